This design comes from an exercise in tuning for small area and a short achievable clock period on the open sky130 flow, not from production work.
Where RTL was checked, it was by simulation tests only, not by an equivalence proof against the original.
Order is by start time. A run may have started before the one above it ended, and the first run may already hold edits.
Not every run is shown, and edits may drop behaviour that the tests do not exercise.
Function not checked in runs 3 and 6 to 12: the RTL went through the layout flow alone.
Power is estimated from default activity; no workload was simulated.

==> design/flow/design.v <==
`timescale 1ns / 1ps
module color_identify(
    input clk,
	input rst_n,
	input per_frame_vsync,
	input per_frame_href,
	input per_frame_clken,
	input [15:0] img_data,
	output post_frame_vsync,
	output post_frame_href,
	output post_frame_clken,
	output  post_img_Y,
	output reg	[7:0]	img_Y_r1,
	output [15:0] y
	);
	wire	[7:0]	per_img_red	;
    wire	[7:0]	per_img_green;
    wire	[7:0]	per_img_blue;
	assign  per_img_red		=	{img_data[15:11], img_data[13:11]};
    assign  per_img_green	=	{img_data[10:5], img_data[6:5]};	
    assign 	per_img_blue	=	{img_data[4:0], img_data[2:0]};	
reg	[15:0]	img_red_r0,		img_red_r1,		img_red_r2;	
reg	[15:0]	img_green_r0,	img_green_r1,	img_green_r2; 
reg	[15:0]	img_blue_r0,	img_blue_r1,	img_blue_r2; 
always@(posedge clk or negedge rst_n)
begin
	if(!rst_n)
		begin
		img_red_r0		<=	0; 		
		img_red_r1		<=	0; 		
		img_red_r2		<=	0; 	
		img_green_r0	<=	0; 		
		img_green_r1	<=	0; 		
		img_green_r2	<=	0; 	
		img_blue_r0		<=	0; 		
		img_blue_r1		<=	0; 		
		img_blue_r2		<=	0; 			
		end
	else
		begin
		img_red_r0		<=	per_img_red 	* 	8'd77; 		
		img_red_r1		<=	per_img_red 	* 	8'd43; 	
		img_red_r2		<=	per_img_red 	* 	8'd128; 	
		img_green_r0	<=	per_img_green 	* 	8'd150; 
		img_green_r1	<=	per_img_green 	* 	8'd85; 		
		img_green_r2	<=	per_img_green 	* 	8'd107; 
		img_blue_r0		<=	per_img_blue 	* 	8'd29; 				
		img_blue_r1		<=	per_img_blue 	* 	8'd128; 			
		img_blue_r2		<=	per_img_blue 	* 	8'd21; 		
		end
end
reg	[15:0]	img_Y_r0;	
reg	[15:0]	img_Cb_r0; 
reg	[15:0]	img_Cr_r0; 
always@(posedge clk or negedge rst_n)
begin
	if(!rst_n)
		begin
		img_Y_r0	<=	0; 		
		img_Cb_r0	<=	0; 		
		img_Cr_r0	<=	0; 	
		end
	else
		begin
		img_Y_r0	<=	img_red_r0 	+ 	img_green_r0 	+ 	img_blue_r0; 		
		img_Cb_r0	<=	img_blue_r1 - 	img_red_r1 		- 	img_green_r1	+	16'd32768; 		
		img_Cr_r0	<=	img_red_r2 	- 	img_green_r2 	- 	img_blue_r2		+	16'd32768; 		
		end
end
reg	[7:0]	img_Cb_r1; 
reg	[7:0]	img_Cr_r1; 
reg [15:0]  y1;
always@(posedge clk or negedge rst_n)
begin
	if(!rst_n)
		begin
		img_Y_r1	<=	0; 		
		img_Cb_r1	<=	0; 		
		img_Cr_r1	<=	0; 	
		y1      <=  0;
		end
	else
		begin
		img_Y_r1	<=	img_Y_r0[15:8];
		img_Cb_r1	<=	img_Cb_r0[15:8];
		img_Cr_r1	<=	img_Cr_r0[15:8]; 
		y1      <=  {img_Y_r0[15:11],img_Y_r0[15:10],img_Y_r0[15:11]};
		end
end
reg     color_zone;
always@(posedge clk or negedge rst_n) begin
	    if(!rst_n) color_zone <= 0;
		else if(img_Cb_r1 >= 'd150 && img_Cb_r1 <= 'd180 && img_Cr_r1 >= 'd80 && img_Cr_r1 <= 'd111) color_zone <= 1'b1;
		else color_zone <= 1'b0;
	end
reg 	[3:0] 	per_frame_clken_r;
reg 	[3:0] 	per_frame_href_r;
reg 	[3:0] 	per_frame_vsync_r;
always @(posedge clk or negedge rst_n)
begin
	if(!rst_n)begin
		per_frame_clken_r <= 4'b0;
		per_frame_href_r <=  4'b0;
		per_frame_vsync_r <= 4'b0;
	end	
	else begin
		per_frame_clken_r <= {per_frame_clken_r [2:0], per_frame_clken};
		per_frame_href_r  <= {per_frame_href_r  [2:0],per_frame_href};
		per_frame_vsync_r <= {per_frame_vsync_r [2:0],per_frame_vsync};
	end
end
assign post_frame_clken = per_frame_clken_r [3];
assign post_frame_href  = per_frame_href_r  [3];
assign post_frame_vsync = per_frame_vsync_r [2];
wire	[7:0]	post_img_Cb; 
wire	[7:0]	post_img_Cr; 
assign	post_img_Y 	= 	post_frame_href ? color_zone : 1'd0;
assign	post_img_Cb =	post_frame_href ? img_Cb_r1: 8'd0;
assign	post_img_Cr = 	post_frame_href ? img_Cr_r1: 8'd0;
assign  y       =   post_frame_href ? y1   : 16'd0;
endmodule
`timescale 1ns / 1ps
module position(
	input					sclk			, 
	input					s_rst_n			,
	input					vsync_i			,
	input					hsync_i			,
	input					data_en_i		,
	input					bound_data_i	,
	output	wire	[10:0]	x_coor			,
	output	wire  	[9:0]	y_coor			,
	output	wire			coor_valid_flag	
);
reg 						data_en_i_pos	;
reg 						data_en_i_r1	;
reg 						vsync_i_pos		;
reg 						vsync_i_neg		;
reg 						vsync_i_r1		;
reg 			[15:0]		valid_num_cnt	;
reg 						valid_flag		;
reg				[31:0]		x_coor_all		;
reg				[31:0]		y_coor_all		;
reg 			[9:0]		row_cnt			;
reg 			[10:0]		col_cnt			;
reg 			[9:0]		row_cnt_0			;
reg 			[9:0]		row_cnt_1			;
reg 			[9:0]		row_cnt_2			;
reg 			[9:0]		row_cnt_3			;
reg 			[10:0]		col_cnt_0			;
reg 			[10:0]		col_cnt_1			;
reg 			[10:0]		col_cnt_2			;
reg 			[10:0]		col_cnt_3			;
parameter     RANGE     =     4000;
always @ (posedge sclk) begin	
	data_en_i_r1 <= data_en_i;
end
always @ (posedge sclk or negedge s_rst_n) begin
	if(s_rst_n == 1'b0)
		data_en_i_pos <= 1'b0;
	else if (~data_en_i_r1 && data_en_i)
	    data_en_i_pos <= 1'b1;    
	else	
        data_en_i_pos <= 1'b0;
end
always @ (posedge sclk) begin	
	vsync_i_r1 <= vsync_i;
end
always @ (posedge sclk or negedge s_rst_n) begin
	if(s_rst_n == 1'b0)
		vsync_i_pos <= 1'b0;
	else if (~vsync_i_r1 && vsync_i)
	    vsync_i_pos <= 1'b1;    
	else	
        vsync_i_pos <= 1'b0;
end
always @ (posedge sclk or negedge s_rst_n) begin
	if(s_rst_n == 1'b0)
		vsync_i_neg <= 1'b0;
	else if (vsync_i_r1 && ~vsync_i)
	    vsync_i_neg <= 1'b1;    
	else	
        vsync_i_neg <= 1'b0;
end
reg vsync_i_neg_r;
always @ (posedge sclk ) 
    vsync_i_neg_r <= vsync_i_neg;
always @ (posedge sclk or negedge s_rst_n) begin
	if(s_rst_n == 1'b0)
		row_cnt <= 10'd0;
	else if (vsync_i_neg == 1'b1)        	
		row_cnt <= 10'd0; 	
	else if (data_en_i_pos == 1'b1 )
		row_cnt <= row_cnt + 1'b1;   
end
 always @ (posedge sclk or negedge s_rst_n) begin
 	if(s_rst_n == 1'b0)
 		col_cnt <= 11'd0;
 	else if (data_en_i == 1'b1 )
 		col_cnt <= col_cnt + 1'b1;
 	else	
         col_cnt <= 11'd0;
 end
always @ (posedge sclk or negedge s_rst_n) begin
	if(s_rst_n == 1'b0)
		valid_num_cnt <= 16'd0;
	else if (vsync_i_neg == 1'b1)
		valid_num_cnt <= 16'd0;   
	else if (data_en_i == 1'b1 && bound_data_i == 1'b1 )
		valid_num_cnt <= valid_num_cnt + 1'b1;   
end
always @ (posedge sclk or negedge s_rst_n) begin
	if(s_rst_n == 1'b0)
		valid_flag <= 1'b0;
	else if (vsync_i_neg == 1'b1)
		valid_flag <= 1'b0;	        
	else if (valid_num_cnt >= RANGE)
		valid_flag <= 1'b1;      
end
always @ (posedge sclk or negedge s_rst_n) begin
	if(s_rst_n == 1'b0)
		x_coor_all <= 32'd0;
	else if (data_en_i == 1'b1 && bound_data_i == 1'b1)
	    x_coor_all <=  x_coor_all +  col_cnt;  
	else if (vsync_i_neg == 1'b1)
	    x_coor_all <= 32'd0;    	   
end
always @ (posedge sclk or negedge s_rst_n) begin
	if(s_rst_n == 1'b0)
		y_coor_all <= 32'd0;
	else if (data_en_i == 1'b1 && bound_data_i == 1'b1 )
	    y_coor_all <=  y_coor_all +  row_cnt;  
	else if (vsync_i_neg == 1'b1)
	    y_coor_all <= 32'd0;    	   
end
reg [10:0] x_coor_nocir; 
reg [9:0] y_coor_nocir; 
always @ (posedge sclk or negedge s_rst_n) begin
	if(s_rst_n == 1'b0)
	   x_coor_nocir <= 11'd0;
	else if((vsync_i == 1'b1 && valid_flag))
	    x_coor_nocir <=  x_coor_all/valid_num_cnt;
	else 
	   x_coor_nocir <= x_coor_nocir;
	 end
assign x_coor = x_coor_nocir ;
reg coor_valid_hold;
always @ (posedge sclk or negedge s_rst_n) begin
	if(s_rst_n == 1'b0)
	   coor_valid_hold <= 1'b0;
	else
	   coor_valid_hold <= coor_valid_flag;
end
assign coor_valid_flag = (vsync_i) ? valid_flag : coor_valid_hold;
always @ (posedge sclk or negedge s_rst_n) begin
	if(s_rst_n == 1'b0)
	   y_coor_nocir <= 10'd0;
	else if((vsync_i == 1'b1 && valid_flag))
	    y_coor_nocir <=  y_coor_all/valid_num_cnt;
	else 
	   y_coor_nocir <= y_coor_nocir;
	 end
 assign y_coor = y_coor_nocir ;
endmodule
`timescale 1ns / 1ps
module color_tracker(
	input			clk,
	input			rst_n,
	input			vsync,
	input			de,
	input	[15:0]	rgb,
	output			mask_valid,
	output			mask,
	output	[10:0]	x_coor,
	output	[9:0]	y_coor,
	output			coor_valid
);
wire		post_vsync;
wire		post_href;
wire		post_clken;
wire		post_mask;
wire [7:0]	img_Y;
wire [15:0]	y_unused;
color_identify color_identify (
	.clk				(clk),
	.rst_n				(rst_n),
	.per_frame_vsync	(vsync),
	.per_frame_href		(de),
	.per_frame_clken	(de),
	.img_data			(rgb),
	.post_frame_vsync	(post_vsync),
	.post_frame_href	(post_href),
	.post_frame_clken	(post_clken),
	.post_img_Y			(post_mask),
	.img_Y_r1			(img_Y),
	.y					(y_unused)
);
position position (
	.sclk				(clk),
	.s_rst_n			(rst_n),
	.vsync_i			(post_vsync),
	.hsync_i			(1'b0),
	.data_en_i			(post_href),
	.bound_data_i		(post_mask),
	.x_coor				(x_coor),
	.y_coor				(y_coor),
	.coor_valid_flag	(coor_valid)
);
assign mask_valid = post_href;
assign mask       = post_mask;
endmodule
==> design/flow/run.sh <==
#!/bin/bash
# synth_recipe.tcl (not shown) runs the flow's synth.tcl, then flattens the netlist and writes it again
# the make line also repeats each setting of config.mk as NAME=value (left out here)
make -C /OpenROAD-flow-scripts/flow DESIGN_CONFIG=/design/flow/config.mk WORK_HOME=/design/flow/orfs CLKGATE_MAP_FILE= SYNTH_SCRIPT=/design/flow/synth_recipe.tcl finish
==> design/flow/config.mk <==
export PLATFORM = sky130hd
export DESIGN_NAME = color_tracker
export DESIGN_NICKNAME = color_tracker
export VERILOG_FILES = /design/flow/design.v
export SDC_FILE = /design/flow/constraint.sdc
export NUM_CORES = 4
export LEC_CHECK = 0
export CAP_MARGIN = 20
export CORE_MARGIN = 2
export CORE_UTILIZATION = 40
export SLEW_MARGIN = 20
==> design/flow/constraint.sdc <==
create_clock -name core_clock -period 95.0 [get_ports {clk}]
set_input_delay 19.0000 -clock core_clock [delete_from_list [all_inputs] [get_ports {clk}]]
set_output_delay 19.0000 -clock core_clock [all_outputs]
set_load 0.01 [all_outputs]
==> metrics.md, run 1 <==
| Metric | Value |
|---|---|
| DRT Pass-1 Iters | 6 |
| Max-cap violations | 0 |
| Status | no timing/DRC/antenna violations |
| I/O pin count | 44 |
| Core ar. | 142,000 um^2 |
| FF+latch area | 5520 um^2 |
| Routed len/inst | 19.0 um |
| Family with the most delay on the worst path | compound AO/OA/AOI/OAI gates |
| Die Span X | 382 um |
| CTS buffer count | 29 |
| Top FF cell, synth | dfrtp_1 |
| Row cnt | 138 |
| Tmin final | 88.80 ns |
| Initial antenna violation count | 2 |
| Max-slew violations | 0 |
| Final nets | 8,848 |
| Root Buffer | clkbuf_16 |
| Count of input and output buffers | 43 |
| Syn. warnings | 2 |
| DR iter-0 viols | 4,196 |
| Non-Filler Instances | 9,738 |
| Worst Slack Setup Final | 6.20 ns |
| Via/cell ratio | 6.01 |
| Dpl ws | -1.41 ns |
| Seq cells post-synth | 221 |
| Sequential share of the synthesized area | 0.0968 |
| Fmax | 11.3 MHz |
| Worst skew pair latency | 0.65 ns |
| Syn_area_per_cell | 7.53 um^2 |
| RePlAce Congestion | 0.945 |
| Post-Syn Instances | 7,579 |
| Gr usage total | 0.241 |
| CTS max path bufs | 3 |
| Post-route design area | 64,100 um^2 |
| CP required | 95.51 ns |
| CTS H-tree lvls | 1 |
| CP startpoint kind | flip-flop |
| CP dominant cell by count | o21a_1 |
| Final hold violations | 0 |
| Synthesized area | 57,100 um^2 |
| CP Data Arrival Time | 89.31 ns |
| CTS sink cnt | 221 |
| Fillcell total | 14,439 |
| Setup Skew | 0.0202 ns |
| First-pass GRT wire length | 291,000 um |
| Yosys top cell by area | ha_1 |
| DRC | 0 |
| Die Ht | 382 um |
| Hpwl dp | 142,000 um |
| Grt total ovfl | 0 |
| Largest stage delay on the critical path | 0.64 ns |
| Vias in the first global route | 54,817 |
| Multi-input logic area | 50,500 um^2 |
| R2r setup slk | 6.20 ns |
| Post-synth EDFFs | 0 |
| Final period util | 0.935 |
| Slew headroom | 0.251 |
| Area growth, synth to finish | 12.3% |
| Final setup vio count | 0 |
| Synth async-reset ratio | 0.991 |
| Commonest cells after routing, fill and taps aside | 964 x ha_1, 697 x nand2_1, 620 x nor2_1, 437 x a21oi_1, 426 x nor3_1 |
| Setup tns final | 0 ns |
| Vias | 58,479 |
| Syn Nets | 8,603 |
| ANT nets after route | 0 |
| CTS Hold Bufs | 0 |
| Setup CP Type | flip-flop to flip-flop |
| Main area contributors after synthesis | ha_1 21%, dfrtp_1 9.6%, o21a_1 5.1% |
| Share of cells above drive strength 1 | 0.130 |
| Initial core utilization | 0.403 |
| Synth top area share | 0.212 |
| Slowest cell on crit path | or4_4 |
| Dpl cells | 9,609 |
| Commonest non-fill, non-tap cell in the layout | ha_1 |
| Largest net degree at the start of global routing | 131 |
| Crit end category | flip-flop |
| Clock-pin slew on the worst setup and hold paths | 0.07 ns |
| Netlist cell types | 132 |
| Critical path buffer and inverter count | 19 |
| CTS tree | done |
| Hold Crit Class | flip-flop to flip-flop |
| Full die area | 146,000 um^2 |
| Worst Tran Pin Value | 1.12 ns |
| Final wirelength | 185,000 um |
| Max FO, Critical Path | 31 |
| Post-Place Cell Area | 61,500 um^2 |
[area by class of cell]
cell class	instances	area share
Clock inverter	17	0.00291
Clock buffer	37	0.0126
Antenna cell	1	0.0000391
Multi-Input combinational cell	6825	0.788
Sequential cell	221	0.0862
Timing Repair Buffer	456	0.0559
Tap cell	1890	0.0369
Inverter	291	0.0172
[cell families (layout without fill, tap and decap cells)]
family | Yosys count | in the layout | synth area share
XOR/XNOR | 449 | 449 | 0.0689
flip-flops | 221 | 221 | 0.0968
other | 0 | 1 | 0
buffers and inverters | 537 | 801 | 0.0370
adder cells (fa/ha/maj) | 1007 | 1007 | 0.226
AO/OA/AOI/OAI | 2385 | 2387 | 0.288
multiplexers | 255 | 255 | 0.0488
AND/OR/NAND/NOR | 2725 | 2727 | 0.234
[sequential cells by signal, summed over array words and instances (netlist names), 10 cells and up]
| register | flops |
|---|---|
| position.row_cnt | 10 |
| position.valid_num_cnt | 16 |
| position.col_cnt | 11 |
| position.y_coor_all | 32 |
| color_identify.img_blue_r2 | 11 |
| color_identify.img_red_r1 | 13 |
| position.x_coor_all | 32 |
| position.x_coor_nocir | 11 |
| position.y_coor_nocir | 10 |
| color_identify.img_green_r2 | 14 |
| color_identify.img_green_r1 | 13 |
[timing repair]
action	in CTS	in global routing
cloned	0	4
endpoints found under the setup margin	1	4
setup buffers	4	66
gates resized for setup	10	233
pin swaps	2	27
[metrics by stage]
stage                     hold slack (ns)   util
after floorplan                     0.331      -
after global placement              0.331  0.434
after detailed placement            0.336  0.434
after CTS                           0.336  0.442
after global routing                0.342  0.453
final                               0.338  0.453
[worst register-to-register path: cells and delay by family, from the launching register on]
kind	cells	cell delay, ns
muxes	8	2.58
DFF	1	0.49
adders and majority gates	31	9.47
and+or+nand+nor	93	18.15
AOI/OAI and AO/OA	266	54.73
buffers and inverters	19	3.23
[worst paths after layout]
| kind | startpoint | end | cells past startpoint |
|---|---|---|---|
| min in group asynchronous | rst_n | color_identify.img_blue_r1[10]$_DFF_PN0_ | 1 |
| max in group asynchronous | rst_n | position.y_coor_nocir[8]$_DFFE_PN0P_ | 2 |
| setup reg to reg | position.valid_num_cnt[13]$_DFFE_PN0P_ | position.x_coor_nocir[0]$_DFFE_PN0P_ | 417 |
| hold / removal | color_identify.per_frame_href_r[2]$_DFF_PN0_ | color_identify.per_frame_href_r[3]$_DFF_PN0_ | 0 |
| hold reg to reg | color_identify.per_frame_href_r[2]$_DFF_PN0_ | color_identify.per_frame_href_r[3]$_DFF_PN0_ | 0 |
| setup / recovery | position.valid_num_cnt[13]$_DFFE_PN0P_ | position.x_coor_nocir[0]$_DFFE_PN0P_ | 417 |
[cells in the mapped netlist, types with 171 or more instances]
cell	instances
ha_1	966
nand2_1	703
nor2_1	629
a21oi_1	470
nor3_1	436
o21a_1	384
o21ai_0	364
inv_1	289
xnor2_1	278
o31ai_1	236
dfrtp_1	219
nand3_1	192
clkbuf_1	188
a21o_1	176
xor2_1	171
[per-layer routing]
layer,up-vias,GRT usage,part of all wire
li1,29019,-,-
met1,27678,0.339,0.48
met2,1537,0.394,0.44
met3,245,0.0221,0.054
met4,0,0.0628,0.025
met5,-,0,0
Power of run 1 is left out: the tool's default activity adds up to more than one toggle a clock period on the data nets, which glitch-free logic cannot reach.
==> inputs of run 2 (changes only) <==
==> design/flow/design.v (replaced) <==
module color_identify(
	input	[15:0]	img_data,
	output			hit
);
wire [7:0] R = {img_data[15:11], img_data[13:11]};
wire [7:0] G = {img_data[10:5],  img_data[6:5]};
wire [7:0] B = {img_data[4:0],   img_data[2:0]};
wire [10:0] u = {3'd0,B} + {2'd0,B,1'b0} + {3'd0,~R} + {2'd0,~G,1'b0};
wire [11:0] v = {3'd0,R,1'b0} + {2'd0,R,2'b0} + {4'd0,~G} + {2'd0,~G,2'b0} + {4'd0,~B};
assign hit = (u >= 11'd897) && (u <= 11'd1082) && (v >= 12'd954) && (v <= 12'd1337);
endmodule
module position(
	input				clk,
	input				rst_n,
	input				vs,		 
	input				mv,		 
	input				hit,	 
	output	reg	[10:0]	x_coor,
	output	reg	[9:0]	y_coor,
	output	reg			coor_valid
);
reg  [10:0] col;	 
reg  [9:0]  line;	 
reg         mv_d;
reg  [15:0] n;		 
reg  [52:0] z;		 
wire        line_end = mv_d & ~mv;
wire        col_inc  = mv | ~col[6];	 
wire        col_ge2  = |col[10:1];
wire [10:0] addx = hit ? col : 11'd0;
wire [10:0] addy = hit ? {1'b0, line} + col_ge2 : 11'd0;
wire [26:0] sx = z[52:26] + addx;
wire [25:0] sy = z[25:0] + addy;
wire        valid = (n >= 16'd4000);
wire        xstep = (col <= 11'd10);
wire        ystep = (col >= 11'd27) && (col <= 11'd36);
wire [16:0] p     = z[52:36];
wire [16:0] diff  = p - {1'b0, n};
wire        q     = (xstep | ystep) & ~diff[16];
wire [15:0] top   = q ? diff[15:0] : p[15:0];
always @(posedge clk or negedge rst_n) begin
	if (!rst_n) begin
		col <= 11'd0;
		line <= 10'd0;
		mv_d <= 1'b0;
		n <= 16'd0;
		z <= 53'd0;
		x_coor <= 11'd0;
		y_coor <= 10'd0;
		coor_valid <= 1'b0;
	end else begin
		mv_d <= mv;
		if (mv | vs)
			col <= col + col_inc;
		else
			col <= 11'd0;
		if (vs)
			line <= 10'd0;
		else
			line <= line + line_end;
		if (vs & col[6])
			n <= 16'd0;
		else
			n <= n + {15'd0, hit};
		if (vs)
			z <= {top, z[35:0], 1'b0};
		else
			z <= {sx, sy};
		if (vs & ~col[6])
			coor_valid <= valid;
		if (vs & valid & (xstep | ystep))
			{x_coor, y_coor} <= {x_coor[9:0], y_coor, q};
	end
end
endmodule
module color_tracker(
	input			clk,
	input			rst_n,
	input			vsync,
	input			de,
	input	[15:0]	rgb,
	output			mask_valid,
	output			mask,
	output	[10:0]	x_coor,
	output	[9:0]	y_coor,
	output			coor_valid
);
wire hit_c;
reg  mv, hit, vs;
color_identify color_identify (
	.img_data	(rgb),
	.hit		(hit_c)
);
always @(posedge clk or negedge rst_n) begin
	if (!rst_n) begin
		mv  <= 1'b0;
		hit <= 1'b0;
		vs  <= 1'b0;
	end else begin
		mv  <= de;
		hit <= de & hit_c;
		vs  <= vsync;
	end
end
position position (
	.clk		(clk),
	.rst_n		(rst_n),
	.vs			(vs),
	.mv			(mv),
	.hit		(hit),
	.x_coor		(x_coor),
	.y_coor		(y_coor),
	.coor_valid	(coor_valid)
);
assign mask_valid = mv;
assign mask       = hit;
endmodule
==> run 2 against run 1 <==
Compared with the run above:
- final cell count is 86% lower
- worst setup slack better by 65 ns
- count of clock-buffer cells in the layout is 19 lower
- first-iteration DRC count is 93% lower
- sequential share of layout area is 19 points higher
- utilization is 1.3 points higher
- via count is 88% lower
- still clean
- wire length is 90% lower
- global-route usage is 8.2 points lower
- register-to-register slack better by 84 ns
- non-clock buffer count is 405 lower
- hold slack better by 0.15 ns
==> metrics.md, run 2 <==
| Metric | Value |
|---|---|
| Status | no timing/DRC/antenna violations |
| Fmax | 42.6 MHz (+280%) |
| Worst Tran Pin Value | 0.864 ns (-0.259 ns) |
| Crit-path cells | clkdlybuf4s50_1 > ha_1 > fa_1 > inv_1 > fa_1 > fa_1 > fa_1 > inv_1 > ha_1 > a21o_1 > a21oi_1 > o21a_1 > nor2_1 > o311a_1 > nor4_1 > o221ai_1 > a31oi_1 |
| Initial core utilization | 0.408 (+0.00492) |
| ANT nets after route | 0 (unchanged) |
| Via/cell ratio | 5.27 (-12%) |
| Utilization after layout | 0.466 (+0.0133) |
| CTS Hold Bufs | 0 (unchanged) |
| P_leak | 0.00477 uW |
| Post-Place Cell Area | 10,000 um^2 (-84%) |
| Row cnt | 55 (-60%) |
| I/O pin count | 44 (unchanged) |
| Main area contributors after synthesis | dfrtp_1 31%, ha_1 13%, fa_1 5.6% |
| CTS buffer count | 17 (-41%) |
| Tmin final | 23.48 ns (-65.32 ns) |
| Reg with most FFs | position.z |
| Hpwl dp | 13,300 um (-91%) |
| Syn_area_per_cell | 9.25 um^2 (+23%) |
| Synthesized area | 9260 um^2 (-84%) |
| Family with the most delay on the worst path | adder cells |
| Max-cap violations | 0 (unchanged) |
| DR iter-0 viols | 286 (-93%) |
| DRC | 0 (unchanged) |
| Slew headroom | 0.424 (+0.173) |
| Root Buffer | clkbuf_16 |
| RePlAce Congestion | 0.813 (-14%) |
| CP required | 95.34 ns (-0.17 ns) |
| Grt total ovfl | 0 (unchanged) |
| CP startpoint kind | input port |
| Vias in the first global route | 6,935 (-87%) |
| Full die area | 24,400 um^2 (-83%) |
| Die Span X | 156 um (-59%) |
| Slowest cell on crit path | fa_1 |
| Hold WS | 0.488 ns (+0.150 ns) |
| Commonest cells after routing, fill and taps aside | 115 x dfrtp_1, 94 x ha_1, 70 x nor2_1, 68 x inv_1, 66 x nand2_1 |
| Sequential share of the synthesized area | 0.313 (+0.217) |
| Largest stage delay on the critical path | 0.62 ns (-0.02 ns) |
| Setup Skew | 0.0156 ns (-0.00462 ns) |
| Syn Nets | 1,141 (-87%) |
| Largest net degree at the start of global routing | 82 (-37%) |
| Final setup vio count | 0 (unchanged) |
| Top cells by count, synth | 116 x dfrtp_1, 94 x ha_1, 70 x nor2_1 |
| DRT Pass-1 Iters | 4 (-2) |
| Setup tns final | 0 ns (unchanged) |
| Gr usage total | 0.159 (-0.0819) |
| Initial antenna violation count | 0 (-2) |
| Synth top area share | 0.313 (+0.102) |
| Most common cell in the netlist | dfrtp_1 |
| CTS max path bufs | 2 (-1) |
| Post-CTS Resized | 0 (-10) |
| Hold Crit Class | flip-flop to flip-flop |
| Synth async-reset ratio | 1.00 (+0.00905) |
| PwrDens | 20.5 nW/um^2 |
| Post-route design area | 10,600 um^2 (-83%) |
| Yosys top cell by area | dfrtp_1 |
| Seq cells post-synth | 116 (-48%) |
| Max FFs per register | 53 |
| Ant. Diodes | 0 (-1) |
| Setup CP Type | input port to flip-flop |
| Vias | 7,076 (-88%) |
| Max-slew violations | 0 (unchanged) |
| Count of input and output buffers | 43 (unchanged) |
| Final hold violations | 0 (unchanged) |
| Critical path buffer and inverter count | 3 (-16) |
| Clock-pin slew on the worst setup and hold paths | 0.06 ns (about the same) |
| Top FF cell, synth | dfrtp_1 |
| Core ar. | 22,700 um^2 (-84%) |
| Netlist cell types | 67 (-49%) |
| Biggest registers after layout | position.z x53, position.n x16 |
| CTS tree | done |
| CTS H-tree lvls | 4 (+3) |
| Max FO, Critical Path | 4 (-87%) |
| Crit end category | flip-flop |
| CP dominant cell by count | fa_1 |
| Syn. warnings | 2 (unchanged) |
| Area growth, synth to finish | 14.2% |
| Final nets | 1,185 (-87%) |
| Share of cells above drive strength 1 | 0.0757 (-0.0539) |
| Worst skew pair latency | 0.43 ns (-0.22 ns) |
| Post-Syn Instances | 1,001 (-87%) |
| Commonest non-fill, non-tap cell in the layout | dfrtp_1 |
| RSZ-0062 raised after global routing | false |
| First-pass GRT wire length | 31,800 um (-89%) |
| Die Ht | 156 um (-59%) |
| Routed len/inst | 13.6 um (-28%) |
| Peak supply drop | 0.0112 mV |
| Overall Power | 217 uW |
| Final period util | 0.247 (-0.688) |
| Fillcell total | 2,196 (-85%) |
| CP Data Arrival Time | 23.82 ns (-65.49 ns) |
| Post-CTS Setup Repair Bufs | 0 (-4) |
| CTS sink cnt | 116 (-48%) |
| Post-synth EDFFs | 0 (unchanged) |
| Final wirelength | 18,300 um (-90%) |
-- run 2: changes by cell type in the layout (fill, tap and decap cells not counted), sizes merged, moves of 159 or more --
cell,previous run,this run
a21o,176,17
a21oi,475,52
buf,414,9
ha,966,94
inv,291,69
nand2,703,66
nor2,636,71
nor3,440,17
o21a,384,14
o21ai,390,56
o31ai,237,2
xnor2,278,51
-- run 2: layout make-up --
cell class	count	area [um^2]	area share
well taps	285	357	0.0337
clock buffers	18	429	0.0406
clock inverters	13	111	0.0105
repair buffers	51	488	0.0461
inverters	68	255	0.0241
flip-flops and latches	116	2900	0.275
multi-input cells	791	6030	0.570
-- run 2: routing by layer --
| metal | track usage | part of all wire | vias to the layer above | routed length [um] |
|---|---|---|---|---|
| met5 | 0 | 0 | - | 0 |
| met4 | 0.0559 | 0.010 | 0 | 185 |
| met3 | 0.0264 | 0.021 | 15 | 387 |
| met2 | 0.276 | 0.49 | 69 | 8890 |
| met1 | 0.202 | 0.48 | 3358 | 8840 |
| li1 | - | - | 3634 | - |
-- run 2: stage by stage --
step,setup WS (ns),instances
after floorplan,71.99,1001
after global placement,71.22,1311
after detailed placement,71.17,1311
after CTS,71.54,1342
after global routing,71.31,1342
final,71.52,1342
-- run 2: power by group --
group          total (uW)  internal, uW  switching [uW]
clock network        59.0          35.6            23.5
logic                94.7          45.0            49.7
registers            63.3          55.0            8.25
-- run 2: logic make-up (layout without fill, tap and decap cells) --
| group | after synthesis | in the layout | synth area share |
|---|---|---|---|
| buffers and inverters | 94 | 150 | 0.0390 |
| adders and majority gates | 120 | 120 | 0.183 |
| AOI/OAI and AO/OA | 213 | 213 | 0.147 |
| xor gates and xnor gates | 90 | 90 | 0.0851 |
| DFF | 116 | 116 | 0.313 |
| and+or+nand+nor | 318 | 318 | 0.174 |
| muxes | 50 | 50 | 0.0578 |
-- run 2: path summary, 6_finish.rpt --
path | startpoint | to | slack [ns] | cells after the start
max in group asynchronous | rst_n | position.z[34]$_DFF_PN0_ | 75.10 | 2
worst min register to register | mv$_DFF_PN0_ | position.mv_d$_DFF_PN0_ | 0.49 | 0
worst max-delay path | rgb[12] | hit$_DFF_PN0_ | 71.52 | 17
worst max register to register | position.col[9]$_DFF_PN0_ | position.z[25]$_DFF_PN0_ | 90.70 | 15
worst min-delay path | mv$_DFF_PN0_ | position.mv_d$_DFF_PN0_ | 0.49 | 0
min in group asynchronous | rst_n | position.z[5]$_DFF_PN0_ | 18.60 | 1
==> inputs of run 3 (changes only) <==
==> design/flow/design.v (replaced) <==
module color_identify(
	input	[15:0]	img_data,
	output			hit
);
function [12:0] radd;
	input [12:0] a, b; input ci;
	integer k; reg c;
	begin
		c = ci;
		for (k = 0; k < 13; k = k + 1) begin
			radd[k] = a[k] ^ b[k] ^ c;
			c = (a[k] & b[k]) | (c & (a[k] ^ b[k]));
		end
	end
endfunction
function rge;
	input [12:0] a, k;
	integer j; reg g;
	begin
		g = 1'b1;
		for (j = 0; j < 13; j = j + 1)
			g = k[j] ? (a[j] & g) : (a[j] | g);
		rge = g;
	end
endfunction
wire [7:0] R = {img_data[15:11], img_data[13:11]};
wire [7:0] G = {img_data[10:5],  img_data[6:5]};
wire [7:0] B = {img_data[4:0],   img_data[2:0]};
wire [12:0] d1 = radd({5'd0,B}, {5'd0,~G}, 1'b1);
wire [12:0] d2 = radd({5'd0,R}, {5'd0,~G}, 1'b1);
wire [12:0] du = {4'd0, d1[8:0]};
wire [12:0] dv = {4'd0, d2[8:0]};
wire [12:0] u1 = radd({3'd0,du[8:0],1'b0}, du, 1'b1);				 
wire [12:0] u  = radd(u1, {4'd0,~dv[8:0]}, 1'b0);				 
wire [12:0] v1 = radd({2'd0,dv[8:0],2'b0}, {3'd0,dv[8:0],1'b0}, 1'b0);
wire [12:0] v  = radd(v1, {4'd0,~du[8:0]}, 1'b0);				 
assign hit = rge(u, 13'd1156) & ~rge(u, 13'd1342) & rge(v, 13'd1215) & ~rge(v, 13'd1599);
endmodule
module position(
	input				clk,
	input				rst_n,
	input				vs,		 
	input				mv,		 
	input				hit,	 
	output	reg	[10:0]	x_coor,
	output	reg	[9:0]	y_coor,
	output	reg			coor_valid
);
reg  [10:0] col;	 
reg  [9:0]  line;	 
reg         mv_d;
reg  [15:0] n;		 
reg  [52:0] z;		 
genvar i;
wire        col_inc = mv | ~col[6];
wire [11:0] col_c;
wire [10:0] col_s;
assign col_c[0] = col_inc;
generate for (i = 0; i < 11; i = i + 1) begin : g_col
	assign col_s[i]   = col[i] ^ col_c[i];
	assign col_c[i+1] = col[i] & col_c[i];
end endgenerate
wire        line_end = mv_d & ~mv;
wire [10:0] line_c;
wire [9:0]  line_s;
assign line_c[0] = line_end;
generate for (i = 0; i < 10; i = i + 1) begin : g_line
	assign line_s[i]   = line[i] ^ line_c[i];
	assign line_c[i+1] = line[i] & line_c[i];
end endgenerate
wire [16:0] n_c;
wire [15:0] n_s;
assign n_c[0] = hit;
generate for (i = 0; i < 16; i = i + 1) begin : g_n
	assign n_s[i]   = n[i] ^ n_c[i];
	assign n_c[i+1] = n[i] & n_c[i];
end endgenerate
wire [26:0] ax = {16'd0, col & {11{hit}}};
wire [25:0] ay = {16'd0, line & {10{hit}}};
wire [27:0] sx_c;
wire [26:0] sx;
wire [26:0] sy_c;
wire [25:0] sy;
assign sx_c[0] = 1'b0;
assign sy_c[0] = hit & (|col[10:1]);
generate for (i = 0; i < 27; i = i + 1) begin : g_sx
	assign sx[i]     = z[26+i] ^ ax[i] ^ sx_c[i];
	assign sx_c[i+1] = (z[26+i] & ax[i]) | (sx_c[i] & (z[26+i] ^ ax[i]));
end endgenerate
generate for (i = 0; i < 26; i = i + 1) begin : g_sy
	assign sy[i]     = z[i] ^ ay[i] ^ sy_c[i];
	assign sy_c[i+1] = (z[i] & ay[i]) | (sy_c[i] & (z[i] ^ ay[i]));
end endgenerate
wire [16:0] p = z[52:36];
wire [16:0] nn = {1'b0, n};
wire [17:0] bw;
wire [16:0] diff;
assign bw[0] = 1'b0;
generate for (i = 0; i < 17; i = i + 1) begin : g_div
	assign diff[i] = p[i] ^ nn[i] ^ bw[i];
	assign bw[i+1] = (~p[i] & nn[i]) | (bw[i] & ~(p[i] ^ nn[i]));
end endgenerate
wire        xstep = ~col[6] & ~col[5] & ~col[4] & (~col[3] | (~col[2] & ~(col[1] & col[0])));	 
wire        ystep = ~col[6] & ((~col[5] & col[4] & col[3] & (col[2] | (col[1] & col[0])))	 
				| (col[5] & ~col[4] & ~col[3] & (~col[2] | (~col[1] & ~col[0]))));			 
wire        step  = xstep | ystep;
wire        q     = step & ~bw[17];
wire [15:0] top   = q ? diff[15:0] : p[15:0];
wire        valid = (|n[15:12]) | (&n[11:7] & (n[6] | n[5]));	 
always @(posedge clk) begin
	col <= (mv | vs) ? col_s : 11'd0;
end
always @(posedge clk or negedge rst_n) begin
	if (!rst_n) begin
		line <= 10'd0;
		mv_d <= 1'b0;
		n <= 16'd0;
		z <= 53'd0;
		x_coor <= 11'd0;
		y_coor <= 10'd0;
		coor_valid <= 1'b0;
	end else begin
		mv_d <= mv;
		line <= vs ? 10'd0 : line_s;
		n <= (vs & col[6]) ? 16'd0 : n_s;
		z <= vs ? {top, z[35:0], 1'b0} : {sx, sy};
		if (vs & ~col[6])
			coor_valid <= valid;
		if (vs & valid & step)
			{x_coor, y_coor} <= {x_coor[9:0], y_coor, q};
	end
end
endmodule
module color_tracker(
	input			clk,
	input			rst_n,
	input			vsync,
	input			de,
	input	[15:0]	rgb,
	output			mask_valid,
	output			mask,
	output	[10:0]	x_coor,
	output	[9:0]	y_coor,
	output			coor_valid
);
reg  [15:0] rgb_r;
reg  de_r, mv, hit, vs;
wire hit_c;
color_identify color_identify (
	.img_data	(rgb_r),
	.hit		(hit_c)
);
always @(posedge clk) begin
	rgb_r <= rgb;
end
always @(posedge clk or negedge rst_n) begin
	if (!rst_n) begin
		de_r <= 1'b0;
		mv   <= 1'b0;
		hit  <= 1'b0;
		vs   <= 1'b0;
	end else begin
		de_r <= de;
		mv   <= de_r;
		hit  <= de_r & hit_c;
		vs   <= vsync;
	end
end
position position (
	.clk		(clk),
	.rst_n		(rst_n),
	.vs			(vs),
	.mv			(mv),
	.hit		(hit),
	.x_coor		(x_coor),
	.y_coor		(y_coor),
	.coor_valid	(coor_valid)
);
assign mask_valid = mv;
assign mask       = hit;
endmodule
--- a/design/flow/config.mk
+++ b/design/flow/config.mk
@@ -8,4 +8,5 @@
 export CAP_MARGIN = 20
 export CORE_MARGIN = 2
 export CORE_UTILIZATION = 40
+export CTS_BUF_LIST = sky130_fd_sc_hd__clkbuf_4 sky130_fd_sc_hd__clkbuf_8
 export SLEW_MARGIN = 20
==> run 3 against run 2 <==
Compared with the run above:
- still clean
- critical path depth shrank 16
- clock skew fell by 0.0021 ns
- register-to-register slack worse by 4.2 ns
- design area fell by 16%
- wire length is 33% lower
- global-route usage fell by 2.3 points
- sequential power up 8.5%
- hold slack worse by 0.095 ns
- largest power group is now sequential cells
==> metrics.md, run 3 <==
| Metric | Value |
|---|---|
| CP startpoint kind | flip-flop |
| Max-slew violations | 0 (unchanged) |
| Comb pwr share | 0.328 (-0.108) |
| DRT Pass-1 Iters | 4 (unchanged) |
| Reg with most FFs | position.z |
| DRC | 0 (unchanged) |
| Synth top area share | 0.342 (+0.0282) |
| Max-cap violations | 0 (unchanged) |
| Slowest cell on crit path | dfrtp_1 |
| Clock power share | 0.272 (about the same) |
| Yosys top cell by area | dfrtp_1 |
| Root Buffer | clkbuf_8 |
| Gr usage total | 0.137 (-0.0226) |
| Core ar. | 18,900 um^2 (-17%) |
| Via/cell ratio | 4.69 (-11%) |
| Most common cell in the netlist | dfrtp_1 |
| Main area contributors after synthesis | dfrtp_1 34%, fa_1 21%, ha_1 12% |
| Routed len/inst | 13.3 um (-2.2%) |
| Share of cells above drive strength 1 | 0.154 (+0.0784) |
| PwrDens | 19.3 nW/um^2 (-5.9%) |
| Sw power | 56.7 uW (-30%) |
| Synthesized area | 7760 um^2 (-16%) |
| Hpwl dp | 9530 um (-28%) |
| Overall Power | 171 uW (-21%) |
| Die Span X | 143 um (-8.2%) |
| Synth async-reset ratio | 0.797 (-0.203) |
| Largest stage delay on the critical path | 0.74 ns (+0.12 ns) |
| Setup CP Type | flip-flop to output port |
| Biggest registers after layout | position.z x53, position.n x16, rgb_r x16 |
| Post-CTS Setup Repair Bufs | 0 (unchanged) |
| Initial antenna violation count | 0 (unchanged) |
| Top cells by count, synth | 106 x dfrtp_1, 90 x inv_1, 80 x fa_1 |
| Final wirelength | 12,300 um (-33%) |
| Post-synth EDFFs | 0 (unchanged) |
| Post-CTS Resized | 0 (unchanged) |
| ANT nets after route | 0 (unchanged) |
| Grt total ovfl | 0 (unchanged) |
| Max FO, Critical Path | 24 (+20) |
| Syn_area_per_cell | 13.0 um^2 (+40%) |
| Max FFs per register | 53 (unchanged) |
| Commonest non-fill, non-tap cell in the layout | dfrtp_1 |
| Worst skew pair latency | 0.45 ns (+0.02 ns) |
| RSZ-0062 raised after global routing | false |
| Fillcell total | 1,733 (-21%) |
| CP Data Arrival Time | 1.84 ns (-21.98 ns) |
| Final hold violations | 0 (unchanged) |
| Critical path buffer and inverter count | 1 (-2) |
| CTS sink cnt | 133 (+15%) |
| Hold WS | 0.393 ns (-0.0951 ns) |
| Sequential Power Share | 0.401 (+0.109) |
| Vias | 4,323 (-39%) |
| Initial core utilization | 0.411 (+0.00311) |
| Internal Pwr Total | 115 uW (-15%) |
| P_leak | 0.00454 uW (-4.7%) |
| Commonest cells after routing, fill and taps aside | 105 x dfrtp_1, 90 x inv_1, 80 x fa_1, 77 x ha_1, 57 x mux2_2 |
| Family with the most delay on the worst path | flip-flops |
| Netlist cell types | 42 (-37%) |
| Count of input and output buffers | 43 (unchanged) |
| Seq cells post-synth | 133 (+15%) |
| Final nets | 826 (-30%) |
| CTS tree | done |
| First-pass GRT wire length | 21,800 um (-31%) |
| Final period util | 0.219 (-0.0278) |
| CTS max path bufs | 2 (unchanged) |
| Area growth, synth to finish | 14.3% |
| I/O pin count | 44 (unchanged) |
| Tmin final | 20.84 ns (-2.64 ns) |
| Switching share of total power | 0.331 (-0.0444) |
| CTS buffer count | 17 (unchanged) |
| Crit end category | output port |
| Peak supply drop | 0.0137 mV (+22%) |
| Post-Syn Instances | 599 (-40%) |
| Clock-pin slew on the worst setup and hold paths | 0.07 ns (about the same) |
| Crit-path cells | clkdlybuf4s50_1 |
| CTS H-tree lvls | 4 (unchanged) |
| Fmax | 48.0 MHz (+13%) |
| CP required | 76.00 ns (-19.34 ns) |
| Ant. Diodes | 0 (unchanged) |
| DR iter-0 viols | 161 (-44%) |
| Worst Tran Pin Value | 0.751 ns (-0.113 ns) |
| Top FF cell, synth | dfrtp_1 |
| Sequential share of the synthesized area | 0.411 (+0.0978) |
| Syn Nets | 776 (-32%) |
| Setup tns final | 0 ns (unchanged) |
| Final setup vio count | 0 (unchanged) |
| CTS Hold Bufs | 0 (unchanged) |
| Full die area | 20,500 um^2 (-16%) |
| RePlAce Congestion | 0.798 (-1.9%) |
| Die Ht | 143 um (-8.2%) |
| Hold Crit Class | flip-flop to flip-flop |
| Row cnt | 50 (-9.1%) |
| Setup Skew | 0.0135 ns (-0.00208 ns) |
| Largest net degree at the start of global routing | 81 (-1.2%) |
| Slew headroom | 0.500 (+0.0756) |
| Syn. warnings | 3 (+1) |
| Status | no timing/DRC/antenna violations |
| Vias in the first global route | 4,771 (-31%) |
## run 3: cell families (layout without fill, tap and decap cells)
group / after synthesis / after routing / synth area share
adder cells (fa/ha/maj): 157 / 157 / 0.330
flip-flops: 133 / 133 / 0.411
buffers and inverters: 105 / 168 / 0.0520
AND/OR/NAND/NOR: 102 / 102 / 0.0759
multiplexers: 64 / 64 / 0.0923
AO/OA/AOI/OAI: 33 / 33 / 0.0325
XOR/XNOR: 5 / 5 / 0.00564
## run 3: power groups by stage
stage / Clock (uW) / Combinational [uW] / Sequential (uW)
global route: 51.0 / 66.6 / 69.8
detailed placement: 0 / 57.5 / 69.8
global placement: 0 / 53.5 / 69.5
floorplan: 0 / 43.9 / 68.1
CTS: 48.4 / 57.6 / 68.8
finish: 46.5 / 56.1 / 68.7
## run 3: area by class of cell
class	count	area, um^2	area share
Inverter	90	338	0.0380
Timing Repair Buffer	46	454	0.0512
Clock buffer	20	269	0.0303
Multi-Input combinational cell	361	4170	0.469
Clock inverter	12	130	0.0147
Tap cell	260	325	0.0366
Sequential cell	133	3190	0.360
## run 3: per-layer routing
layer | vias up | part of all wire | GRT usage
met4 | 0 | 0.013 | 0.0433
met3 | 13 | 0.035 | 0.0400
li1 | 2041 | - | -
met1 | 2207 | 0.40 | 0.154
met2 | 62 | 0.55 | 0.250
met5 | - | 0 | 0
## run 3: final timing paths
check | start | to | slack (ns) | cells past startpoint
max in group asynchronous | rst_n | vs$_DFF_PN0_ | 75.46 | 2
min in group asynchronous | rst_n | position.z[37]$_DFF_PN0_ | 18.45 | 1
hold reg to reg | de_r$_DFF_PN0_ | mv$_DFF_PN0_ | 0.39 | 0
hold / removal | de_r$_DFF_PN0_ | mv$_DFF_PN0_ | 0.39 | 0
setup reg to reg | hit$_DFF_PN0_ | position.z[52]$_DFF_PN0_ | 86.46 | 33
setup / recovery | hit$_DFF_PN0_ | mask | 74.16 | 1
## run 3: through the flow
step	utilization	setup slack, ns	cell area (um^2)	cells
floorplan	-	75.58	7760	599
global placement	0.449	74.63	8480	890
detailed placement	0.449	74.57	8480	890
CTS	0.470	74.09	8870	922
global route	0.470	74.02	8880	922
finish	0.470	74.16	8880	922
==> inputs of run 4 (changes only) <==
--- a/design/flow/design.v
+++ b/design/flow/design.v
@@ -2,7 +2,7 @@
 	input	[15:0]	img_data,
 	output			hit
 );
-function [12:0] radd;
+function [12:0] radd;	 
 	input [12:0] a, b; input ci;
 	integer k; reg c;
 	begin
@@ -13,7 +13,7 @@
 		end
 	end
 endfunction
-function rge;
+function rge;	 
 	input [12:0] a, k;
 	integer j; reg g;
 	begin
@@ -26,15 +26,15 @@
 wire [7:0] R = {img_data[15:11], img_data[13:11]};
 wire [7:0] G = {img_data[10:5],  img_data[6:5]};
 wire [7:0] B = {img_data[4:0],   img_data[2:0]};
-wire [12:0] d1 = radd({5'd0,B}, {5'd0,~G}, 1'b1);
-wire [12:0] d2 = radd({5'd0,R}, {5'd0,~G}, 1'b1);
-wire [12:0] du = {4'd0, d1[8:0]};
-wire [12:0] dv = {4'd0, d2[8:0]};
-wire [12:0] u1 = radd({3'd0,du[8:0],1'b0}, du, 1'b1);				 
-wire [12:0] u  = radd(u1, {4'd0,~dv[8:0]}, 1'b0);				 
-wire [12:0] v1 = radd({2'd0,dv[8:0],2'b0}, {3'd0,dv[8:0],1'b0}, 1'b0);
-wire [12:0] v  = radd(v1, {4'd0,~du[8:0]}, 1'b0);				 
-assign hit = rge(u, 13'd1156) & ~rge(u, 13'd1342) & rge(v, 13'd1215) & ~rge(v, 13'd1599);
+wire [12:0] d1 = radd({5'd0,B}, {5'd0,~G}, 1'b1);	 
+wire [12:0] d2 = radd({5'd0,R}, {5'd0,~G}, 1'b1);	 
+wire        inr = d1[8] & ~d1[7] & ~d2[8] & d2[7];	 
+wire [6:0]  a = d1[6:0], b = d2[6:0];				 
+wire [12:0] u1 = radd({5'd0,a,1'b0}, {6'd0,a}, 1'b0);
+wire [12:0] u  = radd(u1, {6'd0,~b}, 1'b0);			 
+wire [12:0] v1 = radd({4'd0,b,2'b0}, {5'd0,b,1'b0}, 1'b0);
+wire [12:0] v  = radd(v1, {6'd0,~a}, 1'b0);			 
+assign hit = inr & rge(u, 13'd131) & ~rge(u, 13'd317) & rge(v, 13'd319) & ~rge(v, 13'd703);
 endmodule
 module position(
 	input				clk,
@@ -144,7 +144,7 @@
 	output			coor_valid
 );
 reg  [15:0] rgb_r;
-reg  de_r, mv, hit, vs;
+reg  de_r, mv, hit, hit_o, vs;	 
 wire hit_c;
 color_identify color_identify (
 	.img_data	(rgb_r),
@@ -158,11 +158,13 @@
 		de_r <= 1'b0;
 		mv   <= 1'b0;
 		hit  <= 1'b0;
+		hit_o <= 1'b0;
 		vs   <= 1'b0;
 	end else begin
 		de_r <= de;
 		mv   <= de_r;
 		hit  <= de_r & hit_c;
+		hit_o <= hit_c;	 
 		vs   <= vsync;
 	end
 end
@@ -177,5 +179,5 @@
 	.coor_valid	(coor_valid)
 );
 assign mask_valid = mv;
-assign mask       = hit;
+assign mask       = hit_o;
 endmodule
==> run 4 against run 3 <==
Compared with the run above:
- still clean on timing, DRC and antenna
- fmax grew 2.1%
- utilization grew 0.28 points
- non-clock buffer count is the same
- sequential power is essentially flat
- via count grew 1.2%
- first-iteration DRC count grew 13%
- synthesized cell count grew 1.5%
- synthesized area is essentially flat
- highest routed layer unchanged
==> metrics.md, run 4 <==
| Metric | Value |
|---|---|
| Max FFs per register | 53 (unchanged) |
| Tmin final | 20.40 ns (-0.437 ns) |
| Family with the most delay on the worst path | buffers and inverters |
| R2r setup slk | 86.27 ns (-0.19 ns) |
| Final period util | 0.215 (-0.00460) |
| Syn_area_per_cell | 12.8 um^2 (-1.4%) |
| Post-Place Cell Area | 8460 um^2 (-0.24%) |
| RePlAce Congestion | 0.803 (+0.65%) |
| CTS H-tree lvls | 4 (unchanged) |
| Hold Crit Class | flip-flop to flip-flop |
| Seq cells post-synth | 134 (+0.75%) |
| Hold WS | 0.451 ns (+0.0584 ns) |
| Status | no timing/DRC/antenna violations |
| Hold path endpoint | position.mv_d$_DFF_PN0_ |
| ANT nets after route | 0 (unchanged) |
| CTS Hold Bufs | 0 (unchanged) |
| Routed len/inst | 13.3 um (-0.27%) |
| Max-cap violations | 0 (unchanged) |
| Count of input and output buffers | 43 (unchanged) |
| Top FF cell, synth | dfrtp_1 |
| Final hold violations | 0 (unchanged) |
| Largest stage delay on the critical path | 0.57 ns (-0.17 ns) |
| Die Ht | 143 um (about the same) |
| Vias in the first global route | 4,865 (+2.0%) |
| Max FO, Critical Path | 5 (-79%) |
| Post-route design area | 8930 um^2 (+0.59%) |
| Row cnt | 50 (unchanged) |
| Critical path buffer and inverter count | 1 (unchanged) |
| Ant. Diodes | 0 (unchanged) |
| Final nets | 827 (+0.12%) |
| DR iter-0 viols | 182 (+13%) |
| Worst hold start | mv$_DFF_PN0_ |
| Setup Skew | 0.0128 ns (-0.000730 ns) |
| Area growth, synth to finish | 14.9% |
| Sequential share of the synthesized area | 0.414 (+0.00296) |
| Gr usage total | 0.139 (+0.00170) |
| Core ar. | 18,900 um^2 (unchanged) |
| Slew headroom | 0.464 (-0.0360) |
| Syn Nets | 779 (+0.39%) |
| Worst Tran Pin Value | 0.805 ns (+0.0540 ns) |
| R2r startpoint | hit$_DFF_PN0_ |
| Post-CTS Setup Repair Bufs | 0 (unchanged) |
| Largest net degree at the start of global routing | 69 (-15%) |
| Clock-pin slew on the worst setup and hold paths | 0.08 ns (about the same) |
| Vias | 4,375 (+1.2%) |
| DRC | 0 (unchanged) |
| Top cells by count, synth | 107 x dfrtp_1, 86 x inv_1, 79 x ha_1 |
| I/O pin count | 44 (unchanged) |
| PwrDens | 19.2 nW/um^2 (-0.32%) |
| Post-synth EDFFs | 0 (unchanged) |
| Synth top area share | 0.345 (+0.00300) |
| Commonest cells after routing, fill and taps aside | 106 x dfrtp_1, 86 x inv_1, 79 x ha_1, 72 x fa_1, 53 x mux2_2 |
| Full die area | 20,600 um^2 (about the same) |
| Reg2reg path depth | 33 (unchanged) |
| Crit end category | output port |
| Via/cell ratio | 4.71 (+0.44%) |
| Hold depth | 0 (unchanged) |
| Biggest registers after layout | position.z x53, position.n x16, rgb_r x16 |
| RR Endpoint | position.z[51]$_DFF_PN0_ |
| Peak supply drop | 0.00931 mV (-32%) |
| Initial antenna violation count | 0 (unchanged) |
| Initial core utilization | 0.411 (about the same) |
| Grt total ovfl | 0 (unchanged) |
| RSZ-0062 raised after global routing | false |
| Setup tns final | 0 ns (unchanged) |
| Hpwl dp | 9120 um (-4.4%) |
| Share of cells above drive strength 1 | 0.158 (+0.00437) |
| CP startpoint kind | flip-flop |
| CTS sink cnt | 134 (+0.75%) |
| Reg with most FFs | position.z |
| Root Buffer | clkbuf_8 |
| First-pass GRT wire length | 22,600 um (+3.5%) |
| CP Data Arrival Time | 1.40 ns (-0.44 ns) |
| Max-slew violations | 0 (unchanged) |
| Setup CP Type | flip-flop to output port |
| CTS tree | done |
| Slowest cell on crit path | clkdlybuf4s50_1 |
| Fmax | 49.0 MHz (+2.1%) |
| Worst skew pair latency | 0.44 ns (about the same) |
| DRT Pass-1 Iters | 4 (unchanged) |
| CTS max path bufs | 2 (unchanged) |
| Netlist cell types | 49 (+17%) |
| Synthesized area | 7770 um^2 (about the same) |
| Crit-path cells | clkdlybuf4s50_1 |
| Yosys top cell by area | dfrtp_1 |
| Final setup vio count | 0 (unchanged) |
| Synth async-reset ratio | 0.799 (+0.00151) |
| Commonest non-fill, non-tap cell in the layout | dfrtp_1 |
| Post-Syn Instances | 608 (+1.5%) |
| Die Span X | 143 um (about the same) |
| CP required | 76.00 ns (about the same) |
| Final wirelength | 12,400 um (+0.49%) |
| Main area contributors after synthesis | dfrtp_1 34%, fa_1 19%, ha_1 13% |
| CTS buffer count | 17 (unchanged) |
| Most common cell in the netlist | dfrtp_1 |
| P_leak | 0.00461 uW (+1.6%) |
| Post-CTS Resized | 0 (unchanged) |
| Syn. warnings | 3 (unchanged) |
-- run 4: changes by cell type in the layout (fill, tap and decap cells not counted), sizes merged, moves of 5 or more --
| cell | change |
|---|---|
| a221o | +14 |
| and2b | +7 |
| clkinvlp | -5 |
| fa | -8 |
| mux2 | -5 |
| mux2i | -5 |
| nand2 | -8 |
| nor2 | +18 |
| nor2b | +7 |
| o21ai | -5 |
| o221ai | -8 |
-- run 4: report_power, final --
| part | internal (uW) | switching, uW |
|---|---|---|
| Clock | 32.2 | 24.4 |
| Sequential | 62.8 | 5.63 |
| Combinational | 22.1 | 24.7 |
| Total | 117 | 54.7 |
-- run 4: routing by layer --
layer  vias up  GRT usage  share of wire
li1       2091          -              -
met1      2216      0.172           0.46
met2        62      0.242           0.50
met3         6     0.0380          0.032
met4         0     0.0325         0.0088
met5         -          0              0
-- run 4: layout make-up --
type / count / area, um^2
inverters: 86 / 323
well taps: 260 / 325
clock inverters: 15 / 241
multi-input cells: 371 / 4140
repair buffers: 46 / 450
flip-flops and latches: 134 / 3220
fillers: 1700 / 9960
clock buffers: 17 / 234
-- run 4: logic make-up (layout without fill, tap and decap cells) --
logic type,count (synthesis),after routing,share of synthesized area
fa+ha+maj,151,151,0.313
flops,134,134,0.414
simple gates,120,120,0.0878
buf+inv,103,164,0.0543
mux,54,54,0.0781
compound gates,41,41,0.0473
xor+xnor,5,5,0.00564
-- run 4: per-stage QoR --
stage                     total power, uW  worst slack, ns  utilization  instances
final                                 172            74.60        0.473        929
after global placement                115            74.63        0.448        897
after floorplan                       105            75.59            -        608
after CTS                             175            74.55        0.473        929
after detailed placement              118            74.57        0.448        897
after global routing                  186            74.51        0.473        929
-- run 4: how the worst max path moves through the flow --
stage / start / endpoint / cells past startpoint
finish: mv$_DFF_PN0_ / mask_valid / 1
floorplan: mv$_DFF_PN0_ / mask_valid / 0
detailed placement: rst_n / vs$_DFF_PN0_ / 2
global placement: rst_n / vs$_DFF_PN0_ / 2
CTS: mv$_DFF_PN0_ / mask_valid / 1
global route: mv$_DFF_PN0_ / mask_valid / 1
==> inputs of run 5 (changes only) <==
==> design/flow/flow/run.sh (new file) <==
#!/bin/bash
# Standard layout, with the port buffers made from the smallest buffer cell.
set -euo pipefail
bash standard.sh "BUFFER_PORTS_ARGS=-buffer_cell sky130_fd_sc_hd__buf_1" finish > flow.log 2>&1
==> design/flow/standard.sh (new file) <==
#!/bin/bash
# synth_recipe.tcl (not shown) runs the flow's synth.tcl, then flattens the netlist and writes it again
# the make line also repeats each setting of config.mk as NAME=value (left out here)
make -C /OpenROAD-flow-scripts/flow DESIGN_CONFIG=/design/flow/config.mk WORK_HOME=/design/flow/orfs CLKGATE_MAP_FILE= SYNTH_SCRIPT=/design/flow/synth_recipe.tcl "${@:-finish}"
removed: design/flow/run.sh
==> run 5 against run 4 <==
Compared with the run above:
- fmax increased by 1.8%
- design area decreased by 3.9%
- sequential power about the same
- die area unchanged
- sequential share of layout area grew 1.5 points
- combinational power grew 3%
- largest cell class unchanged
==> metrics.md, run 5 <==
| Metric | Value |
|---|---|
| CP Data Arrival Time | 1.03 ns (-0.37 ns) |
| Synth async-reset ratio | 0.799 (unchanged) |
| Slowest cell on crit path | dfrtp_1 |
| Slew headroom | 0.394 (-0.0699) |
| Non-Filler Instances | 929 (unchanged) |
| Main area contributors after synthesis | dfrtp_1 34%, fa_1 19%, ha_1 13% |
| CP required | 76.00 ns (about the same) |
| Status | no timing/DRC/antenna violations |
| Hpwl dp | 9090 um (-0.30%) |
| Hold depth | 0 (unchanged) |
| Most common cell in the netlist | dfrtp_1 |
| CP startpoint kind | flip-flop |
| Commonest non-fill, non-tap cell in the layout | dfrtp_1 |
| Syn_area_per_cell | 12.8 um^2 (unchanged) |
| Post-synth EDFFs | 0 (unchanged) |
| Post-route design area | 8580 um^2 (-3.9%) |
| Setup CP Type | flip-flop to output port |
| CTS Hold Bufs | 0 (unchanged) |
| Family with the most delay on the worst path | flip-flops |
| Gr usage total | 0.136 (-0.00260) |
| CTS tree | done |
| Largest stage delay on the critical path | 0.40 ns (-0.17 ns) |
| Initial antenna violation count | 0 (unchanged) |
| Post-Syn Instances | 608 (unchanged) |
| PwrDens | 19.0 nW/um^2 (-1.5%) |
| RR Endpoint | position.z[51]$_DFF_PN0_ |
| Clock-pin slew on the worst setup and hold paths | 0.07 ns (about the same) |
| Die Ht | 143 um (unchanged) |
| CTS buffer count | 17 (unchanged) |
| Initial core utilization | 0.411 (unchanged) |
| Seq cells post-synth | 134 (unchanged) |
| Ant. Diodes | 0 (unchanged) |
| Critical path buffer and inverter count | 1 (unchanged) |
| Core ar. | 18,900 um^2 (unchanged) |
| DR iter-0 viols | 234 (+29%) |
| Count of input and output buffers | 43 (unchanged) |
| Max-cap violations | 0 (unchanged) |
| Commonest cells after routing, fill and taps aside | 106 x dfrtp_1, 86 x inv_1, 79 x ha_1, 72 x fa_1, 53 x mux2_2 |
| Root Buffer | clkbuf_8 |
| Post-CTS Resized | 0 (unchanged) |
| Dpl cells | 897 (unchanged) |
| Yosys top cell by area | dfrtp_1 |
| Vias | 4,310 (-1.5%) |
| Peak supply drop | 0.00924 mV (-0.70%) |
| DRT Pass-1 Iters | 4 (unchanged) |
| Synth top area share | 0.345 (unchanged) |
| Reg with most FFs | position.z |
| Final nets | 827 (unchanged) |
| Worst skew pair latency | 0.44 ns (about the same) |
| Syn Nets | 779 (unchanged) |
| Via/cell ratio | 4.64 (-1.5%) |
| Final wirelength | 12,600 um (+2.1%) |
| Fmax | 49.9 MHz (+1.8%) |
| Top cells by count, synth | 107 x dfrtp_1, 86 x inv_1, 79 x ha_1 |
| R2r startpoint | hit$_DFF_PN0_ |
| Worst hold start | de_r$_DFF_PN0_ |
| ANT nets after route | 0 (unchanged) |
| Max FFs per register | 53 (unchanged) |
| Tmin final | 20.03 ns (-0.366 ns) |
| DRC | 0 (unchanged) |
| Row cnt | 50 (unchanged) |
| Max FO, Critical Path | 5 (unchanged) |
| Routed len/inst | 13.6 um (+2.1%) |
| Final hold violations | 0 (unchanged) |
| Vias in the first global route | 4,722 (-2.9%) |
| Fillcell total | 1,740 (+2.4%) |
| P_leak | 0.00446 uW (-3.3%) |
| Biggest registers after layout | position.z x53, position.n x16, rgb_r x16 |
| Max-slew violations | 0 (unchanged) |
| Crit-path cells | buf_1 |
| Sequential share of the synthesized area | 0.414 (unchanged) |
| Share of cells above drive strength 1 | 0.158 (unchanged) |
| Grt total ovfl | 0 (unchanged) |
| Synthesized area | 7770 um^2 (unchanged) |
| Reg2reg path depth | 33 (unchanged) |
| Hold Crit Class | flip-flop to flip-flop |
| Setup tns final | 0 ns (unchanged) |
| Post-CTS Setup Repair Bufs | 0 (unchanged) |
| Syn. warnings | 3 (unchanged) |
| Crit end category | output port |
| Setup Skew | 0.0145 ns (+0.00172 ns) |
| Worst Tran Pin Value | 0.910 ns (+0.105 ns) |
| Post-Place Cell Area | 8190 um^2 (-3.1%) |
| Largest net degree at the start of global routing | 73 (+5.8%) |
| R2r setup slk | 86.28 ns (about the same) |
| Hold path endpoint | mv$_DFF_PN0_ |
| Final setup vio count | 0 (unchanged) |
| Final period util | 0.211 (-0.00385) |
| I/O pin count | 44 (unchanged) |
| First-pass GRT wire length | 21,800 um (-3.6%) |
| Area growth, synth to finish | 10.4% |
| CTS max path bufs | 2 (unchanged) |
| RSZ-0062 raised after global routing | false |
| Netlist cell types | 49 (unchanged) |
| Full die area | 20,600 um^2 (unchanged) |
| Dpl ws | 74.57 ns (+0.00330 ns) |
| CTS sink cnt | 134 (unchanged) |
| Die Span X | 143 um (unchanged) |
| Top FF cell, synth | dfrtp_1 |
| CTS H-tree lvls | 4 (unchanged) |
| RePlAce Congestion | 0.816 (+1.6%) |
| Worst Slack Setup Final | 74.97 ns (+0.366 ns) |
## run 5: cell counts after synthesis
Identical to the previous run, type by type.
## run 5: layout make-up
| type | instances | area (um^2) | area share |
|---|---|---|---|
| clock inverter | 7 | 75.1 | 0.00875 |
| timing repair buffer | 46 | 188 | 0.0219 |
| sequential | 134 | 3220 | 0.375 |
| multi-input combinational | 371 | 4140 | 0.482 |
| inverter | 86 | 323 | 0.0376 |
| tap | 260 | 325 | 0.0379 |
| clock buffer | 25 | 313 | 0.0365 |
## run 5: worst max-delay path by stage
| stage | from | endpoint | depth (start not counted) |
|---|---|---|---|
| after global placement | rst_n | position.z[10]$_DFF_PN0_ | 2 |
| after detailed placement | rst_n | position.z[11]$_DFF_PN0_ | 2 |
| after CTS | mv$_DFF_PN0_ | mask_valid | 1 |
| final | mv$_DFF_PN0_ | mask_valid | 1 |
| after floorplan | mv$_DFF_PN0_ | mask_valid | 0 |
| after global routing | mv$_DFF_PN0_ | mask_valid | 1 |
## run 5: report_power, final
| part | leakage (uW) | internal, uW | switching, uW |
|---|---|---|---|
| sequential | 0.00168 | 62.9 | 5.49 |
| combinational | 0.00259 | 22.1 | 26.0 |
| clock | 0.000194 | 24.3 | 21.9 |
| total | 0.00446 | 109 | 53.4 |
## run 5: metrics by stage
stage          power, uW   util  hold slack [ns]
2_1_floorplan        105      -            0.354
3_3_place_gp         114  0.434            0.432
3_5_place_dp         118  0.434            0.445
4_1_cts              165  0.454            0.461
5_1_grt              176  0.454            0.473
6_report             163  0.454            0.443
## run 5: per-layer routing
layer	track usage	up-vias	part of all wire
met5	0	-	0
met4	0.0490	0	0.016
met3	0.0387	15	0.034
met2	0.230	64	0.49
met1	0.167	2139	0.46
li1	-	2092	-
## run 5: cells by family after synthesis
family,after synthesis,share of synthesized area
and+or+nand+nor,120,0.0878
muxes,54,0.0781
adders and majority gates,151,0.313
DFF,134,0.414
xor gates and xnor gates,5,0.00564
AOI/OAI and AO/OA,41,0.0473
buffers and inverters,103,0.0543
==> inputs of run 6 (changes only) <==
--- a/design/flow/design.v
+++ b/design/flow/design.v
@@ -7,10 +7,8 @@
 	integer k; reg c;
 	begin
 		c = ci;
-		for (k = 0; k < 13; k = k + 1) begin
-			radd[k] = a[k] ^ b[k] ^ c;
-			c = (a[k] & b[k]) | (c & (a[k] ^ b[k]));
-		end
+		for (k = 0; k < 13; k = k + 1)
+			{c, radd[k]} = a[k] + b[k] + c;
 	end
 endfunction
 function rge;	 
@@ -26,15 +24,16 @@
 wire [7:0] R = {img_data[15:11], img_data[13:11]};
 wire [7:0] G = {img_data[10:5],  img_data[6:5]};
 wire [7:0] B = {img_data[4:0],   img_data[2:0]};
-wire [12:0] d1 = radd({5'd0,B}, {5'd0,~G}, 1'b1);	 
-wire [12:0] d2 = radd({5'd0,R}, {5'd0,~G}, 1'b1);	 
-wire        inr = d1[8] & ~d1[7] & ~d2[8] & d2[7];	 
-wire [6:0]  a = d1[6:0], b = d2[6:0];				 
-wire [12:0] u1 = radd({5'd0,a,1'b0}, {6'd0,a}, 1'b0);
-wire [12:0] u  = radd(u1, {6'd0,~b}, 1'b0);			 
-wire [12:0] v1 = radd({4'd0,b,2'b0}, {5'd0,b,1'b0}, 1'b0);
-wire [12:0] v  = radd(v1, {6'd0,~a}, 1'b0);			 
-assign hit = inr & rge(u, 13'd131) & ~rge(u, 13'd317) & rge(v, 13'd319) & ~rge(v, 13'd703);
+wire [7:0] Gn = ~G, Rn = ~R;
+wire [12:0] dx = radd({5'd0,B}, {5'd0,Gn}, 1'b1);	 
+wire [12:0] dy = radd({5'd0,G}, {5'd0,Rn}, 1'b1);	 
+wire        inr = dx[8] & ~dx[7] & dy[8] & ~dy[7];	 
+wire [6:0]  x = dx[6:0], y = dy[6:0];
+wire [12:0] u1 = radd({5'd0,x,1'b0}, {6'd0,x}, 1'b0);
+wire [12:0] u  = radd(u1, {6'd0,y}, 1'b0);			 
+wire [12:0] w1 = radd({4'd0,y,2'b0}, {5'd0,y,1'b0}, 1'b0);
+wire [12:0] w  = radd(w1, {6'd0,x}, 1'b0);			 
+assign hit = inr & rge(u, 13'd132) & ~rge(u, 13'd318) & rge(w, 13'd193) & ~rge(w, 13'd577);
 endmodule
 module position(
 	input				clk,
@@ -57,23 +56,20 @@
 wire [10:0] col_s;
 assign col_c[0] = col_inc;
 generate for (i = 0; i < 11; i = i + 1) begin : g_col
-	assign col_s[i]   = col[i] ^ col_c[i];
-	assign col_c[i+1] = col[i] & col_c[i];
+	assign {col_c[i+1], col_s[i]} = col[i] + col_c[i];
 end endgenerate
 wire        line_end = mv_d & ~mv;
 wire [10:0] line_c;
 wire [9:0]  line_s;
 assign line_c[0] = line_end;
 generate for (i = 0; i < 10; i = i + 1) begin : g_line
-	assign line_s[i]   = line[i] ^ line_c[i];
-	assign line_c[i+1] = line[i] & line_c[i];
+	assign {line_c[i+1], line_s[i]} = line[i] + line_c[i];
 end endgenerate
 wire [16:0] n_c;
 wire [15:0] n_s;
 assign n_c[0] = hit;
 generate for (i = 0; i < 16; i = i + 1) begin : g_n
-	assign n_s[i]   = n[i] ^ n_c[i];
-	assign n_c[i+1] = n[i] & n_c[i];
+	assign {n_c[i+1], n_s[i]} = n[i] + n_c[i];
 end endgenerate
 wire [26:0] ax = {16'd0, col & {11{hit}}};
 wire [25:0] ay = {16'd0, line & {10{hit}}};
@@ -84,27 +80,24 @@
 assign sx_c[0] = 1'b0;
 assign sy_c[0] = hit & (|col[10:1]);
 generate for (i = 0; i < 27; i = i + 1) begin : g_sx
-	assign sx[i]     = z[26+i] ^ ax[i] ^ sx_c[i];
-	assign sx_c[i+1] = (z[26+i] & ax[i]) | (sx_c[i] & (z[26+i] ^ ax[i]));
+	assign {sx_c[i+1], sx[i]} = z[26+i] + ax[i] + sx_c[i];
 end endgenerate
 generate for (i = 0; i < 26; i = i + 1) begin : g_sy
-	assign sy[i]     = z[i] ^ ay[i] ^ sy_c[i];
-	assign sy_c[i+1] = (z[i] & ay[i]) | (sy_c[i] & (z[i] ^ ay[i]));
+	assign {sy_c[i+1], sy[i]} = z[i] + ay[i] + sy_c[i];
 end endgenerate
 wire [16:0] p = z[52:36];
-wire [16:0] nn = {1'b0, n};
-wire [17:0] bw;
+wire [16:0] nb = ~{1'b0, n};
+wire [17:0] dc;		 
 wire [16:0] diff;
-assign bw[0] = 1'b0;
+assign dc[0] = 1'b1;
 generate for (i = 0; i < 17; i = i + 1) begin : g_div
-	assign diff[i] = p[i] ^ nn[i] ^ bw[i];
-	assign bw[i+1] = (~p[i] & nn[i]) | (bw[i] & ~(p[i] ^ nn[i]));
+	assign {dc[i+1], diff[i]} = p[i] + nb[i] + dc[i];
 end endgenerate
 wire        xstep = ~col[6] & ~col[5] & ~col[4] & (~col[3] | (~col[2] & ~(col[1] & col[0])));	 
 wire        ystep = ~col[6] & ((~col[5] & col[4] & col[3] & (col[2] | (col[1] & col[0])))	 
 				| (col[5] & ~col[4] & ~col[3] & (~col[2] | (~col[1] & ~col[0]))));			 
 wire        step  = xstep | ystep;
-wire        q     = step & ~bw[17];
+wire        q     = step & dc[17];
 wire [15:0] top   = q ? diff[15:0] : p[15:0];
 wire        valid = (|n[15:12]) | (&n[11:7] & (n[6] | n[5]));	 
 always @(posedge clk) begin
==> run 6 against run 5 <==
Compared with the run above:
- wire length fell by 7.3%
- global-route usage decreased by 0.50 points
- fmax barely moved
==> metrics.md, run 6 <==
| Metric | Value |
|---|---|
| Sw power | 54.8 uW (+2.5%) |
| Final period util | 0.211 (about the same) |
| CTS max path bufs | 2 (unchanged) |
| Grt total ovfl | 0 (unchanged) |
| Yosys top cell by area | dfrtp_1 |
| Seq cells post-synth | 134 (unchanged) |
| Final hold violations | 0 (unchanged) |
| PwrDens | 19.6 nW/um^2 (+3.5%) |
| CTS tree | done |
| Synth async-reset ratio | 0.799 (unchanged) |
| Family with the most delay on the worst path | flip-flops |
| Row cnt | 50 (unchanged) |
| CP required | 76.00 ns (about the same) |
| Max-slew violations | 0 (unchanged) |
| Post-CTS Setup Repair Bufs | 0 (unchanged) |
| DR iter-0 viols | 119 (-49%) |
| Internal Pwr Total | 110 uW (+0.71%) |
| Via/cell ratio | 4.83 (+4.2%) |
| Hold WS | 0.451 ns (+0.00794 ns) |
| Peak supply drop | 0.0118 mV (+28%) |
| I/O pin count | 44 (unchanged) |
| DRC | 0 (unchanged) |
| Commonest non-fill, non-tap cell in the layout | dfrtp_1 |
| Slew headroom | 0.291 (-0.102) |
| Comb pwr share | 0.292 (-0.004) |
| Netlist cell types | 38 (-22%) |
| Top cells by count, synth | 107 x dfrtp_1, 82 x ha_1, 70 x fa_1 |
| CP Data Arrival Time | 1.03 ns (about the same) |
| Crit end category | output port |
| Non-Filler Instances | 865 (-6.9%) |
| Worst skew pair latency | 0.44 ns (about the same) |
| RePlAce Congestion | 0.803 (-1.5%) |
| ANT nets after route | 0 (unchanged) |
| Critical path buffer and inverter count | 1 (unchanged) |
| Hpwl dp | 8530 um (-6.1%) |
| Share of cells above drive strength 1 | 0.176 (+0.0175) |
| Die Span X | 142 um (-1.0%) |
| CTS Hold Bufs | 0 (unchanged) |
| Fmax | 49.9 MHz (about the same) |
| Top FF cell, synth | dfrtp_1 |
| Clock power share | 0.291 (+0.007) |
| Setup Skew | 0.0111 ns (-0.00338 ns) |
| Max FO, Critical Path | 5 (unchanged) |
| Hold Crit Class | flip-flop to flip-flop |
| Final setup vio count | 0 (unchanged) |
| Max-cap violations | 0 (unchanged) |
| Sequential share of the synthesized area | 0.423 (+0.00879) |
| WL met1 | 5440 um (-6.3%) |
| Syn. warnings | 3 (unchanged) |
| Worst Tran Pin Value | 1.06 ns (+0.153 ns) |
| Main area contributors after synthesis | dfrtp_1 35%, fa_1 18%, ha_1 13% |
| Max FFs per register | 53 (unchanged) |
| Sequential Power Share | 0.417 (-0.003) |
| Fillcell total | 1,674 (-3.8%) |
| Final nets | 790 (-4.5%) |
| Setup tns final | 0 ns (unchanged) |
| Highest routed layer | met4 |
| Gr usage total | 0.131 (-0.00499) |
| Post-Place Cell Area | 7990 um^2 (-2.5%) |
| Overall Power | 165 uW (+1.3%) |
| Largest stage delay on the critical path | 0.40 ns (about the same) |
| Final wirelength | 11,700 um (-7.3%) |
| P_leak | 0.00437 uW (-2.1%) |
| Setup CP Type | flip-flop to output port |
| CTS H-tree lvls | 4 (unchanged) |
| Switching share of total power | 0.332 (+0.00385) |
| RSZ-0062 raised after global routing | false |
| Initial core utilization | 0.407 (-0.00450) |
| Dpl cells | 832 (-7.2%) |
| Root Buffer | clkbuf_8 |
| Die Ht | 142 um (-1.0%) |
| Post-Syn Instances | 569 (-6.4%) |
| DRT Pass-1 Iters | 4 (unchanged) |
| Count of input and output buffers | 43 (unchanged) |
| Post-synth EDFFs | 0 (unchanged) |
| CP startpoint kind | flip-flop |
| Initial antenna violation count | 0 (unchanged) |
| Crit-path cells | buf_1 |
| Synth top area share | 0.352 (+0.00731) |
| Met3 WL | 418 um (-3.9%) |
| Largest net degree at the start of global routing | 69 (-5.5%) |
| Vias in the first global route | 4,541 (-3.8%) |
| First-pass GRT wire length | 20,800 um (-4.2%) |
| Clock-pin slew on the worst setup and hold paths | 0.08 ns (about the same) |
| CTS buffer count | 17 (unchanged) |
| Tmin final | 20.03 ns (-0.000300 ns) |
| Reg with most FFs | position.z |
| Synthesized area | 7610 um^2 (-2.1%) |
| Syn_area_per_cell | 13.4 um^2 (+4.6%) |
| Ant. Diodes | 0 (unchanged) |
| Full die area | 20,100 um^2 (-2.0%) |
| Slowest cell on crit path | dfrtp_1 |
| Met2 wire length | 5720 um (-7.4%) |
| Most common cell in the netlist | dfrtp_1 |
| Routed len/inst | 13.5 um (-0.46%) |
| Post-CTS Resized | 0 (unchanged) |
| Commonest cells after routing, fill and taps aside | 106 x dfrtp_1, 82 x ha_1, 70 x fa_1, 68 x inv_1, 56 x mux2_2 |
| Core ar. | 18,700 um^2 (-0.99%) |
| Syn Nets | 741 (-4.9%) |
| Vias | 4,181 (-3.0%) |
| CTS sink cnt | 134 (unchanged) |
| Area growth, synth to finish | 10.4% (about the same) |
| Post-route design area | 8400 um^2 (-2.1%) |
| Status | no timing/DRC/antenna violations |
| Biggest registers after layout | position.z x53, position.n x16, rgb_r x16 |
[run 6: cell types whose count changed after synthesis, moves of 7 or more]
cell / delta
nor2_1: -8
and2b_1: -7
a221o_1: -7
a221oi_2: +9
nand2_1: -7
inv_1: -18
[run 6: final timing paths]
kind / from / endpoint / slack [ns] / cells after the start
hold reg to reg: de_r$_DFF_PN0_ / mv$_DFF_PN0_ / 0.45 / 0
setup reg to reg: hit$_DFF_PN0_ / position.z[52]$_DFF_PN0_ / 86.49 / 33
min in group asynchronous: rst_n / position.x_coor[9]$_DFFE_PN0P_ / 18.61 / 1
setup / recovery: mv$_DFF_PN0_ / mask_valid / 74.97 / 1
hold / removal: de_r$_DFF_PN0_ / mv$_DFF_PN0_ / 0.45 / 0
max in group asynchronous: rst_n / vs$_DFF_PN0_ / 75.12 / 2
[run 6: layer usage]
layer / vias to the layer above / track usage
li1: 1983 / -
met1: 2129 / 0.166
met2: 60 / 0.218
met3: 9 / 0.0388
met4: 0 / 0.0405
met5: - / 0
[run 6: cells by family (layout without fill, tap and decap cells)]
kind of cell	count (synthesis)	count (layout)	share of synthesized area
adders and majority gates	152	152	0.319
DFF	134	134	0.423
and+or+nand+nor	103	103	0.0791
buffers and inverters	84	146	0.0459
muxes	57	57	0.0842
AOI/OAI and AO/OA	34	34	0.0431
xor gates and xnor gates	5	5	0.00576
[run 6: layout make-up]
type	count	area (um^2)	area share
tap	234	293	0.0349
inverter	68	255	0.0304
multi-input combinational	351	4040	0.481
clock inverter	15	166	0.0198
timing repair buffer	46	191	0.0228
sequential	134	3220	0.383
clock buffer	17	234	0.0279
[run 6: stage by stage]
step                utilization  worst slack, ns
floorplan                     -            75.59
global placement          0.427            74.61
detailed placement        0.427            74.56
CTS                       0.448            74.92
global route              0.449            74.85
finish                    0.449            74.97
[run 6: power by group through the flow]
stage                     combinational, uW  sequential, uW  clock, uW
final                                  48.1            68.7       48.0
after detailed placement               48.9            69.9          0
after global routing                   56.6            69.7       52.1
after CTS                              49.2            68.7       49.6
after floorplan                        38.5            68.4          0
after global placement                 45.7            69.5          0
==> inputs of run 7 (changes only) <==
--- a/design/flow/config.mk
+++ b/design/flow/config.mk
@@ -8,5 +8,6 @@
 export CAP_MARGIN = 20
 export CORE_MARGIN = 2
 export CORE_UTILIZATION = 40
-export CTS_BUF_LIST = sky130_fd_sc_hd__clkbuf_4 sky130_fd_sc_hd__clkbuf_8
+export CTS_BUF_LIST = sky130_fd_sc_hd__clkbuf_8
+export CTS_CLUSTER_SIZE = 20
 export SLEW_MARGIN = 20
==> run 7 against run 6 <==
Compared with the run above:
- critical endpoint unchanged
- via count unchanged
- design area unchanged
- power unchanged
- largest power group unchanged
- fmax unchanged
- sequential power about the same
- largest cell class unchanged
- count of clock-buffer cells in the layout unchanged
==> metrics.md, run 7 <==
| Metric | Value |
|---|---|
| Status | no timing/DRC/antenna violations |
| Vias | 4,181 (unchanged) |
| Max-slew violations | 0 (unchanged) |
| Count of input and output buffers | 43 (unchanged) |
| Core ar. | 18,700 um^2 (unchanged) |
| Final period util | 0.211 (unchanged) |
| Via/cell ratio | 4.83 (unchanged) |
| Post-Syn Instances | 569 (unchanged) |
| Row cnt | 50 (unchanged) |
| Routed len/inst | 13.5 um (unchanged) |
| Dpl ws | 74.56 ns (unchanged) |
| Sequential share of the synthesized area | 0.423 (unchanged) |
| Post-synth EDFFs | 0 (unchanged) |
| Initial core utilization | 0.407 (unchanged) |
| Initial antenna violation count | 0 (unchanged) |
| Syn Nets | 741 (unchanged) |
| Ant. Diodes | 0 (unchanged) |
| Worst Tran Pin Value | 1.06 ns (unchanged) |
| Top cells by count, synth | 107 x dfrtp_1, 82 x ha_1, 70 x fa_1 |
| Slowest cell on crit path | dfrtp_1 |
| Crit-path cells | buf_1 |
| Yosys top cell by area | dfrtp_1 |
| Biggest registers after layout | position.z x53, position.n x16, rgb_r x16 |
| Setup tns final | 0 ns (unchanged) |
| Max FFs per register | 53 (unchanged) |
| CTS sink cnt | 134 (unchanged) |
| Hold WS | 0.451 ns (unchanged) |
| Root Buffer | clkbuf_8 |
| Area growth, synth to finish | 10.4% (unchanged) |
| Setup Skew | 0.0111 ns (unchanged) |
| RePlAce Congestion | 0.803 (unchanged) |
| CTS Hold Bufs | 0 (unchanged) |
| Top FF cell, synth | dfrtp_1 |
| CTS buffer count | 17 (unchanged) |
| Utilization after layout | 0.449 (unchanged) |
| Seq cells post-synth | 134 (unchanged) |
| Fmax | 49.9 MHz (unchanged) |
| DR iter-0 viols | 119 (unchanged) |
| Vias in the first global route | 4,541 (unchanged) |
| Critical path buffer and inverter count | 1 (unchanged) |
| Peak supply drop | 0.0118 mV (unchanged) |
| Max FO, Critical Path | 5 (unchanged) |
| Tmin final | 20.03 ns (unchanged) |
| RSZ-0062 raised after global routing | false |
| CP required | 76.00 ns (about the same) |
| Final wirelength | 11,700 um (unchanged) |
| Reg with most FFs | position.z |
| Full die area | 20,100 um^2 (unchanged) |
| DRT Pass-1 Iters | 4 (unchanged) |
| Final hold violations | 0 (unchanged) |
| ANT nets after route | 0 (unchanged) |
| Commonest non-fill, non-tap cell in the layout | dfrtp_1 |
| CP Data Arrival Time | 1.03 ns (about the same) |
| Worst Slack Setup Final | 74.97 ns (unchanged) |
| Max-cap violations | 0 (unchanged) |
| Final nets | 790 (unchanged) |
| Setup CP Type | flip-flop to output port |
| Overall Power | 165 uW (unchanged) |
| Slew headroom | 0.291 (unchanged) |
| PwrDens | 19.6 nW/um^2 (unchanged) |
| Hold Crit Class | flip-flop to flip-flop |
| Crit end category | output port |
| CTS H-tree lvls | 4 (unchanged) |
| Final setup vio count | 0 (unchanged) |
| Post-CTS Setup Repair Bufs | 0 (unchanged) |
| Most common cell in the netlist | dfrtp_1 |
| Largest net degree at the start of global routing | 69 (unchanged) |
| Netlist cell types | 38 (unchanged) |
| Commonest cells after routing, fill and taps aside | 106 x dfrtp_1, 82 x ha_1, 70 x fa_1, 68 x inv_1, 56 x mux2_2 |
| R2r setup slk | 86.49 ns (about the same) |
| I/O pin count | 44 (unchanged) |
| Post-CTS Resized | 0 (unchanged) |
| Gr usage total | 0.131 (unchanged) |
| Syn_area_per_cell | 13.4 um^2 (unchanged) |
| CTS max path bufs | 2 (unchanged) |
| FF+latch area | 3220 um^2 (unchanged) |
| Largest stage delay on the critical path | 0.40 ns (about the same) |
| DRC | 0 (unchanged) |
| Synth top area share | 0.352 (unchanged) |
| Synth async-reset ratio | 0.799 (unchanged) |
| First-pass GRT wire length | 20,800 um (unchanged) |
| P_leak | 0.00437 uW (unchanged) |
| CTS tree | done |
| Syn. warnings | 3 (unchanged) |
| Die Span X | 142 um (unchanged) |
| CP startpoint kind | flip-flop |
| Family with the most delay on the worst path | flip-flops |
| Fillcell total | 1,674 (unchanged) |
| Synthesized area | 7610 um^2 (unchanged) |
| Share of cells above drive strength 1 | 0.176 (unchanged) |
| Grt total ovfl | 0 (unchanged) |
| Main area contributors after synthesis | dfrtp_1 35%, fa_1 18%, ha_1 13% |
| Worst skew pair latency | 0.44 ns (about the same) |
| Die Ht | 142 um (unchanged) |
| Clock-pin slew on the worst setup and hold paths | 0.08 ns (about the same) |
| Hpwl dp | 8530 um (unchanged) |
| Multi-input logic area | 4040 um^2 (unchanged) |
## run 7: cell counts in the layout (fill, tap and decap cells not counted)
Identical to the previous run, type by type.
## run 7: metal layers
metal	global-route usage	vias to the layer above	wire (um)
met1	0.166	2129	5440
met4	0.0405	0	125
met5	0	-	0
met3	0.0388	9	418
met2	0.218	60	5720
li1	-	1983	-
## run 7: cell type report
| type | instances | area share |
|---|---|---|
| clock inverter | 15 | 0.0198 |
| inverter | 68 | 0.0304 |
| tap | 234 | 0.0349 |
| timing repair buffer | 46 | 0.0228 |
| multi-input combinational | 351 | 0.481 |
| sequential | 134 | 0.383 |
| clock buffer | 17 | 0.0279 |
## run 7: stage by stage
stage,instances,cell area [um^2]
floorplan,569,7610
CTS,864,8390
finish,865,8400
global route,865,8400
detailed placement,832,7990
global placement,832,7990
## run 7: kinds of logic (layout without fill, tap and decap cells)
kind of cell    after synthesis  count (layout)  share of synthesized area
flops                       134             134                      0.423
buf+inv                      84             146                     0.0459
compound gates               34              34                     0.0431
mux                          57              57                     0.0842
xor+xnor                      5               5                    0.00576
fa+ha+maj                   152             152                      0.319
simple gates                103             103                     0.0791
## run 7: path summary, 6_finish.rpt
kind                                 from                        endpoint  cells past startpoint
max                          mv$_DFF_PN0_                      mask_valid                      1
max in group asynchronous           rst_n                    vs$_DFF_PN0_                      2
min reg2reg                de_r$_DFF_PN0_                    mv$_DFF_PN0_                      0
min                        de_r$_DFF_PN0_                    mv$_DFF_PN0_                      0
min in group asynchronous           rst_n  position.x_coor[9]$_DFFE_PN0P_                      1
max reg2reg                 hit$_DFF_PN0_        position.z[52]$_DFF_PN0_                     33
## run 7: where the power goes
| group | total (uW) | switching [uW] | leakage (uW) | internal [uW] |
|---|---|---|---|---|
| clock | 48.0 | 24.0 | 0.000200 | 23.9 |
| combinational | 48.1 | 25.4 | 0.00251 | 22.8 |
| sequential | 68.7 | 5.37 | 0.00165 | 63.3 |
| total | 165 | 54.8 | 0.00437 | 110 |
==> inputs of run 8 (changes only) <==
--- a/design/flow/design.v
+++ b/design/flow/design.v
@@ -40,6 +40,7 @@
 	input				rst_n,
 	input				vs,		 
 	input				mv,		 
+	input				mv_next,	 
 	input				hit,	 
 	output	reg	[10:0]	x_coor,
 	output	reg	[9:0]	y_coor,
@@ -47,7 +48,6 @@
 );
 reg  [10:0] col;	 
 reg  [9:0]  line;	 
-reg         mv_d;
 reg  [15:0] n;		 
 reg  [52:0] z;		 
 genvar i;
@@ -58,7 +58,7 @@
 generate for (i = 0; i < 11; i = i + 1) begin : g_col
 	assign {col_c[i+1], col_s[i]} = col[i] + col_c[i];
 end endgenerate
-wire        line_end = mv_d & ~mv;
+wire        line_end = mv & ~mv_next;	 
 wire [10:0] line_c;
 wire [9:0]  line_s;
 assign line_c[0] = line_end;
@@ -106,14 +106,12 @@
 always @(posedge clk or negedge rst_n) begin
 	if (!rst_n) begin
 		line <= 10'd0;
-		mv_d <= 1'b0;
 		n <= 16'd0;
 		z <= 53'd0;
 		x_coor <= 11'd0;
 		y_coor <= 10'd0;
 		coor_valid <= 1'b0;
 	end else begin
-		mv_d <= mv;
 		line <= vs ? 10'd0 : line_s;
 		n <= (vs & col[6]) ? 16'd0 : n_s;
 		z <= vs ? {top, z[35:0], 1'b0} : {sx, sy};
@@ -166,6 +164,7 @@
 	.rst_n		(rst_n),
 	.vs			(vs),
 	.mv			(mv),
+	.mv_next	(de_r),
 	.hit		(hit),
 	.x_coor		(x_coor),
 	.y_coor		(y_coor),
==> design/flow/flow/run.sh (replaced) <==
#!/bin/bash
# Standard layout, with the port buffers made from the smallest buffer cell
# and a clock tree without dummy balancing loads.
set -euo pipefail
bash standard.sh "BUFFER_PORTS_ARGS=-buffer_cell sky130_fd_sc_hd__buf_1" \
	"CTS_ARGS=-sink_clustering_enable -repair_clock_nets -dont_use_dummy_load -buf_list sky130_fd_sc_hd__clkbuf_8" \
	finish > flow.log 2>&1
--- a/design/flow/config.mk
+++ b/design/flow/config.mk
@@ -8,6 +8,4 @@
 export CAP_MARGIN = 20
 export CORE_MARGIN = 2
 export CORE_UTILIZATION = 40
-export CTS_BUF_LIST = sky130_fd_sc_hd__clkbuf_8
-export CTS_CLUSTER_SIZE = 20
 export SLEW_MARGIN = 20
==> run 8 against run 7 <==
Compared with the run above:
- synthesized area decreased by 0.48%
- critical path depth is the same
- synthesized cell count grew 2.6%
- worst setup slack better by 0.018 ns
- clock power shrank about 30%
- still clean
- sequential share of layout area up 0.67 points
- count of clock-buffer cells in the layout stayed put
- clock skew is 0.017 ns higher
- wire length is 0.62% lower
- utilization down 0.96 points
- global-route usage grew 0.16 points
- die area is 0.46% lower
==> metrics.md, run 8 <==
| Metric | Value |
|---|---|
| DRT Pass-1 Iters | 4 (unchanged) |
| Area growth, synth to finish | 8.20% |
| Synthesized area | 7570 um^2 (-0.48%) |
| Tmin final | 20.02 ns (-0.0184 ns) |
| Comb pwr share | 0.331 (+0.039) |
| Post-CTS Setup Repair Bufs | 0 (unchanged) |
| ANT nets after route | 0 (unchanged) |
| CTS Hold Bufs | 0 (unchanged) |
| I/O pin count | 44 (unchanged) |
| Slowest cell on crit path | dfrtp_1 |
| Final nets | 803 (+1.6%) |
| Worst hold start | de_r$_DFF_PN0_ |
| Peak supply drop | 0.0129 mV (+8.7%) |
| Seq cells post-synth | 133 (-0.75%) |
| Worst Tran Pin Value | 0.985 ns (-0.0781 ns) |
| Crit end category | output port |
| Die Ht | 142 um (-0.23%) |
| Max-cap violations | 0 (unchanged) |
| Reg with most FFs | position.z |
| Routed len/inst | 13.5 um (-0.39%) |
| Die Span X | 142 um (-0.23%) |
| Family with the most delay on the worst path | flip-flops |
| Initial core utilization | 0.406 (-0.000581) |
| Row cnt | 50 (unchanged) |
| R2r startpoint | hit$_DFF_PN0_ |
| Max-slew violations | 0 (unchanged) |
| Synth async-reset ratio | 0.797 (-0.00151) |
| Yosys top cell by area | dfrtp_1 |
| CTS sink cnt | 133 (-0.75%) |
| Switching share of total power | 0.323 (-0.00890) |
| Post-route design area | 8190 um^2 (-2.5%) |
| Sequential Power Share | 0.447 (+0.030) |
| Root Buffer | clkbuf_8 |
| R2r setup slk | 86.53 ns (+0.04 ns) |
| Post-CTS Resized | 0 (unchanged) |
| Fmax | 50.0 MHz (about the same) |
| Main area contributors after synthesis | dfrtp_1 35%, fa_1 19%, ha_1 14% |
| RePlAce Congestion | 0.773 (-3.8%) |
| CP startpoint kind | flip-flop |
| Count of input and output buffers | 43 (unchanged) |
| RSZ-0062 raised after global routing | false |
| Syn. warnings | 3 (unchanged) |
| CP Data Arrival Time | 1.02 ns (about the same) |
| Final wirelength | 11,600 um (-0.62%) |
| Hold Crit Class | flip-flop to flip-flop |
| Sequential share of the synthesized area | 0.422 (-0.00128) |
| Initial antenna violation count | 0 (unchanged) |
| Largest net degree at the start of global routing | 74 (+7.2%) |
| DRC | 0 (unchanged) |
| Hold depth | 0 (unchanged) |
| Vias in the first global route | 4,717 (+3.9%) |
| Syn Nets | 756 (+2.0%) |
| Max FO, Critical Path | 4 (-1) |
| Final period util | 0.211 (about the same) |
| CTS max path bufs | 2 (unchanged) |
| First-pass GRT wire length | 21,300 um (+2.0%) |
| Commonest non-fill, non-tap cell in the layout | dfrtp_1 |
| DR iter-0 viols | 154 (+29%) |
| Clock power share | 0.222 (-0.069) |
| Setup tns final | 0 ns (unchanged) |
| Crit path depth | 1 (unchanged) |
| Crit-path cells | buf_1 |
| Post-Place Cell Area | 7960 um^2 (-0.38%) |
| Vias | 4,185 (+0.096%) |
| CTS buffer count | 17 (unchanged) |
| Syn_area_per_cell | 13.0 um^2 (-3.0%) |
| Setup CP Type | flip-flop to output port |
| Netlist cell types | 38 (unchanged) |
| P_leak | 0.00427 uW (-2.2%) |
| Most common cell in the netlist | dfrtp_1 |
| Internal Pwr Total | 102 uW (-7.5%) |
| Max FFs per register | 53 (unchanged) |
| Final setup vio count | 0 (unchanged) |
| Ant. Diodes | 0 (unchanged) |
| RR Endpoint | position.z[52]$_DFF_PN0_ |
| Hpwl dp | 8710 um (+2.0%) |
| Post-Syn Instances | 584 (+2.6%) |
| Gr usage total | 0.133 (+0.00161) |
| CP required | 76.00 ns (about the same) |
| Commonest cells after routing, fill and taps aside | 105 x dfrtp_1, 82 x ha_1, 70 x fa_1, 59 x inv_1, 42 x buf_1 |
| Worst skew pair latency | 0.44 ns (about the same) |
| Via/cell ratio | 4.85 (+0.33%) |
| PwrDens | 18.4 nW/um^2 (-6.4%) |
| Sw power | 48.7 uW (-11%) |
| Top FF cell, synth | dfrtp_1 |
| Setup Skew | 0.0282 ns (+0.0171 ns) |
| Post-synth EDFFs | 0 (unchanged) |
| Status | no timing/DRC/antenna violations |
| Clock-pin slew on the worst setup and hold paths | 0.07 ns (about the same) |
| Grt total ovfl | 0 (unchanged) |
| Hold path endpoint | mv$_DFF_PN0_ |
| Core ar. | 18,600 um^2 (-0.33%) |
| Share of cells above drive strength 1 | 0.0986 (-0.0773) |
| Final hold violations | 0 (unchanged) |
| Full die area | 20,000 um^2 (-0.46%) |
| CTS H-tree lvls | 4 (unchanged) |
| Slew headroom | 0.343 (+0.0513) |
| Critical path buffer and inverter count | 1 (unchanged) |
| Top cells by count, synth | 106 x dfrtp_1, 82 x ha_1, 70 x fa_1 |
| Synth top area share | 0.350 (-0.00162) |
| Largest stage delay on the critical path | 0.40 ns (about the same) |
| Biggest registers after layout | position.z x53, position.n x16, rgb_r x16 |
| CTS tree | done |
| Reg2reg path depth | 32 (-3.0%) |
## run 8: cell types whose count changed after synthesis, moves of 4 or more
cell	delta
nand2_1	+22
mux2_2	-21
mux2_1	+20
a22o_1	+12
a21oi_1	+11
a221oi_2	-9
inv_1	-9
nor2_1	-7
a221o_2	-6
and2_1	+4
## run 8: routing by layer
metal / track usage / vias up / wire, um
met4: 0.0374 / 0 / 117
met5: 0 / - / 0
li1: - / 1997 / -
met3: 0.0371 / 11 / 423
met1: 0.156 / 2112 / 5050
met2: 0.238 / 65 / 6040
## run 8: worst max path at each step
| stage | end | startpoint | slack, ns |
|---|---|---|---|
| finish | mask_valid | mv$_DFF_PN0_ | 74.98 |
| global route | vs$_DFF_PN0_ | rst_n | 74.81 |
| CTS | mask_valid | mv$_DFF_PN0_ | 74.95 |
| detailed placement | vs$_DFF_PN0_ | rst_n | 74.52 |
| global placement | vs$_DFF_PN0_ | rst_n | 74.59 |
| floorplan | mask_valid | mv$_DFF_PN0_ | 75.60 |
## run 8: kinds of logic (layout without fill, tap and decap cells)
logic type / Yosys count / in the layout / synth area share
AOI/OAI and AO/OA: 44 / 44 / 0.0387
xor gates and xnor gates: 5 / 5 / 0.00578
DFF: 133 / 133 / 0.422
adders and majority gates: 152 / 152 / 0.321
muxes: 58 / 58 / 0.0869
and+or+nand+nor: 115 / 115 / 0.0851
buffers and inverters: 77 / 122 / 0.0413
## run 8: metrics by stage
stage | std cells | worst slack [ns] | total power, uW | utilization | hold WS (ns)
2_1_floorplan | 584 | 75.60 | 107 | - | 0.367
3_3_place_gp | 846 | 74.59 | 116 | 0.427 | 0.393
3_5_place_dp | 846 | 74.52 | 119 | 0.427 | 0.398
4_1_cts | 863 | 74.95 | 154 | 0.439 | 0.409
5_1_grt | 863 | 74.81 | 165 | 0.439 | 0.449
6_report | 863 | 74.98 | 150 | 0.439 | 0.405
## run 8: cell type report
cell class                      count  area (um^2)
Timing Repair Buffer               45          180
Fill cell                        1697        10500
Sequential cell                   133         3190
Tap cell                          234          293
Clock buffer                       17          234
Inverter                           60          225
Multi-Input combinational cell    374         4070
## run 8: power by group through the flow
| stage | Clock, uW | Sequential (uW) | Combinational, uW |
|---|---|---|---|
| 5_1_grt | 37.5 | 68.4 | 58.6 |
| 2_1_floorplan | 0 | 67.1 | 39.8 |
| 4_1_cts | 35.2 | 67.4 | 51.2 |
| 3_3_place_gp | 0 | 68.2 | 47.9 |
| 6_report | 33.4 | 67.3 | 49.8 |
| 3_5_place_dp | 0 | 68.4 | 50.8 |
==> inputs of run 9 (changes only) <==
==> design/flow/flow/run.sh (replaced) <==
#!/bin/bash
# Standard layout, with the port buffers made from the smallest buffer cell
# and a clock tree without dummy balancing loads.
set -euo pipefail
bash standard.sh "BUFFER_PORTS_ARGS=-buffer_cell sky130_fd_sc_hd__buf_1" \
	"CTS_ARGS=-sink_clustering_enable -repair_clock_nets -dont_use_dummy_load -buf_list sky130_fd_sc_hd__clkbuf_8 -sink_clustering_size 30 -sink_clustering_max_diameter 200" \
	finish > flow.log 2>&1
==> run 9 against run 8 <==
Compared with the run above:
- power unchanged
- critical endpoint unchanged
- die area unchanged
- combinational power about the same
- synthesized cell count unchanged
- sequential share of layout area unchanged
- design area unchanged
- still clean on timing, DRC and antenna
==> metrics.md, run 9 <==
| Metric | Value |
|---|---|
| Status | no timing/DRC/antenna violations |
| CP Data Arrival Time | 1.02 ns (about the same) |
| CP startpoint kind | flip-flop |
| Clock-pin slew on the worst setup and hold paths | 0.07 ns (about the same) |
| Hpwl dp | 8710 um (unchanged) |
| Slowest cell on crit path | dfrtp_1 |
| Seq cells post-synth | 133 (unchanged) |
| ANT nets after route | 0 (unchanged) |
| Synth top area share | 0.350 (unchanged) |
| Crit end category | output port |
| CTS H-tree lvls | 4 (unchanged) |
| Sequential share of the synthesized area | 0.422 (unchanged) |
| Crit-path cells | buf_1 |
| Vias in the first global route | 4,717 (unchanged) |
| Reg with most FFs | position.z |
| I/O pin count | 44 (unchanged) |
| Final nets | 803 (unchanged) |
| Post-synth EDFFs | 0 (unchanged) |
| Root Buffer | clkbuf_8 |
| Main area contributors after synthesis | dfrtp_1 35%, fa_1 19%, ha_1 14% |
| CTS sink cnt | 133 (unchanged) |
| Hold WS | 0.405 ns (unchanged) |
| Final hold violations | 0 (unchanged) |
| RePlAce Congestion | 0.773 (unchanged) |
| Initial core utilization | 0.406 (unchanged) |
| Routed len/inst | 13.5 um (unchanged) |
| Post-Syn Instances | 584 (unchanged) |
| Sw power | 48.7 uW (unchanged) |
| Top FF cell, synth | dfrtp_1 |
| Clock power share | 0.222 (about the same) |
| Family with the most delay on the worst path | flip-flops |
| Internal Pwr Total | 102 uW (unchanged) |
| Syn. warnings | 3 (unchanged) |
| Hold Crit Class | flip-flop to flip-flop |
| Fmax | 50.0 MHz (unchanged) |
| Full die area | 20,000 um^2 (unchanged) |
| Comb pwr share | 0.331 (about the same) |
| Vias | 4,185 (unchanged) |
| Final wirelength | 11,600 um (unchanged) |
| DRT Pass-1 Iters | 4 (unchanged) |
| Die Ht | 142 um (unchanged) |
| Worst Tran Pin Value | 0.985 ns (unchanged) |
| Max FFs per register | 53 (unchanged) |
| Via/cell ratio | 4.85 (unchanged) |
| Count of input and output buffers | 43 (unchanged) |
| Synth async-reset ratio | 0.797 (unchanged) |
| CTS Hold Bufs | 0 (unchanged) |
| Die Span X | 142 um (unchanged) |
| PwrDens | 18.4 nW/um^2 (unchanged) |
| Row cnt | 50 (unchanged) |
| Sequential Power Share | 0.447 (about the same) |
| Post-CTS Setup Repair Bufs | 0 (unchanged) |
| Ant. Diodes | 0 (unchanged) |
| Area growth, synth to finish | 8.20% (unchanged) |
| Core ar. | 18,600 um^2 (unchanged) |
| Syn Nets | 756 (unchanged) |
| Commonest cells after routing, fill and taps aside | 105 x dfrtp_1, 82 x ha_1, 70 x fa_1, 59 x inv_1, 42 x buf_1 |
| Top cells by count, synth | 106 x dfrtp_1, 82 x ha_1, 70 x fa_1 |
| Final setup vio count | 0 (unchanged) |
| Gr usage total | 0.133 (unchanged) |
| Switching share of total power | 0.323 (unchanged) |
| CTS max path bufs | 2 (unchanged) |
| Setup Skew | 0.0282 ns (unchanged) |
| Slew headroom | 0.343 (unchanged) |
| Peak supply drop | 0.0129 mV (unchanged) |
| Syn_area_per_cell | 13.0 um^2 (unchanged) |
| Initial antenna violation count | 0 (unchanged) |
| Max-slew violations | 0 (unchanged) |
| Yosys top cell by area | dfrtp_1 |
| Netlist cell types | 38 (unchanged) |
| P_leak | 0.00427 uW (unchanged) |
| Max-cap violations | 0 (unchanged) |
| CTS tree | done |
| Share of cells above drive strength 1 | 0.0986 (unchanged) |
| Synthesized area | 7570 um^2 (unchanged) |
| Grt total ovfl | 0 (unchanged) |
| DRC | 0 (unchanged) |
| Commonest non-fill, non-tap cell in the layout | dfrtp_1 |
| Largest net degree at the start of global routing | 74 (unchanged) |
| Max FO, Critical Path | 4 (unchanged) |
| RSZ-0062 raised after global routing | false |
| Setup tns final | 0 ns (unchanged) |
| Fillcell total | 1,697 (unchanged) |
| Final period util | 0.211 (unchanged) |
| First-pass GRT wire length | 21,300 um (unchanged) |
| Tmin final | 20.02 ns (unchanged) |
| Biggest registers after layout | position.z x53, position.n x16, rgb_r x16 |
| Most common cell in the netlist | dfrtp_1 |
| Setup CP Type | flip-flop to output port |
| CTS buffer count | 17 (unchanged) |
| Worst skew pair latency | 0.44 ns (about the same) |
| Largest stage delay on the critical path | 0.40 ns (about the same) |
| CP required | 76.00 ns (about the same) |
| DR iter-0 viols | 154 (unchanged) |
| Critical path buffer and inverter count | 1 (unchanged) |
| Post-CTS Resized | 0 (unchanged) |
## run 9: cell counts in the layout (fill, tap and decap cells not counted)
Identical to the previous run, type by type.
## run 9: worst paths after layout
check	end	cells after the start	slack [ns]	start
worst max-delay path	mask_valid	1	74.98	mv$_DFF_PN0_
worst min-delay path	mv$_DFF_PN0_	0	0.40	de_r$_DFF_PN0_
worst max register to register	position.z[52]$_DFF_PN0_	32	86.53	hit$_DFF_PN0_
worst min register to register	mv$_DFF_PN0_	0	0.40	de_r$_DFF_PN0_
max in group asynchronous	vs$_DFF_PN0_	2	75.06	rst_n
min in group asynchronous	position.y_coor[4]$_DFFE_PN0P_	1	18.56	rst_n
## run 9: stage by stage
stage / instances / worst slack (ns) / total power, uW / cell area [um^2] / util
floorplan: 584 / 75.60 / 107 / 7570 / -
global placement: 846 / 74.59 / 116 / 7960 / 0.427
detailed placement: 846 / 74.52 / 119 / 7960 / 0.427
CTS: 863 / 74.95 / 154 / 8190 / 0.439
global route: 863 / 74.81 / 165 / 8190 / 0.439
finish: 863 / 74.98 / 150 / 8190 / 0.439
## run 9: routing by layer
| metal | track usage | routed length [um] |
|---|---|---|
| met1 | 0.156 | 5050 |
| met2 | 0.238 | 6040 |
| met3 | 0.0371 | 423 |
| met4 | 0.0374 | 117 |
| met5 | 0 | 0 |
## run 9: power by group through the flow
stage                     clock, uW  combinational, uW  sequential [uW]
final                          33.4               49.8             67.3
after CTS                      35.2               51.2             67.4
after detailed placement          0               50.8             68.4
after global routing           37.5               58.6             68.4
after global placement            0               47.9             68.2
after floorplan                   0               39.8             67.1
## run 9: layout make-up
| type | instances | area (um^2) | share of cell area |
|---|---|---|---|
| clock buffer | 17 | 234 | 0.0286 |
| timing repair buffer | 45 | 180 | 0.0220 |
| sequential | 133 | 3190 | 0.390 |
| tap | 234 | 293 | 0.0357 |
| inverter | 60 | 225 | 0.0275 |
| multi-input combinational | 374 | 4070 | 0.496 |
## run 9: kinds of logic (layout without fill, tap and decap cells)
group                    after synthesis  in the layout  share of synthesized area
AO/OA/AOI/OAI                         44             44                     0.0387
XOR/XNOR                               5              5                    0.00578
adder cells (fa/ha/maj)              152            152                      0.321
buffers and inverters                 77            122                     0.0413
flip-flops                           133            133                      0.422
multiplexers                          58             58                     0.0869
AND/OR/NAND/NOR                      115            115                     0.0851
==> inputs of run 10 (changes only) <==
--- a/design/flow/design.v
+++ b/design/flow/design.v
@@ -40,7 +40,7 @@
 	input				rst_n,
 	input				vs,		 
 	input				mv,		 
-	input				mv_next,	 
+	input				mv_prev,	 
 	input				hit,	 
 	output	reg	[10:0]	x_coor,
 	output	reg	[9:0]	y_coor,
@@ -58,7 +58,7 @@
 generate for (i = 0; i < 11; i = i + 1) begin : g_col
 	assign {col_c[i+1], col_s[i]} = col[i] + col_c[i];
 end endgenerate
-wire        line_end = mv & ~mv_next;	 
+wire        line_end = mv_prev & ~mv;	 
 wire [10:0] line_c;
 wire [9:0]  line_s;
 assign line_c[0] = line_end;
@@ -135,7 +135,7 @@
 	output			coor_valid
 );
 reg  [15:0] rgb_r;
-reg  de_r, mv, hit, hit_o, vs;	 
+reg  de_r, mv, hit_o, vs;
 wire hit_c;
 color_identify color_identify (
 	.img_data	(rgb_r),
@@ -148,14 +148,12 @@
 	if (!rst_n) begin
 		de_r <= 1'b0;
 		mv   <= 1'b0;
-		hit  <= 1'b0;
 		hit_o <= 1'b0;
 		vs   <= 1'b0;
 	end else begin
 		de_r <= de;
 		mv   <= de_r;
-		hit  <= de_r & hit_c;
-		hit_o <= hit_c;	 
+		hit_o <= hit_c;		 
 		vs   <= vsync;
 	end
 end
@@ -163,9 +161,9 @@
 	.clk		(clk),
 	.rst_n		(rst_n),
 	.vs			(vs),
-	.mv			(mv),
-	.mv_next	(de_r),
-	.hit		(hit),
+	.mv			(de_r),
+	.mv_prev	(mv),
+	.hit		(de_r & hit_c),
 	.x_coor		(x_coor),
 	.y_coor		(y_coor),
 	.coor_valid	(coor_valid)
==> design/flow/flow/run.sh (replaced) <==
#!/bin/bash
# Standard layout, with the port buffers made from the smallest buffer cell
# and a clock tree without dummy balancing loads.
set -euo pipefail
bash standard.sh "BUFFER_PORTS_ARGS=-buffer_cell sky130_fd_sc_hd__buf_1" \
	"CTS_ARGS=-sink_clustering_enable -repair_clock_nets -dont_use_dummy_load -buf_list {sky130_fd_sc_hd__clkbuf_4 sky130_fd_sc_hd__clkbuf_8}" \
	finish > flow.log 2>&1
==> run 10 against run 9 <==
Compared with the run above:
- largest power group unchanged
- still clean on timing, DRC and antenna
- worst setup slack improved by 0.051 ns
- largest cell class unchanged
- critical path depth stayed put
- power rose by 3.2%
- first-iteration DRC count shrank 19%
==> metrics.md, run 10 <==
| Metric | Value |
|---|---|
| DRC | 0 (unchanged) |
| Largest net degree at the start of global routing | 70 (-5.4%) |
| Setup tns final | 0 ns (unchanged) |
| CTS tree | done |
| Setup CP Type | flip-flop to output port |
| Sequential share of the synthesized area | 0.416 (-0.00592) |
| Fmax | 50.1 MHz (+0.26%) |
| CTS sink cnt | 132 (-0.75%) |
| Final wirelength | 12,200 um (+5.0%) |
| Reg2reg path depth | 45 (+41%) |
| Grt total ovfl | 0 (unchanged) |
| Tmin final | 19.97 ns (-0.0512 ns) |
| Synth async-reset ratio | 0.795 (-0.00154) |
| Sw power | 54.1 uW (+11%) |
| Worst Slack Setup Final | 75.04 ns (+0.0512 ns) |
| Critical path buffer and inverter count | 1 (unchanged) |
| Hold Crit Class | flip-flop to flip-flop |
| Biggest registers after layout | position.z x53, position.n x16, rgb_r x16 |
| Status | no timing/DRC/antenna violations |
| CP startpoint kind | flip-flop |
| Area growth, synth to finish | 8.47% |
| Vias | 4,196 (+0.26%) |
| Post-CTS Setup Repair Bufs | 0 (unchanged) |
| Row cnt | 50 (unchanged) |
| M2 GR Usage | 0.231 (-0.00649) |
| Commonest non-fill, non-tap cell in the layout | dfrtp_1 |
| Synthesized area | 7620 um^2 (+0.63%) |
| Final nets | 799 (-0.50%) |
| Syn_area_per_cell | 13.1 um^2 (+1.1%) |
| Gr usage total | 0.137 (+0.00482) |
| Hold depth | 2 (+2) |
| Top FF cell, synth | dfrtp_1 |
| DR iter-0 viols | 124 (-19%) |
| Gr busiest metal | met2 |
| Vias in the first global route | 4,735 (+0.38%) |
| Core ar. | 18,700 um^2 (+0.34%) |
| Clock power share | 0.218 (-0.004) |
| Routed len/inst | 14.2 um (+5.5%) |
| Full die area | 20,200 um^2 (+0.61%) |
| Yosys top cell by area | dfrtp_1 |
| Max-cap violations | 0 (unchanged) |
| Ant. Diodes | 0 (unchanged) |
| CP Data Arrival Time | 0.96 ns (-0.06 ns) |
| Reg with most FFs | position.z |
| Syn Nets | 753 (-0.40%) |
| Utilization after layout | 0.442 (+0.00241) |
| Non-Filler Instances | 859 (-0.46%) |
| CTS buffer count | 17 (unchanged) |
| Switching share of total power | 0.348 (+0.0248) |
| Slew headroom | 0.382 (+0.0392) |
| Clock-pin slew on the worst setup and hold paths | 0.06 ns (about the same) |
| Dpl ws | 74.60 ns (+0.0813 ns) |
| Count of input and output buffers | 43 (unchanged) |
| Internal Pwr Total | 101 uW (-0.58%) |
| P_leak | 0.00422 uW (-1.3%) |
| Main area contributors after synthesis | dfrtp_1 34%, fa_1 18%, ha_1 13% |
| Worst Tran Pin Value | 0.927 ns (-0.0577 ns) |
| Root Buffer | clkbuf_8 |
| Initial core utilization | 0.407 (+0.00118) |
| Crit path depth | 1 (unchanged) |
| Crit end category | output port |
| Syn. warnings | 3 (unchanged) |
| First-pass GRT wire length | 22,000 um (+3.6%) |
| CTS max path bufs | 2 (unchanged) |
| Slowest cell on crit path | dfrtp_1 |
| RSZ-0062 raised after global routing | false |
| Worst skew pair latency | 0.45 ns (about the same) |
| Most common cell in the netlist | dfrtp_1 |
| ANT nets after route | 0 (unchanged) |
| Largest stage delay on the critical path | 0.37 ns (-0.03 ns) |
| CTS Hold Bufs | 0 (unchanged) |
| Top cells by count, synth | 105 x dfrtp_1, 82 x ha_1, 70 x fa_1 |
| Final period util | 0.210 (-0.000539) |
| GRT met1 Usage | 0.172 (+0.0155) |
| CP required | 76.00 ns (about the same) |
| Dpl cells | 842 (-0.47%) |
| Setup Skew | 0.0386 ns (+0.0104 ns) |
| Comb pwr share | 0.363 (+0.032) |
| Die Span X | 142 um (+0.30%) |
| Hpwl dp | 9150 um (+5.0%) |
| Die Ht | 142 um (+0.30%) |
| Max-slew violations | 0 (unchanged) |
| CTS H-tree lvls | 4 (unchanged) |
| Commonest cells after routing, fill and taps aside | 104 x dfrtp_1, 82 x ha_1, 70 x fa_1, 55 x mux2_2, 54 x inv_1 |
| Sequential Power Share | 0.419 (-0.028) |
| DRT Pass-1 Iters | 4 (unchanged) |
| Initial antenna violation count | 0 (unchanged) |
| Hold WS | 0.486 ns (+0.0810 ns) |
| Via/cell ratio | 4.88 (+0.73%) |
| Family with the most delay on the worst path | flip-flops |
| Post-synth EDFFs | 0 (unchanged) |
| Final hold violations | 0 (unchanged) |
| Post-Syn Instances | 581 (-0.51%) |
| Crit-path cells | buf_1 |
| Final setup vio count | 0 (unchanged) |
| Max FFs per register | 53 (unchanged) |
| Netlist cell types | 41 (+7.9%) |
| Post-CTS Resized | 0 (unchanged) |
| Peak supply drop | 0.00917 mV (-29%) |
| Share of cells above drive strength 1 | 0.154 (+0.0550) |
| I/O pin count | 44 (unchanged) |
| Synth top area share | 0.345 (-0.00547) |
| PwrDens | 18.8 nW/um^2 (+2.3%) |
| Max FO, Critical Path | 3 (-1) |
| M3 GR Usage | 0.0299 (-0.00718) |
| RePlAce Congestion | 0.773 (about the same) |
| Seq cells post-synth | 132 (-0.75%) |
run 10: final timing paths:
path / from / to / slack (ns)
max: position.y_coor[7]$_DFFE_PN0P_ / y_coor[7] / 75.04
min: position.coor_valid$_DFFE_PN0P_ / position.coor_valid$_DFFE_PN0P_ / 0.49
max reg2reg: rgb_r[0]$_DFF_P_ / position.z[52]$_DFF_PN0_ / 81.63
min reg2reg: position.coor_valid$_DFFE_PN0P_ / position.coor_valid$_DFFE_PN0P_ / 0.49
max in group asynchronous: rst_n / position.z[36]$_DFF_PN0_ / 75.19
min in group asynchronous: rst_n / position.z[17]$_DFF_PN0_ / 18.62
run 10: per-layer routing:
layer  part of all wire  up-vias
met4              0.021        0
met5                  0        -
met1               0.43     2118
met2               0.53       30
met3              0.019       21
li1                   -     2027
run 10: logic make-up (layout without fill, tap and decap cells):
kind of cell | Yosys count | count (layout) | synth area share
adder cells (fa/ha/maj) | 152 | 152 | 0.319
flip-flops | 132 | 132 | 0.416
AND/OR/NAND/NOR | 123 | 123 | 0.0883
buffers and inverters | 76 | 120 | 0.0407
multiplexers | 65 | 65 | 0.0944
AO/OA/AOI/OAI | 28 | 28 | 0.0365
XOR/XNOR | 5 | 5 | 0.00575
run 10: area by class of cell:
type,count,area [um^2]
clock buffers,17,234
repair buffers,49,210
multi-input cells,373,4160
flip-flops and latches,132,3170
inverters,54,203
well taps,234,293
fillers,1706,10400
run 10: power by group through the flow:
stage | sequential [uW] | combinational, uW | clock, uW
floorplan | 65.0 | 43.7 | 0
global placement | 65.9 | 53.3 | 0
detailed placement | 66.1 | 57.4 | 0
CTS | 65.0 | 57.8 | 35.3
global route | 65.8 | 65.6 | 37.5
finish | 65.0 | 56.4 | 33.9
run 10: through the flow:
stage	cell area, um^2	power, uW
after floorplan	7620	109
after global placement	8030	119
after detailed placement	8030	123
after CTS	8270	158
after global routing	8270	169
final	8270	155
==> inputs of run 11 (changes only) <==
--- a/design/flow/design.v
+++ b/design/flow/design.v
@@ -2,15 +2,6 @@
 	input	[15:0]	img_data,
 	output			hit
 );
-function [12:0] radd;	 
-	input [12:0] a, b; input ci;
-	integer k; reg c;
-	begin
-		c = ci;
-		for (k = 0; k < 13; k = k + 1)
-			{c, radd[k]} = a[k] + b[k] + c;
-	end
-endfunction
 function rge;	 
 	input [12:0] a, k;
 	integer j; reg g;
@@ -25,15 +16,54 @@
 wire [7:0] G = {img_data[10:5],  img_data[6:5]};
 wire [7:0] B = {img_data[4:0],   img_data[2:0]};
 wire [7:0] Gn = ~G, Rn = ~R;
-wire [12:0] dx = radd({5'd0,B}, {5'd0,Gn}, 1'b1);	 
-wire [12:0] dy = radd({5'd0,G}, {5'd0,Rn}, 1'b1);	 
-wire        inr = dx[8] & ~dx[7] & dy[8] & ~dy[7];	 
+genvar i;
+wire [8:0] cx, cy; wire [8:0] dx, dy;
+assign dx[0] = ~(B[0] ^ Gn[0]);	assign cx[1] = B[0] | Gn[0];
+assign dy[0] = ~(G[0] ^ Rn[0]);	assign cy[1] = G[0] | Rn[0];
+generate for (i = 1; i < 8; i = i + 1) begin : g_xy
+	fa_c fx (.a(B[i]), .b(Gn[i]), .ci(cx[i]), .s(dx[i]), .co(cx[i+1]));
+	fa_c fy (.a(G[i]), .b(Rn[i]), .ci(cy[i]), .s(dy[i]), .co(cy[i+1]));
+end endgenerate
+assign dx[8] = cx[8]; assign dy[8] = cy[8];
+wire        inr = dx[8] & ~dx[7] & dy[8] & ~dy[7];
 wire [6:0]  x = dx[6:0], y = dy[6:0];
-wire [12:0] u1 = radd({5'd0,x,1'b0}, {6'd0,x}, 1'b0);
-wire [12:0] u  = radd(u1, {6'd0,y}, 1'b0);			 
-wire [12:0] w1 = radd({4'd0,y,2'b0}, {5'd0,y,1'b0}, 1'b0);
-wire [12:0] w  = radd(w1, {6'd0,x}, 1'b0);			 
-assign hit = inr & rge(u, 13'd132) & ~rge(u, 13'd318) & rge(w, 13'd193) & ~rge(w, 13'd577);
+wire [8:0] u1; wire [8:0] cu1;
+assign u1[0] = x[0];
+ha_c hu1 (.a(x[1]), .b(x[0]), .s(u1[1]), .co(cu1[2]));
+generate for (i = 2; i < 7; i = i + 1) begin : g_u1
+	fa_c f (.a(x[i]), .b(x[i-1]), .ci(cu1[i]), .s(u1[i]), .co(cu1[i+1]));
+end endgenerate
+ha_c hu7 (.a(x[6]), .b(cu1[7]), .s(u1[7]), .co(u1[8]));
+wire [9:0] u; wire [9:0] cu;
+ha_c hu0 (.a(u1[0]), .b(y[0]), .s(u[0]), .co(cu[1]));
+generate for (i = 1; i < 7; i = i + 1) begin : g_u
+	fa_c f (.a(u1[i]), .b(y[i]), .ci(cu[i]), .s(u[i]), .co(cu[i+1]));
+end endgenerate
+ha_c hu8 (.a(u1[7]), .b(cu[7]), .s(u[7]), .co(cu[8]));
+ha_c hu9 (.a(u1[8]), .b(cu[8]), .s(u[8]), .co(u[9]));
+wire [9:0] w1; wire [9:0] cw1;
+assign w1[0] = 1'b0; assign w1[1] = y[0];
+ha_c hw2 (.a(y[1]), .b(y[0]), .s(w1[2]), .co(cw1[3]));
+generate for (i = 3; i < 8; i = i + 1) begin : g_w1
+	fa_c f (.a(y[i-1]), .b(y[i-2]), .ci(cw1[i]), .s(w1[i]), .co(cw1[i+1]));
+end endgenerate
+ha_c hw8 (.a(y[6]), .b(cw1[8]), .s(w1[8]), .co(w1[9]));
+wire [10:0] w; wire [10:0] cw;
+assign w[0] = x[0];
+ha_c hwa (.a(w1[1]), .b(x[1]), .s(w[1]), .co(cw[2]));
+generate for (i = 2; i < 7; i = i + 1) begin : g_w
+	fa_c f (.a(w1[i]), .b(x[i]), .ci(cw[i]), .s(w[i]), .co(cw[i+1]));
+end endgenerate
+ha_c hw7 (.a(w1[7]), .b(cw[7]), .s(w[7]), .co(cw[8]));
+ha_c hw9 (.a(w1[8]), .b(cw[8]), .s(w[8]), .co(cw[9]));
+ha_c hwb (.a(w1[9]), .b(cw[9]), .s(w[9]), .co(w[10]));
+assign hit = inr & rge({3'd0,u}, 13'd132) & ~rge({3'd0,u}, 13'd318) & rge({2'd0,w}, 13'd193) & ~rge({2'd0,w}, 13'd577);
+endmodule
+module fa_c(input a, input b, input ci, output s, output co);
+assign {co, s} = a + b + ci;
+endmodule
+module ha_c(input a, input b, output s, output co);
+assign {co, s} = a + b;
 endmodule
 module position(
 	input				clk,
==> design/flow/flow/run.sh (replaced) <==
#!/bin/bash
# Standard layout, with the port buffers made from the smallest buffer cell
# and a clock tree without dummy balancing loads.
set -euo pipefail
bash standard.sh "BUFFER_PORTS_ARGS=-buffer_cell sky130_fd_sc_hd__buf_1" \
	"CTS_ARGS=-sink_clustering_enable -repair_clock_nets -dont_use_dummy_load -buf_list sky130_fd_sc_hd__clkbuf_4" \
	finish > flow.log 2>&1
--- a/design/flow/config.mk
+++ b/design/flow/config.mk
@@ -7,5 +7,8 @@
 export LEC_CHECK = 0
 export CAP_MARGIN = 20
 export CORE_MARGIN = 2
-export CORE_UTILIZATION = 40
+export CORE_UTILIZATION = 70
+export PLACE_DENSITY = 0.8
 export SLEW_MARGIN = 20
+export SYNTH_HIERARCHICAL = 1
+export SYNTH_MINIMUM_KEEP_SIZE = 0
==> run 11 against run 10 <==
Compared with the run above:
- worst setup slack worse by 0.14 ns
- via count up 3.3%
- count of clock-buffer cells in the layout unchanged
- sequential power up 2%
- power down 11%
- design area down 2.8%
- final cell count down 13%
- sequential share of layout area up 1.1 points
- critical endpoint is now y_coor[0]
- largest cell class unchanged
==> metrics.md, run 11 <==
| Metric | Value |
|---|---|
| Initial antenna violation count | 1 (+1) |
| Worst Tran Pin Value | 1.10 ns (+0.174 ns) |
| Largest stage delay on the critical path | 0.40 ns (+0.03 ns) |
| Final hold violations | 0 (unchanged) |
| Grt total ovfl | 0 (unchanged) |
| Hold Crit Class | flip-flop to flip-flop |
| CTS max path bufs | 2 (unchanged) |
| Multiplexer area fraction after synthesis | 0.0921 (-0.00235) |
| Setup tns final | 0 ns (unchanged) |
| Full die area | 11,800 um^2 (-41%) |
| Clock-pin slew on the worst setup and hold paths | 0.10 ns (+0.04 ns) |
| Max-slew violations | 0 (unchanged) |
| Post-CTS Setup Repair Bufs | 0 (unchanged) |
| Biggest registers after layout | position.z x53, position.n x16, rgb_r x16 |
| Setup CP Type | flip-flop to output port |
| Synth top area share | 0.343 (-0.00203) |
| R2r startpoint | rgb_r[5]$_DFF_P_ |
| Largest net degree at the start of global routing | 86 (+23%) |
| RR Endpoint | position.z[24]$_DFF_PN0_ |
| Netlist cell types | 42 (+2.4%) |
| Row cnt | 38 (-24%) |
| CP startpoint kind | flip-flop |
| Fmax | 49.7 MHz (-0.68%) |
| Post-CTS Resized | 0 (unchanged) |
| Tmin final | 20.10 ns (+0.137 ns) |
| I/O pin count | 44 (unchanged) |
| Via/cell ratio | 5.83 (+19%) |
| Hpwl dp | 8830 um (-3.5%) |
| Slew headroom | 0.266 (-0.116) |
| Largest family of logic cells by synthesized area | adder cells |
| Die Ht | 109 um (-24%) |
| Yosys top cell by area | dfrtp_1 |
| Hold WS | 0.512 ns (+0.0257 ns) |
| Slowest cell on crit path | dfrtp_1 |
| Status | no timing/DRC/antenna violations |
| Synthesized area | 7660 um^2 (+0.59%) |
| Sequential share of the synthesized area | 0.413 (-0.00244) |
| Final setup vio count | 0 (unchanged) |
| Main area contributors after synthesis | dfrtp_1 34%, fa_1 18%, ha_1 13% |
| CP Data Arrival Time | 1.10 ns (+0.14 ns) |
| Peak supply drop | 0.0163 mV (+78%) |
| Vias in the first global route | 4,677 (-1.2%) |
| Count of input and output buffers | 43 (unchanged) |
| Seq cells post-synth | 132 (unchanged) |
| DR iter-0 viols | 203 (+64%) |
| Commonest cells after routing, fill and taps aside | 104 x dfrtp_1, 79 x ha_1, 70 x fa_1, 43 x inv_1, 42 x buf_1 |
| Synth async-reset ratio | 0.795 (unchanged) |
| Worst skew pair latency | 0.55 ns (+0.10 ns) |
| Die Span X | 109 um (-24%) |
| Dpl cells | 726 (-14%) |
| CTS H-tree lvls | 4 (unchanged) |
| RSZ-0062 raised after global routing | false |
| Final wirelength | 12,100 um (-0.66%) |
| Crit end category | output port |
| Reg with most FFs | position.z |
| Top FF cell, synth | dfrtp_1 |
| DRC | 0 (unchanged) |
| Worst hold start | position.z[22]$_DFF_PN0_ |
| CP required | 76.00 ns (about the same) |
| Area growth, synth to finish | 4.80% |
| Family with the most delay on the worst path | flip-flops |
| CTS sink cnt | 132 (unchanged) |
| Non-Filler Instances | 744 (-13%) |
| P_leak | 0.00418 uW (-0.96%) |
| Fillcell total | 712 (-58%) |
| Syn. warnings | 9 (+6) |
| Gr usage total | 0.241 (+0.103) |
| Reg2reg path depth | 44 (-2.2%) |
| Crit-path cells | buf_1 |
| First-pass GRT wire length | 21,400 um (-2.9%) |
| Max-cap violations | 0 (unchanged) |
| ANT nets after route | 0 (unchanged) |
| Setup Skew | 0.0272 ns (-0.0114 ns) |
| Vias | 4,335 (+3.3%) |
| Critical path buffer and inverter count | 1 (unchanged) |
| Post-Syn Instances | 564 (-2.9%) |
| CTS tree | done |
| DRT Pass-1 Iters | 4 (unchanged) |
| R2r setup slk | 81.89 ns (+0.26 ns) |
| Root Buffer | clkbuf_4 |
| Hold depth | 1 (-1) |
| Share of cells above drive strength 1 | 0.139 (-0.0143) |
| Final period util | 0.212 (+0.00144) |
| Initial core utilization | 0.713 (+0.306) |
| Post-Synth XOR/XNOR Area | 0.00571 (-0.0000338) |
| Top cells by count, synth | 105 x dfrtp_1, 79 x ha_1, 70 x fa_1 |
| Post-synthesis adder-cell area fraction | 0.312 (-0.00677) |
| Commonest non-fill, non-tap cell in the layout | dfrtp_1 |
| Final nets | 774 (-3.1%) |
| Syn_area_per_cell | 13.6 um^2 (+3.6%) |
| Routed len/inst | 16.3 um (+15%) |
| RePlAce Congestion | 0.811 (+4.9%) |
| Syn Nets | 733 (-2.7%) |
| CTS Hold Bufs | 0 (unchanged) |
| Core ar. | 10,700 um^2 (-43%) |
| Post-synthesis simple-gate area fraction | 0.0728 (-0.0155) |
| Post-synth EDFFs | 0 (unchanged) |
| Max FFs per register | 53 (unchanged) |
| Most common cell in the netlist | dfrtp_1 |
| Max FO, Critical Path | 3 (unchanged) |
| Post-synthesis compound-gate area fraction | 0.0674 (+0.0310) |
| CTS buffer count | 17 (unchanged) |
| Hold path endpoint | position.z[23]$_DFF_PN0_ |
| PwrDens | 17.1 nW/um^2 (-8.8%) |
-- run 11: routing by layer --
layer  up-vias  GRT usage  routed length (um)
met1      2211      0.305                5310
li1       2020          -                   -
met3        19     0.0556                 422
met2        85      0.400                6160
met4         0      0.106                 234
met5         -          0                   0
-- run 11: layout make-up --
class,instances,area [um^2],area share
diodes,1,2.50,0.000312
clock buffers,17,128,0.0159
inverters,43,161,0.0201
multi-input cells,366,4220,0.525
flip-flops and latches,132,3170,0.395
well taps,140,175,0.0218
repair buffers,45,180,0.0224
-- run 11: worst max path at each step --
stage / start / cells after the start / endpoint
6_report: position.y_coor[0]$_DFFE_PN0P_ / 1 / y_coor[0]
5_1_grt: position.y_coor[8]$_DFFE_PN0P_ / 1 / y_coor[8]
4_1_cts: position.y_coor[0]$_DFFE_PN0P_ / 1 / y_coor[0]
3_5_place_dp: rst_n / 2 / vs$_DFF_PN0_
3_3_place_gp: rst_n / 2 / vs$_DFF_PN0_
2_1_floorplan: position.x_coor[0]$_DFFE_PN0P_ / 0 / x_coor[0]
-- run 11: cell families (layout without fill, tap and decap cells) --
group | count (synthesis) | count (layout)
AOI/OAI and AO/OA | 65 | 65
xor gates and xnor gates | 5 | 5
adders and majority gates | 149 | 149
buffers and inverters | 66 | 105
DFF | 132 | 132
muxes | 56 | 56
other | 0 | 1
and+or+nand+nor | 91 | 91
-- run 11: modules after synthesis, one instance, submodules excluded --
module,times used,area (um^2),flip-flops and latches
position,1,6200,112
ha_c,11,12.5,0
color_identify,1,201,0
fa_c,35,20.0,0
color_tracker,1,427,20
-- run 11: metrics by stage --
step / cell area (um^2) / total power (uW) / worst slack, ns / utilization
5_1_grt: 8030 / 150 / 74.81 / 0.748
3_5_place_dp: 7900 / 115 / 74.61 / 0.735
3_3_place_gp: 7900 / 111 / 74.64 / 0.735
2_1_floorplan: 7660 / 103 / 75.61 / -
6_report: 8030 / 138 / 74.90 / 0.748
4_1_cts: 8030 / 139 / 74.85 / 0.747
-- run 11: where the power goes --
part           internal, uW  leakage, uW  switching (uW)
combinational          22.2      0.00246            24.8
clock                  8.14    0.0000782            16.3
sequential             61.5      0.00164            4.68
total                  91.9      0.00418            45.8
==> inputs of run 12 (changes only) <==
==> design/flow/flow/run.sh (replaced) <==
#!/bin/bash
# Standard layout, with the port buffers made from the smallest buffer cell
# and a clock tree without dummy balancing loads.
set -euo pipefail
bash standard.sh "BUFFER_PORTS_ARGS=-buffer_cell sky130_fd_sc_hd__buf_1" \
	"CTS_ARGS=-sink_clustering_enable -repair_clock_nets -dont_use_dummy_load -buf_list sky130_fd_sc_hd__clkbuf_8" \
	finish > flow.log 2>&1
--- a/design/flow/config.mk
+++ b/design/flow/config.mk
@@ -7,8 +7,7 @@
 export LEC_CHECK = 0
 export CAP_MARGIN = 20
 export CORE_MARGIN = 2
-export CORE_UTILIZATION = 70
-export PLACE_DENSITY = 0.8
+export CORE_UTILIZATION = 40
 export SLEW_MARGIN = 20
 export SYNTH_HIERARCHICAL = 1
 export SYNTH_MINIMUM_KEEP_SIZE = 0
==> run 12 against run 11 <==
Compared with the run above:
- sequential share of layout area down 1.1 points
- still clean
- wire length grew 7.3%
- fmax rose by 0.58%
- synthesized cell count unchanged
- global-route usage shrank 10 points
- non-clock buffer count rose by 1
- highest routed layer unchanged
- final cell count is 13% higher
- critical path type unchanged
- count of clock-buffer cells in the layout stayed put
- utilization is 31 points lower
- flip-flop and latch count is the same
- design area up 2.9%
==> metrics.md, run 12 <==
| Metric | Value |
|---|---|
| Synth async-reset ratio | 0.795 (unchanged) |
| DRC | 0 (unchanged) |
| Fillcell total | 1,706 (+140%) |
| Final nets | 775 (+0.13%) |
| Area growth, synth to finish | 7.79% |
| Routed len/inst | 15.5 um (-4.8%) |
| CTS buffer count | 17 (unchanged) |
| Most common cell in the netlist | dfrtp_1 |
| Critical path buffer and inverter count | 1 (unchanged) |
| Core ar. | 18,800 um^2 (+75%) |
| Slew headroom | 0.212 (-0.0542) |
| Syn_area_per_cell | 13.6 um^2 (unchanged) |
| Crit-path cells | buf_1 |
| DRT Pass-1 Iters | 4 (unchanged) |
| Slowest cell on crit path | dfrtp_1 |
| CTS Hold Bufs | 0 (unchanged) |
| Setup tns final | 0 ns (unchanged) |
| Row cnt | 50 (+32%) |
| CTS tree | done |
| Syn. warnings | 9 (unchanged) |
| Largest net degree at the start of global routing | 86 (unchanged) |
| Synth top area share | 0.343 (unchanged) |
| Seq cells post-synth | 132 (unchanged) |
| Count of input and output buffers | 43 (unchanged) |
| Gr usage total | 0.141 (-0.100) |
| Post-route design area | 8260 um^2 (+2.9%) |
| First-pass GRT wire length | 22,300 um (+4.3%) |
| Max-cap violations | 0 (unchanged) |
| ANT nets after route | 0 (unchanged) |
| Family with the most delay on the worst path | flip-flops |
| Yosys top cell by area | dfrtp_1 |
| Via/cell ratio | 5.13 (-12%) |
| Biggest registers after layout | position.z x53, position.n x16, rgb_r x16 |
| Main area contributors after synthesis | dfrtp_1 34%, fa_1 18%, ha_1 13% |
| CP startpoint kind | flip-flop |
| Initial core utilization | 0.408 (-0.305) |
| Top cells by count, synth | 105 x dfrtp_1, 79 x ha_1, 70 x fa_1 |
| Max-slew violations | 0 (unchanged) |
| Initial antenna violation count | 0 (-1) |
| Largest stage delay on the critical path | 0.38 ns (-0.02 ns) |
| Post-CTS Resized | 0 (unchanged) |
| Post-Place Cell Area | 8030 um^2 (+1.6%) |
| CTS max path bufs | 2 (unchanged) |
| Top FF cell, synth | dfrtp_1 |
| Sequential share of the synthesized area | 0.413 (unchanged) |
| Tmin final | 19.99 ns (-0.116 ns) |
| Reg with most FFs | position.z |
| Ant. Diodes | 0 (-1) |
| Syn Nets | 733 (unchanged) |
| Root Buffer | clkbuf_8 |
| RePlAce Congestion | 0.746 (-8.0%) |
| Post-Syn Instances | 564 (unchanged) |
| Final hold violations | 0 (unchanged) |
| Final wirelength | 13,000 um (+7.3%) |
| Final period util | 0.210 (-0.00122) |
| Commonest cells after routing, fill and taps aside | 104 x dfrtp_1, 79 x ha_1, 70 x fa_1, 43 x inv_1, 42 x buf_1 |
| FF+latch area | 3170 um^2 (unchanged) |
| Dpl cells | 821 (+13%) |
| Setup Skew | 0.0196 ns (-0.00759 ns) |
| Max FO, Critical Path | 3 (unchanged) |
| Hold Crit Class | flip-flop to flip-flop |
| Post-CTS Setup Repair Bufs | 0 (unchanged) |
| CP required | 76.00 ns (about the same) |
| CTS sink cnt | 132 (unchanged) |
| Worst skew pair latency | 0.43 ns (-0.12 ns) |
| Netlist cell types | 42 (unchanged) |
| Die Ht | 142 um (+31%) |
| Final setup vio count | 0 (unchanged) |
| Clock-pin slew on the worst setup and hold paths | 0.07 ns (-0.03 ns) |
| Share of cells above drive strength 1 | 0.141 (+0.00142) |
| DR iter-0 viols | 149 (-27%) |
| Post-synth EDFFs | 0 (unchanged) |
| Peak supply drop | 0.00955 mV (-42%) |
| P_leak | 0.00422 uW (+1.2%) |
| Multi-input logic area | 4220 um^2 (unchanged) |
| Crit end category | output port |
| Setup CP Type | flip-flop to output port |
| Vias in the first global route | 4,667 (-0.21%) |
| PwrDens | 17.8 nW/um^2 (+4.1%) |
| Synthesized area | 7660 um^2 (unchanged) |
| I/O pin count | 44 (unchanged) |
| Full die area | 20,300 um^2 (+72%) |
| Die Span X | 142 um (+31%) |
| Grt total ovfl | 0 (unchanged) |
| Worst Tran Pin Value | 1.18 ns (+0.0812 ns) |
| Fmax | 50.0 MHz (+0.58%) |
| Non-Filler Instances | 838 (+13%) |
| Commonest non-fill, non-tap cell in the layout | dfrtp_1 |
| Max FFs per register | 53 (unchanged) |
| Utilization after layout | 0.440 (-0.307) |
| Vias | 4,301 (-0.78%) |
| Hpwl dp | 9130 um (+3.4%) |
| CP Data Arrival Time | 0.99 ns (-0.11 ns) |
| RSZ-0062 raised after global routing | false |
| Status | no timing/DRC/antenna violations |
| CTS H-tree lvls | 4 (unchanged) |
-- run 12: cell counts after synthesis --
No cell type changed its count.
-- run 12: tightest hold or removal path, delay by kind of cell (launching register included) --
kind / cells / cell delay (ns)
flip-flops: 1 / 0.34
AO/OA/AOI/OAI: 1 / 0.06
AND/OR/NAND/NOR: 1 / 0.05
-- run 12: routing by layer --
| layer | GRT usage | share of wire | vias up | wire (um) |
|---|---|---|---|---|
| li1 | - | - | 2014 | - |
| met1 | 0.172 | 0.45 | 2193 | 5810 |
| met2 | 0.238 | 0.51 | 77 | 6580 |
| met3 | 0.0336 | 0.032 | 17 | 416 |
| met4 | 0.0599 | 0.016 | 0 | 211 |
| met5 | 0 | 0 | - | 0 |
-- run 12: modules after synthesis (local to each module, per instance) --
module | cells inside | flip-flops and latches
color_identify | 36 | 0
position | 461 | 112
ha_c | 1 | 0
color_tracker | 21 | 20
fa_c | 1 | 0
-- run 12: worst paths after layout --
path / depth (start not counted) / slack, ns / from / to
setup / recovery: 1 / 75.01 / position.y_coor[5]$_DFFE_PN0P_ / y_coor[5]
hold / removal: 2 / 0.50 / position.z[24]$_DFF_PN0_ / position.z[25]$_DFF_PN0_
setup reg to reg: 48 / 81.53 / rgb_r[5]$_DFF_P_ / position.z[52]$_DFF_PN0_
hold reg to reg: 2 / 0.50 / position.z[24]$_DFF_PN0_ / position.z[25]$_DFF_PN0_
max in group asynchronous: 2 / 75.12 / rst_n / position.line[4]$_DFF_PN0_
min in group asynchronous: 1 / 18.53 / rst_n / position.x_coor[0]$_DFFE_PN0P_
-- run 12: metrics by stage --
| step | setup slack [ns] | hold WS [ns] | total power (uW) |
|---|---|---|---|
| floorplan | 75.61 | 0.400 | 103 |
| global placement | 74.67 | 0.471 | 111 |
| detailed placement | 74.60 | 0.495 | 115 |
| CTS | 74.97 | 0.510 | 150 |
| global route | 74.88 | 0.525 | 160 |
| finish | 75.01 | 0.498 | 147 |
-- run 12: cells by family after synthesis --
kind of cell / share of synthesized area
simple gates: 0.0728
compound gates: 0.0674
mux: 0.0921
fa+ha+maj: 0.312
buf+inv: 0.0369
xor+xnor: 0.00571
flops: 0.413
-- run 12: final cells by class --
| cell class | count | area share |
|---|---|---|
| inverters | 43 | 0.0195 |
| flip-flops and latches | 132 | 0.384 |
| well taps | 234 | 0.0354 |
| repair buffers | 46 | 0.0227 |
| clock buffers | 17 | 0.0283 |
| multi-input cells | 366 | 0.510 |
-- run 12: power by group --
part / internal [uW] / switching [uW] / total, uW / leakage [uW]
clock: 15.7 / 18.3 / 34.0 / 0.000122
sequential: 61.6 / 4.30 / 65.9 / 0.00164
combinational: 22.2 / 25.2 / 47.4 / 0.00247
total: 99.6 / 47.8 / 147 / 0.00422
==> inputs of run 13 (changes only) <==
--- a/design/flow/design.v
+++ b/design/flow/design.v
@@ -78,6 +78,7 @@
 );
 reg  [10:0] col;	 
 reg  [9:0]  line;	 
+reg         run;	 
 reg  [15:0] n;		 
 reg  [52:0] z;		 
 genvar i;
@@ -132,18 +133,18 @@
 wire        valid = (|n[15:12]) | (&n[11:7] & (n[6] | n[5]));	 
 always @(posedge clk) begin
 	col <= (mv | vs) ? col_s : 11'd0;
+	line <= (vs | ~run) ? 10'd0 : line_s;
+	n <= ((vs & col[6]) | ~run) ? 16'd0 : n_s;
 end
 always @(posedge clk or negedge rst_n) begin
 	if (!rst_n) begin
-		line <= 10'd0;
-		n <= 16'd0;
+		run <= 1'b0;
 		z <= 53'd0;
 		x_coor <= 11'd0;
 		y_coor <= 10'd0;
 		coor_valid <= 1'b0;
 	end else begin
-		line <= vs ? 10'd0 : line_s;
-		n <= (vs & col[6]) ? 16'd0 : n_s;
+		run <= 1'b1;
 		z <= vs ? {top, z[35:0], 1'b0} : {sx, sy};
 		if (vs & ~col[6])
 			coor_valid <= valid;
==> run 13 against run 12 <==
Compared with the run above:
- largest power group unchanged
- hold slack lost 0.011 ns
- synthesized cell count fell by 1.4%
- critical path type unchanged
- clock power is essentially flat
- sequential share of layout area down 0.090 points
- still clean on timing, DRC and antenna
- critical endpoint is now x_coor[4]
==> metrics.md, run 13 <==
| Metric | Value |
|---|---|
| Final nets | 773 (-0.26%) |
| DR iter-0 viols | 106 (-29%) |
| Peak supply drop | 0.0134 mV (+40%) |
| Area growth, synth to finish | 8.46% |
| Non-Filler Instances | 831 (-0.84%) |
| Most common cell in the netlist | dfrtp_1 |
| Routed len/inst | 13.8 um (-11%) |
| P_leak | 0.00405 uW (-4.2%) |
| Gr usage total | 0.133 (-0.00739) |
| Final hold violations | 0 (unchanged) |
| ANT nets after route | 0 (unchanged) |
| Worst Tran Pin Value | 1.03 ns (-0.155 ns) |
| Setup tns final | 0 ns (unchanged) |
| DRT Pass-1 Iters | 4 (unchanged) |
| Reg with most FFs | position.z |
| Hold Crit Class | flip-flop to flip-flop |
| Final wirelength | 11,500 um (-12%) |
| CTS sink cnt | 133 (+0.76%) |
| Top cells by count, synth | 80 x dfrtp_1, 79 x ha_1, 70 x fa_1 |
| Final period util | 0.210 (about the same) |
| Syn Nets | 725 (-1.1%) |
| Core ar. | 18,000 um^2 (-4.0%) |
| Post-CTS Setup Repair Bufs | 0 (unchanged) |
| RePlAce Congestion | 0.793 (+6.3%) |
| Main area contributors after synthesis | dfrtp_1 27%, fa_1 19%, dfxtp_1 14% |
| Initial core utilization | 0.410 (+0.00115) |
| Family with the most delay on the worst path | flip-flops |
| PwrDens | 17.8 nW/um^2 (-0.40%) |
| Count of input and output buffers | 43 (unchanged) |
| Clock-pin slew on the worst setup and hold paths | 0.06 ns (about the same) |
| Setup CP Type | flip-flop to output port |
| Max-slew violations | 0 (unchanged) |
| Tmin final | 19.99 ns (+0.00360 ns) |
| Die Ht | 140 um (-1.8%) |
| Root Buffer | clkbuf_8 |
| Via/cell ratio | 4.76 (-7.3%) |
| Max FFs per register | 53 (unchanged) |
| Status | no timing/DRC/antenna violations |
| Syn. warnings | 9 (unchanged) |
| Vias | 3,952 (-8.1%) |
| Full die area | 19,600 um^2 (-3.6%) |
| Critical path buffer and inverter count | 1 (unchanged) |
| Row cnt | 49 (-2.0%) |
| Max-cap violations | 0 (unchanged) |
| Hold WS | 0.486 ns (-0.0115 ns) |
| Grt total ovfl | 0 (unchanged) |
| Netlist cell types | 43 (+2.4%) |
| Sequential share of the synthesized area | 0.415 (+0.00159) |
| Slowest cell on crit path | dfrtp_1 |
| Ant. Diodes | 0 (unchanged) |
| Post-CTS Resized | 0 (unchanged) |
| Worst skew pair latency | 0.44 ns (about the same) |
| CTS H-tree lvls | 4 (unchanged) |
| Setup Skew | 0.0161 ns (-0.00355 ns) |
| Commonest cells after routing, fill and taps aside | 79 x ha_1, 79 x dfrtp_1, 70 x fa_1, 53 x dfxtp_1, 48 x and2_1 |
| Dpl cells | 814 (-0.85%) |
| Crit end category | output port |
| Fmax | 50.0 MHz (about the same) |
| Vias in the first global route | 4,441 (-4.8%) |
| CP required | 76.00 ns (about the same) |
| CTS Hold Bufs | 0 (unchanged) |
| Die Span X | 140 um (-1.8%) |
| Crit-path cells | buf_1 |
| CTS buffer count | 17 (unchanged) |
| Post-synth EDFFs | 0 (unchanged) |
| CP Data Arrival Time | 0.99 ns (about the same) |
| Syn_area_per_cell | 13.3 um^2 (-2.3%) |
| Share of cells above drive strength 1 | 0.128 (-0.0128) |
| Final setup vio count | 0 (unchanged) |
| Top FF cell, synth | dfrtp_1 |
| Biggest registers after layout | position.z x53, position.n x16, rgb_r x16 |
| CP startpoint kind | flip-flop |
| Initial antenna violation count | 0 (unchanged) |
| Hpwl dp | 8640 um (-5.4%) |
| I/O pin count | 44 (unchanged) |
| Slew headroom | 0.314 (+0.102) |
| First-pass GRT wire length | 20,800 um (-7.0%) |
| Largest net degree at the start of global routing | 81 (-5.8%) |
| CTS tree | done |
| Yosys top cell by area | dfrtp_1 |
| Largest stage delay on the critical path | 0.40 ns (+0.02 ns) |
| Synthesized area | 7380 um^2 (-3.7%) |
| DRC | 0 (unchanged) |
| Max FO, Critical Path | 3 (unchanged) |
| Post-Syn Instances | 556 (-1.4%) |
| CTS max path bufs | 2 (unchanged) |
| Synth top area share | 0.271 (-0.0716) |
| Synth async-reset ratio | 0.602 (-0.194) |
| Seq cells post-synth | 133 (+0.76%) |
| RSZ-0062 raised after global routing | false |
==> run 13: cell types whose count changed after synthesis, sizes merged, moves of 11 or more <==
cell / change
dfxtp: +26
nand2: +11
and2: +12
dfrtp: -25
o41ai: -16
a31oi: -16
o22a: -13
==> run 13: cells by family after synthesis <==
family	share of synthesized area
buffers and inverters	0.0317
AOI/OAI and AO/OA	0.0341
DFF	0.415
other	0.000508
xor gates and xnor gates	0.00593
adders and majority gates	0.324
and+or+nand+nor	0.0853
muxes	0.104
==> run 13: power breakdown <==
part | leakage, uW | total (uW) | internal [uW] | switching (uW)
sequential | 0.00149 | 65.1 | 61.2 | 3.94
combinational | 0.00243 | 43.4 | 20.6 | 22.8
clock | 0.000122 | 33.7 | 15.7 | 18.0
==> run 13: modules after synthesis, one instance, submodules excluded <==
module,flip-flops and latches,copies in the design,cells,area (um^2)
fa_c,0,35,1,20.0
color_tracker,20,1,21,427
color_identify,0,1,36,201
ha_c,0,11,1,12.5
position,113,1,453,5920
==> run 13: final timing paths <==
kind / slack, ns / endpoint / startpoint / depth (start not counted)
setup / recovery: 75.01 / x_coor[4] / position.x_coor[4]$_DFFE_PN0P_ / 1
hold / removal: 0.49 / mv$_DFF_PN0_ / de_r$_DFF_PN0_ / 0
setup reg to reg: 81.79 / position.z[52]$_DFF_PN0_ / rgb_r[5]$_DFF_P_ / 48
hold reg to reg: 0.49 / mv$_DFF_PN0_ / de_r$_DFF_PN0_ / 0
max in group asynchronous: 75.75 / vs$_DFF_PN0_ / rst_n / 2
min in group asynchronous: 18.71 / position.z[41]$_DFF_PN0_ / rst_n / 2
==> run 13: worst register-to-register path: cells and delay by family (launching register included) <==
family,cells,cell delay [ns]
adder cells (fa/ha/maj),37,11.08
flip-flops,1,0.40
AO/OA/AOI/OAI,4,0.53
XOR/XNOR,1,0.13
buffers and inverters,3,0.17
AND/OR/NAND/NOR,3,0.81
==> run 13: cell type report <==
cell class	count	area, um^2
fill	1637	10000
multi-input combinational	369	4090
sequential	133	3060
tap	229	287
clock buffer	17	234
timing repair buffer	46	191
inverter	37	139
==> run 13: metal layers <==
layer / wire, um / share of wire / GRT usage / vias up
met5: 0 / 0 / 0 / -
met4: 159 / 0.014 / 0.0474 / 0
met3: 364 / 0.032 / 0.0368 / 16
met2: 5640 / 0.49 / 0.221 / 39
met1: 5300 / 0.46 / 0.168 / 1968
li1: - / - / - / 1929
==> run 13: through the flow <==
step	cell area [um^2]	setup slack, ns	total power [uW]	util
3_5_place_dp	7760	74.85	111	0.431
2_1_floorplan	7380	75.61	100	-
3_3_place_gp	7760	74.92	107	0.431
4_1_cts	8000	74.97	145	0.444
5_1_grt	8010	74.93	155	0.444
6_report	8010	75.01	142	0.444
==> inputs of run 14 (changes only) <==
==> design/flow/flow/run.sh (replaced) <==
#!/bin/bash
# Standard layout, with the port buffers made from the smallest buffer cell
# and a clock tree without dummy balancing loads.
set -euo pipefail
bash standard.sh "BUFFER_PORTS_ARGS=-buffer_cell sky130_fd_sc_hd__buf_1" \
	"CTS_ARGS=-sink_clustering_enable -repair_clock_nets -dont_use_dummy_load -buf_list sky130_fd_sc_hd__clkbuf_4" \
	finish > flow.log 2>&1
--- a/design/flow/config.mk
+++ b/design/flow/config.mk
@@ -7,7 +7,8 @@
 export LEC_CHECK = 0
 export CAP_MARGIN = 20
 export CORE_MARGIN = 2
-export CORE_UTILIZATION = 40
+export CORE_UTILIZATION = 70
+export PLACE_DENSITY = 0.8
 export SLEW_MARGIN = 20
 export SYNTH_HIERARCHICAL = 1
 export SYNTH_MINIMUM_KEEP_SIZE = 0
==> run 14 against run 13 <==
Compared with the run above:
- critical path type unchanged
- sequential power is essentially flat
- worst setup slack lost 0.082 ns
- first-iteration DRC count increased by 9.4%
- combinational power barely moved
- hold slack improved by 0.011 ns
- register-to-register slack improved by 0.03 ns
- wire length down 6.5%
- clock power down 26%
- critical path depth is the same
- global-route usage up 8.3 points
- clock skew grew 0.015 ns
- utilization is 32 points higher
- critical endpoint is now x_coor[2]
==> metrics.md, run 14 <==
| Metric | Value |
|---|---|
| Status | no timing/DRC/antenna violations |
| Post-CTS Resized | 0 (unchanged) |
| Slew headroom | 0.240 (-0.0743) |
| Post-Syn Instances | 556 (unchanged) |
| Max FFs per register | 53 (unchanged) |
| Worst Slack Setup Final | 74.93 ns (-0.0820 ns) |
| Hpwl dp | 8060 um (-6.6%) |
| Reg with most FFs | position.z |
| CTS buffer count | 17 (unchanged) |
| Setup tns final | 0 ns (unchanged) |
| Dpl ws | 74.92 ns (+0.0726 ns) |
| Main area contributors after synthesis | dfrtp_1 27%, fa_1 19%, dfxtp_1 14% |
| Peak supply drop | 0.0121 mV (-10%) |
| Max FO, Critical Path | 3 (unchanged) |
| Setup Skew | 0.0314 ns (+0.0153 ns) |
| Share of cells above drive strength 1 | 0.128 (-0.000212) |
| P_leak | 0.00401 uW (-0.82%) |
| Yosys top cell by area | dfrtp_1 |
| Post-CTS Setup Repair Bufs | 0 (unchanged) |
| Crit end category | output port |
| Post-Place Cell Area | 7650 um^2 (-1.5%) |
| RSZ-0062 raised after global routing | false |
| Setup CP Type | flip-flop to output port |
| Worst Tran Pin Value | 1.14 ns (+0.110 ns) |
| Initial core utilization | 0.718 (+0.309) |
| Post-Synth XOR/XNOR Area | 0.00593 (unchanged) |
| CTS H-tree lvls | 4 (unchanged) |
| Row cnt | 37 (-24%) |
| DRT Pass-1 Iters | 4 (unchanged) |
| Core ar. | 10,300 um^2 (-43%) |
| Initial antenna violation count | 1 (+1) |
| PwrDens | 17.1 nW/um^2 (-3.9%) |
| Die Ht | 107 um (-24%) |
| Top FF cell, synth | dfrtp_1 |
| Count of input and output buffers | 43 (unchanged) |
| CTS tree | done |
| Final nets | 774 (+0.13%) |
| CP startpoint kind | flip-flop |
| RePlAce Congestion | 0.769 (-3.0%) |
| Synth top area share | 0.271 (unchanged) |
| Full die area | 11,400 um^2 (-42%) |
| Final period util | 0.211 (+0.000863) |
| Biggest registers after layout | position.z x53, position.n x16, rgb_r x16 |
| R2r startpoint | rgb_r[5]$_DFF_P_ |
| CP required | 76.00 ns (about the same) |
| Clock-pin slew on the worst setup and hold paths | 0.11 ns (+0.05 ns) |
| Grt total ovfl | 0 (unchanged) |
| Largest net degree at the start of global routing | 81 (unchanged) |
| Die Span X | 107 um (-24%) |
| Worst skew pair latency | 0.52 ns (+0.08 ns) |
| Dpl cells | 721 (-11%) |
| Post-synthesis simple-gate area fraction | 0.0853 (unchanged) |
| Critical path buffer and inverter count | 1 (unchanged) |
| Final wirelength | 10,700 um (-6.5%) |
| Post-synthesis compound-gate area fraction | 0.0341 (unchanged) |
| Hold Crit Class | flip-flop to flip-flop |
| DR iter-0 viols | 116 (+9.4%) |
| Via/cell ratio | 5.40 (+14%) |
| Slowest cell on crit path | dfrtp_1 |
| Family with the most delay on the worst path | flip-flops |
| Vias in the first global route | 4,346 (-2.1%) |
| Worst setup path start | position.x_coor[2]$_DFFE_PN0P_ |
| Syn_area_per_cell | 13.3 um^2 (unchanged) |
| Largest family of logic cells by synthesized area | adder cells |
| Root Buffer | clkbuf_4 |
| ANT nets after route | 0 (unchanged) |
| Final hold violations | 0 (unchanged) |
| Post-synth EDFFs | 0 (unchanged) |
| DRC | 0 (unchanged) |
| Post-synthesis adder-cell area fraction | 0.324 (unchanged) |
| Fillcell total | 690 (-58%) |
| Area growth, synth to finish | 5.75% |
| Tmin final | 20.07 ns (+0.0820 ns) |
| Post-route design area | 7810 um^2 (-2.5%) |
| CTS max path bufs | 2 (unchanged) |
| Top cells by count, synth | 80 x dfrtp_1, 79 x ha_1, 70 x fa_1 |
| Worst hold start | position.x_coor[10]$_DFFE_PN0P_ |
| CP Data Arrival Time | 1.07 ns (+0.08 ns) |
| CTS Hold Bufs | 0 (unchanged) |
| Commonest cells after routing, fill and taps aside | 79 x ha_1, 79 x dfrtp_1, 70 x fa_1, 53 x dfxtp_1, 48 x and2_1 |
| Multiplexer area fraction after synthesis | 0.104 (unchanged) |
| Non-Filler Instances | 740 (-11%) |
| Vias | 3,999 (+1.2%) |
| Synth async-reset ratio | 0.602 (unchanged) |
| FF+latch area | 3060 um^2 (unchanged) |
| Netlist cell types | 43 (unchanged) |
| Max-slew violations | 0 (unchanged) |
| Crit-path cells | buf_1 |
| Sequential share of the synthesized area | 0.415 (unchanged) |
| Largest stage delay on the critical path | 0.39 ns (about the same) |
| Multi-input logic area | 4090 um^2 (about the same) |
| I/O pin count | 44 (unchanged) |
| Most common cell in the netlist | dfrtp_1 |
| Gr usage total | 0.216 (+0.0828) |
| Routed len/inst | 14.5 um (+5.0%) |
| First-pass GRT wire length | 18,900 um (-8.7%) |
| Seq cells post-synth | 133 (unchanged) |
| CTS sink cnt | 133 (unchanged) |
| Fmax | 49.8 MHz (-0.41%) |
| Final setup vio count | 0 (unchanged) |
| Max-cap violations | 0 (unchanged) |
| Synthesized area | 7380 um^2 (unchanged) |
| Syn Nets | 725 (unchanged) |
| Syn. warnings | 9 (unchanged) |
-- run 14: cell counts after synthesis --
No cell type changed its count.
-- run 14: worst paths after layout --
| check | slack [ns] | endpoint | depth (start not counted) |
|---|---|---|---|
| worst min-delay path | 0.50 | position.x_coor[10]$_DFFE_PN0P_ | 1 |
| max in group asynchronous | 75.92 | hit_o$_DFF_PN0_ | 3 |
| worst max register to register | 81.82 | position.z[52]$_DFF_PN0_ | 48 |
| worst max-delay path | 74.93 | x_coor[2] | 1 |
| worst min register to register | 0.50 | position.x_coor[10]$_DFFE_PN0P_ | 1 |
| min in group asynchronous | 18.47 | position.z[1]$_DFF_PN0_ | 2 |
-- run 14: final cells by class --
type | count | share of cell area
Antenna cell | 1 | 0.000321
Clock buffer | 17 | 0.0163
Inverter | 37 | 0.0178
Multi-Input combinational cell | 369 | 0.524
Sequential cell | 133 | 0.393
Tap cell | 136 | 0.0218
Timing Repair Buffer | 47 | 0.0276
-- run 14: kinds of logic after synthesis --
kind of cell	Yosys count
adders and majority gates	149
DFF	133
and+or+nand+nor	112
muxes	69
buffers and inverters	54
AOI/OAI and AO/OA	33
xor gates and xnor gates	5
other	1
-- run 14: power breakdown --
part | switching, uW | internal (uW)
clock | 16.7 | 8.17
combinational | 22.6 | 20.8
sequential | 3.86 | 61.1
-- run 14: through the flow --
step / utilization / hold WS, ns / power [uW]
4_1_cts: 0.757 / 0.494 / 135
2_1_floorplan: - / 0.400 / 100
5_1_grt: 0.760 / 0.512 / 144
3_5_place_dp: 0.744 / 0.464 / 110
3_3_place_gp: 0.744 / 0.466 / 107
6_report: 0.760 / 0.497 / 133
-- run 14: routing by layer --
layer,share of wire,GRT usage,vias up
li1,-,-,1936
met5,0,0,-
met2,0.52,0.372,45
met3,0.022,0.0462,21
met1,0.43,0.263,1997
met4,0.025,0.0955,0
-- run 14: modules after synthesis, one instance, submodules excluded --
module | flip-flops and latches | times used
fa_c | 0 | 35
color_tracker | 20 | 1
position | 113 | 1
color_identify | 0 | 1
ha_c | 0 | 11
==> inputs of run 15 (changes only) <==
==> design/flow/flow/run.sh (replaced) <==
#!/bin/bash
# Standard layout, with the port buffers made from the smallest buffer cell
# and a clock tree without dummy balancing loads.
set -euo pipefail
bash standard.sh "BUFFER_PORTS_ARGS=-buffer_cell sky130_fd_sc_hd__buf_1" \
	"CTS_ARGS=-repair_clock_nets -dont_use_dummy_load -buf_list sky130_fd_sc_hd__clkbuf_4" \
	finish > flow.log 2>&1
==> run 15 against run 14 <==
Compared with the run above:
- fmax stayed put
- largest power group unchanged
- register-to-register slack hardly changed
- critical path depth stayed put
- via count stayed put
- still clean on timing, DRC and antenna
- clock power hardly changed
- global-route usage stayed put
- largest cell class unchanged
- final cell count stayed put
- sequential share of layout area stayed put
==> metrics.md, run 15 <==
| Metric | Value |
|---|---|
| DR iter-0 viols | 116 (unchanged) |
| Largest net degree at the start of global routing | 81 (unchanged) |
| Final wirelength | 10,700 um (unchanged) |
| Syn Nets | 725 (unchanged) |
| Fmax | 49.8 MHz (unchanged) |
| Syn_area_per_cell | 13.3 um^2 (unchanged) |
| Multi-input logic area | 4090 um^2 (unchanged) |
| Hold Crit Class | flip-flop to flip-flop |
| Status | no timing/DRC/antenna violations |
| Syn. warnings | 9 (unchanged) |
| Post-route design area | 7810 um^2 (unchanged) |
| Post-Place Cell Area | 7650 um^2 (unchanged) |
| Core ar. | 10,300 um^2 (unchanged) |
| Final period util | 0.211 (unchanged) |
| Top cells by count, synth | 80 x dfrtp_1, 79 x ha_1, 70 x fa_1 |
| Die Ht | 107 um (unchanged) |
| CTS H-tree lvls | 4 (unchanged) |
| Full die area | 11,400 um^2 (unchanged) |
| Initial antenna violation count | 1 (unchanged) |
| Vias in the first global route | 4,346 (unchanged) |
| CP required | 76.00 ns (about the same) |
| Synth top area share | 0.271 (unchanged) |
| Post-CTS Resized | 0 (unchanged) |
| Max FFs per register | 53 (unchanged) |
| Routed len/inst | 14.5 um (unchanged) |
| Family with the most delay on the worst path | flip-flops |
| CTS tree | done |
| First-pass GRT wire length | 18,900 um (unchanged) |
| Largest stage delay on the critical path | 0.39 ns (about the same) |
| Area growth, synth to finish | 5.75% (unchanged) |
| Post-CTS Setup Repair Bufs | 0 (unchanged) |
| Max-slew violations | 0 (unchanged) |
| PwrDens | 17.1 nW/um^2 (unchanged) |
| Slowest cell on crit path | dfrtp_1 |
| Count of input and output buffers | 43 (unchanged) |
| RePlAce Congestion | 0.769 (unchanged) |
| Clock-pin slew on the worst setup and hold paths | 0.11 ns (about the same) |
| Reg with most FFs | position.z |
| Max FO, Critical Path | 3 (unchanged) |
| Synth async-reset ratio | 0.602 (unchanged) |
| Post-synth EDFFs | 0 (unchanged) |
| Synthesized area | 7380 um^2 (unchanged) |
| CTS buffer count | 17 (unchanged) |
| Max-cap violations | 0 (unchanged) |
| Yosys top cell by area | dfrtp_1 |
| CTS Hold Bufs | 0 (unchanged) |
| Main area contributors after synthesis | dfrtp_1 27%, fa_1 19%, dfxtp_1 14% |
| FF+latch area | 3060 um^2 (unchanged) |
| Final hold violations | 0 (unchanged) |
| Setup Skew | 0.0314 ns (unchanged) |
| RSZ-0062 raised after global routing | false |
| Worst Tran Pin Value | 1.14 ns (unchanged) |
| Via/cell ratio | 5.40 (unchanged) |
| Gr usage total | 0.216 (unchanged) |
| Crit end category | output port |
| CTS max path bufs | 2 (unchanged) |
| Sequential share of the synthesized area | 0.415 (unchanged) |
| Peak supply drop | 0.0121 mV (unchanged) |
| DRC | 0 (unchanged) |
| Vias | 3,999 (unchanged) |
| Post-Syn Instances | 556 (unchanged) |
| CTS sink cnt | 133 (unchanged) |
| Worst skew pair latency | 0.52 ns (about the same) |
| ANT nets after route | 0 (unchanged) |
| Setup tns final | 0 ns (unchanged) |
| Most common cell in the netlist | dfrtp_1 |
| Commonest cells after routing, fill and taps aside | 79 x ha_1, 79 x dfrtp_1, 70 x fa_1, 53 x dfxtp_1, 48 x and2_1 |
| Seq cells post-synth | 133 (unchanged) |
| Critical path buffer and inverter count | 1 (unchanged) |
| Biggest registers after layout | position.z x53, position.n x16, rgb_r x16 |
| CP Data Arrival Time | 1.07 ns (about the same) |
| Root Buffer | clkbuf_4 |
| Top FF cell, synth | dfrtp_1 |
| Final nets | 774 (unchanged) |
| Initial core utilization | 0.718 (unchanged) |
| DRT Pass-1 Iters | 4 (unchanged) |
| Crit-path cells | buf_1 |
| CP startpoint kind | flip-flop |
| Hpwl dp | 8060 um (unchanged) |
| Die Span X | 107 um (unchanged) |
| Grt total ovfl | 0 (unchanged) |
| P_leak | 0.00401 uW (unchanged) |
| Slew headroom | 0.240 (unchanged) |
| Row cnt | 37 (unchanged) |
| Tmin final | 20.07 ns (unchanged) |
| Final setup vio count | 0 (unchanged) |
| I/O pin count | 44 (unchanged) |
| Setup CP Type | flip-flop to output port |
| Fillcell total | 690 (unchanged) |
| Share of cells above drive strength 1 | 0.128 (unchanged) |
| Netlist cell types | 43 (unchanged) |
[run 15: cell counts after synthesis]
Identical to the previous run, type by type.
[run 15: final cells by class]
class / instances / area share
clock buffer: 17 / 0.0163
tap: 136 / 0.0218
antenna: 1 / 0.000321
timing repair buffer: 47 / 0.0276
multi-input combinational: 369 / 0.524
inverter: 37 / 0.0178
sequential: 133 / 0.393
[run 15: where the power goes]
group          total, uW  leakage [uW]  switching [uW]  internal, uW
clock               24.8     0.0000782            16.7          8.17
sequential          64.9       0.00149            3.86          61.1
combinational       43.5       0.00244            22.6          20.8
[run 15: per-module statistics from Yosys, one instance, submodules excluded]
| module | cells | flip-flops and latches | copies in the design | area, um^2 |
|---|---|---|---|---|
| color_identify | 36 | 0 | 1 | 201 |
| color_tracker | 21 | 20 | 1 | 427 |
| fa_c | 1 | 0 | 35 | 20.0 |
| ha_c | 1 | 0 | 11 | 12.5 |
| position | 453 | 113 | 1 | 5920 |
[run 15: cell families (layout without fill, tap and decap cells)]
group / count (synthesis) / in the layout / synth area share
compound gates: 33 / 33 / 0.0341
buf+inv: 54 / 101 / 0.0317
flops: 133 / 133 / 0.415
fa+ha+maj: 149 / 149 / 0.324
other cells: 1 / 2 / 0.000508
mux: 69 / 69 / 0.104
xor+xnor: 5 / 5 / 0.00593
simple gates: 112 / 112 / 0.0853
[run 15: through the flow]
| step | power, uW | instances | setup WS (ns) | hold slack (ns) | utilization |
|---|---|---|---|---|---|
| after floorplan | 100 | 556 | 75.61 | 0.400 | - |
| after global placement | 107 | 721 | 74.96 | 0.466 | 0.744 |
| after detailed placement | 110 | 721 | 74.92 | 0.464 | 0.744 |
| after CTS | 135 | 738 | 74.88 | 0.494 | 0.757 |
| after global routing | 144 | 740 | 74.84 | 0.512 | 0.760 |
| final | 133 | 740 | 74.93 | 0.497 | 0.760 |
[run 15: final timing paths]
kind	slack, ns	cells past startpoint	end	from
hold / removal	0.50	1	position.x_coor[10]$_DFFE_PN0P_	position.x_coor[10]$_DFFE_PN0P_
setup / recovery	74.93	1	x_coor[2]	position.x_coor[2]$_DFFE_PN0P_
setup reg to reg	81.82	48	position.z[52]$_DFF_PN0_	rgb_r[5]$_DFF_P_
hold reg to reg	0.50	1	position.x_coor[10]$_DFFE_PN0P_	position.x_coor[10]$_DFFE_PN0P_
max in group asynchronous	75.92	3	hit_o$_DFF_PN0_	rst_n
min in group asynchronous	18.47	2	position.z[1]$_DFF_PN0_	rst_n
[run 15: metal layers]
metal | part of all wire | GRT usage | vias up
li1 | - | - | 1936
met3 | 0.022 | 0.0462 | 21
met2 | 0.52 | 0.372 | 45
met4 | 0.025 | 0.0955 | 0
met1 | 0.43 | 0.263 | 1997
met5 | 0 | 0 | -
[run 15: worst register-to-register path, delay by kind of cell (launching register included)]
| family | cells | cell delay, ns |
|---|---|---|
| DFF | 1 | 0.42 |
| and+or+nand+nor | 3 | 0.79 |
| AOI/OAI and AO/OA | 4 | 0.40 |
| adders and majority gates | 37 | 11.14 |
| buffers and inverters | 3 | 0.17 |
| xor gates and xnor gates | 1 | 0.18 |
==> inputs of run 16 (changes only) <==
==> design/flow/flow/run.sh (replaced) <==
#!/bin/bash
# Standard layout, with the port buffers made from the smallest buffer cell
# and a clock tree without dummy balancing loads.
set -euo pipefail
bash standard.sh "BUFFER_PORTS_ARGS=-buffer_cell sky130_fd_sc_hd__buf_1" \
	"CTS_ARGS=-sink_clustering_enable -repair_clock_nets -dont_use_dummy_load -buf_list sky130_fd_sc_hd__clkbuf_4" \
	finish > flow.log 2>&1
--- a/design/flow/config.mk
+++ b/design/flow/config.mk
@@ -8,6 +8,8 @@
 export CAP_MARGIN = 20
 export CORE_MARGIN = 2
 export CORE_UTILIZATION = 70
+export GPL_ROUTABILITY_DRIVEN = 0
+export GPL_TIMING_DRIVEN = 0
 export PLACE_DENSITY = 0.8
 export SLEW_MARGIN = 20
 export SYNTH_HIERARCHICAL = 1
==> run 16 against run 15 <==
Compared with the run above:
- worst setup slack got worse by 0.039 ns
- largest cell class unchanged
- clock power barely moved
- synthesized cell count did not move
- design area rose by 1.1%
- count of clock-buffer cells in the layout did not move
==> metrics.md, run 16 <==
| Metric | Value |
|---|---|
| Status | no timing/DRC/antenna violations |
| Synth top area share | 0.271 (unchanged) |
| Top cells by count, synth | 80 x dfrtp_1, 79 x ha_1, 70 x fa_1 |
| Gr usage total | 0.256 (+0.0398) |
| Via/cell ratio | 5.59 (+3.4%) |
| Synthesized area | 7380 um^2 (unchanged) |
| Root Buffer | clkbuf_4 |
| Setup Skew | 0.0286 ns (-0.00274 ns) |
| Routed len/inst | 16.5 um (+14%) |
| Final period util | 0.212 (+0.000407) |
| Utilization after layout | 0.768 (+0.00816) |
| Fmax | 49.7 MHz (-0.19%) |
| Slew headroom | 0.509 (+0.269) |
| Post-synth EDFFs | 0 (unchanged) |
| Biggest registers after layout | position.z x53, position.n x16, rgb_r x16 |
| Share of cells above drive strength 1 | 0.131 (+0.00337) |
| CTS Hold Bufs | 0 (unchanged) |
| Max FFs per register | 53 (unchanged) |
| Critical path buffer and inverter count | 1 (unchanged) |
| DRC | 0 (unchanged) |
| Sequential share of the synthesized area | 0.415 (unchanged) |
| Final wirelength | 12,400 um (+16%) |
| DRT Pass-1 Iters | 6 (+2) |
| Syn_area_per_cell | 13.3 um^2 (unchanged) |
| Most common cell in the netlist | dfrtp_1 |
| Netlist cell types | 43 (unchanged) |
| Post-CTS Resized | 0 (unchanged) |
| CP required | 76.00 ns (about the same) |
| CTS sink cnt | 133 (unchanged) |
| CTS max path bufs | 2 (unchanged) |
| Slowest cell on crit path | dfrtp_1 |
| Hold WS | 0.503 ns (+0.00636 ns) |
| Seq cells post-synth | 133 (unchanged) |
| Crit-path cells | buf_1 |
| DR iter-0 viols | 150 (+29%) |
| Main area contributors after synthesis | dfrtp_1 27%, fa_1 19%, dfxtp_1 14% |
| PwrDens | 17.2 nW/um^2 (+0.85%) |
| CTS buffer count | 17 (unchanged) |
| RSZ-0062 raised after global routing | false |
| Yosys top cell by area | dfrtp_1 |
| Crit end category | output port |
| Reg with most FFs | position.z |
| Largest net degree at the start of global routing | 33 (-59%) |
| Final nets | 789 (+1.9%) |
| I/O pin count | 44 (unchanged) |
| Initial antenna violation count | 0 (-1) |
| Syn. warnings | 9 (unchanged) |
| Vias | 4,214 (+5.4%) |
| Hpwl dp | 9820 um (+22%) |
| Final hold violations | 0 (unchanged) |
| Count of input and output buffers | 43 (unchanged) |
| Worst skew pair latency | 0.54 ns (+0.02 ns) |
| Peak supply drop | 0.0149 mV (+24%) |
| Die Span X | 107 um (unchanged) |
| Post-CTS Setup Repair Bufs | 0 (unchanged) |
| Vias in the first global route | 4,710 (+8.4%) |
| CP Data Arrival Time | 1.11 ns (+0.04 ns) |
| Setup CP Type | flip-flop to output port |
| Max-cap violations | 0 (unchanged) |
| Area growth, synth to finish | 6.88% |
| Top FF cell, synth | dfrtp_1 |
| Initial core utilization | 0.718 (unchanged) |
| Synth async-reset ratio | 0.602 (unchanged) |
| Hold Crit Class | flip-flop to flip-flop |
| Grt total ovfl | 0 (unchanged) |
| Max-slew violations | 0 (unchanged) |
| Syn Nets | 725 (unchanged) |
| Post-Syn Instances | 556 (unchanged) |
| Largest stage delay on the critical path | 0.41 ns (+0.02 ns) |
| Row cnt | 37 (unchanged) |
| Commonest non-fill, non-tap cell in the layout | dfrtp_1 |
| First-pass GRT wire length | 22,100 um (+17%) |
| Worst Tran Pin Value | 0.737 ns (-0.401 ns) |
| Die Ht | 107 um (unchanged) |
| Setup tns final | 0 ns (unchanged) |
| Core ar. | 10,300 um^2 (unchanged) |
| P_leak | 0.00406 uW (+1.2%) |
| CP startpoint kind | flip-flop |
| ANT nets after route | 0 (unchanged) |
| Full die area | 11,400 um^2 (unchanged) |
| Final setup vio count | 0 (unchanged) |
| Commonest cells after routing, fill and taps aside | 80 x dfrtp_1, 79 x ha_1, 70 x fa_1, 53 x dfxtp_1, 48 x and2_1 |
| Clock-pin slew on the worst setup and hold paths | 0.10 ns (about the same) |
| CTS H-tree lvls | 4 (unchanged) |
| Max FO, Critical Path | 3 (unchanged) |
| Ant. Diodes | 0 (-1) |
| CTS tree | done |
| Tmin final | 20.11 ns (+0.0387 ns) |
| Family with the most delay on the worst path | flip-flops |
-- run 16: cell types whose count changed in the layout (fill, tap and decap cells not counted), sizes merged --
cell    before  now
clkbuf      18   25
diode        1    0
buf         46   54
-- run 16: kinds of logic (layout without fill, tap and decap cells) --
logic type      Yosys count  count (layout)  synth area share
compound gates           33              33            0.0341
xor+xnor                  5               5           0.00593
fa+ha+maj               149             149             0.324
buf+inv                  54             116            0.0317
flops                   133             133             0.415
mux                      69              69             0.104
other cells               1               1          0.000508
simple gates            112             112            0.0853
-- run 16: per-stage QoR --
stage / instances / cell area, um^2 / total power [uW] / setup slack (ns)
2_1_floorplan: 556 / 7380 / 100 / 75.61
3_3_place_gp: 735 / 7710 / 108 / 71.79
3_5_place_dp: 737 / 7760 / 113 / 75.08
4_1_cts: 754 / 7890 / 137 / 74.85
5_1_grt: 754 / 7890 / 147 / 74.82
6_report: 754 / 7890 / 136 / 74.89
-- run 16: routing by layer --
layer / track usage / routed length, um / vias to the layer above
li1: - / - / 1974
met2: 0.428 / 6340 / 67
met4: 0.115 / 343 / 0
met5: 0 / 0 / -
met1: 0.324 / 5420 / 2141
met3: 0.0535 / 347 / 32
-- run 16: cell type report --
cell class | count | area, um^2
multi-input cells | 369 | 4090
flip-flops and latches | 133 | 3060
fillers | 671 | 2390
repair buffers | 45 | 210
well taps | 136 | 170
inverters | 37 | 139
clock buffers | 17 | 128
plain buffers | 17 | 95.1
-- run 16: worst paths after layout --
kind                            slack (ns)  cells past startpoint                      startpoint                       end
max in group asynchronous            75.68                      3                           rst_n  position.z[32]$_DFF_PN0_
worst min-delay path                  0.50                      1        position.z[16]$_DFF_PN0_  position.z[17]$_DFF_PN0_
worst max register to register       81.82                     46                rgb_r[5]$_DFF_P_  position.z[24]$_DFF_PN0_
worst min register to register        0.50                      1        position.z[16]$_DFF_PN0_  position.z[17]$_DFF_PN0_
worst max-delay path                 74.89                      1  position.x_coor[3]$_DFFE_PN0P_                 x_coor[3]
min in group asynchronous            18.51                      1                           rst_n   position.z[8]$_DFF_PN0_
-- run 16: power by group --
group / internal (uW) / switching [uW] / total [uW]
Combinational: 21.8 / 24.2 / 45.9
Clock: 8.15 / 16.7 / 24.8
Sequential: 61.1 / 4.01 / 65.1
-- run 16: per-module statistics from Yosys (local to each module, per instance) --
| module | area (um^2) | flops+latches | cells |
|---|---|---|---|
| color_identify | 201 | 0 | 36 |
| color_tracker | 427 | 20 | 21 |
| fa_c | 20.0 | 0 | 1 |
| ha_c | 12.5 | 0 | 1 |
| position | 5920 | 113 | 453 |
==> inputs of run 17 (changes only) <==
==> design/flow/flow/run.sh (replaced) <==
#!/bin/bash
# Standard layout, with the port buffers made from the smallest buffer cell
# and a clock tree without dummy balancing loads.
set -euo pipefail
bash standard.sh "BUFFER_PORTS_ARGS=-buffer_cell sky130_fd_sc_hd__buf_1" \
	"CTS_ARGS=-sink_clustering_enable -repair_clock_nets -dont_use_dummy_load -buf_list sky130_fd_sc_hd__clkbuf_4 -root_buf sky130_fd_sc_hd__clkbuf_8" \
	finish > flow.log 2>&1
--- a/design/flow/config.mk
+++ b/design/flow/config.mk
@@ -8,8 +8,6 @@
 export CAP_MARGIN = 20
 export CORE_MARGIN = 2
 export CORE_UTILIZATION = 70
-export GPL_ROUTABILITY_DRIVEN = 0
-export GPL_TIMING_DRIVEN = 0
 export PLACE_DENSITY = 0.8
 export SLEW_MARGIN = 20
 export SYNTH_HIERARCHICAL = 1
==> run 17 against run 16 <==
Compared with the run above:
- sequential power barely moved
- non-clock buffer count down 15
- critical endpoint is now x_coor[2]
- utilization fell by 0.78 points
- largest cell class unchanged
- first-iteration DRC count fell by 29%
- combinational power down 5.0%
- count of clock-buffer cells in the layout unchanged
- design area fell by 1.0%
- still clean on timing, DRC and antenna
- clock power rose by 2%
- die area unchanged
- synthesized cell count unchanged
==> metrics.md, run 17 <==
| Metric | Value |
|---|---|
| Final period util | 0.210 (-0.00158) |
| Core ar. | 10,300 um^2 (unchanged) |
| Setup tns final | 0 ns (unchanged) |
| PwrDens | 17.1 nW/um^2 (-0.41%) |
| Largest net degree at the start of global routing | 81 (+150%) |
| Worst hold start | position.x_coor[10]$_DFFE_PN0P_ |
| Die Ht | 107 um (unchanged) |
| Worst skew pair latency | 0.41 ns (-0.13 ns) |
| Peak supply drop | 0.0121 mV (-19%) |
| Biggest registers after layout | position.z x53, position.n x16, rgb_r x16 |
| Netlist cell types | 43 (unchanged) |
| Final hold violations | 0 (unchanged) |
| Crit-path cells | buf_1 |
| Yosys top cell by area | dfrtp_1 |
| Main area contributors after synthesis | dfrtp_1 27%, fa_1 19%, dfxtp_1 14% |
| Clock-pin slew on the worst setup and hold paths | 0.11 ns (about the same) |
| Most common cell in the netlist | dfrtp_1 |
| Hold path endpoint | position.x_coor[10]$_DFFE_PN0P_ |
| Syn. warnings | 9 (unchanged) |
| Synthesized area | 7380 um^2 (unchanged) |
| Overall Power | 134 uW (-1.4%) |
| Final nets | 774 (-1.9%) |
| CTS tree | done |
| CP Data Arrival Time | 0.96 ns (-0.15 ns) |
| Worst Tran Pin Value | 1.12 ns (+0.386 ns) |
| Utilization after layout | 0.760 (-0.00779) |
| Vias | 3,993 (-5.2%) |
| Slowest cell on crit path | dfrtp_1 |
| Syn_area_per_cell | 13.3 um^2 (unchanged) |
| Post-CTS Resized | 0 (unchanged) |
| Seq cells post-synth | 133 (unchanged) |
| Hold depth | 1 (unchanged) |
| Gr usage total | 0.216 (-0.0399) |
| Top cells by count, synth | 80 x dfrtp_1, 79 x ha_1, 70 x fa_1 |
| CTS Hold Bufs | 0 (unchanged) |
| Top FF cell, synth | dfrtp_1 |
| Crit end category | output port |
| CP required | 76.00 ns (about the same) |
| Dpl ws | 74.92 ns (-0.165 ns) |
| I/O pin count | 44 (unchanged) |
| Ant. Diodes | 0 (unchanged) |
| Setup CP Type | flip-flop to output port |
| Die Span X | 107 um (unchanged) |
| CTS H-tree lvls | 4 (unchanged) |
| Initial core utilization | 0.718 (unchanged) |
| Hold Crit Class | flip-flop to flip-flop |
| Status | no timing/DRC/antenna violations |
| Max FFs per register | 53 (unchanged) |
| DRC | 0 (unchanged) |
| Max-cap violations | 0 (unchanged) |
| Vias in the first global route | 4,346 (-7.7%) |
| R2r startpoint | rgb_r[5]$_DFF_P_ |
| DRT Pass-1 Iters | 4 (-2) |
| Reg2reg path depth | 48 (+4.3%) |
| Largest stage delay on the critical path | 0.39 ns (-0.02 ns) |
| Critical path buffer and inverter count | 1 (unchanged) |
| Worst Slack Setup Final | 75.04 ns (+0.150 ns) |
| Sequential share of the synthesized area | 0.415 (unchanged) |
| Final setup vio count | 0 (unchanged) |
| First-pass GRT wire length | 19,000 um (-14%) |
| Share of cells above drive strength 1 | 0.128 (-0.00337) |
| CTS sink cnt | 133 (unchanged) |
| Commonest cells after routing, fill and taps aside | 79 x ha_1, 79 x dfrtp_1, 70 x fa_1, 53 x dfxtp_1, 48 x and2_1 |
| Synth top area share | 0.271 (unchanged) |
| Family with the most delay on the worst path | flip-flops |
| Row cnt | 37 (unchanged) |
| Multi-input logic area | 4090 um^2 (about the same) |
| Max FO, Critical Path | 3 (unchanged) |
| Area growth, synth to finish | 5.80% |
| Setup Skew | 0.0321 ns (+0.00348 ns) |
| RR Endpoint | position.z[52]$_DFF_PN0_ |
| Max-slew violations | 0 (unchanged) |
| Reg with most FFs | position.z |
| CTS max path bufs | 2 (unchanged) |
| Initial antenna violation count | 0 (unchanged) |
| FF+latch area | 3060 um^2 (about the same) |
| P_leak | 0.00402 uW (-1.1%) |
| R2r setup slk | 81.80 ns (-0.02 ns) |
| CP startpoint kind | flip-flop |
| ANT nets after route | 0 (unchanged) |
| Via/cell ratio | 5.40 (-3.3%) |
| Routed len/inst | 14.6 um (-12%) |
| CTS buffer count | 17 (unchanged) |
| Count of input and output buffers | 43 (unchanged) |
| Root Buffer | clkbuf_8 |
| Final wirelength | 10,800 um (-13%) |
| Post-Syn Instances | 556 (unchanged) |
| DR iter-0 viols | 106 (-29%) |
| Hpwl dp | 8060 um (-18%) |
| Syn Nets | 725 (unchanged) |
| Fillcell total | 690 (+2.8%) |
| Fmax | 50.1 MHz (+0.75%) |
| Grt total ovfl | 0 (unchanged) |
| Post-synth EDFFs | 0 (unchanged) |
| RePlAce Congestion | 0.769 |
| Synth async-reset ratio | 0.602 (unchanged) |
| Tmin final | 19.96 ns (-0.150 ns) |
| Post-CTS Setup Repair Bufs | 0 (unchanged) |
| Slew headroom | 0.250 (-0.259) |
| Full die area | 11,400 um^2 (unchanged) |
| RSZ-0062 raised after global routing | false |
==> run 17: layout make-up <==
cell class	instances	area share
Sequential cell	133	0.392
Timing Repair Buffer	47	0.0276
Inverter	37	0.0178
Tap cell	136	0.0218
Multi-Input combinational cell	369	0.523
Clock buffer	17	0.0171
==> run 17: metal layers <==
metal | GRT usage | vias to the layer above | wire length [um]
li1 | - | 1935 | -
met1 | 0.263 | 1995 | 4700
met2 | 0.373 | 45 | 5590
met3 | 0.0462 | 18 | 247
met4 | 0.0928 | 0 | 237
met5 | 0 | - | 0
==> run 17: worst max path at each step <==
stage,startpoint,end,cells after the start
after floorplan,position.x_coor[2]$_DFFE_PN0P_,x_coor[2],0
after global placement,rst_n,vs$_DFF_PN0_,2
after detailed placement,rst_n,vs$_DFF_PN0_,2
after CTS,position.y_coor[0]$_DFFE_PN0P_,y_coor[0],1
after global routing,position.y_coor[0]$_DFFE_PN0P_,y_coor[0],1
final,position.x_coor[2]$_DFFE_PN0P_,x_coor[2],1
==> run 17: per-stage QoR <==
| stage | std cells | hold WS (ns) | cell area, um^2 |
|---|---|---|---|
| 6_report | 739 | 0.496 | 7810 |
| 3_3_place_gp | 721 | 0.466 | 7650 |
| 4_1_cts | 738 | 0.494 | 7780 |
| 3_5_place_dp | 721 | 0.464 | 7650 |
| 2_1_floorplan | 556 | 0.400 | 7380 |
| 5_1_grt | 739 | 0.511 | 7810 |
==> run 17: cell families (layout without fill, tap and decap cells) <==
| kind of cell | after synthesis | in the layout | share of synthesized area |
|---|---|---|---|
| simple gates | 112 | 112 | 0.0853 |
| compound gates | 33 | 33 | 0.0341 |
| mux | 69 | 69 | 0.104 |
| buf+inv | 54 | 101 | 0.0317 |
| other cells | 1 | 1 | 0.000508 |
| fa+ha+maj | 149 | 149 | 0.324 |
| xor+xnor | 5 | 5 | 0.00593 |
| flops | 133 | 133 | 0.415 |
==> run 17: modules after synthesis (local to each module, per instance) <==
| module | cell area, um^2 | flops+latches |
|---|---|---|
| color_tracker | 427 | 20 |
| color_identify | 201 | 0 |
| fa_c | 20.0 | 0 |
| position | 5920 | 113 |
| ha_c | 12.5 | 0 |
==> run 17: where the power goes <==
group          switching (uW)  internal, uW  leakage (uW)
registers                3.89          61.1       0.00149
clock network            16.6          8.78     0.0000808
logic                    22.7          20.9       0.00244
==> inputs of run 18 (changes only) <==
--- a/design/flow/design.v
+++ b/design/flow/design.v
@@ -27,36 +27,37 @@
 assign dx[8] = cx[8]; assign dy[8] = cy[8];
 wire        inr = dx[8] & ~dx[7] & dy[8] & ~dy[7];
 wire [6:0]  x = dx[6:0], y = dy[6:0];
-wire [8:0] u1; wire [8:0] cu1;
-assign u1[0] = x[0];
-ha_c hu1 (.a(x[1]), .b(x[0]), .s(u1[1]), .co(cu1[2]));
-generate for (i = 2; i < 7; i = i + 1) begin : g_u1
-	fa_c f (.a(x[i]), .b(x[i-1]), .ci(cu1[i]), .s(u1[i]), .co(cu1[i+1]));
-end endgenerate
-ha_c hu7 (.a(x[6]), .b(cu1[7]), .s(u1[7]), .co(u1[8]));
+wire [7:0] us, uc;		 
+ha_c cu0 (.a(x[0]), .b(y[0]), .s(us[0]), .co(uc[1]));
+generate for (i = 1; i < 7; i = i + 1) begin : g_uc
+	fa_c f (.a(x[i]), .b(x[i-1]), .ci(y[i]), .s(us[i]), .co(uc[i+1]));
+end endgenerate
+assign us[7] = x[6];
 wire [9:0] u; wire [9:0] cu;
-ha_c hu0 (.a(u1[0]), .b(y[0]), .s(u[0]), .co(cu[1]));
-generate for (i = 1; i < 7; i = i + 1) begin : g_u
-	fa_c f (.a(u1[i]), .b(y[i]), .ci(cu[i]), .s(u[i]), .co(cu[i+1]));
-end endgenerate
-ha_c hu8 (.a(u1[7]), .b(cu[7]), .s(u[7]), .co(cu[8]));
-ha_c hu9 (.a(u1[8]), .b(cu[8]), .s(u[8]), .co(u[9]));
-wire [9:0] w1; wire [9:0] cw1;
-assign w1[0] = 1'b0; assign w1[1] = y[0];
-ha_c hw2 (.a(y[1]), .b(y[0]), .s(w1[2]), .co(cw1[3]));
-generate for (i = 3; i < 8; i = i + 1) begin : g_w1
-	fa_c f (.a(y[i-1]), .b(y[i-2]), .ci(cw1[i]), .s(w1[i]), .co(cw1[i+1]));
-end endgenerate
-ha_c hw8 (.a(y[6]), .b(cw1[8]), .s(w1[8]), .co(w1[9]));
+assign u[0] = us[0];
+ha_c hu1 (.a(us[1]), .b(uc[1]), .s(u[1]), .co(cu[2]));
+generate for (i = 2; i < 8; i = i + 1) begin : g_u
+	fa_c f (.a(us[i]), .b(uc[i]), .ci(cu[i]), .s(u[i]), .co(cu[i+1]));
+end endgenerate
+assign u[8] = cu[8];
+assign u[9] = 1'b0;
+wire [8:0] ws, wc;		 
+assign ws[0] = x[0];
+ha_c cw1 (.a(x[1]), .b(y[0]), .s(ws[1]), .co(wc[2]));
+fa_c cw2 (.a(x[2]), .b(y[1]), .ci(y[0]), .s(ws[2]), .co(wc[3]));
+generate for (i = 3; i < 7; i = i + 1) begin : g_wc
+	fa_c f (.a(x[i]), .b(y[i-1]), .ci(y[i-2]), .s(ws[i]), .co(wc[i+1]));
+end endgenerate
+ha_c cw7 (.a(y[6]), .b(y[5]), .s(ws[7]), .co(wc[8]));
+assign ws[8] = y[6];
 wire [10:0] w; wire [10:0] cw;
-assign w[0] = x[0];
-ha_c hwa (.a(w1[1]), .b(x[1]), .s(w[1]), .co(cw[2]));
-generate for (i = 2; i < 7; i = i + 1) begin : g_w
-	fa_c f (.a(w1[i]), .b(x[i]), .ci(cw[i]), .s(w[i]), .co(cw[i+1]));
-end endgenerate
-ha_c hw7 (.a(w1[7]), .b(cw[7]), .s(w[7]), .co(cw[8]));
-ha_c hw9 (.a(w1[8]), .b(cw[8]), .s(w[8]), .co(cw[9]));
-ha_c hwb (.a(w1[9]), .b(cw[9]), .s(w[9]), .co(w[10]));
+assign w[1:0] = ws[1:0];
+ha_c hw2 (.a(ws[2]), .b(wc[2]), .s(w[2]), .co(cw[3]));
+generate for (i = 3; i < 9; i = i + 1) begin : g_w
+	fa_c f (.a(ws[i]), .b(wc[i]), .ci(cw[i]), .s(w[i]), .co(cw[i+1]));
+end endgenerate
+assign w[9] = cw[9];
+assign w[10] = 1'b0;
 assign hit = inr & rge({3'd0,u}, 13'd132) & ~rge({3'd0,u}, 13'd318) & rge({2'd0,w}, 13'd193) & ~rge({2'd0,w}, 13'd577);
 endmodule
 module fa_c(input a, input b, input ci, output s, output co);
==> run 18 against run 17 <==
Compared with the run above:
- fmax about the same
- wire length up 1.0%
- synthesized cell count down 2.0%
- sequential share of layout area up 0.19 points
- first-iteration DRC count up 31%
- register-to-register slack worse by 0.32 ns
- clock power about the same
- sequential power up 4.0%
- count of clock-buffer cells in the layout unchanged
- power up 3.3%
==> metrics.md, run 18 <==
| Metric | Value |
|---|---|
| Status | no timing/DRC/antenna violations |
| Via/cell ratio | 5.43 (+0.47%) |
| Worst Slack Setup Final | 75.04 ns (-0.000400 ns) |
| Biggest registers after layout | position.z x53, position.n x16, rgb_r x16 |
| Netlist cell types | 42 (-2.3%) |
| I/O pin count | 44 (unchanged) |
| Seq cells post-synth | 133 (unchanged) |
| P_leak | 0.00392 uW (-2.4%) |
| Die Ht | 107 um (-0.16%) |
| Initial antenna violation count | 0 (unchanged) |
| Initial core utilization | 0.716 (-0.00243) |
| Fillcell total | 710 (+2.9%) |
| Family with the most delay on the worst path | flip-flops |
| Syn. warnings | 9 (unchanged) |
| Sequential Power Share | 0.489 (+0.004) |
| M3 GR Usage | 0.0570 (+0.0108) |
| Die Span X | 107 um (-0.16%) |
| Sequential share of the synthesized area | 0.416 (+0.00141) |
| Largest stage delay on the critical path | 0.41 ns (+0.02 ns) |
| Reg with most FFs | position.z |
| CTS Hold Bufs | 0 (unchanged) |
| Internal Pwr Total | 93.2 uW (+2.7%) |
| Post-synth EDFFs | 0 (unchanged) |
| RePlAce Congestion | 0.776 (+0.91%) |
| DRC | 0 (unchanged) |
| CTS H-tree lvls | 4 (unchanged) |
| Synthesized area | 7360 um^2 (-0.34%) |
| Hold Crit Class | flip-flop to flip-flop |
| Switching share of total power | 0.326 (+0.00345) |
| Slowest cell on crit path | dfrtp_1 |
| Top FF cell, synth | dfrtp_1 |
| Fmax | 50.1 MHz (about the same) |
| CTS sink cnt | 133 (unchanged) |
| GRT met1 Usage | 0.282 (+0.0188) |
| Gr usage total | 0.224 (+0.00823) |
| Critical path buffer and inverter count | 1 (unchanged) |
| Vias | 3,952 (-1.0%) |
| Final hold violations | 0 (unchanged) |
| Max-cap violations | 0 (unchanged) |
| Syn_area_per_cell | 13.5 um^2 (+1.7%) |
| Worst Tran Pin Value | 1.01 ns (-0.115 ns) |
| Ant. Diodes | 0 (unchanged) |
| First-pass GRT wire length | 19,400 um (+2.2%) |
| Final setup vio count | 0 (unchanged) |
| Sw power | 45.1 uW (+4.4%) |
| Count of input and output buffers | 43 (unchanged) |
| Root Buffer | clkbuf_8 |
| Hpwl dp | 8130 um (+0.82%) |
| Crit end category | output port |
| Final wirelength | 10,900 um (+1.0%) |
| Setup CP Type | flip-flop to output port |
| Largest net degree at the start of global routing | 81 (unchanged) |
| Routed len/inst | 15.0 um (+2.6%) |
| Row cnt | 37 (unchanged) |
| M2 GR Usage | 0.376 (+0.00331) |
| Main area contributors after synthesis | dfrtp_1 27%, fa_1 20%, dfxtp_1 14% |
| CTS buffer count | 17 (unchanged) |
| CP startpoint kind | flip-flop |
| Top cells by count, synth | 80 x dfrtp_1, 73 x ha_1, 72 x fa_1 |
| Non-Filler Instances | 728 (-1.5%) |
| Yosys top cell by area | dfrtp_1 |
| ANT nets after route | 0 (unchanged) |
| CP required | 76.00 ns (about the same) |
| Final period util | 0.210 (about the same) |
| Final nets | 759 (-1.9%) |
| CTS tree | done |
| Post-Place Cell Area | 7610 um^2 (-0.49%) |
| Comb pwr share | 0.327 (+0.002) |
| CP Data Arrival Time | 0.96 ns (about the same) |
| Gr busiest metal | met2 |
| Worst setup path start | position.y_coor[1]$_DFFE_PN0P_ |
| Grt total ovfl | 0 (unchanged) |
| Max FO, Critical Path | 3 (unchanged) |
| Slew headroom | 0.327 (+0.0770) |
| Post-CTS Setup Repair Bufs | 0 (unchanged) |
| Max-slew violations | 0 (unchanged) |
| Full die area | 11,300 um^2 (-0.32%) |
| Synth top area share | 0.272 (+0.000922) |
| CTS max path bufs | 2 (unchanged) |
| DRT Pass-1 Iters | 4 (unchanged) |
| Setup tns final | 0 ns (unchanged) |
| Most common cell in the netlist | dfrtp_1 |
| Post-route design area | 7770 um^2 (-0.48%) |
| Clock-pin slew on the worst setup and hold paths | 0.10 ns (about the same) |
| Clock power share | 0.184 (-0.005) |
| DR iter-0 viols | 139 (+31%) |
| Setup Skew | 0.0234 ns (-0.00870 ns) |
| Commonest non-fill, non-tap cell in the layout | dfrtp_1 |
| Tmin final | 19.96 ns (+0.000400 ns) |
| Overall Power | 138 uW (+3.3%) |
| Max FFs per register | 53 (unchanged) |
| Vias in the first global route | 4,346 (unchanged) |
| Post-Syn Instances | 545 (-2.0%) |
| Dpl cells | 710 (-1.5%) |
| PwrDens | 17.8 nW/um^2 (+3.8%) |
| Worst hold start | de_r$_DFF_PN0_ |
| R2r startpoint | rgb_r[5]$_DFF_P_ |
| RSZ-0062 raised after global routing | false |
| Commonest cells after routing, fill and taps aside | 79 x dfrtp_1, 73 x ha_1, 72 x fa_1, 63 x mux2_2, 53 x dfxtp_1 |
| Post-CTS Resized | 0 (unchanged) |
| Crit-path cells | buf_1 |
| Peak supply drop | 0.0143 mV (+19%) |
| Share of cells above drive strength 1 | 0.164 (+0.0362) |
| Core ar. | 10,300 um^2 (unchanged) |
| Worst skew pair latency | 0.42 ns (about the same) |
| Dpl ws | 74.91 ns (-0.00880 ns) |
| Syn Nets | 710 (-2.1%) |
| Synth async-reset ratio | 0.602 (unchanged) |
| Area growth, synth to finish | 5.65% |
-- run 18: changes by cell type after synthesis, sizes merged, moves of 2 or more --
cell / change
fa: +2
nand2: -3
mux2: +2
mux2i: +2
ha: -6
o21a: -2
-- run 18: worst paths after layout --
check	cells after the start	end	slack, ns
setup / recovery	1	y_coor[1]	75.04
hold / removal	0	mv$_DFF_PN0_	0.46
setup reg to reg	48	position.z[52]$_DFF_PN0_	81.48
hold reg to reg	0	mv$_DFF_PN0_	0.46
max in group asynchronous	2	position.z[5]$_DFF_PN0_	75.95
min in group asynchronous	1	vs$_DFF_PN0_	18.46
-- run 18: power by group through the flow --
stage / logic (uW) / registers, uW / clock network, uW
finish: 45.2 / 67.6 / 25.4
global route: 53.0 / 68.5 / 29.0
CTS: 46.0 / 67.6 / 26.7
detailed placement: 45.9 / 68.8 / 0
global placement: 41.6 / 68.4 / 0
floorplan: 36.5 / 67.5 / 0
-- run 18: metal layers --
layer | part of all wire | vias up
met1 | 0.43 | 1985
li1 | - | 1904
met4 | 0.016 | 0
met5 | 0 | -
met2 | 0.52 | 46
met3 | 0.031 | 17
-- run 18: area by class of cell --
type / count / area [um^2] / share of cell area
Inverter: 37 / 139 / 0.0179
Timing Repair Buffer: 45 / 200 / 0.0258
Multi-Input combinational cell: 360 / 4070 / 0.523
Clock buffer: 17 / 134 / 0.0172
Tap cell: 136 / 170 / 0.0219
Sequential cell: 133 / 3060 / 0.394
-- run 18: kinds of logic (layout without fill, tap and decap cells) --
group | count (synthesis) | in the layout | synth area share
AO/OA/AOI/OAI | 29 | 29 | 0.0303
XOR/XNOR | 5 | 5 | 0.00595
adder cells (fa/ha/maj) | 145 | 145 | 0.320
buffers and inverters | 52 | 99 | 0.0311
flip-flops | 133 | 133 | 0.416
multiplexers | 73 | 73 | 0.111
other | 1 | 1 | 0.000510
AND/OR/NAND/NOR | 107 | 107 | 0.0852
-- run 18: modules after synthesis (local to each module, per instance) --
module | copies in the design | flip-flops and latches | cell area [um^2] | cells inside
position | 1 | 113 | 5930 | 447
color_tracker | 1 | 20 | 427 | 21
color_identify | 1 | 0 | 196 | 35
fa_c | 37 | 0 | 20.0 | 1
ha_c | 5 | 0 | 12.5 | 1
-- run 18: through the flow --
stage / utilization / hold WS, ns
floorplan: - / 0.400
global placement: 0.741 / 0.464
detailed placement: 0.741 / 0.459
CTS: 0.754 / 0.479
global route: 0.756 / 0.504
finish: 0.756 / 0.461
==> inputs of run 19 (changes only) <==
--- a/design/flow/config.mk
+++ b/design/flow/config.mk
@@ -5,10 +5,10 @@
 export SDC_FILE = /design/flow/constraint.sdc
 export NUM_CORES = 4
 export LEC_CHECK = 0
-export CAP_MARGIN = 20
+export CAP_MARGIN = 0
 export CORE_MARGIN = 2
 export CORE_UTILIZATION = 70
 export PLACE_DENSITY = 0.8
-export SLEW_MARGIN = 20
+export SLEW_MARGIN = 0
 export SYNTH_HIERARCHICAL = 1
 export SYNTH_MINIMUM_KEEP_SIZE = 0
==> run 19 against run 18 <==
Compared with the run above:
- register-to-register slack about the same
- hold slack got worse by 0.0014 ns
- sequential share of layout area increased by 0.14 points
- count of clock-buffer cells in the layout unchanged
- combinational power about the same
- non-clock buffer count decreased by 1
- fmax about the same
- global-route usage unchanged
- worst setup slack got worse by 0.0013 ns
- synthesized area unchanged
- clock power about the same
- die area unchanged
- largest power group unchanged
==> metrics.md, run 19 <==
| Metric | Value |
|---|---|
| Status | no timing/DRC/antenna violations |
| Setup Skew | 0.0228 ns (-0.000634 ns) |
| DR iter-0 viols | 101 (-27%) |
| Critical path buffer and inverter count | 1 (unchanged) |
| Yosys top cell by area | dfrtp_1 |
| CTS buffer count | 17 (unchanged) |
| Vias in the first global route | 4,346 (unchanged) |
| Final hold violations | 0 (unchanged) |
| Setup CP Type | flip-flop to output port |
| Core ar. | 10,300 um^2 (unchanged) |
| Clock-pin slew on the worst setup and hold paths | 0.10 ns (about the same) |
| Die Span X | 107 um (unchanged) |
| DRC | 0 (unchanged) |
| Netlist cell types | 42 (unchanged) |
| Max-slew violations | 0 (unchanged) |
| Setup tns final | 0 ns (unchanged) |
| Grt total ovfl | 0 (unchanged) |
| ANT nets after route | 0 (unchanged) |
| CP required | 76.00 ns (about the same) |
| Final nets | 758 (-0.13%) |
| Initial antenna violation count | 0 (unchanged) |
| CP startpoint kind | flip-flop |
| Largest stage delay on the critical path | 0.39 ns (-0.02 ns) |
| Crit end category | output port |
| Final period util | 0.210 (about the same) |
| Syn_area_per_cell | 13.5 um^2 (unchanged) |
| Ant. Diodes | 0 (unchanged) |
| Post-synth EDFFs | 0 (unchanged) |
| Worst Tran Pin Value | 1.08 ns (+0.0703 ns) |
| P_leak | 0.00391 uW (-0.33%) |
| Worst skew pair latency | 0.42 ns (about the same) |
| Syn. warnings | 9 (unchanged) |
| CTS Hold Bufs | 0 (unchanged) |
| Post-CTS Resized | 0 (unchanged) |
| CTS H-tree lvls | 4 (unchanged) |
| PwrDens | 17.8 nW/um^2 (+0.15%) |
| Slowest cell on crit path | dfrtp_1 |
| Die Ht | 107 um (unchanged) |
| Post-Syn Instances | 545 (unchanged) |
| DRT Pass-1 Iters | 4 (unchanged) |
| Main area contributors after synthesis | dfrtp_1 27%, fa_1 20%, dfxtp_1 14% |
| Max-cap violations | 0 (unchanged) |
| Vias | 3,928 (-0.61%) |
| Largest net degree at the start of global routing | 81 (unchanged) |
| Area growth, synth to finish | 5.27% |
| CTS max path bufs | 2 (unchanged) |
| Syn Nets | 710 (unchanged) |
| Root Buffer | clkbuf_8 |
| Reg with most FFs | position.z |
| Post-CTS Setup Repair Bufs | 0 (unchanged) |
| Tmin final | 19.96 ns (+0.00130 ns) |
| I/O pin count | 44 (unchanged) |
| Synth top area share | 0.272 (unchanged) |
| Hold Crit Class | flip-flop to flip-flop |
| Top FF cell, synth | dfrtp_1 |
| M2 GR Usage | 0.376 (unchanged) |
| Biggest registers after layout | position.z x53, position.n x16, rgb_r x16 |
| Max FFs per register | 53 (unchanged) |
| Hpwl dp | 8130 um (unchanged) |
| Max FO, Critical Path | 3 (unchanged) |
| GRT met1 Usage | 0.282 (unchanged) |
| Sequential share of the synthesized area | 0.416 (unchanged) |
| Slew headroom | 0.281 (-0.0455) |
| Full die area | 11,300 um^2 (unchanged) |
| Routed len/inst | 14.9 um (-0.60%) |
| Utilization after layout | 0.754 (-0.00268) |
| Fmax | 50.1 MHz (about the same) |
| Synth async-reset ratio | 0.602 (unchanged) |
| RePlAce Congestion | 0.776 (unchanged) |
| CTS tree | done |
| Peak supply drop | 0.0143 mV (about the same) |
| CTS sink cnt | 133 (unchanged) |
| Seq cells post-synth | 133 (unchanged) |
| Commonest cells after routing, fill and taps aside | 79 x dfrtp_1, 73 x ha_1, 72 x fa_1, 63 x mux2_2, 53 x dfxtp_1 |
| Commonest non-fill, non-tap cell in the layout | dfrtp_1 |
| Count of input and output buffers | 43 (unchanged) |
| Final wirelength | 10,800 um (-0.73%) |
| First-pass GRT wire length | 19,400 um (unchanged) |
| Row cnt | 37 (unchanged) |
| Family with the most delay on the worst path | flip-flops |
| Gr busiest metal | met2 |
| Synthesized area | 7360 um^2 (unchanged) |
| Most common cell in the netlist | dfrtp_1 |
| CP Data Arrival Time | 0.96 ns (about the same) |
| RSZ-0062 raised after global routing | false |
| Final setup vio count | 0 (unchanged) |
| Top cells by count, synth | 80 x dfrtp_1, 73 x ha_1, 72 x fa_1 |
| Share of cells above drive strength 1 | 0.162 (-0.00141) |
| Gr usage total | 0.224 (unchanged) |
| M3 GR Usage | 0.0570 (unchanged) |
| Initial core utilization | 0.716 (unchanged) |
| Crit-path cells | buf_1 |
| Via/cell ratio | 5.40 (-0.47%) |
## run 19: cell counts after synthesis
Identical to the previous run, type by type.
## run 19: metrics by stage
step           setup WS, ns  hold WS [ns]  power [uW]  instance area [um^2]  cells
2_1_floorplan         75.61         0.400         104                  7360    545
5_1_grt               74.96         0.504         150                  7740    727
3_3_place_gp          74.95         0.464         110                  7610    710
3_5_place_dp          74.91         0.459         115                  7610    710
4_1_cts               75.00         0.479         140                  7740    727
6_report              75.04         0.459         138                  7740    727
## run 19: area by class of cell
class	count	area, um^2
multi-input combinational	360	4070
sequential	133	3060
fill	712	2530
timing repair buffer	44	173
tap	136	170
inverter	37	139
clock buffer	17	134
## run 19: worst register-to-register path: cells and delay by family, from the launching register on
family          cells  cell delay [ns]
fa+ha+maj          36            11.72
simple gates        4             0.78
flops               1             0.41
mux                 1             0.27
compound gates      2             0.21
buf+inv             1             0.05
## run 19: final timing paths
kind,slack [ns],end,cells after the start,startpoint
max,75.04,x_coor[1],1,position.x_coor[1]$_DFFE_PN0P_
min,0.46,mv$_DFF_PN0_,0,de_r$_DFF_PN0_
max reg2reg,81.49,position.z[24]$_DFF_PN0_,44,rgb_r[5]$_DFF_P_
min reg2reg,0.46,mv$_DFF_PN0_,0,de_r$_DFF_PN0_
max in group asynchronous,75.49,vs$_DFF_PN0_,1,rst_n
min in group asynchronous,18.80,position.z[47]$_DFF_PN0_,1,rst_n
## run 19: layer usage
| layer | share of wire | wire (um) |
|---|---|---|
| met5 | 0 | 0 |
| met4 | 0.016 | 170 |
| met3 | 0.031 | 337 |
| met2 | 0.51 | 5550 |
| met1 | 0.44 | 4750 |
## run 19: per-module statistics from Yosys (local to each module, per instance)
module | copies in the design | flip-flops and latches | cell area (um^2) | cells inside
color_identify | 1 | 0 | 196 | 35
color_tracker | 1 | 20 | 427 | 21
fa_c | 37 | 0 | 20.0 | 1
ha_c | 5 | 0 | 12.5 | 1
position | 1 | 113 | 5930 | 447
## run 19: kinds of logic after synthesis
group | share of synthesized area
buffers and inverters | 0.0311
XOR/XNOR | 0.00595
flip-flops | 0.416
AND/OR/NAND/NOR | 0.0852
multiplexers | 0.111
other | 0.000510
adder cells (fa/ha/maj) | 0.320
AO/OA/AOI/OAI | 0.0303
## run 19: report_power, final
group	switching [uW]	total [uW]	internal, uW	leakage (uW)
Sequential	5.09	67.5	62.4	0.00148
Clock	16.8	25.5	8.76	0.0000808
Combinational	23.1	44.9	21.9	0.00234
Total	44.9	138	93.1	0.00391
==> inputs of run 20 (changes only) <==
--- a/design/flow/design.v
+++ b/design/flow/design.v
@@ -169,6 +169,7 @@
 reg  [15:0] rgb_r;
 reg  de_r, mv, hit_o, vs;
 wire hit_c;
+wire hit = de_r & hit_c;	 
 color_identify color_identify (
 	.img_data	(rgb_r),
 	.hit		(hit_c)
@@ -185,7 +186,7 @@
 	end else begin
 		de_r <= de;
 		mv   <= de_r;
-		hit_o <= hit_c;		 
+		hit_o <= hit;
 		vs   <= vsync;
 	end
 end
@@ -195,7 +196,7 @@
 	.vs			(vs),
 	.mv			(de_r),
 	.mv_prev	(mv),
-	.hit		(de_r & hit_c),
+	.hit		(hit),
 	.x_coor		(x_coor),
 	.y_coor		(y_coor),
 	.coor_valid	(coor_valid)
==> run 20 against run 19 <==
Compared with the run above:
- still clean
- global-route usage barely moved
- combinational power about the same
- sequential power is essentially flat
- fmax rose by 0.12%
- register-to-register slack got worse by 0.06 ns
- via count grew 0.18%
- critical endpoint is now y_coor[0]
==> metrics.md, run 20 <==
| Metric | Value |
|---|---|
| Synth async-reset ratio | 0.602 (unchanged) |
| Crit path depth | 1 (unchanged) |
| Initial antenna violation count | 0 (unchanged) |
| Gr usage total | 0.224 (about the same) |
| Slew headroom | 0.280 (-0.00127) |
| Synth top area share | 0.272 (about the same) |
| Syn_area_per_cell | 13.5 um^2 (-0.31%) |
| Post-CTS Resized | 0 (unchanged) |
| FF+latch area | 3060 um^2 (unchanged) |
| Hold Crit Class | flip-flop to flip-flop |
| Hold path endpoint | position.z[24]$_DFF_PN0_ |
| CTS H-tree lvls | 4 (unchanged) |
| Fillcell total | 707 (-0.70%) |
| Worst Tran Pin Value | 1.08 ns (+0.00191 ns) |
| Netlist cell types | 42 (unchanged) |
| Grt total ovfl | 0 (unchanged) |
| Final period util | 0.210 (-0.000259) |
| Max-slew violations | 0 (unchanged) |
| DRC | 0 (unchanged) |
| First-pass GRT wire length | 19,700 um (+1.6%) |
| Root Buffer | clkbuf_8 |
| Setup tns final | 0 ns (unchanged) |
| CTS Hold Bufs | 0 (unchanged) |
| Final wirelength | 10,600 um (-1.8%) |
| Main area contributors after synthesis | dfrtp_1 27%, fa_1 20%, dfxtp_1 14% |
| Setup CP Type | flip-flop to output port |
| Full die area | 11,400 um^2 (about the same) |
| Vias | 3,935 (+0.18%) |
| CTS sink cnt | 133 (unchanged) |
| Biggest registers after layout | position.z x53, position.n x16, rgb_r x16 |
| Critical path buffer and inverter count | 1 (unchanged) |
| Worst skew pair latency | 0.41 ns (about the same) |
| CP Data Arrival Time | 0.94 ns (-0.02 ns) |
| I/O pin count | 44 (unchanged) |
| Status | no timing/DRC/antenna violations |
| Reg2reg path depth | 48 (+9.1%) |
| DRT Pass-1 Iters | 4 (unchanged) |
| Peak supply drop | 0.0163 mV (+14%) |
| Max FFs per register | 53 (unchanged) |
| Reg with most FFs | position.z |
| CTS buffer count | 17 (unchanged) |
| Largest net degree at the start of global routing | 81 (unchanged) |
| Routed len/inst | 14.5 um (-2.2%) |
| Syn. warnings | 9 (unchanged) |
| CP required | 76.00 ns (about the same) |
| Core ar. | 10,300 um^2 (unchanged) |
| R2r setup slk | 81.43 ns (-0.06 ns) |
| P_leak | 0.00391 uW (+0.20%) |
| Yosys top cell by area | dfrtp_1 |
| Hold WS | 0.506 ns (+0.0463 ns) |
| Crit end category | output port |
| CP startpoint kind | flip-flop |
| Final nets | 761 (+0.40%) |
| Syn Nets | 712 (+0.28%) |
| RePlAce Congestion | 0.748 (-3.6%) |
| Die Ht | 107 um (about the same) |
| Post-CTS Setup Repair Bufs | 0 (unchanged) |
| Hpwl dp | 7900 um (-2.8%) |
| Crit-path cells | buf_1 |
| CTS max path bufs | 2 (unchanged) |
| Most common cell in the netlist | dfrtp_1 |
| Seq cells post-synth | 133 (unchanged) |
| Worst hold start | position.z[23]$_DFF_PN0_ |
| RR Endpoint | position.z[52]$_DFF_PN0_ |
| Top FF cell, synth | dfrtp_1 |
| Tmin final | 19.94 ns (-0.0246 ns) |
| Slowest cell on crit path | dfrtp_1 |
| R2r startpoint | rgb_r[5]$_DFF_P_ |
| Die Span X | 107 um (about the same) |
| Share of cells above drive strength 1 | 0.162 (-0.000820) |
| Family with the most delay on the worst path | flip-flops |
| Max-cap violations | 0 (unchanged) |
| Row cnt | 37 (unchanged) |
| Fmax | 50.2 MHz (+0.12%) |
| Final hold violations | 0 (unchanged) |
| Overall Power | 138 uW (-0.19%) |
| Clock-pin slew on the worst setup and hold paths | 0.10 ns (about the same) |
| Top cells by count, synth | 80 x dfrtp_1, 73 x ha_1, 72 x fa_1 |
| RSZ-0062 raised after global routing | false |
| DR iter-0 viols | 109 (+7.9%) |
| Via/cell ratio | 5.39 (-0.23%) |
| Vias in the first global route | 4,426 (+1.8%) |
| Count of input and output buffers | 43 (unchanged) |
| Commonest non-fill, non-tap cell in the layout | dfrtp_1 |
| Multi-input logic area | 4070 um^2 (about the same) |
| Largest stage delay on the critical path | 0.37 ns (-0.02 ns) |
| PwrDens | 17.8 nW/um^2 (-0.32%) |
| Sequential share of the synthesized area | 0.416 (about the same) |
| Setup Skew | 0.0264 ns (+0.00361 ns) |
| Post-Syn Instances | 547 (+0.37%) |
| Final setup vio count | 0 (unchanged) |
| Synthesized area | 7360 um^2 (about the same) |
| Max FO, Critical Path | 3 (unchanged) |
| Post-synth EDFFs | 0 (unchanged) |
| ANT nets after route | 0 (unchanged) |
| Ant. Diodes | 0 (unchanged) |
| Area growth, synth to finish | 5.35% (about the same) |
| CTS tree | done |
| Initial core utilization | 0.716 (about the same) |
| Hold depth | 1 (+1) |
| Commonest cells after routing, fill and taps aside | 79 x dfrtp_1, 73 x ha_1, 72 x fa_1, 61 x mux2_2, 53 x dfxtp_1 |
-- run 20: layout make-up --
class                   count  area share
clock buffers              17      0.0173
repair buffers             45      0.0232
inverters                  37      0.0179
multi-input cells         362       0.525
well taps                 136      0.0219
flip-flops and latches    133       0.395
-- run 20: power breakdown --
group / switching (uW) / internal [uW]
Combinational: 23.3 / 21.8
Sequential: 5.21 / 62.4
Clock: 16.2 / 8.77
-- run 20: routing by layer --
layer | up-vias | global-route usage | part of all wire | routed length (um)
met5 | - | 0 | 0 | 0
met4 | 0 | 0.0714 | 0.012 | 125
met3 | 12 | 0.0711 | 0.029 | 311
met2 | 46 | 0.377 | 0.51 | 5360
met1 | 1971 | 0.279 | 0.45 | 4810
li1 | 1906 | - | - | -
-- run 20: kinds of logic (layout without fill, tap and decap cells) --
group | Yosys count | after routing | synth area share
adders and majority gates | 145 | 145 | 0.320
DFF | 133 | 133 | 0.416
and+or+nand+nor | 109 | 109 | 0.0862
muxes | 71 | 71 | 0.108
buffers and inverters | 52 | 99 | 0.0313
AOI/OAI and AO/OA | 31 | 31 | 0.0325
xor gates and xnor gates | 5 | 5 | 0.00595
other | 1 | 1 | 0.000509
-- run 20: modules after synthesis, one instance, submodules excluded --
module,cells,flip-flops and latches
position,449,113
color_tracker,21,20
color_identify,35,0
fa_c,1,0
ha_c,1,0
-- run 20: per-stage QoR --
step	area, um^2	setup WS (ns)	cells	utilization
4_1_cts	7750	75.02	730	0.755
6_report	7750	75.06	730	0.755
2_1_floorplan	7360	75.61	547	-
3_3_place_gp	7620	74.95	713	0.742
5_1_grt	7750	74.97	730	0.755
3_5_place_dp	7620	74.90	713	0.742
-- run 20: how the worst max path moves through the flow --
stage,start,endpoint,slack (ns)
after floorplan,position.x_coor[2]$_DFFE_PN0P_,x_coor[2],75.61
after global placement,rst_n,vs$_DFF_PN0_,74.95
after detailed placement,rst_n,vs$_DFF_PN0_,74.90
after CTS,position.y_coor[0]$_DFFE_PN0P_,y_coor[0],75.02
after global routing,position.x_coor[2]$_DFFE_PN0P_,x_coor[2],74.97
final,position.y_coor[0]$_DFFE_PN0P_,y_coor[0],75.06

## what the ideal ports hide
The flow's constraints put no driver on any port. The routed layouts listed below were extracted and timed again, unchanged, in two steps.
Step 1 assumes that a clkbuf_16 drives the clock port and a buf_2 every other input.
Step 2 adds t to the input delays and takes it off the output delays; t is the mean of the earliest and latest rising clock arrival at the registers after step 1. Input paths then give back, and output paths get back, about the clock's delay inside the block.
Three values: ideal, step 1, step 2; two values: the first two.
run	t (ns)	slack for setup (ns)	worst setup path after step 2	latest minus earliest clock arrival (ns)	worst data-port slew with drivers (ns)
run 1	0.707	6.200 / 6.200 / 6.200	register to register	0.021 / 0.022	0.08
run 2	0.462	71.518 / 71.537 / 71.075	input to register	0.016 / 0.017	0.04
run 3	0.476	74.162 / 74.127 / 74.602	register to output	0.014 / 0.015	0.03
run 4	0.468	74.600 / 74.561 / 74.707	input, reset recovery	0.014 / 0.014	0.03
run 5	0.474	74.965 / 74.925 / 74.702	input, reset recovery	0.014 / 0.015	0.04
run 6	0.474	74.965 / 74.930 / 74.639	input, reset recovery	0.013 / 0.012	0.05
run 7	0.474	74.965 / 74.930 / 74.639	input, reset recovery	0.013 / 0.012	0.05
run 8	0.456	74.984 / 74.950 / 74.598	input, reset recovery	0.028 / 0.029	0.04
run 9	0.456	74.984 / 74.950 / 74.598	input, reset recovery	0.028 / 0.029	0.04
run 10	0.469	75.035 / 74.998 / 74.724	input, reset recovery	0.039 / 0.038	0.03
run 11	0.566	74.898 / 74.865 / 74.770	input, reset recovery	0.027 / 0.028	0.03
run 12	0.460	75.014 / 74.980 / 74.671	input, reset recovery	0.022 / 0.022	0.04
run 13	0.468	75.010 / 74.972 / 75.295	input, reset recovery	0.016 / 0.017	0.04
run 14	0.542	74.928 / 74.891 / 75.388	input, reset recovery	0.031 / 0.031	0.04
run 15	0.542	74.928 / 74.891 / 75.388	input, reset recovery	0.031 / 0.031	0.04
run 16	0.559	74.890 / 74.854 / 75.133	input, reset recovery	0.029 / 0.029	0.03
run 17	0.429	75.040 / 75.005 / 75.378	input, reset recovery	0.032 / 0.032	0.04
run 18	0.443	75.039 / 75.001 / 75.444	register to output	0.024 / 0.024	0.03
run 19	0.445	75.038 / 75.000 / 75.058	input, reset recovery	0.023 / 0.023	0.03
run 20	0.430	75.063 / 75.028 / 75.009	input, reset recovery	0.027 / 0.027	0.03
After both steps setup and hold are still met in every run listed. The setup slack of run 2, which loses most, moves by +0.019 ns with the drivers and by -0.443 ns with both steps. The worst setup slack also covers recovery checks on asynchronous resets.
